This design comes from an exercise in tuning for small area and a short achievable clock period on the open sky130 flow, not from production work. Only simulation tests tie the RTL to the original design; equivalence was not proved. Runs are listed by start time; runs that overlapped did not see each other's results, and the first one shown may already differ from the original design. Not every run is shown, and edits may drop behaviour that the tests do not exercise.

## flow/design.v

```verilog
module FFTSmall(
  input          clock,
  input          reset,
  input          io_in_valid,
  input  [15:0]  io_in_bits_0_real,
  input  [15:0]  io_in_bits_0_imag,
  input  [15:0]  io_in_bits_1_real,
  input  [15:0]  io_in_bits_1_imag,
  input  [15:0]  io_in_bits_2_real,
  input  [15:0]  io_in_bits_2_imag,
  input  [15:0]  io_in_bits_3_real,
  input  [15:0]  io_in_bits_3_imag,
  input  [15:0]  io_in_bits_4_real,
  input  [15:0]  io_in_bits_4_imag,
  input  [15:0]  io_in_bits_5_real,
  input  [15:0]  io_in_bits_5_imag,
  input  [15:0]  io_in_bits_6_real,
  input  [15:0]  io_in_bits_6_imag,
  input  [15:0]  io_in_bits_7_real,
  input  [15:0]  io_in_bits_7_imag,
  input          io_in_sync,
  output         io_out_valid,
  output [15:0]  io_out_bits_0_real,
  output [15:0]  io_out_bits_0_imag,
  output [15:0]  io_out_bits_1_real,
  output [15:0]  io_out_bits_1_imag,
  output [15:0]  io_out_bits_2_real,
  output [15:0]  io_out_bits_2_imag,
  output [15:0]  io_out_bits_3_real,
  output [15:0]  io_out_bits_3_imag,
  output [15:0]  io_out_bits_4_real,
  output [15:0]  io_out_bits_4_imag,
  output [15:0]  io_out_bits_5_real,
  output [15:0]  io_out_bits_5_imag,
  output [15:0]  io_out_bits_6_real,
  output [15:0]  io_out_bits_6_imag,
  output [15:0]  io_out_bits_7_real,
  output [15:0]  io_out_bits_7_imag,
  output         io_out_sync,
  output         io_data_set_end_status,
  input          io_data_set_end_clear
);
  wire metaReset = 1'b0;
  wire [191:0] auto_cover_out;
  wire  direct_metaReset;  
  wire  direct_clock;  
  wire  direct_reset;  
  wire  direct_io_in_valid;  
  wire [16:0] direct_io_in_bits_0_real;  
  wire [16:0] direct_io_in_bits_0_imag;  
  wire [16:0] direct_io_in_bits_1_real;  
  wire [16:0] direct_io_in_bits_1_imag;  
  wire [16:0] direct_io_in_bits_2_real;  
  wire [16:0] direct_io_in_bits_2_imag;  
  wire [16:0] direct_io_in_bits_3_real;  
  wire [16:0] direct_io_in_bits_3_imag;  
  wire [16:0] direct_io_in_bits_4_real;  
  wire [16:0] direct_io_in_bits_4_imag;  
  wire [16:0] direct_io_in_bits_5_real;  
  wire [16:0] direct_io_in_bits_5_imag;  
  wire [16:0] direct_io_in_bits_6_real;  
  wire [16:0] direct_io_in_bits_6_imag;  
  wire [16:0] direct_io_in_bits_7_real;  
  wire [16:0] direct_io_in_bits_7_imag;  
  wire  direct_io_in_sync;  
  wire  direct_io_out_valid;  
  wire [15:0] direct_io_out_bits_0_real;  
  wire [15:0] direct_io_out_bits_0_imag;  
  wire [15:0] direct_io_out_bits_1_real;  
  wire [15:0] direct_io_out_bits_1_imag;  
  wire [15:0] direct_io_out_bits_2_real;  
  wire [15:0] direct_io_out_bits_2_imag;  
  wire [15:0] direct_io_out_bits_3_real;  
  wire [15:0] direct_io_out_bits_3_imag;  
  wire [15:0] direct_io_out_bits_4_real;  
  wire [15:0] direct_io_out_bits_4_imag;  
  wire [15:0] direct_io_out_bits_5_real;  
  wire [15:0] direct_io_out_bits_5_imag;  
  wire [15:0] direct_io_out_bits_6_real;  
  wire [15:0] direct_io_out_bits_6_imag;  
  wire [15:0] direct_io_out_bits_7_real;  
  wire [15:0] direct_io_out_bits_7_imag;  
  wire  direct_io_out_sync;  
  wire  direct__GEN_161_0;  
  wire  direct__GEN_104_0;  
  wire  direct__GEN_54_0;  
  wire  direct__GEN_176_0;  
  wire  direct__GEN_220_0;  
  wire  direct__GEN_92_0;  
  wire  direct__GEN_214_0;  
  wire  direct__GEN_193_0;  
  wire  direct__GEN_98_0;  
  wire  direct__GEN_142_0;  
  wire  direct__GEN_77_0;  
  wire  direct__GEN_119_0;  
  wire  direct__GEN_179_0;  
  wire  direct__GEN_170_0;  
  wire  direct__GEN_61_0;  
  wire  direct__GEN_107_0;  
  wire  direct__GEN_30_0;  
  wire  direct__GEN_202_0;  
  wire  direct__GEN_101_0;  
  wire  direct__GEN_86_0;  
  wire  direct__GEN_208_0;  
  wire  direct__GEN_164_0;  
  wire  direct__GEN_173_0;  
  wire  direct__GEN_89_0;  
  wire  direct__GEN_49_0;  
  wire  direct__GEN_37_0;  
  wire  direct__GEN_19_0;  
  wire  direct__GEN_167_0;  
  wire  direct__GEN_42_0;  
  wire  direct__GEN_156_0;  
  wire  direct__GEN_135_0;  
  wire  direct__GEN_228_0;  
  wire  direct__GEN_222_0;  
  wire  direct__GEN_106_0;  
  wire  direct__GEN_121_0;  
  wire  direct__GEN_144_0;  
  wire  direct__GEN_159_0;  
  wire  direct__GEN_216_0;  
  wire  direct__GEN_207_0;  
  wire  direct__GEN_150_0;  
  wire  direct__GEN_109_0;  
  wire  direct__GEN_204_0;  
  wire  direct__GEN_210_0;  
  wire  direct__GEN_172_0;  
  wire  direct__GEN_115_0;  
  wire  direct__GEN_147_0;  
  wire  direct__GEN_153_0;  
  wire  direct__GEN_88_0;  
  wire  direct__GEN_94_0;  
  wire  direct__GEN_225_0;  
  wire  direct__GEN_175_0;  
  wire  direct__GEN_41_1;  
  wire  direct__GEN_97_0;  
  wire  direct__GEN_103_0;  
  wire  direct__GEN_91_0;  
  wire  direct__GEN_118_0;  
  wire  direct__GEN_53_0;  
  wire  direct__GEN_192_0;  
  wire  direct__GEN_219_0;  
  wire  direct__GEN_213_0;  
  wire  direct__GEN_160_0;  
  wire  direct__GEN_169_0;  
  wire  direct__GEN_112_0;  
  wire  direct__GEN_29_0;  
  wire  direct__GEN_163_0;  
  wire  direct__GEN_201_0;  
  wire  direct__GEN_58_0;  
  wire  direct__GEN_85_0;  
  wire  direct__GEN_100_0;  
  wire  direct__GEN_178_0;  
  wire  direct__GEN_76_0;  
  wire  direct__GEN_46_0;  
  wire  direct__GEN_34_0;  
  wire  direct__GEN_152_0;  
  wire  direct__GEN_166_0;  
  wire  direct__GEN_5_2;  
  wire  direct__GEN_146_0;  
  wire  direct__GEN_218_0;  
  wire  direct__GEN_111_0;  
  wire  direct__GEN_117_0;  
  wire  direct__GEN_155_0;  
  wire  direct__GEN_149_0;  
  wire  direct__GEN_134_0;  
  wire  direct__GEN_212_0;  
  wire  direct__GEN_200_0;  
  wire  direct__GEN_227_0;  
  wire  direct__GEN_177_0;  
  wire  direct__GEN_120_0;  
  wire  direct__GEN_143_0;  
  wire  direct__GEN_215_0;  
  wire  direct__GEN_158_0;  
  wire  direct__GEN_99_0;  
  wire  direct__GEN_105_0;  
  wire  direct__GEN_221_0;  
  wire  direct__GEN_62_0;  
  wire  direct__GEN_93_0;  
  wire  direct__GEN_108_0;  
  wire  direct__GEN_171_0;  
  wire  direct__GEN_114_0;  
  wire  direct__GEN_87_0;  
  wire  direct__GEN_209_0;  
  wire  direct__GEN_203_0;  
  wire  direct__GEN_102_0;  
  wire  direct__GEN_224_0;  
  wire  direct__GEN_165_0;  
  wire  direct__GEN_38_0;  
  wire  direct__GEN_174_0;  
  wire  direct__GEN_50_0;  
  wire  direct__GEN_206_0;  
  wire  direct__GEN_96_0;  
  wire  direct__GEN_168_0;  
  wire  direct__GEN_90_0;  
  wire  direct__GEN_180_0;  
  wire  direct__GEN_57_0;  
  wire  direct__GEN_84_0;  
  wire  direct__GEN_45_0;  
  wire  direct__GEN_157_0;  
  wire  direct__GEN_26_0;  
  wire  direct__GEN_162_0;  
  wire  direct__GEN_33_1;  
  wire  direct__GEN_4_1;  
  wire  direct__GEN_151_0;  
  wire  direct__GEN_122_0;  
  wire  direct__GEN_113_0;  
  wire  direct__GEN_229_0;  
  wire  direct__GEN_223_0;  
  wire  direct__GEN_145_0;  
  wire  direct__GEN_95_0;  
  wire  direct__GEN_217_0;  
  wire  direct__GEN_211_0;  
  wire  direct__GEN_205_0;  
  wire  direct__GEN_148_0;  
  wire  direct__GEN_116_0;  
  wire  direct__GEN_110_0;  
  wire  direct__GEN_226_0;  
  wire  direct__GEN_154_0;  
  wire  BiplexFFT_metaReset;  
  wire  BiplexFFT_clock;  
  wire  BiplexFFT_reset;  
  wire  BiplexFFT_io_in_valid;  
  wire [15:0] BiplexFFT_io_in_bits_0_real;  
  wire [15:0] BiplexFFT_io_in_bits_0_imag;  
  wire [15:0] BiplexFFT_io_in_bits_1_real;  
  wire [15:0] BiplexFFT_io_in_bits_1_imag;  
  wire [15:0] BiplexFFT_io_in_bits_2_real;  
  wire [15:0] BiplexFFT_io_in_bits_2_imag;  
  wire [15:0] BiplexFFT_io_in_bits_3_real;  
  wire [15:0] BiplexFFT_io_in_bits_3_imag;  
  wire [15:0] BiplexFFT_io_in_bits_4_real;  
  wire [15:0] BiplexFFT_io_in_bits_4_imag;  
  wire [15:0] BiplexFFT_io_in_bits_5_real;  
  wire [15:0] BiplexFFT_io_in_bits_5_imag;  
  wire [15:0] BiplexFFT_io_in_bits_6_real;  
  wire [15:0] BiplexFFT_io_in_bits_6_imag;  
  wire [15:0] BiplexFFT_io_in_bits_7_real;  
  wire [15:0] BiplexFFT_io_in_bits_7_imag;  
  wire  BiplexFFT_io_in_sync;  
  wire  BiplexFFT_io_out_valid;  
  wire [16:0] BiplexFFT_io_out_bits_0_real;  
  wire [16:0] BiplexFFT_io_out_bits_0_imag;  
  wire [16:0] BiplexFFT_io_out_bits_1_real;  
  wire [16:0] BiplexFFT_io_out_bits_1_imag;  
  wire [16:0] BiplexFFT_io_out_bits_2_real;  
  wire [16:0] BiplexFFT_io_out_bits_2_imag;  
  wire [16:0] BiplexFFT_io_out_bits_3_real;  
  wire [16:0] BiplexFFT_io_out_bits_3_imag;  
  wire [16:0] BiplexFFT_io_out_bits_4_real;  
  wire [16:0] BiplexFFT_io_out_bits_4_imag;  
  wire [16:0] BiplexFFT_io_out_bits_5_real;  
  wire [16:0] BiplexFFT_io_out_bits_5_imag;  
  wire [16:0] BiplexFFT_io_out_bits_6_real;  
  wire [16:0] BiplexFFT_io_out_bits_6_imag;  
  wire [16:0] BiplexFFT_io_out_bits_7_real;  
  wire [16:0] BiplexFFT_io_out_bits_7_imag;  
  wire  BiplexFFT_io_out_sync;  
  wire  BiplexFFT__GEN_13_0;  
  wire  BiplexFFT__GEN_52_0;  
  wire  BiplexFFT__GEN_28_0;  
  wire  BiplexFFT__GEN_44_0;  
  wire  BiplexFFT__GEN_36_0;  
  wire  BiplexFFT__GEN_12_0;  
  wire  BiplexFFT__GEN_20_0;  
  wire  BiplexFFT__GEN_55_0;  
  wire  BiplexFFT__GEN_49_1;  
  wire  BiplexFFT__GEN_41_0;  
  wire  BiplexFFT__GEN_25_0;  
  wire  BiplexFFT__GEN_33_0;  
  wire  BiplexFFT__GEN_5_0;  
  wire  BiplexFFT__GEN_17_1;  
  wire  BiplexFFT__GEN_51_0;  
  wire  BiplexFFT__GEN_32_0;  
  wire  BiplexFFT__GEN_43_0;  
  wire  BiplexFFT__GEN_4_0;  
  wire  BiplexFFT__GEN_35_0;  
  wire  BiplexFFT__GEN_27_0;  
  wire  BiplexFFT__GEN_54_1;  
  wire  BiplexFFT__GEN_48_0;  
  wire  BiplexFFT__GEN_9_1;  
  wire  BiplexFFT__GEN_19_1;  
  wire  BiplexFFT__GEN_40_0;  
  wire  BiplexFFT__GEN_24_0;  
  wire  BiplexFFT__GEN_16_1;  
  wire  BiplexFFT__GEN_47_0;  
  wire  BiplexFFT__GEN_50_1;  
  wire  BiplexFFT__GEN_31_0;  
  wire  BiplexFFT__GEN_42_1;  
  wire  BiplexFFT__GEN_23_0;  
  wire  BiplexFFT__GEN_26_1;  
  wire  BiplexFFT__GEN_53_1;  
  wire  BiplexFFT__GEN_34_1;  
  wire  BiplexFFT__GEN_39_0;  
  wire  BiplexFFT__GEN_18_0;  
  wire  BiplexFFT__GEN_8_1;  
  wire  profilePin_0 = ~io_in_valid;  
  wire [9:0] _GEN_221 = {io_data_set_end_clear,profilePin_0,profilePin_0,profilePin_0,profilePin_0,profilePin_0,profilePin_0,profilePin_0,profilePin_0,profilePin_0};
  wire  profilePin_17 = direct__GEN_4_1;
  wire [18:0] _GEN_230 = {_GEN_221,profilePin_0,profilePin_0,profilePin_0,profilePin_0,profilePin_0,profilePin_0,profilePin_0,reset,profilePin_17};
  wire  profilePin_18 = direct__GEN_5_2;
  wire  profilePin_19 = direct__GEN_19_0;
  wire  profilePin_20 = direct__GEN_26_0;
  wire  profilePin_21 = direct__GEN_29_0;
  wire  profilePin_22 = direct__GEN_30_0;
  wire  profilePin_23 = direct__GEN_33_1;
  wire  profilePin_24 = direct__GEN_34_0;
  wire  profilePin_25 = direct__GEN_37_0;
  wire  profilePin_26 = direct__GEN_38_0;
  wire [27:0] _GEN_239 = {_GEN_230,profilePin_18,profilePin_19,profilePin_20,profilePin_21,profilePin_22,profilePin_23,profilePin_24,profilePin_25,profilePin_26};
  wire  profilePin_27 = direct__GEN_41_1;
  wire  profilePin_28 = direct__GEN_42_0;
  wire  profilePin_29 = direct__GEN_45_0;
  wire  profilePin_30 = direct__GEN_46_0;
  wire  profilePin_31 = direct__GEN_49_0;
  wire  profilePin_32 = direct__GEN_50_0;
  wire  profilePin_33 = direct__GEN_53_0;
  wire  profilePin_34 = direct__GEN_54_0;
  wire  profilePin_35 = direct__GEN_57_0;
  wire [36:0] _GEN_248 = {_GEN_239,profilePin_27,profilePin_28,profilePin_29,profilePin_30,profilePin_31,profilePin_32,profilePin_33,profilePin_34,profilePin_35};
  wire  profilePin_36 = direct__GEN_58_0;
  wire  profilePin_37 = direct__GEN_61_0;
  wire  profilePin_38 = direct__GEN_62_0;
  wire  profilePin_39 = direct__GEN_76_0;
  wire  profilePin_40 = direct__GEN_77_0;
  wire  profilePin_41 = direct__GEN_84_0;
  wire  profilePin_42 = direct__GEN_85_0;
  wire  profilePin_43 = direct__GEN_86_0;
  wire  profilePin_44 = direct__GEN_87_0;
  wire [45:0] _GEN_257 = {_GEN_248,profilePin_36,profilePin_37,profilePin_38,profilePin_39,profilePin_40,profilePin_41,profilePin_42,profilePin_43,profilePin_44};
  wire  profilePin_45 = direct__GEN_88_0;
  wire  profilePin_46 = direct__GEN_89_0;
  wire  profilePin_47 = direct__GEN_90_0;
  wire  profilePin_48 = direct__GEN_91_0;
  wire  profilePin_49 = direct__GEN_92_0;
  wire  profilePin_50 = direct__GEN_93_0;
  wire  profilePin_51 = direct__GEN_94_0;
  wire  profilePin_52 = direct__GEN_95_0;
  wire  profilePin_53 = direct__GEN_96_0;
  wire [54:0] _GEN_266 = {_GEN_257,profilePin_45,profilePin_46,profilePin_47,profilePin_48,profilePin_49,profilePin_50,profilePin_51,profilePin_52,profilePin_53};
  wire  profilePin_54 = direct__GEN_97_0;
  wire  profilePin_55 = direct__GEN_98_0;
  wire  profilePin_56 = direct__GEN_99_0;
  wire  profilePin_57 = direct__GEN_100_0;
  wire  profilePin_58 = direct__GEN_101_0;
  wire  profilePin_59 = direct__GEN_102_0;
  wire  profilePin_60 = direct__GEN_103_0;
  wire  profilePin_61 = direct__GEN_104_0;
  wire  profilePin_62 = direct__GEN_105_0;
  wire [63:0] _GEN_275 = {_GEN_266,profilePin_54,profilePin_55,profilePin_56,profilePin_57,profilePin_58,profilePin_59,profilePin_60,profilePin_61,profilePin_62};
  wire  profilePin_63 = direct__GEN_106_0;
  wire  profilePin_64 = direct__GEN_107_0;
  wire  profilePin_65 = direct__GEN_108_0;
  wire  profilePin_66 = direct__GEN_109_0;
  wire  profilePin_67 = direct__GEN_110_0;
  wire  profilePin_68 = direct__GEN_111_0;
  wire  profilePin_69 = direct__GEN_112_0;
  wire  profilePin_70 = direct__GEN_113_0;
  wire  profilePin_71 = direct__GEN_114_0;
  wire [72:0] _GEN_284 = {_GEN_275,profilePin_63,profilePin_64,profilePin_65,profilePin_66,profilePin_67,profilePin_68,profilePin_69,profilePin_70,profilePin_71};
  wire  profilePin_72 = direct__GEN_115_0;
  wire  profilePin_73 = direct__GEN_116_0;
  wire  profilePin_74 = direct__GEN_117_0;
  wire  profilePin_75 = direct__GEN_118_0;
  wire  profilePin_76 = direct__GEN_119_0;
  wire  profilePin_77 = direct__GEN_120_0;
  wire  profilePin_78 = direct__GEN_121_0;
  wire  profilePin_79 = direct__GEN_122_0;
  wire  profilePin_80 = direct__GEN_134_0;
  wire [81:0] _GEN_293 = {_GEN_284,profilePin_72,profilePin_73,profilePin_74,profilePin_75,profilePin_76,profilePin_77,profilePin_78,profilePin_79,profilePin_80};
  wire  profilePin_81 = direct__GEN_135_0;
  wire  profilePin_82 = direct__GEN_142_0;
  wire  profilePin_83 = direct__GEN_143_0;
  wire  profilePin_84 = direct__GEN_144_0;
  wire  profilePin_85 = direct__GEN_145_0;
  wire  profilePin_86 = direct__GEN_146_0;
  wire  profilePin_87 = direct__GEN_147_0;
  wire  profilePin_88 = direct__GEN_148_0;
  wire  profilePin_89 = direct__GEN_149_0;
  wire [90:0] _GEN_302 = {_GEN_293,profilePin_81,profilePin_82,profilePin_83,profilePin_84,profilePin_85,profilePin_86,profilePin_87,profilePin_88,profilePin_89};
  wire  profilePin_90 = direct__GEN_150_0;
  wire  profilePin_91 = direct__GEN_151_0;
  wire  profilePin_92 = direct__GEN_152_0;
  wire  profilePin_93 = direct__GEN_153_0;
  wire  profilePin_94 = direct__GEN_154_0;
  wire  profilePin_95 = direct__GEN_155_0;
  wire  profilePin_96 = direct__GEN_156_0;
  wire  profilePin_97 = direct__GEN_157_0;
  wire  profilePin_98 = direct__GEN_158_0;
  wire [99:0] _GEN_311 = {_GEN_302,profilePin_90,profilePin_91,profilePin_92,profilePin_93,profilePin_94,profilePin_95,profilePin_96,profilePin_97,profilePin_98};
  wire  profilePin_99 = direct__GEN_159_0;
  wire  profilePin_100 = direct__GEN_160_0;
  wire  profilePin_101 = direct__GEN_161_0;
  wire  profilePin_102 = direct__GEN_162_0;
  wire  profilePin_103 = direct__GEN_163_0;
  wire  profilePin_104 = direct__GEN_164_0;
  wire  profilePin_105 = direct__GEN_165_0;
  wire  profilePin_106 = direct__GEN_166_0;
  wire  profilePin_107 = direct__GEN_167_0;
  wire [108:0] _GEN_320 = {_GEN_311,profilePin_99,profilePin_100,profilePin_101,profilePin_102,profilePin_103,profilePin_104,profilePin_105,profilePin_106,profilePin_107};
  wire  profilePin_108 = direct__GEN_168_0;
  wire  profilePin_109 = direct__GEN_169_0;
  wire  profilePin_110 = direct__GEN_170_0;
  wire  profilePin_111 = direct__GEN_171_0;
  wire  profilePin_112 = direct__GEN_172_0;
  wire  profilePin_113 = direct__GEN_173_0;
  wire  profilePin_114 = direct__GEN_174_0;
  wire  profilePin_115 = direct__GEN_175_0;
  wire  profilePin_116 = direct__GEN_176_0;
  wire [117:0] _GEN_329 = {_GEN_320,profilePin_108,profilePin_109,profilePin_110,profilePin_111,profilePin_112,profilePin_113,profilePin_114,profilePin_115,profilePin_116};
  wire  profilePin_117 = direct__GEN_177_0;
  wire  profilePin_118 = direct__GEN_178_0;
  wire  profilePin_119 = direct__GEN_179_0;
  wire  profilePin_120 = direct__GEN_180_0;
  wire  profilePin_121 = direct__GEN_192_0;
  wire  profilePin_122 = direct__GEN_193_0;
  wire  profilePin_123 = direct__GEN_200_0;
  wire  profilePin_124 = direct__GEN_201_0;
  wire  profilePin_125 = direct__GEN_202_0;
  wire [126:0] _GEN_338 = {_GEN_329,profilePin_117,profilePin_118,profilePin_119,profilePin_120,profilePin_121,profilePin_122,profilePin_123,profilePin_124,profilePin_125};
  wire  profilePin_126 = direct__GEN_203_0;
  wire  profilePin_127 = direct__GEN_204_0;
  wire  profilePin_128 = direct__GEN_205_0;
  wire  profilePin_129 = direct__GEN_206_0;
  wire  profilePin_130 = direct__GEN_207_0;
  wire  profilePin_131 = direct__GEN_208_0;
  wire  profilePin_132 = direct__GEN_209_0;
  wire  profilePin_133 = direct__GEN_210_0;
  wire  profilePin_134 = direct__GEN_211_0;
  wire [135:0] _GEN_347 = {_GEN_338,profilePin_126,profilePin_127,profilePin_128,profilePin_129,profilePin_130,profilePin_131,profilePin_132,profilePin_133,profilePin_134};
  wire  profilePin_135 = direct__GEN_212_0;
  wire  profilePin_136 = direct__GEN_213_0;
  wire  profilePin_137 = direct__GEN_214_0;
  wire  profilePin_138 = direct__GEN_215_0;
  wire  profilePin_139 = direct__GEN_216_0;
  wire  profilePin_140 = direct__GEN_217_0;
  wire  profilePin_141 = direct__GEN_218_0;
  wire  profilePin_142 = direct__GEN_219_0;
  wire  profilePin_143 = direct__GEN_220_0;
  wire [144:0] _GEN_356 = {_GEN_347,profilePin_135,profilePin_136,profilePin_137,profilePin_138,profilePin_139,profilePin_140,profilePin_141,profilePin_142,profilePin_143};
  wire  profilePin_144 = direct__GEN_221_0;
  wire  profilePin_145 = direct__GEN_222_0;
  wire  profilePin_146 = direct__GEN_223_0;
  wire  profilePin_147 = direct__GEN_224_0;
  wire  profilePin_148 = direct__GEN_225_0;
  wire  profilePin_149 = direct__GEN_226_0;
  wire  profilePin_150 = direct__GEN_227_0;
  wire  profilePin_151 = direct__GEN_228_0;
  wire  profilePin_152 = direct__GEN_229_0;
  wire [153:0] _GEN_365 = {_GEN_356,profilePin_144,profilePin_145,profilePin_146,profilePin_147,profilePin_148,profilePin_149,profilePin_150,profilePin_151,profilePin_152};
  wire  profilePin_153 = BiplexFFT__GEN_4_0;
  wire  profilePin_154 = BiplexFFT__GEN_5_0;
  wire  profilePin_155 = BiplexFFT__GEN_8_1;
  wire  profilePin_156 = BiplexFFT__GEN_9_1;
  wire  profilePin_157 = BiplexFFT__GEN_12_0;
  wire  profilePin_158 = BiplexFFT__GEN_13_0;
  wire  profilePin_159 = BiplexFFT__GEN_16_1;
  wire  profilePin_160 = BiplexFFT__GEN_17_1;
  wire  profilePin_161 = BiplexFFT__GEN_18_0;
  wire [162:0] _GEN_374 = {_GEN_365,profilePin_153,profilePin_154,profilePin_155,profilePin_156,profilePin_157,profilePin_158,profilePin_159,profilePin_160,profilePin_161};
  wire  profilePin_162 = BiplexFFT__GEN_19_1;
  wire  profilePin_163 = BiplexFFT__GEN_20_0;
  wire  profilePin_164 = BiplexFFT__GEN_23_0;
  wire  profilePin_165 = BiplexFFT__GEN_24_0;
  wire  profilePin_166 = BiplexFFT__GEN_25_0;
  wire  profilePin_167 = BiplexFFT__GEN_26_1;
  wire  profilePin_168 = BiplexFFT__GEN_27_0;
  wire  profilePin_169 = BiplexFFT__GEN_28_0;
  wire  profilePin_170 = BiplexFFT__GEN_31_0;
  wire [171:0] _GEN_383 = {_GEN_374,profilePin_162,profilePin_163,profilePin_164,profilePin_165,profilePin_166,profilePin_167,profilePin_168,profilePin_169,profilePin_170};
  wire  profilePin_171 = BiplexFFT__GEN_32_0;
  wire  profilePin_172 = BiplexFFT__GEN_33_0;
  wire  profilePin_173 = BiplexFFT__GEN_34_1;
  wire  profilePin_174 = BiplexFFT__GEN_35_0;
  wire  profilePin_175 = BiplexFFT__GEN_36_0;
  wire  profilePin_176 = BiplexFFT__GEN_39_0;
  wire  profilePin_177 = BiplexFFT__GEN_40_0;
  wire  profilePin_178 = BiplexFFT__GEN_41_0;
  wire  profilePin_179 = BiplexFFT__GEN_42_1;
  wire [180:0] _GEN_392 = {_GEN_383,profilePin_171,profilePin_172,profilePin_173,profilePin_174,profilePin_175,profilePin_176,profilePin_177,profilePin_178,profilePin_179};
  wire  profilePin_180 = BiplexFFT__GEN_43_0;
  wire  profilePin_181 = BiplexFFT__GEN_44_0;
  wire  profilePin_182 = BiplexFFT__GEN_47_0;
  wire  profilePin_183 = BiplexFFT__GEN_48_0;
  wire  profilePin_184 = BiplexFFT__GEN_49_1;
  wire  profilePin_185 = BiplexFFT__GEN_50_1;
  wire  profilePin_186 = BiplexFFT__GEN_51_0;
  wire  profilePin_187 = BiplexFFT__GEN_52_0;
  wire  profilePin_188 = BiplexFFT__GEN_53_1;
  wire [189:0] _GEN_401 = {_GEN_392,profilePin_180,profilePin_181,profilePin_182,profilePin_183,profilePin_184,profilePin_185,profilePin_186,profilePin_187,profilePin_188};
  wire  profilePin_189 = BiplexFFT__GEN_54_1;
  wire [190:0] _GEN_402 = {_GEN_401,profilePin_189};
  wire  profilePin_190 = BiplexFFT__GEN_55_0;
  reg  valid_delay;  
  reg  dses;  
  wire  _GEN_33 = io_data_set_end_clear ? 1'h0 : dses;  
  wire  _T_1005 = ~io_out_valid;  
  wire  _T_1006 = valid_delay & _T_1005;  
  wire  _T_1008 = ~io_data_set_end_clear;  
  wire  _T_1009 = _T_1008 & _T_1006;  
  wire  _GEN_34 = _T_1009 | _GEN_33;  
  DirectFFT direct (  
    .metaReset(direct_metaReset),
    .clock(direct_clock),
    .reset(direct_reset),
    .io_in_valid(direct_io_in_valid),
    .io_in_bits_0_real(direct_io_in_bits_0_real),
    .io_in_bits_0_imag(direct_io_in_bits_0_imag),
    .io_in_bits_1_real(direct_io_in_bits_1_real),
    .io_in_bits_1_imag(direct_io_in_bits_1_imag),
    .io_in_bits_2_real(direct_io_in_bits_2_real),
    .io_in_bits_2_imag(direct_io_in_bits_2_imag),
    .io_in_bits_3_real(direct_io_in_bits_3_real),
    .io_in_bits_3_imag(direct_io_in_bits_3_imag),
    .io_in_bits_4_real(direct_io_in_bits_4_real),
    .io_in_bits_4_imag(direct_io_in_bits_4_imag),
    .io_in_bits_5_real(direct_io_in_bits_5_real),
    .io_in_bits_5_imag(direct_io_in_bits_5_imag),
    .io_in_bits_6_real(direct_io_in_bits_6_real),
    .io_in_bits_6_imag(direct_io_in_bits_6_imag),
    .io_in_bits_7_real(direct_io_in_bits_7_real),
    .io_in_bits_7_imag(direct_io_in_bits_7_imag),
    .io_in_sync(direct_io_in_sync),
    .io_out_valid(direct_io_out_valid),
    .io_out_bits_0_real(direct_io_out_bits_0_real),
    .io_out_bits_0_imag(direct_io_out_bits_0_imag),
    .io_out_bits_1_real(direct_io_out_bits_1_real),
    .io_out_bits_1_imag(direct_io_out_bits_1_imag),
    .io_out_bits_2_real(direct_io_out_bits_2_real),
    .io_out_bits_2_imag(direct_io_out_bits_2_imag),
    .io_out_bits_3_real(direct_io_out_bits_3_real),
    .io_out_bits_3_imag(direct_io_out_bits_3_imag),
    .io_out_bits_4_real(direct_io_out_bits_4_real),
    .io_out_bits_4_imag(direct_io_out_bits_4_imag),
    .io_out_bits_5_real(direct_io_out_bits_5_real),
    .io_out_bits_5_imag(direct_io_out_bits_5_imag),
    .io_out_bits_6_real(direct_io_out_bits_6_real),
    .io_out_bits_6_imag(direct_io_out_bits_6_imag),
    .io_out_bits_7_real(direct_io_out_bits_7_real),
    .io_out_bits_7_imag(direct_io_out_bits_7_imag),
    .io_out_sync(direct_io_out_sync),
    ._GEN_161_0(direct__GEN_161_0),
    ._GEN_104_0(direct__GEN_104_0),
    ._GEN_54_0(direct__GEN_54_0),
    ._GEN_176_0(direct__GEN_176_0),
    ._GEN_220_0(direct__GEN_220_0),
    ._GEN_92_0(direct__GEN_92_0),
    ._GEN_214_0(direct__GEN_214_0),
    ._GEN_193_0(direct__GEN_193_0),
    ._GEN_98_0(direct__GEN_98_0),
    ._GEN_142_0(direct__GEN_142_0),
    ._GEN_77_0(direct__GEN_77_0),
    ._GEN_119_0(direct__GEN_119_0),
    ._GEN_179_0(direct__GEN_179_0),
    ._GEN_170_0(direct__GEN_170_0),
    ._GEN_61_0(direct__GEN_61_0),
    ._GEN_107_0(direct__GEN_107_0),
    ._GEN_30_0(direct__GEN_30_0),
    ._GEN_202_0(direct__GEN_202_0),
    ._GEN_101_0(direct__GEN_101_0),
    ._GEN_86_0(direct__GEN_86_0),
    ._GEN_208_0(direct__GEN_208_0),
    ._GEN_164_0(direct__GEN_164_0),
    ._GEN_173_0(direct__GEN_173_0),
    ._GEN_89_0(direct__GEN_89_0),
    ._GEN_49_0(direct__GEN_49_0),
    ._GEN_37_0(direct__GEN_37_0),
    ._GEN_19_0(direct__GEN_19_0),
    ._GEN_167_0(direct__GEN_167_0),
    ._GEN_42_0(direct__GEN_42_0),
    ._GEN_156_0(direct__GEN_156_0),
    ._GEN_135_0(direct__GEN_135_0),
    ._GEN_228_0(direct__GEN_228_0),
    ._GEN_222_0(direct__GEN_222_0),
    ._GEN_106_0(direct__GEN_106_0),
    ._GEN_121_0(direct__GEN_121_0),
    ._GEN_144_0(direct__GEN_144_0),
    ._GEN_159_0(direct__GEN_159_0),
    ._GEN_216_0(direct__GEN_216_0),
    ._GEN_207_0(direct__GEN_207_0),
    ._GEN_150_0(direct__GEN_150_0),
    ._GEN_109_0(direct__GEN_109_0),
    ._GEN_204_0(direct__GEN_204_0),
    ._GEN_210_0(direct__GEN_210_0),
    ._GEN_172_0(direct__GEN_172_0),
    ._GEN_115_0(direct__GEN_115_0),
    ._GEN_147_0(direct__GEN_147_0),
    ._GEN_153_0(direct__GEN_153_0),
    ._GEN_88_0(direct__GEN_88_0),
    ._GEN_94_0(direct__GEN_94_0),
    ._GEN_225_0(direct__GEN_225_0),
    ._GEN_175_0(direct__GEN_175_0),
    ._GEN_41_1(direct__GEN_41_1),
    ._GEN_97_0(direct__GEN_97_0),
    ._GEN_103_0(direct__GEN_103_0),
    ._GEN_91_0(direct__GEN_91_0),
    ._GEN_118_0(direct__GEN_118_0),
    ._GEN_53_0(direct__GEN_53_0),
    ._GEN_192_0(direct__GEN_192_0),
    ._GEN_219_0(direct__GEN_219_0),
    ._GEN_213_0(direct__GEN_213_0),
    ._GEN_160_0(direct__GEN_160_0),
    ._GEN_169_0(direct__GEN_169_0),
    ._GEN_112_0(direct__GEN_112_0),
    ._GEN_29_0(direct__GEN_29_0),
    ._GEN_163_0(direct__GEN_163_0),
    ._GEN_201_0(direct__GEN_201_0),
    ._GEN_58_0(direct__GEN_58_0),
    ._GEN_85_0(direct__GEN_85_0),
    ._GEN_100_0(direct__GEN_100_0),
    ._GEN_178_0(direct__GEN_178_0),
    ._GEN_76_0(direct__GEN_76_0),
    ._GEN_46_0(direct__GEN_46_0),
    ._GEN_34_0(direct__GEN_34_0),
    ._GEN_152_0(direct__GEN_152_0),
    ._GEN_166_0(direct__GEN_166_0),
    ._GEN_5_2(direct__GEN_5_2),
    ._GEN_146_0(direct__GEN_146_0),
    ._GEN_218_0(direct__GEN_218_0),
    ._GEN_111_0(direct__GEN_111_0),
    ._GEN_117_0(direct__GEN_117_0),
    ._GEN_155_0(direct__GEN_155_0),
    ._GEN_149_0(direct__GEN_149_0),
    ._GEN_134_0(direct__GEN_134_0),
    ._GEN_212_0(direct__GEN_212_0),
    ._GEN_200_0(direct__GEN_200_0),
    ._GEN_227_0(direct__GEN_227_0),
    ._GEN_177_0(direct__GEN_177_0),
    ._GEN_120_0(direct__GEN_120_0),
    ._GEN_143_0(direct__GEN_143_0),
    ._GEN_215_0(direct__GEN_215_0),
    ._GEN_158_0(direct__GEN_158_0),
    ._GEN_99_0(direct__GEN_99_0),
    ._GEN_105_0(direct__GEN_105_0),
    ._GEN_221_0(direct__GEN_221_0),
    ._GEN_62_0(direct__GEN_62_0),
    ._GEN_93_0(direct__GEN_93_0),
    ._GEN_108_0(direct__GEN_108_0),
    ._GEN_171_0(direct__GEN_171_0),
    ._GEN_114_0(direct__GEN_114_0),
    ._GEN_87_0(direct__GEN_87_0),
    ._GEN_209_0(direct__GEN_209_0),
    ._GEN_203_0(direct__GEN_203_0),
    ._GEN_102_0(direct__GEN_102_0),
    ._GEN_224_0(direct__GEN_224_0),
    ._GEN_165_0(direct__GEN_165_0),
    ._GEN_38_0(direct__GEN_38_0),
    ._GEN_174_0(direct__GEN_174_0),
    ._GEN_50_0(direct__GEN_50_0),
    ._GEN_206_0(direct__GEN_206_0),
    ._GEN_96_0(direct__GEN_96_0),
    ._GEN_168_0(direct__GEN_168_0),
    ._GEN_90_0(direct__GEN_90_0),
    ._GEN_180_0(direct__GEN_180_0),
    ._GEN_57_0(direct__GEN_57_0),
    ._GEN_84_0(direct__GEN_84_0),
    ._GEN_45_0(direct__GEN_45_0),
    ._GEN_157_0(direct__GEN_157_0),
    ._GEN_26_0(direct__GEN_26_0),
    ._GEN_162_0(direct__GEN_162_0),
    ._GEN_33_1(direct__GEN_33_1),
    ._GEN_4_1(direct__GEN_4_1),
    ._GEN_151_0(direct__GEN_151_0),
    ._GEN_122_0(direct__GEN_122_0),
    ._GEN_113_0(direct__GEN_113_0),
    ._GEN_229_0(direct__GEN_229_0),
    ._GEN_223_0(direct__GEN_223_0),
    ._GEN_145_0(direct__GEN_145_0),
    ._GEN_95_0(direct__GEN_95_0),
    ._GEN_217_0(direct__GEN_217_0),
    ._GEN_211_0(direct__GEN_211_0),
    ._GEN_205_0(direct__GEN_205_0),
    ._GEN_148_0(direct__GEN_148_0),
    ._GEN_116_0(direct__GEN_116_0),
    ._GEN_110_0(direct__GEN_110_0),
    ._GEN_226_0(direct__GEN_226_0),
    ._GEN_154_0(direct__GEN_154_0)
  );
  BiplexFFT BiplexFFT (  
    .metaReset(BiplexFFT_metaReset),
    .clock(BiplexFFT_clock),
    .reset(BiplexFFT_reset),
    .io_in_valid(BiplexFFT_io_in_valid),
    .io_in_bits_0_real(BiplexFFT_io_in_bits_0_real),
    .io_in_bits_0_imag(BiplexFFT_io_in_bits_0_imag),
    .io_in_bits_1_real(BiplexFFT_io_in_bits_1_real),
    .io_in_bits_1_imag(BiplexFFT_io_in_bits_1_imag),
    .io_in_bits_2_real(BiplexFFT_io_in_bits_2_real),
    .io_in_bits_2_imag(BiplexFFT_io_in_bits_2_imag),
    .io_in_bits_3_real(BiplexFFT_io_in_bits_3_real),
    .io_in_bits_3_imag(BiplexFFT_io_in_bits_3_imag),
    .io_in_bits_4_real(BiplexFFT_io_in_bits_4_real),
    .io_in_bits_4_imag(BiplexFFT_io_in_bits_4_imag),
    .io_in_bits_5_real(BiplexFFT_io_in_bits_5_real),
    .io_in_bits_5_imag(BiplexFFT_io_in_bits_5_imag),
    .io_in_bits_6_real(BiplexFFT_io_in_bits_6_real),
    .io_in_bits_6_imag(BiplexFFT_io_in_bits_6_imag),
    .io_in_bits_7_real(BiplexFFT_io_in_bits_7_real),
    .io_in_bits_7_imag(BiplexFFT_io_in_bits_7_imag),
    .io_in_sync(BiplexFFT_io_in_sync),
    .io_out_valid(BiplexFFT_io_out_valid),
    .io_out_bits_0_real(BiplexFFT_io_out_bits_0_real),
    .io_out_bits_0_imag(BiplexFFT_io_out_bits_0_imag),
    .io_out_bits_1_real(BiplexFFT_io_out_bits_1_real),
    .io_out_bits_1_imag(BiplexFFT_io_out_bits_1_imag),
    .io_out_bits_2_real(BiplexFFT_io_out_bits_2_real),
    .io_out_bits_2_imag(BiplexFFT_io_out_bits_2_imag),
    .io_out_bits_3_real(BiplexFFT_io_out_bits_3_real),
    .io_out_bits_3_imag(BiplexFFT_io_out_bits_3_imag),
    .io_out_bits_4_real(BiplexFFT_io_out_bits_4_real),
    .io_out_bits_4_imag(BiplexFFT_io_out_bits_4_imag),
    .io_out_bits_5_real(BiplexFFT_io_out_bits_5_real),
    .io_out_bits_5_imag(BiplexFFT_io_out_bits_5_imag),
    .io_out_bits_6_real(BiplexFFT_io_out_bits_6_real),
    .io_out_bits_6_imag(BiplexFFT_io_out_bits_6_imag),
    .io_out_bits_7_real(BiplexFFT_io_out_bits_7_real),
    .io_out_bits_7_imag(BiplexFFT_io_out_bits_7_imag),
    .io_out_sync(BiplexFFT_io_out_sync),
    ._GEN_13_0(BiplexFFT__GEN_13_0),
    ._GEN_52_0(BiplexFFT__GEN_52_0),
    ._GEN_28_0(BiplexFFT__GEN_28_0),
    ._GEN_44_0(BiplexFFT__GEN_44_0),
    ._GEN_36_0(BiplexFFT__GEN_36_0),
    ._GEN_12_0(BiplexFFT__GEN_12_0),
    ._GEN_20_0(BiplexFFT__GEN_20_0),
    ._GEN_55_0(BiplexFFT__GEN_55_0),
    ._GEN_49_1(BiplexFFT__GEN_49_1),
    ._GEN_41_0(BiplexFFT__GEN_41_0),
    ._GEN_25_0(BiplexFFT__GEN_25_0),
    ._GEN_33_0(BiplexFFT__GEN_33_0),
    ._GEN_5_0(BiplexFFT__GEN_5_0),
    ._GEN_17_1(BiplexFFT__GEN_17_1),
    ._GEN_51_0(BiplexFFT__GEN_51_0),
    ._GEN_32_0(BiplexFFT__GEN_32_0),
    ._GEN_43_0(BiplexFFT__GEN_43_0),
    ._GEN_4_0(BiplexFFT__GEN_4_0),
    ._GEN_35_0(BiplexFFT__GEN_35_0),
    ._GEN_27_0(BiplexFFT__GEN_27_0),
    ._GEN_54_1(BiplexFFT__GEN_54_1),
    ._GEN_48_0(BiplexFFT__GEN_48_0),
    ._GEN_9_1(BiplexFFT__GEN_9_1),
    ._GEN_19_1(BiplexFFT__GEN_19_1),
    ._GEN_40_0(BiplexFFT__GEN_40_0),
    ._GEN_24_0(BiplexFFT__GEN_24_0),
    ._GEN_16_1(BiplexFFT__GEN_16_1),
    ._GEN_47_0(BiplexFFT__GEN_47_0),
    ._GEN_50_1(BiplexFFT__GEN_50_1),
    ._GEN_31_0(BiplexFFT__GEN_31_0),
    ._GEN_42_1(BiplexFFT__GEN_42_1),
    ._GEN_23_0(BiplexFFT__GEN_23_0),
    ._GEN_26_1(BiplexFFT__GEN_26_1),
    ._GEN_53_1(BiplexFFT__GEN_53_1),
    ._GEN_34_1(BiplexFFT__GEN_34_1),
    ._GEN_39_0(BiplexFFT__GEN_39_0),
    ._GEN_18_0(BiplexFFT__GEN_18_0),
    ._GEN_8_1(BiplexFFT__GEN_8_1)
  );
  assign direct_metaReset = metaReset;
  assign BiplexFFT_metaReset = metaReset;
  assign io_out_valid = direct_io_out_valid;  
  assign io_out_bits_0_real = direct_io_out_bits_0_real;  
  assign io_out_bits_0_imag = direct_io_out_bits_0_imag;  
  assign io_out_bits_1_real = direct_io_out_bits_1_real;  
  assign io_out_bits_1_imag = direct_io_out_bits_1_imag;  
  assign io_out_bits_2_real = direct_io_out_bits_2_real;  
  assign io_out_bits_2_imag = direct_io_out_bits_2_imag;  
  assign io_out_bits_3_real = direct_io_out_bits_3_real;  
  assign io_out_bits_3_imag = direct_io_out_bits_3_imag;  
  assign io_out_bits_4_real = direct_io_out_bits_4_real;  
  assign io_out_bits_4_imag = direct_io_out_bits_4_imag;  
  assign io_out_bits_5_real = direct_io_out_bits_5_real;  
  assign io_out_bits_5_imag = direct_io_out_bits_5_imag;  
  assign io_out_bits_6_real = direct_io_out_bits_6_real;  
  assign io_out_bits_6_imag = direct_io_out_bits_6_imag;  
  assign io_out_bits_7_real = direct_io_out_bits_7_real;  
  assign io_out_bits_7_imag = direct_io_out_bits_7_imag;  
  assign io_out_sync = direct_io_out_sync;  
  assign io_data_set_end_status = dses;  
  assign auto_cover_out = {_GEN_402,profilePin_190};
  assign direct_clock = clock;
  assign direct_reset = reset;
  assign direct_io_in_valid = BiplexFFT_io_out_valid;  
  assign direct_io_in_bits_0_real = BiplexFFT_io_out_bits_0_real;  
  assign direct_io_in_bits_0_imag = BiplexFFT_io_out_bits_0_imag;  
  assign direct_io_in_bits_1_real = BiplexFFT_io_out_bits_1_real;  
  assign direct_io_in_bits_1_imag = BiplexFFT_io_out_bits_1_imag;  
  assign direct_io_in_bits_2_real = BiplexFFT_io_out_bits_2_real;  
  assign direct_io_in_bits_2_imag = BiplexFFT_io_out_bits_2_imag;  
  assign direct_io_in_bits_3_real = BiplexFFT_io_out_bits_3_real;  
  assign direct_io_in_bits_3_imag = BiplexFFT_io_out_bits_3_imag;  
  assign direct_io_in_bits_4_real = BiplexFFT_io_out_bits_4_real;  
  assign direct_io_in_bits_4_imag = BiplexFFT_io_out_bits_4_imag;  
  assign direct_io_in_bits_5_real = BiplexFFT_io_out_bits_5_real;  
  assign direct_io_in_bits_5_imag = BiplexFFT_io_out_bits_5_imag;  
  assign direct_io_in_bits_6_real = BiplexFFT_io_out_bits_6_real;  
  assign direct_io_in_bits_6_imag = BiplexFFT_io_out_bits_6_imag;  
  assign direct_io_in_bits_7_real = BiplexFFT_io_out_bits_7_real;  
  assign direct_io_in_bits_7_imag = BiplexFFT_io_out_bits_7_imag;  
  assign direct_io_in_sync = BiplexFFT_io_out_sync;  
  assign BiplexFFT_clock = clock;
  assign BiplexFFT_reset = reset;
  assign BiplexFFT_io_in_valid = io_in_valid;  
  assign BiplexFFT_io_in_bits_0_real = profilePin_0 ? $signed(16'sh0) : $signed(io_in_bits_0_real);  
  assign BiplexFFT_io_in_bits_0_imag = profilePin_0 ? $signed(16'sh0) : $signed(io_in_bits_0_imag);  
  assign BiplexFFT_io_in_bits_1_real = profilePin_0 ? $signed(16'sh0) : $signed(io_in_bits_1_real);  
  assign BiplexFFT_io_in_bits_1_imag = profilePin_0 ? $signed(16'sh0) : $signed(io_in_bits_1_imag);  
  assign BiplexFFT_io_in_bits_2_real = profilePin_0 ? $signed(16'sh0) : $signed(io_in_bits_2_real);  
  assign BiplexFFT_io_in_bits_2_imag = profilePin_0 ? $signed(16'sh0) : $signed(io_in_bits_2_imag);  
  assign BiplexFFT_io_in_bits_3_real = profilePin_0 ? $signed(16'sh0) : $signed(io_in_bits_3_real);  
  assign BiplexFFT_io_in_bits_3_imag = profilePin_0 ? $signed(16'sh0) : $signed(io_in_bits_3_imag);  
  assign BiplexFFT_io_in_bits_4_real = profilePin_0 ? $signed(16'sh0) : $signed(io_in_bits_4_real);  
  assign BiplexFFT_io_in_bits_4_imag = profilePin_0 ? $signed(16'sh0) : $signed(io_in_bits_4_imag);  
  assign BiplexFFT_io_in_bits_5_real = profilePin_0 ? $signed(16'sh0) : $signed(io_in_bits_5_real);  
  assign BiplexFFT_io_in_bits_5_imag = profilePin_0 ? $signed(16'sh0) : $signed(io_in_bits_5_imag);  
  assign BiplexFFT_io_in_bits_6_real = profilePin_0 ? $signed(16'sh0) : $signed(io_in_bits_6_real);  
  assign BiplexFFT_io_in_bits_6_imag = profilePin_0 ? $signed(16'sh0) : $signed(io_in_bits_6_imag);  
  assign BiplexFFT_io_in_bits_7_real = profilePin_0 ? $signed(16'sh0) : $signed(io_in_bits_7_real);  
  assign BiplexFFT_io_in_bits_7_imag = profilePin_0 ? $signed(16'sh0) : $signed(io_in_bits_7_imag);  
  assign BiplexFFT_io_in_sync = io_in_sync;  
  always @(posedge clock) begin
    if (metaReset) begin
      valid_delay <= 1'h0;
    end else begin
      valid_delay <= io_out_valid;
    end
    if (metaReset) begin
      dses <= 1'h0;
    end else if (reset) begin
      dses <= 1'h0;
    end else begin
      dses <= _GEN_34;
    end
  end
endmodule
module DirectFFT(
  input         metaReset,
  input         clock,
  input         reset,
  input         io_in_valid,
  input  [16:0] io_in_bits_0_real,
  input  [16:0] io_in_bits_0_imag,
  input  [16:0] io_in_bits_1_real,
  input  [16:0] io_in_bits_1_imag,
  input  [16:0] io_in_bits_2_real,
  input  [16:0] io_in_bits_2_imag,
  input  [16:0] io_in_bits_3_real,
  input  [16:0] io_in_bits_3_imag,
  input  [16:0] io_in_bits_4_real,
  input  [16:0] io_in_bits_4_imag,
  input  [16:0] io_in_bits_5_real,
  input  [16:0] io_in_bits_5_imag,
  input  [16:0] io_in_bits_6_real,
  input  [16:0] io_in_bits_6_imag,
  input  [16:0] io_in_bits_7_real,
  input  [16:0] io_in_bits_7_imag,
  input         io_in_sync,
  output        io_out_valid,
  output [15:0] io_out_bits_0_real,
  output [15:0] io_out_bits_0_imag,
  output [15:0] io_out_bits_1_real,
  output [15:0] io_out_bits_1_imag,
  output [15:0] io_out_bits_2_real,
  output [15:0] io_out_bits_2_imag,
  output [15:0] io_out_bits_3_real,
  output [15:0] io_out_bits_3_imag,
  output [15:0] io_out_bits_4_real,
  output [15:0] io_out_bits_4_imag,
  output [15:0] io_out_bits_5_real,
  output [15:0] io_out_bits_5_imag,
  output [15:0] io_out_bits_6_real,
  output [15:0] io_out_bits_6_imag,
  output [15:0] io_out_bits_7_real,
  output [15:0] io_out_bits_7_imag,
  output        io_out_sync,
  output        _GEN_161_0,
  output        _GEN_104_0,
  output        _GEN_54_0,
  output        _GEN_176_0,
  output        _GEN_220_0,
  output        _GEN_92_0,
  output        _GEN_214_0,
  output        _GEN_193_0,
  output        _GEN_98_0,
  output        _GEN_142_0,
  output        _GEN_77_0,
  output        _GEN_119_0,
  output        _GEN_179_0,
  output        _GEN_170_0,
  output        _GEN_61_0,
  output        _GEN_107_0,
  output        _GEN_30_0,
  output        _GEN_202_0,
  output        _GEN_101_0,
  output        _GEN_86_0,
  output        _GEN_208_0,
  output        _GEN_164_0,
  output        _GEN_173_0,
  output        _GEN_89_0,
  output        _GEN_49_0,
  output        _GEN_37_0,
  output        _GEN_19_0,
  output        _GEN_167_0,
  output        _GEN_42_0,
  output        _GEN_156_0,
  output        _GEN_135_0,
  output        _GEN_228_0,
  output        _GEN_222_0,
  output        _GEN_106_0,
  output        _GEN_121_0,
  output        _GEN_144_0,
  output        _GEN_159_0,
  output        _GEN_216_0,
  output        _GEN_207_0,
  output        _GEN_150_0,
  output        _GEN_109_0,
  output        _GEN_204_0,
  output        _GEN_210_0,
  output        _GEN_172_0,
  output        _GEN_115_0,
  output        _GEN_147_0,
  output        _GEN_153_0,
  output        _GEN_88_0,
  output        _GEN_94_0,
  output        _GEN_225_0,
  output        _GEN_175_0,
  output        _GEN_41_1,
  output        _GEN_97_0,
  output        _GEN_103_0,
  output        _GEN_91_0,
  output        _GEN_118_0,
  output        _GEN_53_0,
  output        _GEN_192_0,
  output        _GEN_219_0,
  output        _GEN_213_0,
  output        _GEN_160_0,
  output        _GEN_169_0,
  output        _GEN_112_0,
  output        _GEN_29_0,
  output        _GEN_163_0,
  output        _GEN_201_0,
  output        _GEN_58_0,
  output        _GEN_85_0,
  output        _GEN_100_0,
  output        _GEN_178_0,
  output        _GEN_76_0,
  output        _GEN_46_0,
  output        _GEN_34_0,
  output        _GEN_152_0,
  output        _GEN_166_0,
  output        _GEN_5_2,
  output        _GEN_146_0,
  output        _GEN_218_0,
  output        _GEN_111_0,
  output        _GEN_117_0,
  output        _GEN_155_0,
  output        _GEN_149_0,
  output        _GEN_134_0,
  output        _GEN_212_0,
  output        _GEN_200_0,
  output        _GEN_227_0,
  output        _GEN_177_0,
  output        _GEN_120_0,
  output        _GEN_143_0,
  output        _GEN_215_0,
  output        _GEN_158_0,
  output        _GEN_99_0,
  output        _GEN_105_0,
  output        _GEN_221_0,
  output        _GEN_62_0,
  output        _GEN_93_0,
  output        _GEN_108_0,
  output        _GEN_171_0,
  output        _GEN_114_0,
  output        _GEN_87_0,
  output        _GEN_209_0,
  output        _GEN_203_0,
  output        _GEN_102_0,
  output        _GEN_224_0,
  output        _GEN_165_0,
  output        _GEN_38_0,
  output        _GEN_174_0,
  output        _GEN_50_0,
  output        _GEN_206_0,
  output        _GEN_96_0,
  output        _GEN_168_0,
  output        _GEN_90_0,
  output        _GEN_180_0,
  output        _GEN_57_0,
  output        _GEN_84_0,
  output        _GEN_45_0,
  output        _GEN_157_0,
  output        _GEN_26_0,
  output        _GEN_162_0,
  output        _GEN_33_1,
  output        _GEN_4_1,
  output        _GEN_151_0,
  output        _GEN_122_0,
  output        _GEN_113_0,
  output        _GEN_229_0,
  output        _GEN_223_0,
  output        _GEN_145_0,
  output        _GEN_95_0,
  output        _GEN_217_0,
  output        _GEN_211_0,
  output        _GEN_205_0,
  output        _GEN_148_0,
  output        _GEN_116_0,
  output        _GEN_110_0,
  output        _GEN_226_0,
  output        _GEN_154_0
);
  reg  valid_delay;  
  wire  _T_553 = ~valid_delay;  
  wire  _T_554 = _T_553 & io_in_valid;  
  reg  value;  
  wire  _T_561 = value + 1'h1;  
  wire  _GEN_1 = io_in_sync ? 1'h0 : _T_561;  
  wire  _GEN_2 = _T_554 | _GEN_1;  
  wire  sync = _T_554 ? 1'h0 : value;  
  wire [2:0] _GEN_768 = {{2'd0}, sync};  
  wire [5:0] start = _GEN_768 * 3'h7;  
  wire  _GEN_413 = 5'h3 == start[4:0];  
  wire [2:0] _GEN_7 = _GEN_413 ? 3'h4 : 3'h0;  
  wire  _GEN_414 = 5'h4 == start[4:0];  
  wire [2:0] _GEN_8 = _GEN_414 ? 3'h4 : _GEN_7;  
  wire  _GEN_415 = 5'h5 == start[4:0];  
  wire [2:0] _GEN_9 = _GEN_415 ? 3'h2 : _GEN_8;  
  wire  _GEN_416 = 5'h6 == start[4:0];  
  wire [2:0] _GEN_10 = _GEN_416 ? 3'h6 : _GEN_9;  
  wire  _GEN_417 = 5'h7 == start[4:0];  
  wire [2:0] _GEN_11 = _GEN_417 ? 3'h4 : _GEN_10;  
  wire  _GEN_418 = 5'h8 == start[4:0];  
  wire [2:0] _GEN_12 = _GEN_418 ? 3'h2 : _GEN_11;  
  wire  _GEN_419 = 5'h9 == start[4:0];  
  wire [2:0] _GEN_13 = _GEN_419 ? 3'h1 : _GEN_12;  
  wire  _GEN_420 = 5'ha == start[4:0];  
  wire [2:0] _GEN_14 = _GEN_420 ? 3'h5 : _GEN_13;  
  wire  _GEN_421 = 5'hb == start[4:0];  
  wire [2:0] _GEN_15 = _GEN_421 ? 3'h6 : _GEN_14;  
  wire  _GEN_422 = 5'hc == start[4:0];  
  wire [2:0] _GEN_16 = _GEN_422 ? 3'h3 : _GEN_15;  
  wire  _GEN_423 = 5'hd == start[4:0];  
  wire [2:0] _GEN_17 = _GEN_423 ? 3'h7 : _GEN_16;  
  wire  _GEN_424 = 2'h1 == _GEN_17[1:0];  
  wire [19:0] _GEN_20 = _GEN_424 ? $signed(20'sh3b20d) : $signed(20'sh40000);  
  wire [19:0] _GEN_21 = _GEN_424 ? $signed(-20'sh187de) : $signed(20'sh0);  
  wire  _GEN_426 = 2'h2 == _GEN_17[1:0];  
  wire [19:0] _GEN_22 = _GEN_426 ? $signed(20'sh2d414) : $signed(_GEN_20);  
  wire [19:0] _GEN_23 = _GEN_426 ? $signed(-20'sh2d414) : $signed(_GEN_21);  
  wire  _GEN_428 = 2'h3 == _GEN_17[1:0];  
  wire [19:0] _GEN_24 = _GEN_428 ? $signed(20'sh187de) : $signed(_GEN_22);  
  wire [19:0] _GEN_25 = _GEN_428 ? $signed(-20'sh3b20d) : $signed(_GEN_23);  
  wire [20:0] _T_790 = 20'sh0 - $signed(_GEN_24);  
  wire [19:0] twiddle_0_real = _GEN_17[2] ? $signed(_GEN_25) : $signed(_GEN_24);  
  wire [19:0] _T_775_imag = _T_790[19:0];  
  wire [19:0] twiddle_0_imag = _GEN_17[2] ? $signed(_T_775_imag) : $signed(_GEN_25);  
  wire [5:0] _T_832 = start + 6'h1;  
  wire  _GEN_464 = 6'h3 == _T_832;  
  wire [2:0] _GEN_65 = _GEN_464 ? 3'h4 : 3'h0;  
  wire  _GEN_465 = 6'h4 == _T_832;  
  wire [2:0] _GEN_66 = _GEN_465 ? 3'h4 : _GEN_65;  
  wire  _GEN_466 = 6'h5 == _T_832;  
  wire [2:0] _GEN_67 = _GEN_466 ? 3'h2 : _GEN_66;  
  wire  _GEN_467 = 6'h6 == _T_832;  
  wire [2:0] _GEN_68 = _GEN_467 ? 3'h6 : _GEN_67;  
  wire  _GEN_468 = 6'h7 == _T_832;  
  wire [2:0] _GEN_69 = _GEN_468 ? 3'h4 : _GEN_68;  
  wire  _GEN_469 = 6'h8 == _T_832;  
  wire [2:0] _GEN_70 = _GEN_469 ? 3'h2 : _GEN_69;  
  wire  _GEN_470 = 6'h9 == _T_832;  
  wire [2:0] _GEN_71 = _GEN_470 ? 3'h1 : _GEN_70;  
  wire  _GEN_471 = 6'ha == _T_832;  
  wire [2:0] _GEN_72 = _GEN_471 ? 3'h5 : _GEN_71;  
  wire  _GEN_472 = 6'hb == _T_832;  
  wire [2:0] _GEN_73 = _GEN_472 ? 3'h6 : _GEN_72;  
  wire  _GEN_473 = 6'hc == _T_832;  
  wire [2:0] _GEN_74 = _GEN_473 ? 3'h3 : _GEN_73;  
  wire  _GEN_474 = 6'hd == _T_832;  
  wire [2:0] _GEN_75 = _GEN_474 ? 3'h7 : _GEN_74;  
  wire  _GEN_475 = 2'h1 == _GEN_75[1:0];  
  wire [19:0] _GEN_78 = _GEN_475 ? $signed(20'sh3b20d) : $signed(20'sh40000);  
  wire [19:0] _GEN_79 = _GEN_475 ? $signed(-20'sh187de) : $signed(20'sh0);  
  wire  _GEN_477 = 2'h2 == _GEN_75[1:0];  
  wire [19:0] _GEN_80 = _GEN_477 ? $signed(20'sh2d414) : $signed(_GEN_78);  
  wire [19:0] _GEN_81 = _GEN_477 ? $signed(-20'sh2d414) : $signed(_GEN_79);  
  wire  _GEN_479 = 2'h3 == _GEN_75[1:0];  
  wire [19:0] _GEN_82 = _GEN_479 ? $signed(20'sh187de) : $signed(_GEN_80);  
  wire [19:0] _GEN_83 = _GEN_479 ? $signed(-20'sh3b20d) : $signed(_GEN_81);  
  wire [20:0] _T_844 = 20'sh0 - $signed(_GEN_82);  
  wire [19:0] twiddle_1_real = _GEN_75[2] ? $signed(_GEN_83) : $signed(_GEN_82);  
  wire [19:0] _T_829_imag = _T_844[19:0];  
  wire [19:0] twiddle_1_imag = _GEN_75[2] ? $signed(_T_829_imag) : $signed(_GEN_83);  
  wire [5:0] _T_886 = start + 6'h2;  
  wire  _GEN_515 = 6'h3 == _T_886;  
  wire [2:0] _GEN_123 = _GEN_515 ? 3'h4 : 3'h0;  
  wire  _GEN_516 = 6'h4 == _T_886;  
  wire [2:0] _GEN_124 = _GEN_516 ? 3'h4 : _GEN_123;  
  wire  _GEN_517 = 6'h5 == _T_886;  
  wire [2:0] _GEN_125 = _GEN_517 ? 3'h2 : _GEN_124;  
  wire  _GEN_518 = 6'h6 == _T_886;  
  wire [2:0] _GEN_126 = _GEN_518 ? 3'h6 : _GEN_125;  
  wire  _GEN_519 = 6'h7 == _T_886;  
  wire [2:0] _GEN_127 = _GEN_519 ? 3'h4 : _GEN_126;  
  wire  _GEN_520 = 6'h8 == _T_886;  
  wire [2:0] _GEN_128 = _GEN_520 ? 3'h2 : _GEN_127;  
  wire  _GEN_521 = 6'h9 == _T_886;  
  wire [2:0] _GEN_129 = _GEN_521 ? 3'h1 : _GEN_128;  
  wire  _GEN_522 = 6'ha == _T_886;  
  wire [2:0] _GEN_130 = _GEN_522 ? 3'h5 : _GEN_129;  
  wire  _GEN_523 = 6'hb == _T_886;  
  wire [2:0] _GEN_131 = _GEN_523 ? 3'h6 : _GEN_130;  
  wire  _GEN_524 = 6'hc == _T_886;  
  wire [2:0] _GEN_132 = _GEN_524 ? 3'h3 : _GEN_131;  
  wire  _GEN_525 = 6'hd == _T_886;  
  wire [2:0] _GEN_133 = _GEN_525 ? 3'h7 : _GEN_132;  
  wire  _GEN_526 = 2'h1 == _GEN_133[1:0];  
  wire [19:0] _GEN_136 = _GEN_526 ? $signed(20'sh3b20d) : $signed(20'sh40000);  
  wire [19:0] _GEN_137 = _GEN_526 ? $signed(-20'sh187de) : $signed(20'sh0);  
  wire  _GEN_528 = 2'h2 == _GEN_133[1:0];  
  wire [19:0] _GEN_138 = _GEN_528 ? $signed(20'sh2d414) : $signed(_GEN_136);  
  wire [19:0] _GEN_139 = _GEN_528 ? $signed(-20'sh2d414) : $signed(_GEN_137);  
  wire  _GEN_530 = 2'h3 == _GEN_133[1:0];  
  wire [19:0] _GEN_140 = _GEN_530 ? $signed(20'sh187de) : $signed(_GEN_138);  
  wire [19:0] _GEN_141 = _GEN_530 ? $signed(-20'sh3b20d) : $signed(_GEN_139);  
  wire [20:0] _T_898 = 20'sh0 - $signed(_GEN_140);  
  wire [19:0] twiddle_2_real = _GEN_133[2] ? $signed(_GEN_141) : $signed(_GEN_140);  
  wire [19:0] _T_883_imag = _T_898[19:0];  
  wire [19:0] twiddle_2_imag = _GEN_133[2] ? $signed(_T_883_imag) : $signed(_GEN_141);  
  wire [5:0] _T_940 = start + 6'h3;  
  wire  _GEN_566 = 6'h3 == _T_940;  
  wire [2:0] _GEN_181 = _GEN_566 ? 3'h4 : 3'h0;  
  wire  _GEN_567 = 6'h4 == _T_940;  
  wire [2:0] _GEN_182 = _GEN_567 ? 3'h4 : _GEN_181;  
  wire  _GEN_568 = 6'h5 == _T_940;  
  wire [2:0] _GEN_183 = _GEN_568 ? 3'h2 : _GEN_182;  
  wire  _GEN_569 = 6'h6 == _T_940;  
  wire [2:0] _GEN_184 = _GEN_569 ? 3'h6 : _GEN_183;  
  wire  _GEN_570 = 6'h7 == _T_940;  
  wire [2:0] _GEN_185 = _GEN_570 ? 3'h4 : _GEN_184;  
  wire  _GEN_571 = 6'h8 == _T_940;  
  wire [2:0] _GEN_186 = _GEN_571 ? 3'h2 : _GEN_185;  
  wire  _GEN_572 = 6'h9 == _T_940;  
  wire [2:0] _GEN_187 = _GEN_572 ? 3'h1 : _GEN_186;  
  wire  _GEN_573 = 6'ha == _T_940;  
  wire [2:0] _GEN_188 = _GEN_573 ? 3'h5 : _GEN_187;  
  wire  _GEN_574 = 6'hb == _T_940;  
  wire [2:0] _GEN_189 = _GEN_574 ? 3'h6 : _GEN_188;  
  wire  _GEN_575 = 6'hc == _T_940;  
  wire [2:0] _GEN_190 = _GEN_575 ? 3'h3 : _GEN_189;  
  wire  _GEN_576 = 6'hd == _T_940;  
  wire [2:0] _GEN_191 = _GEN_576 ? 3'h7 : _GEN_190;  
  wire  _GEN_577 = 2'h1 == _GEN_191[1:0];  
  wire [19:0] _GEN_194 = _GEN_577 ? $signed(20'sh3b20d) : $signed(20'sh40000);  
  wire [19:0] _GEN_195 = _GEN_577 ? $signed(-20'sh187de) : $signed(20'sh0);  
  wire  _GEN_579 = 2'h2 == _GEN_191[1:0];  
  wire [19:0] _GEN_196 = _GEN_579 ? $signed(20'sh2d414) : $signed(_GEN_194);  
  wire [19:0] _GEN_197 = _GEN_579 ? $signed(-20'sh2d414) : $signed(_GEN_195);  
  wire  _GEN_581 = 2'h3 == _GEN_191[1:0];  
  wire [19:0] _GEN_198 = _GEN_581 ? $signed(20'sh187de) : $signed(_GEN_196);  
  wire [19:0] _GEN_199 = _GEN_581 ? $signed(-20'sh3b20d) : $signed(_GEN_197);  
  wire [20:0] _T_952 = 20'sh0 - $signed(_GEN_198);  
  wire [19:0] twiddle_3_real = _GEN_191[2] ? $signed(_GEN_199) : $signed(_GEN_198);  
  wire [19:0] _T_937_imag = _T_952[19:0];  
  wire [19:0] twiddle_3_imag = _GEN_191[2] ? $signed(_T_937_imag) : $signed(_GEN_199);  
  wire [5:0] _T_994 = start + 6'h4;  
  wire  _GEN_617 = 6'h3 == _T_994;  
  wire [2:0] _GEN_239 = _GEN_617 ? 3'h4 : 3'h0;  
  wire  _GEN_618 = 6'h4 == _T_994;  
  wire [2:0] _GEN_240 = _GEN_618 ? 3'h4 : _GEN_239;  
  wire  _GEN_619 = 6'h5 == _T_994;  
  wire [2:0] _GEN_241 = _GEN_619 ? 3'h2 : _GEN_240;  
  wire  _GEN_620 = 6'h6 == _T_994;  
  wire [2:0] _GEN_242 = _GEN_620 ? 3'h6 : _GEN_241;  
  wire  _GEN_621 = 6'h7 == _T_994;  
  wire [2:0] _GEN_243 = _GEN_621 ? 3'h4 : _GEN_242;  
  wire  _GEN_622 = 6'h8 == _T_994;  
  wire [2:0] _GEN_244 = _GEN_622 ? 3'h2 : _GEN_243;  
  wire  _GEN_623 = 6'h9 == _T_994;  
  wire [2:0] _GEN_245 = _GEN_623 ? 3'h1 : _GEN_244;  
  wire  _GEN_624 = 6'ha == _T_994;  
  wire [2:0] _GEN_246 = _GEN_624 ? 3'h5 : _GEN_245;  
  wire  _GEN_625 = 6'hb == _T_994;  
  wire [2:0] _GEN_247 = _GEN_625 ? 3'h6 : _GEN_246;  
  wire  _GEN_626 = 6'hc == _T_994;  
  wire [2:0] _GEN_248 = _GEN_626 ? 3'h3 : _GEN_247;  
  wire  _GEN_627 = 6'hd == _T_994;  
  wire [2:0] _GEN_249 = _GEN_627 ? 3'h7 : _GEN_248;  
  wire  _GEN_628 = 2'h1 == _GEN_249[1:0];  
  wire [19:0] _GEN_252 = _GEN_628 ? $signed(20'sh3b20d) : $signed(20'sh40000);  
  wire [19:0] _GEN_253 = _GEN_628 ? $signed(-20'sh187de) : $signed(20'sh0);  
  wire  _GEN_630 = 2'h2 == _GEN_249[1:0];  
  wire [19:0] _GEN_254 = _GEN_630 ? $signed(20'sh2d414) : $signed(_GEN_252);  
  wire [19:0] _GEN_255 = _GEN_630 ? $signed(-20'sh2d414) : $signed(_GEN_253);  
  wire  _GEN_632 = 2'h3 == _GEN_249[1:0];  
  wire [19:0] _GEN_256 = _GEN_632 ? $signed(20'sh187de) : $signed(_GEN_254);  
  wire [19:0] _GEN_257 = _GEN_632 ? $signed(-20'sh3b20d) : $signed(_GEN_255);  
  wire [20:0] _T_1006 = 20'sh0 - $signed(_GEN_256);  
  wire [19:0] twiddle_4_real = _GEN_249[2] ? $signed(_GEN_257) : $signed(_GEN_256);  
  wire [19:0] _T_991_imag = _T_1006[19:0];  
  wire [19:0] twiddle_4_imag = _GEN_249[2] ? $signed(_T_991_imag) : $signed(_GEN_257);  
  wire [5:0] _T_1048 = start + 6'h5;  
  wire  _GEN_668 = 6'h3 == _T_1048;  
  wire [2:0] _GEN_297 = _GEN_668 ? 3'h4 : 3'h0;  
  wire  _GEN_669 = 6'h4 == _T_1048;  
  wire [2:0] _GEN_298 = _GEN_669 ? 3'h4 : _GEN_297;  
  wire  _GEN_670 = 6'h5 == _T_1048;  
  wire [2:0] _GEN_299 = _GEN_670 ? 3'h2 : _GEN_298;  
  wire  _GEN_671 = 6'h6 == _T_1048;  
  wire [2:0] _GEN_300 = _GEN_671 ? 3'h6 : _GEN_299;  
  wire  _GEN_672 = 6'h7 == _T_1048;  
  wire [2:0] _GEN_301 = _GEN_672 ? 3'h4 : _GEN_300;  
  wire  _GEN_673 = 6'h8 == _T_1048;  
  wire [2:0] _GEN_302 = _GEN_673 ? 3'h2 : _GEN_301;  
  wire  _GEN_674 = 6'h9 == _T_1048;  
  wire [2:0] _GEN_303 = _GEN_674 ? 3'h1 : _GEN_302;  
  wire  _GEN_675 = 6'ha == _T_1048;  
  wire [2:0] _GEN_304 = _GEN_675 ? 3'h5 : _GEN_303;  
  wire  _GEN_676 = 6'hb == _T_1048;  
  wire [2:0] _GEN_305 = _GEN_676 ? 3'h6 : _GEN_304;  
  wire  _GEN_677 = 6'hc == _T_1048;  
  wire [2:0] _GEN_306 = _GEN_677 ? 3'h3 : _GEN_305;  
  wire  _GEN_678 = 6'hd == _T_1048;  
  wire [2:0] _GEN_307 = _GEN_678 ? 3'h7 : _GEN_306;  
  wire  _GEN_679 = 2'h1 == _GEN_307[1:0];  
  wire [19:0] _GEN_310 = _GEN_679 ? $signed(20'sh3b20d) : $signed(20'sh40000);  
  wire [19:0] _GEN_311 = _GEN_679 ? $signed(-20'sh187de) : $signed(20'sh0);  
  wire  _GEN_681 = 2'h2 == _GEN_307[1:0];  
  wire [19:0] _GEN_312 = _GEN_681 ? $signed(20'sh2d414) : $signed(_GEN_310);  
  wire [19:0] _GEN_313 = _GEN_681 ? $signed(-20'sh2d414) : $signed(_GEN_311);  
  wire  _GEN_683 = 2'h3 == _GEN_307[1:0];  
  wire [19:0] _GEN_314 = _GEN_683 ? $signed(20'sh187de) : $signed(_GEN_312);  
  wire [19:0] _GEN_315 = _GEN_683 ? $signed(-20'sh3b20d) : $signed(_GEN_313);  
  wire [20:0] _T_1060 = 20'sh0 - $signed(_GEN_314);  
  wire [19:0] twiddle_5_real = _GEN_307[2] ? $signed(_GEN_315) : $signed(_GEN_314);  
  wire [19:0] _T_1045_imag = _T_1060[19:0];  
  wire [19:0] twiddle_5_imag = _GEN_307[2] ? $signed(_T_1045_imag) : $signed(_GEN_315);  
  wire [5:0] _T_1102 = start + 6'h6;  
  wire  _GEN_719 = 6'h3 == _T_1102;  
  wire [2:0] _GEN_355 = _GEN_719 ? 3'h4 : 3'h0;  
  wire  _GEN_720 = 6'h4 == _T_1102;  
  wire [2:0] _GEN_356 = _GEN_720 ? 3'h4 : _GEN_355;  
  wire  _GEN_721 = 6'h5 == _T_1102;  
  wire [2:0] _GEN_357 = _GEN_721 ? 3'h2 : _GEN_356;  
  wire  _GEN_722 = 6'h6 == _T_1102;  
  wire [2:0] _GEN_358 = _GEN_722 ? 3'h6 : _GEN_357;  
  wire  _GEN_723 = 6'h7 == _T_1102;  
  wire [2:0] _GEN_359 = _GEN_723 ? 3'h4 : _GEN_358;  
  wire  _GEN_724 = 6'h8 == _T_1102;  
  wire [2:0] _GEN_360 = _GEN_724 ? 3'h2 : _GEN_359;  
  wire  _GEN_725 = 6'h9 == _T_1102;  
  wire [2:0] _GEN_361 = _GEN_725 ? 3'h1 : _GEN_360;  
  wire  _GEN_726 = 6'ha == _T_1102;  
  wire [2:0] _GEN_362 = _GEN_726 ? 3'h5 : _GEN_361;  
  wire  _GEN_727 = 6'hb == _T_1102;  
  wire [2:0] _GEN_363 = _GEN_727 ? 3'h6 : _GEN_362;  
  wire  _GEN_728 = 6'hc == _T_1102;  
  wire [2:0] _GEN_364 = _GEN_728 ? 3'h3 : _GEN_363;  
  wire  _GEN_729 = 6'hd == _T_1102;  
  wire [2:0] _GEN_365 = _GEN_729 ? 3'h7 : _GEN_364;  
  wire  _GEN_730 = 2'h1 == _GEN_365[1:0];  
  wire [19:0] _GEN_368 = _GEN_730 ? $signed(20'sh3b20d) : $signed(20'sh40000);  
  wire [19:0] _GEN_369 = _GEN_730 ? $signed(-20'sh187de) : $signed(20'sh0);  
  wire  _GEN_732 = 2'h2 == _GEN_365[1:0];  
  wire [19:0] _GEN_370 = _GEN_732 ? $signed(20'sh2d414) : $signed(_GEN_368);  
  wire [19:0] _GEN_371 = _GEN_732 ? $signed(-20'sh2d414) : $signed(_GEN_369);  
  wire  _GEN_734 = 2'h3 == _GEN_365[1:0];  
  wire [19:0] _GEN_372 = _GEN_734 ? $signed(20'sh187de) : $signed(_GEN_370);  
  wire [19:0] _GEN_373 = _GEN_734 ? $signed(-20'sh3b20d) : $signed(_GEN_371);  
  wire [20:0] _T_1114 = 20'sh0 - $signed(_GEN_372);  
  wire [19:0] twiddle_6_real = _GEN_365[2] ? $signed(_GEN_373) : $signed(_GEN_372);  
  wire [19:0] _T_1099_imag = _T_1114[19:0];  
  wire [19:0] twiddle_6_imag = _GEN_365[2] ? $signed(_T_1099_imag) : $signed(_GEN_373);  
  wire [20:0] _T_1279 = $signed(twiddle_0_real) + $signed(twiddle_0_imag);  
  wire [19:0] stage_outputs_0_4_real = {{3{io_in_bits_4_real[16]}},io_in_bits_4_real};  
  wire [19:0] stage_outputs_0_4_imag = {{3{io_in_bits_4_imag[16]}},io_in_bits_4_imag};  
  wire [20:0] _T_1281 = $signed(stage_outputs_0_4_real) + $signed(stage_outputs_0_4_imag);  
  wire [20:0] _T_1283 = $signed(stage_outputs_0_4_imag) - $signed(stage_outputs_0_4_real);  
  wire [20:0] _GEN_776 = {{1{stage_outputs_0_4_real[19]}},stage_outputs_0_4_real};  
  wire [41:0] _T_1285 = $signed(_GEN_776) * $signed(_T_1279);  
  wire [34:0] _T_1287 = _T_1285[41:7];  
  wire [20:0] _GEN_777 = {{1{twiddle_0_imag[19]}},twiddle_0_imag};  
  wire [41:0] _T_1288 = $signed(_T_1281) * $signed(_GEN_777);  
  wire [34:0] _T_1290 = _T_1288[41:7];  
  wire [20:0] _GEN_778 = {{1{twiddle_0_real[19]}},twiddle_0_real};  
  wire [41:0] _T_1291 = $signed(_T_1283) * $signed(_GEN_778);  
  wire [34:0] _T_1293 = _T_1291[41:7];  
  wire [35:0] _T_1294 = $signed(_T_1287) - $signed(_T_1290);  
  wire [35:0] _T_1296 = $signed(_T_1287) + $signed(_T_1293);  
  wire [19:0] stage_outputs_0_0_real = {{3{io_in_bits_0_real[16]}},io_in_bits_0_real};  
  wire [30:0] _GEN_779 = {$signed(stage_outputs_0_0_real), 11'h0};  
  wire [34:0] _GEN_780 = {{4{_GEN_779[30]}},_GEN_779};  
  wire [35:0] _GEN_0 = {{1{_GEN_780[34]}},_GEN_780};  
  wire [36:0] _T_1306 = $signed(_GEN_0) + $signed(_T_1294);  
  wire [19:0] stage_outputs_0_0_imag = {{3{io_in_bits_0_imag[16]}},io_in_bits_0_imag};  
  wire [30:0] _GEN_781 = {$signed(stage_outputs_0_0_imag), 11'h0};  
  wire [34:0] _GEN_782 = {{4{_GEN_781[30]}},_GEN_781};  
  wire [35:0] _GEN_3 = {{1{_GEN_782[34]}},_GEN_782};  
  wire [36:0] _T_1308 = $signed(_GEN_3) + $signed(_T_1296);  
  wire [36:0] _T_1318 = $signed(_GEN_0) - $signed(_T_1294);  
  wire [36:0] _T_1320 = $signed(_GEN_3) - $signed(_T_1296);  
  wire [19:0] stage_outputs_0_5_real = {{3{io_in_bits_5_real[16]}},io_in_bits_5_real};  
  wire [19:0] stage_outputs_0_5_imag = {{3{io_in_bits_5_imag[16]}},io_in_bits_5_imag};  
  wire [20:0] _T_1338 = $signed(stage_outputs_0_5_real) + $signed(stage_outputs_0_5_imag);  
  wire [20:0] _T_1340 = $signed(stage_outputs_0_5_imag) - $signed(stage_outputs_0_5_real);  
  wire [20:0] _GEN_787 = {{1{stage_outputs_0_5_real[19]}},stage_outputs_0_5_real};  
  wire [41:0] _T_1342 = $signed(_GEN_787) * $signed(_T_1279);  
  wire [34:0] _T_1344 = _T_1342[41:7];  
  wire [41:0] _T_1345 = $signed(_T_1338) * $signed(_GEN_777);  
  wire [34:0] _T_1347 = _T_1345[41:7];  
  wire [41:0] _T_1348 = $signed(_T_1340) * $signed(_GEN_778);  
  wire [34:0] _T_1350 = _T_1348[41:7];  
  wire [35:0] _T_1351 = $signed(_T_1344) - $signed(_T_1347);  
  wire [35:0] _T_1353 = $signed(_T_1344) + $signed(_T_1350);  
  wire [19:0] stage_outputs_0_1_real = {{3{io_in_bits_1_real[16]}},io_in_bits_1_real};  
  wire [30:0] _GEN_790 = {$signed(stage_outputs_0_1_real), 11'h0};  
  wire [34:0] _GEN_791 = {{4{_GEN_790[30]}},_GEN_790};  
  wire [35:0] _GEN_6 = {{1{_GEN_791[34]}},_GEN_791};  
  wire [36:0] _T_1363 = $signed(_GEN_6) + $signed(_T_1351);  
  wire [19:0] stage_outputs_0_1_imag = {{3{io_in_bits_1_imag[16]}},io_in_bits_1_imag};  
  wire [30:0] _GEN_792 = {$signed(stage_outputs_0_1_imag), 11'h0};  
  wire [34:0] _GEN_793 = {{4{_GEN_792[30]}},_GEN_792};  
  wire [35:0] _GEN_18 = {{1{_GEN_793[34]}},_GEN_793};  
  wire [36:0] _T_1365 = $signed(_GEN_18) + $signed(_T_1353);  
  wire [36:0] _T_1375 = $signed(_GEN_6) - $signed(_T_1351);  
  wire [36:0] _T_1377 = $signed(_GEN_18) - $signed(_T_1353);  
  wire [19:0] stage_outputs_0_6_real = {{3{io_in_bits_6_real[16]}},io_in_bits_6_real};  
  wire [19:0] stage_outputs_0_6_imag = {{3{io_in_bits_6_imag[16]}},io_in_bits_6_imag};  
  wire [20:0] _T_1395 = $signed(stage_outputs_0_6_real) + $signed(stage_outputs_0_6_imag);  
  wire [20:0] _T_1397 = $signed(stage_outputs_0_6_imag) - $signed(stage_outputs_0_6_real);  
  wire [20:0] _GEN_798 = {{1{stage_outputs_0_6_real[19]}},stage_outputs_0_6_real};  
  wire [41:0] _T_1399 = $signed(_GEN_798) * $signed(_T_1279);  
  wire [34:0] _T_1401 = _T_1399[41:7];  
  wire [41:0] _T_1402 = $signed(_T_1395) * $signed(_GEN_777);  
  wire [34:0] _T_1404 = _T_1402[41:7];  
  wire [41:0] _T_1405 = $signed(_T_1397) * $signed(_GEN_778);  
  wire [34:0] _T_1407 = _T_1405[41:7];  
  wire [35:0] _T_1408 = $signed(_T_1401) - $signed(_T_1404);  
  wire [35:0] _T_1410 = $signed(_T_1401) + $signed(_T_1407);  
  wire [19:0] stage_outputs_0_2_real = {{3{io_in_bits_2_real[16]}},io_in_bits_2_real};  
  wire [30:0] _GEN_801 = {$signed(stage_outputs_0_2_real), 11'h0};  
  wire [34:0] _GEN_802 = {{4{_GEN_801[30]}},_GEN_801};  
  wire [35:0] _GEN_27 = {{1{_GEN_802[34]}},_GEN_802};  
  wire [36:0] _T_1420 = $signed(_GEN_27) + $signed(_T_1408);  
  wire [19:0] stage_outputs_0_2_imag = {{3{io_in_bits_2_imag[16]}},io_in_bits_2_imag};  
  wire [30:0] _GEN_803 = {$signed(stage_outputs_0_2_imag), 11'h0};  
  wire [34:0] _GEN_804 = {{4{_GEN_803[30]}},_GEN_803};  
  wire [35:0] _GEN_28 = {{1{_GEN_804[34]}},_GEN_804};  
  wire [36:0] _T_1422 = $signed(_GEN_28) + $signed(_T_1410);  
  wire [36:0] _T_1432 = $signed(_GEN_27) - $signed(_T_1408);  
  wire [36:0] _T_1434 = $signed(_GEN_28) - $signed(_T_1410);  
  wire [19:0] stage_outputs_0_7_real = {{3{io_in_bits_7_real[16]}},io_in_bits_7_real};  
  wire [19:0] stage_outputs_0_7_imag = {{3{io_in_bits_7_imag[16]}},io_in_bits_7_imag};  
  wire [20:0] _T_1452 = $signed(stage_outputs_0_7_real) + $signed(stage_outputs_0_7_imag);  
  wire [20:0] _T_1454 = $signed(stage_outputs_0_7_imag) - $signed(stage_outputs_0_7_real);  
  wire [20:0] _GEN_809 = {{1{stage_outputs_0_7_real[19]}},stage_outputs_0_7_real};  
  wire [41:0] _T_1456 = $signed(_GEN_809) * $signed(_T_1279);  
  wire [34:0] _T_1458 = _T_1456[41:7];  
  wire [41:0] _T_1459 = $signed(_T_1452) * $signed(_GEN_777);  
  wire [34:0] _T_1461 = _T_1459[41:7];  
  wire [41:0] _T_1462 = $signed(_T_1454) * $signed(_GEN_778);  
  wire [34:0] _T_1464 = _T_1462[41:7];  
  wire [35:0] _T_1465 = $signed(_T_1458) - $signed(_T_1461);  
  wire [35:0] _T_1467 = $signed(_T_1458) + $signed(_T_1464);  
  wire [19:0] stage_outputs_0_3_real = {{3{io_in_bits_3_real[16]}},io_in_bits_3_real};  
  wire [30:0] _GEN_812 = {$signed(stage_outputs_0_3_real), 11'h0};  
  wire [34:0] _GEN_813 = {{4{_GEN_812[30]}},_GEN_812};  
  wire [35:0] _GEN_31 = {{1{_GEN_813[34]}},_GEN_813};  
  wire [36:0] _T_1477 = $signed(_GEN_31) + $signed(_T_1465);  
  wire [19:0] stage_outputs_0_3_imag = {{3{io_in_bits_3_imag[16]}},io_in_bits_3_imag};  
  wire [30:0] _GEN_814 = {$signed(stage_outputs_0_3_imag), 11'h0};  
  wire [34:0] _GEN_815 = {{4{_GEN_814[30]}},_GEN_814};  
  wire [35:0] _GEN_32 = {{1{_GEN_815[34]}},_GEN_815};  
  wire [36:0] _T_1479 = $signed(_GEN_32) + $signed(_T_1467);  
  wire [36:0] _T_1489 = $signed(_GEN_31) - $signed(_T_1465);  
  wire [36:0] _T_1491 = $signed(_GEN_32) - $signed(_T_1467);  
  wire [20:0] _T_1507 = $signed(twiddle_1_real) + $signed(twiddle_1_imag);  
  wire [25:0] _GEN_820 = _T_1420[36:11];  
  wire [19:0] stage_outputs_1_2_real = _GEN_820[19:0];  
  wire [25:0] _GEN_822 = _T_1422[36:11];  
  wire [19:0] stage_outputs_1_2_imag = _GEN_822[19:0];  
  wire [20:0] _T_1509 = $signed(stage_outputs_1_2_real) + $signed(stage_outputs_1_2_imag);  
  wire [20:0] _T_1511 = $signed(stage_outputs_1_2_imag) - $signed(stage_outputs_1_2_real);  
  wire [20:0] _GEN_824 = {{1{stage_outputs_1_2_real[19]}},stage_outputs_1_2_real};  
  wire [41:0] _T_1513 = $signed(_GEN_824) * $signed(_T_1507);  
  wire [34:0] _T_1515 = _T_1513[41:7];  
  wire [20:0] _GEN_825 = {{1{twiddle_1_imag[19]}},twiddle_1_imag};  
  wire [41:0] _T_1516 = $signed(_T_1509) * $signed(_GEN_825);  
  wire [34:0] _T_1518 = _T_1516[41:7];  
  wire [20:0] _GEN_826 = {{1{twiddle_1_real[19]}},twiddle_1_real};  
  wire [41:0] _T_1519 = $signed(_T_1511) * $signed(_GEN_826);  
  wire [34:0] _T_1521 = _T_1519[41:7];  
  wire [35:0] _T_1522 = $signed(_T_1515) - $signed(_T_1518);  
  wire [35:0] _T_1524 = $signed(_T_1515) + $signed(_T_1521);  
  wire [25:0] _GEN_827 = _T_1306[36:11];  
  wire [19:0] stage_outputs_1_0_real = _GEN_827[19:0];  
  wire [30:0] _GEN_829 = {$signed(stage_outputs_1_0_real), 11'h0};  
  wire [34:0] _GEN_830 = {{4{_GEN_829[30]}},_GEN_829};  
  wire [35:0] _GEN_35 = {{1{_GEN_830[34]}},_GEN_830};  
  wire [36:0] _T_1534 = $signed(_GEN_35) + $signed(_T_1522);  
  wire [25:0] _GEN_831 = _T_1308[36:11];  
  wire [19:0] stage_outputs_1_0_imag = _GEN_831[19:0];  
  wire [30:0] _GEN_833 = {$signed(stage_outputs_1_0_imag), 11'h0};  
  wire [34:0] _GEN_834 = {{4{_GEN_833[30]}},_GEN_833};  
  wire [35:0] _GEN_36 = {{1{_GEN_834[34]}},_GEN_834};  
  wire [36:0] _T_1536 = $signed(_GEN_36) + $signed(_T_1524);  
  wire [36:0] _T_1546 = $signed(_GEN_35) - $signed(_T_1522);  
  wire [36:0] _T_1548 = $signed(_GEN_36) - $signed(_T_1524);  
  wire [25:0] _GEN_839 = _T_1477[36:11];  
  wire [19:0] stage_outputs_1_3_real = _GEN_839[19:0];  
  wire [25:0] _GEN_841 = _T_1479[36:11];  
  wire [19:0] stage_outputs_1_3_imag = _GEN_841[19:0];  
  wire [20:0] _T_1566 = $signed(stage_outputs_1_3_real) + $signed(stage_outputs_1_3_imag);  
  wire [20:0] _T_1568 = $signed(stage_outputs_1_3_imag) - $signed(stage_outputs_1_3_real);  
  wire [20:0] _GEN_843 = {{1{stage_outputs_1_3_real[19]}},stage_outputs_1_3_real};  
  wire [41:0] _T_1570 = $signed(_GEN_843) * $signed(_T_1507);  
  wire [34:0] _T_1572 = _T_1570[41:7];  
  wire [41:0] _T_1573 = $signed(_T_1566) * $signed(_GEN_825);  
  wire [34:0] _T_1575 = _T_1573[41:7];  
  wire [41:0] _T_1576 = $signed(_T_1568) * $signed(_GEN_826);  
  wire [34:0] _T_1578 = _T_1576[41:7];  
  wire [35:0] _T_1579 = $signed(_T_1572) - $signed(_T_1575);  
  wire [35:0] _T_1581 = $signed(_T_1572) + $signed(_T_1578);  
  wire [25:0] _GEN_846 = _T_1363[36:11];  
  wire [19:0] stage_outputs_1_1_real = _GEN_846[19:0];  
  wire [30:0] _GEN_848 = {$signed(stage_outputs_1_1_real), 11'h0};  
  wire [34:0] _GEN_849 = {{4{_GEN_848[30]}},_GEN_848};  
  wire [35:0] _GEN_39 = {{1{_GEN_849[34]}},_GEN_849};  
  wire [36:0] _T_1591 = $signed(_GEN_39) + $signed(_T_1579);  
  wire [25:0] _GEN_850 = _T_1365[36:11];  
  wire [19:0] stage_outputs_1_1_imag = _GEN_850[19:0];  
  wire [30:0] _GEN_852 = {$signed(stage_outputs_1_1_imag), 11'h0};  
  wire [34:0] _GEN_853 = {{4{_GEN_852[30]}},_GEN_852};  
  wire [35:0] _GEN_40 = {{1{_GEN_853[34]}},_GEN_853};  
  wire [36:0] _T_1593 = $signed(_GEN_40) + $signed(_T_1581);  
  wire [36:0] _T_1603 = $signed(_GEN_39) - $signed(_T_1579);  
  wire [36:0] _T_1605 = $signed(_GEN_40) - $signed(_T_1581);  
  wire [20:0] _T_1621 = $signed(twiddle_4_real) + $signed(twiddle_4_imag);  
  wire [25:0] _GEN_858 = _T_1432[36:11];  
  wire [19:0] stage_outputs_1_6_real = _GEN_858[19:0];  
  wire [25:0] _GEN_860 = _T_1434[36:11];  
  wire [19:0] stage_outputs_1_6_imag = _GEN_860[19:0];  
  wire [20:0] _T_1623 = $signed(stage_outputs_1_6_real) + $signed(stage_outputs_1_6_imag);  
  wire [20:0] _T_1625 = $signed(stage_outputs_1_6_imag) - $signed(stage_outputs_1_6_real);  
  wire [20:0] _GEN_862 = {{1{stage_outputs_1_6_real[19]}},stage_outputs_1_6_real};  
  wire [41:0] _T_1627 = $signed(_GEN_862) * $signed(_T_1621);  
  wire [34:0] _T_1629 = _T_1627[41:7];  
  wire [20:0] _GEN_863 = {{1{twiddle_4_imag[19]}},twiddle_4_imag};  
  wire [41:0] _T_1630 = $signed(_T_1623) * $signed(_GEN_863);  
  wire [34:0] _T_1632 = _T_1630[41:7];  
  wire [20:0] _GEN_864 = {{1{twiddle_4_real[19]}},twiddle_4_real};  
  wire [41:0] _T_1633 = $signed(_T_1625) * $signed(_GEN_864);  
  wire [34:0] _T_1635 = _T_1633[41:7];  
  wire [35:0] _T_1636 = $signed(_T_1629) - $signed(_T_1632);  
  wire [35:0] _T_1638 = $signed(_T_1629) + $signed(_T_1635);  
  wire [25:0] _GEN_865 = _T_1318[36:11];  
  wire [19:0] stage_outputs_1_4_real = _GEN_865[19:0];  
  wire [30:0] _GEN_867 = {$signed(stage_outputs_1_4_real), 11'h0};  
  wire [34:0] _GEN_868 = {{4{_GEN_867[30]}},_GEN_867};  
  wire [35:0] _GEN_43 = {{1{_GEN_868[34]}},_GEN_868};  
  wire [36:0] _T_1648 = $signed(_GEN_43) + $signed(_T_1636);  
  wire [25:0] _GEN_869 = _T_1320[36:11];  
  wire [19:0] stage_outputs_1_4_imag = _GEN_869[19:0];  
  wire [30:0] _GEN_871 = {$signed(stage_outputs_1_4_imag), 11'h0};  
  wire [34:0] _GEN_872 = {{4{_GEN_871[30]}},_GEN_871};  
  wire [35:0] _GEN_44 = {{1{_GEN_872[34]}},_GEN_872};  
  wire [36:0] _T_1650 = $signed(_GEN_44) + $signed(_T_1638);  
  wire [36:0] _T_1660 = $signed(_GEN_43) - $signed(_T_1636);  
  wire [36:0] _T_1662 = $signed(_GEN_44) - $signed(_T_1638);  
  wire [25:0] _GEN_877 = _T_1489[36:11];  
  wire [19:0] stage_outputs_1_7_real = _GEN_877[19:0];  
  wire [25:0] _GEN_879 = _T_1491[36:11];  
  wire [19:0] stage_outputs_1_7_imag = _GEN_879[19:0];  
  wire [20:0] _T_1680 = $signed(stage_outputs_1_7_real) + $signed(stage_outputs_1_7_imag);  
  wire [20:0] _T_1682 = $signed(stage_outputs_1_7_imag) - $signed(stage_outputs_1_7_real);  
  wire [20:0] _GEN_881 = {{1{stage_outputs_1_7_real[19]}},stage_outputs_1_7_real};  
  wire [41:0] _T_1684 = $signed(_GEN_881) * $signed(_T_1621);  
  wire [34:0] _T_1686 = _T_1684[41:7];  
  wire [41:0] _T_1687 = $signed(_T_1680) * $signed(_GEN_863);  
  wire [34:0] _T_1689 = _T_1687[41:7];  
  wire [41:0] _T_1690 = $signed(_T_1682) * $signed(_GEN_864);  
  wire [34:0] _T_1692 = _T_1690[41:7];  
  wire [35:0] _T_1693 = $signed(_T_1686) - $signed(_T_1689);  
  wire [35:0] _T_1695 = $signed(_T_1686) + $signed(_T_1692);  
  wire [25:0] _GEN_884 = _T_1375[36:11];  
  wire [19:0] stage_outputs_1_5_real = _GEN_884[19:0];  
  wire [30:0] _GEN_886 = {$signed(stage_outputs_1_5_real), 11'h0};  
  wire [34:0] _GEN_887 = {{4{_GEN_886[30]}},_GEN_886};  
  wire [35:0] _GEN_47 = {{1{_GEN_887[34]}},_GEN_887};  
  wire [36:0] _T_1705 = $signed(_GEN_47) + $signed(_T_1693);  
  wire [25:0] _GEN_888 = _T_1377[36:11];  
  wire [19:0] stage_outputs_1_5_imag = _GEN_888[19:0];  
  wire [30:0] _GEN_890 = {$signed(stage_outputs_1_5_imag), 11'h0};  
  wire [34:0] _GEN_891 = {{4{_GEN_890[30]}},_GEN_890};  
  wire [35:0] _GEN_48 = {{1{_GEN_891[34]}},_GEN_891};  
  wire [36:0] _T_1707 = $signed(_GEN_48) + $signed(_T_1695);  
  wire [36:0] _T_1717 = $signed(_GEN_47) - $signed(_T_1693);  
  wire [36:0] _T_1719 = $signed(_GEN_48) - $signed(_T_1695);  
  wire [20:0] _T_1735 = $signed(twiddle_2_real) + $signed(twiddle_2_imag);  
  wire [25:0] _GEN_896 = _T_1591[36:11];  
  wire [19:0] stage_outputs_2_1_real = _GEN_896[19:0];  
  wire [25:0] _GEN_898 = _T_1593[36:11];  
  wire [19:0] stage_outputs_2_1_imag = _GEN_898[19:0];  
  wire [20:0] _T_1737 = $signed(stage_outputs_2_1_real) + $signed(stage_outputs_2_1_imag);  
  wire [20:0] _T_1739 = $signed(stage_outputs_2_1_imag) - $signed(stage_outputs_2_1_real);  
  wire [20:0] _GEN_900 = {{1{stage_outputs_2_1_real[19]}},stage_outputs_2_1_real};  
  wire [41:0] _T_1741 = $signed(_GEN_900) * $signed(_T_1735);  
  wire [34:0] _T_1743 = _T_1741[41:7];  
  wire [20:0] _GEN_901 = {{1{twiddle_2_imag[19]}},twiddle_2_imag};  
  wire [41:0] _T_1744 = $signed(_T_1737) * $signed(_GEN_901);  
  wire [34:0] _T_1746 = _T_1744[41:7];  
  wire [20:0] _GEN_902 = {{1{twiddle_2_real[19]}},twiddle_2_real};  
  wire [41:0] _T_1747 = $signed(_T_1739) * $signed(_GEN_902);  
  wire [34:0] _T_1749 = _T_1747[41:7];  
  wire [35:0] _T_1750 = $signed(_T_1743) - $signed(_T_1746);  
  wire [35:0] _T_1752 = $signed(_T_1743) + $signed(_T_1749);  
  wire [25:0] _GEN_903 = _T_1534[36:11];  
  wire [19:0] stage_outputs_2_0_real = _GEN_903[19:0];  
  wire [30:0] _GEN_905 = {$signed(stage_outputs_2_0_real), 11'h0};  
  wire [34:0] _GEN_906 = {{4{_GEN_905[30]}},_GEN_905};  
  wire [35:0] _GEN_51 = {{1{_GEN_906[34]}},_GEN_906};  
  wire [36:0] _T_1762 = $signed(_GEN_51) + $signed(_T_1750);  
  wire [25:0] _GEN_907 = _T_1536[36:11];  
  wire [19:0] stage_outputs_2_0_imag = _GEN_907[19:0];  
  wire [30:0] _GEN_909 = {$signed(stage_outputs_2_0_imag), 11'h0};  
  wire [34:0] _GEN_910 = {{4{_GEN_909[30]}},_GEN_909};  
  wire [35:0] _GEN_52 = {{1{_GEN_910[34]}},_GEN_910};  
  wire [36:0] _T_1764 = $signed(_GEN_52) + $signed(_T_1752);  
  wire [36:0] _T_1774 = $signed(_GEN_51) - $signed(_T_1750);  
  wire [36:0] _T_1776 = $signed(_GEN_52) - $signed(_T_1752);  
  wire [20:0] _T_1792 = $signed(twiddle_3_real) + $signed(twiddle_3_imag);  
  wire [25:0] _GEN_915 = _T_1603[36:11];  
  wire [19:0] stage_outputs_2_3_real = _GEN_915[19:0];  
  wire [25:0] _GEN_917 = _T_1605[36:11];  
  wire [19:0] stage_outputs_2_3_imag = _GEN_917[19:0];  
  wire [20:0] _T_1794 = $signed(stage_outputs_2_3_real) + $signed(stage_outputs_2_3_imag);  
  wire [20:0] _T_1796 = $signed(stage_outputs_2_3_imag) - $signed(stage_outputs_2_3_real);  
  wire [20:0] _GEN_919 = {{1{stage_outputs_2_3_real[19]}},stage_outputs_2_3_real};  
  wire [41:0] _T_1798 = $signed(_GEN_919) * $signed(_T_1792);  
  wire [34:0] _T_1800 = _T_1798[41:7];  
  wire [20:0] _GEN_920 = {{1{twiddle_3_imag[19]}},twiddle_3_imag};  
  wire [41:0] _T_1801 = $signed(_T_1794) * $signed(_GEN_920);  
  wire [34:0] _T_1803 = _T_1801[41:7];  
  wire [20:0] _GEN_921 = {{1{twiddle_3_real[19]}},twiddle_3_real};  
  wire [41:0] _T_1804 = $signed(_T_1796) * $signed(_GEN_921);  
  wire [34:0] _T_1806 = _T_1804[41:7];  
  wire [35:0] _T_1807 = $signed(_T_1800) - $signed(_T_1803);  
  wire [35:0] _T_1809 = $signed(_T_1800) + $signed(_T_1806);  
  wire [25:0] _GEN_922 = _T_1546[36:11];  
  wire [19:0] stage_outputs_2_2_real = _GEN_922[19:0];  
  wire [30:0] _GEN_924 = {$signed(stage_outputs_2_2_real), 11'h0};  
  wire [34:0] _GEN_925 = {{4{_GEN_924[30]}},_GEN_924};  
  wire [35:0] _GEN_55 = {{1{_GEN_925[34]}},_GEN_925};  
  wire [36:0] _T_1819 = $signed(_GEN_55) + $signed(_T_1807);  
  wire [25:0] _GEN_926 = _T_1548[36:11];  
  wire [19:0] stage_outputs_2_2_imag = _GEN_926[19:0];  
  wire [30:0] _GEN_928 = {$signed(stage_outputs_2_2_imag), 11'h0};  
  wire [34:0] _GEN_929 = {{4{_GEN_928[30]}},_GEN_928};  
  wire [35:0] _GEN_56 = {{1{_GEN_929[34]}},_GEN_929};  
  wire [36:0] _T_1821 = $signed(_GEN_56) + $signed(_T_1809);  
  wire [36:0] _T_1831 = $signed(_GEN_55) - $signed(_T_1807);  
  wire [36:0] _T_1833 = $signed(_GEN_56) - $signed(_T_1809);  
  wire [20:0] _T_1849 = $signed(twiddle_5_real) + $signed(twiddle_5_imag);  
  wire [25:0] _GEN_934 = _T_1705[36:11];  
  wire [19:0] stage_outputs_2_5_real = _GEN_934[19:0];  
  wire [25:0] _GEN_936 = _T_1707[36:11];  
  wire [19:0] stage_outputs_2_5_imag = _GEN_936[19:0];  
  wire [20:0] _T_1851 = $signed(stage_outputs_2_5_real) + $signed(stage_outputs_2_5_imag);  
  wire [20:0] _T_1853 = $signed(stage_outputs_2_5_imag) - $signed(stage_outputs_2_5_real);  
  wire [20:0] _GEN_938 = {{1{stage_outputs_2_5_real[19]}},stage_outputs_2_5_real};  
  wire [41:0] _T_1855 = $signed(_GEN_938) * $signed(_T_1849);  
  wire [34:0] _T_1857 = _T_1855[41:7];  
  wire [20:0] _GEN_939 = {{1{twiddle_5_imag[19]}},twiddle_5_imag};  
  wire [41:0] _T_1858 = $signed(_T_1851) * $signed(_GEN_939);  
  wire [34:0] _T_1860 = _T_1858[41:7];  
  wire [20:0] _GEN_940 = {{1{twiddle_5_real[19]}},twiddle_5_real};  
  wire [41:0] _T_1861 = $signed(_T_1853) * $signed(_GEN_940);  
  wire [34:0] _T_1863 = _T_1861[41:7];  
  wire [35:0] _T_1864 = $signed(_T_1857) - $signed(_T_1860);  
  wire [35:0] _T_1866 = $signed(_T_1857) + $signed(_T_1863);  
  wire [25:0] _GEN_941 = _T_1648[36:11];  
  wire [19:0] stage_outputs_2_4_real = _GEN_941[19:0];  
  wire [30:0] _GEN_943 = {$signed(stage_outputs_2_4_real), 11'h0};  
  wire [34:0] _GEN_944 = {{4{_GEN_943[30]}},_GEN_943};  
  wire [35:0] _GEN_59 = {{1{_GEN_944[34]}},_GEN_944};  
  wire [36:0] _T_1876 = $signed(_GEN_59) + $signed(_T_1864);  
  wire [25:0] _GEN_945 = _T_1650[36:11];  
  wire [19:0] stage_outputs_2_4_imag = _GEN_945[19:0];  
  wire [30:0] _GEN_947 = {$signed(stage_outputs_2_4_imag), 11'h0};  
  wire [34:0] _GEN_948 = {{4{_GEN_947[30]}},_GEN_947};  
  wire [35:0] _GEN_60 = {{1{_GEN_948[34]}},_GEN_948};  
  wire [36:0] _T_1878 = $signed(_GEN_60) + $signed(_T_1866);  
  wire [36:0] _T_1888 = $signed(_GEN_59) - $signed(_T_1864);  
  wire [36:0] _T_1890 = $signed(_GEN_60) - $signed(_T_1866);  
  wire [20:0] _T_1906 = $signed(twiddle_6_real) + $signed(twiddle_6_imag);  
  wire [25:0] _GEN_953 = _T_1717[36:11];  
  wire [19:0] stage_outputs_2_7_real = _GEN_953[19:0];  
  wire [25:0] _GEN_955 = _T_1719[36:11];  
  wire [19:0] stage_outputs_2_7_imag = _GEN_955[19:0];  
  wire [20:0] _T_1908 = $signed(stage_outputs_2_7_real) + $signed(stage_outputs_2_7_imag);  
  wire [20:0] _T_1910 = $signed(stage_outputs_2_7_imag) - $signed(stage_outputs_2_7_real);  
  wire [20:0] _GEN_957 = {{1{stage_outputs_2_7_real[19]}},stage_outputs_2_7_real};  
  wire [41:0] _T_1912 = $signed(_GEN_957) * $signed(_T_1906);  
  wire [34:0] _T_1914 = _T_1912[41:7];  
  wire [20:0] _GEN_958 = {{1{twiddle_6_imag[19]}},twiddle_6_imag};  
  wire [41:0] _T_1915 = $signed(_T_1908) * $signed(_GEN_958);  
  wire [34:0] _T_1917 = _T_1915[41:7];  
  wire [20:0] _GEN_959 = {{1{twiddle_6_real[19]}},twiddle_6_real};  
  wire [41:0] _T_1918 = $signed(_T_1910) * $signed(_GEN_959);  
  wire [34:0] _T_1920 = _T_1918[41:7];  
  wire [35:0] _T_1921 = $signed(_T_1914) - $signed(_T_1917);  
  wire [35:0] _T_1923 = $signed(_T_1914) + $signed(_T_1920);  
  wire [25:0] _GEN_960 = _T_1660[36:11];  
  wire [19:0] stage_outputs_2_6_real = _GEN_960[19:0];  
  wire [30:0] _GEN_962 = {$signed(stage_outputs_2_6_real), 11'h0};  
  wire [34:0] _GEN_963 = {{4{_GEN_962[30]}},_GEN_962};  
  wire [35:0] _GEN_63 = {{1{_GEN_963[34]}},_GEN_963};  
  wire [36:0] _T_1933 = $signed(_GEN_63) + $signed(_T_1921);  
  wire [25:0] _GEN_964 = _T_1662[36:11];  
  wire [19:0] stage_outputs_2_6_imag = _GEN_964[19:0];  
  wire [30:0] _GEN_966 = {$signed(stage_outputs_2_6_imag), 11'h0};  
  wire [34:0] _GEN_967 = {{4{_GEN_966[30]}},_GEN_966};  
  wire [35:0] _GEN_64 = {{1{_GEN_967[34]}},_GEN_967};  
  wire [36:0] _T_1935 = $signed(_GEN_64) + $signed(_T_1923);  
  wire [36:0] _T_1945 = $signed(_GEN_63) - $signed(_T_1921);  
  wire [36:0] _T_1947 = $signed(_GEN_64) - $signed(_T_1923);  
  wire [25:0] _GEN_972 = _T_1762[36:11];  
  wire [19:0] stage_outputs_3_0_real = _GEN_972[19:0];  
  wire [25:0] _GEN_974 = _T_1764[36:11];  
  wire [19:0] stage_outputs_3_0_imag = _GEN_974[19:0];  
  wire [25:0] _GEN_976 = _T_1774[36:11];  
  wire [19:0] stage_outputs_3_1_real = _GEN_976[19:0];  
  wire [25:0] _GEN_978 = _T_1776[36:11];  
  wire [19:0] stage_outputs_3_1_imag = _GEN_978[19:0];  
  wire [25:0] _GEN_980 = _T_1819[36:11];  
  wire [19:0] stage_outputs_3_2_real = _GEN_980[19:0];  
  wire [25:0] _GEN_982 = _T_1821[36:11];  
  wire [19:0] stage_outputs_3_2_imag = _GEN_982[19:0];  
  wire [25:0] _GEN_984 = _T_1831[36:11];  
  wire [19:0] stage_outputs_3_3_real = _GEN_984[19:0];  
  wire [25:0] _GEN_986 = _T_1833[36:11];  
  wire [19:0] stage_outputs_3_3_imag = _GEN_986[19:0];  
  wire [25:0] _GEN_988 = _T_1876[36:11];  
  wire [19:0] stage_outputs_3_4_real = _GEN_988[19:0];  
  wire [25:0] _GEN_990 = _T_1878[36:11];  
  wire [19:0] stage_outputs_3_4_imag = _GEN_990[19:0];  
  wire [25:0] _GEN_992 = _T_1888[36:11];  
  wire [19:0] stage_outputs_3_5_real = _GEN_992[19:0];  
  wire [25:0] _GEN_994 = _T_1890[36:11];  
  wire [19:0] stage_outputs_3_5_imag = _GEN_994[19:0];  
  wire [25:0] _GEN_996 = _T_1933[36:11];  
  wire [19:0] stage_outputs_3_6_real = _GEN_996[19:0];  
  wire [25:0] _GEN_998 = _T_1935[36:11];  
  wire [19:0] stage_outputs_3_6_imag = _GEN_998[19:0];  
  wire [25:0] _GEN_1000 = _T_1945[36:11];  
  wire [19:0] stage_outputs_3_7_real = _GEN_1000[19:0];  
  wire [25:0] _GEN_1002 = _T_1947[36:11];  
  wire [19:0] stage_outputs_3_7_imag = _GEN_1002[19:0];  
  assign io_out_valid = io_in_valid;  
  assign io_out_bits_0_real = stage_outputs_3_0_real[15:0];  
  assign io_out_bits_0_imag = stage_outputs_3_0_imag[15:0];  
  assign io_out_bits_1_real = stage_outputs_3_1_real[15:0];  
  assign io_out_bits_1_imag = stage_outputs_3_1_imag[15:0];  
  assign io_out_bits_2_real = stage_outputs_3_2_real[15:0];  
  assign io_out_bits_2_imag = stage_outputs_3_2_imag[15:0];  
  assign io_out_bits_3_real = stage_outputs_3_3_real[15:0];  
  assign io_out_bits_3_imag = stage_outputs_3_3_imag[15:0];  
  assign io_out_bits_4_real = stage_outputs_3_4_real[15:0];  
  assign io_out_bits_4_imag = stage_outputs_3_4_imag[15:0];  
  assign io_out_bits_5_real = stage_outputs_3_5_real[15:0];  
  assign io_out_bits_5_imag = stage_outputs_3_5_imag[15:0];  
  assign io_out_bits_6_real = stage_outputs_3_6_real[15:0];  
  assign io_out_bits_6_imag = stage_outputs_3_6_imag[15:0];  
  assign io_out_bits_7_real = stage_outputs_3_7_real[15:0];  
  assign io_out_bits_7_imag = stage_outputs_3_7_imag[15:0];  
  assign io_out_sync = io_in_valid & sync;  
  assign _GEN_161_0 = 6'h9 == _T_994;
  assign _GEN_104_0 = 6'h7 == _T_886;
  assign _GEN_54_0 = 2'h3 == _GEN_17[1:0];
  assign _GEN_176_0 = 6'h5 == _T_1048;
  assign _GEN_220_0 = 6'hd == _T_1102;
  assign _GEN_92_0 = 2'h1 == _GEN_75[1:0];
  assign _GEN_214_0 = 6'h7 == _T_1102;
  assign _GEN_193_0 = 6'hb == _T_1048;
  assign _GEN_98_0 = _GEN_75[2];
  assign _GEN_142_0 = 6'h9 == _T_940;
  assign _GEN_77_0 = 6'h5 == _T_832;
  assign _GEN_119_0 = 6'h3 == _T_940;
  assign _GEN_179_0 = 6'h8 == _T_1048;
  assign _GEN_170_0 = 2'h3 == _GEN_249[1:0];
  assign _GEN_61_0 = _GEN_17[2];
  assign _GEN_107_0 = 6'ha == _T_886;
  assign _GEN_30_0 = 5'h6 == start[4:0];
  assign _GEN_202_0 = 2'h1 == _GEN_307[1:0];
  assign _GEN_101_0 = 6'h4 == _T_886;
  assign _GEN_86_0 = 6'h8 == _T_832;
  assign _GEN_208_0 = _GEN_307[2];
  assign _GEN_164_0 = 6'hc == _T_994;
  assign _GEN_173_0 = _GEN_249[2];
  assign _GEN_89_0 = 6'hb == _T_832;
  assign _GEN_49_0 = 2'h1 == _GEN_17[1:0];
  assign _GEN_37_0 = 5'h9 == start[4:0];
  assign _GEN_19_0 = 5'h3 == start[4:0];
  assign _GEN_167_0 = 2'h1 == _GEN_249[1:0];
  assign _GEN_42_0 = 5'hc == start[4:0];
  assign _GEN_156_0 = 6'h4 == _T_994;
  assign _GEN_135_0 = 6'h8 == _T_940;
  assign _GEN_228_0 = _GEN_365[2];
  assign _GEN_222_0 = 2'h1 == _GEN_365[1:0];
  assign _GEN_106_0 = 6'h9 == _T_886;
  assign _GEN_121_0 = 6'h5 == _T_940;
  assign _GEN_144_0 = 6'hb == _T_940;
  assign _GEN_159_0 = 6'h7 == _T_994;
  assign _GEN_216_0 = 6'h9 == _T_1102;
  assign _GEN_207_0 = 2'h3 == _GEN_307[1:0];
  assign _GEN_150_0 = 2'h2 == _GEN_191[1:0];
  assign _GEN_109_0 = 6'hc == _T_886;
  assign _GEN_204_0 = 2'h2 == _GEN_307[1:0];
  assign _GEN_210_0 = 6'h3 == _T_1102;
  assign _GEN_172_0 = _GEN_249[2];
  assign _GEN_115_0 = 2'h3 == _GEN_133[1:0];
  assign _GEN_147_0 = 2'h1 == _GEN_191[1:0];
  assign _GEN_153_0 = _GEN_191[2];
  assign _GEN_88_0 = 6'ha == _T_832;
  assign _GEN_94_0 = 2'h2 == _GEN_75[1:0];
  assign _GEN_225_0 = 2'h3 == _GEN_365[1:0];
  assign _GEN_175_0 = 6'h4 == _T_1048;
  assign _GEN_41_1 = 5'hb == start[4:0];
  assign _GEN_97_0 = 2'h3 == _GEN_75[1:0];
  assign _GEN_103_0 = 6'h6 == _T_886;
  assign _GEN_91_0 = 6'hd == _T_832;
  assign _GEN_118_0 = _GEN_133[2];
  assign _GEN_53_0 = 2'h2 == _GEN_17[1:0];
  assign _GEN_192_0 = 6'ha == _T_1048;
  assign _GEN_219_0 = 6'hc == _T_1102;
  assign _GEN_213_0 = 6'h6 == _T_1102;
  assign _GEN_160_0 = 6'h8 == _T_994;
  assign _GEN_169_0 = 2'h2 == _GEN_249[1:0];
  assign _GEN_112_0 = 2'h1 == _GEN_133[1:0];
  assign _GEN_29_0 = 5'h5 == start[4:0];
  assign _GEN_163_0 = 6'hb == _T_994;
  assign _GEN_201_0 = 6'hd == _T_1048;
  assign _GEN_58_0 = _GEN_17[2];
  assign _GEN_85_0 = 6'h7 == _T_832;
  assign _GEN_100_0 = 6'h3 == _T_886;
  assign _GEN_178_0 = 6'h7 == _T_1048;
  assign _GEN_76_0 = 6'h4 == _T_832;
  assign _GEN_46_0 = 2'h1 == _GEN_17[1:0];
  assign _GEN_34_0 = 5'h8 == start[4:0];
  assign _GEN_152_0 = 2'h3 == _GEN_191[1:0];
  assign _GEN_166_0 = 2'h1 == _GEN_249[1:0];
  assign _GEN_5_2 = _T_553 & io_in_valid;
  assign _GEN_146_0 = 6'hd == _T_940;
  assign _GEN_218_0 = 6'hb == _T_1102;
  assign _GEN_111_0 = 2'h1 == _GEN_133[1:0];
  assign _GEN_117_0 = _GEN_133[2];
  assign _GEN_155_0 = 6'h3 == _T_994;
  assign _GEN_149_0 = 2'h2 == _GEN_191[1:0];
  assign _GEN_134_0 = 6'h7 == _T_940;
  assign _GEN_212_0 = 6'h5 == _T_1102;
  assign _GEN_200_0 = 6'hc == _T_1048;
  assign _GEN_227_0 = _GEN_365[2];
  assign _GEN_177_0 = 6'h6 == _T_1048;
  assign _GEN_120_0 = 6'h4 == _T_940;
  assign _GEN_143_0 = 6'ha == _T_940;
  assign _GEN_215_0 = 6'h8 == _T_1102;
  assign _GEN_158_0 = 6'h6 == _T_994;
  assign _GEN_99_0 = _GEN_75[2];
  assign _GEN_105_0 = 6'h8 == _T_886;
  assign _GEN_221_0 = 2'h1 == _GEN_365[1:0];
  assign _GEN_62_0 = 6'h3 == _T_832;
  assign _GEN_93_0 = 2'h1 == _GEN_75[1:0];
  assign _GEN_108_0 = 6'hb == _T_886;
  assign _GEN_171_0 = 2'h3 == _GEN_249[1:0];
  assign _GEN_114_0 = 2'h2 == _GEN_133[1:0];
  assign _GEN_87_0 = 6'h9 == _T_832;
  assign _GEN_209_0 = _GEN_307[2];
  assign _GEN_203_0 = 2'h1 == _GEN_307[1:0];
  assign _GEN_102_0 = 6'h5 == _T_886;
  assign _GEN_224_0 = 2'h2 == _GEN_365[1:0];
  assign _GEN_165_0 = 6'hd == _T_994;
  assign _GEN_38_0 = 5'ha == start[4:0];
  assign _GEN_174_0 = 6'h3 == _T_1048;
  assign _GEN_50_0 = 2'h2 == _GEN_17[1:0];
  assign _GEN_206_0 = 2'h3 == _GEN_307[1:0];
  assign _GEN_96_0 = 2'h3 == _GEN_75[1:0];
  assign _GEN_168_0 = 2'h2 == _GEN_249[1:0];
  assign _GEN_90_0 = 6'hc == _T_832;
  assign _GEN_180_0 = 6'h9 == _T_1048;
  assign _GEN_57_0 = 2'h3 == _GEN_17[1:0];
  assign _GEN_84_0 = 6'h6 == _T_832;
  assign _GEN_45_0 = 5'hd == start[4:0];
  assign _GEN_157_0 = 6'h5 == _T_994;
  assign _GEN_26_0 = 5'h4 == start[4:0];
  assign _GEN_162_0 = 6'ha == _T_994;
  assign _GEN_33_1 = 5'h7 == start[4:0];
  assign _GEN_4_1 = io_in_sync;
  assign _GEN_151_0 = 2'h3 == _GEN_191[1:0];
  assign _GEN_122_0 = 6'h6 == _T_940;
  assign _GEN_113_0 = 2'h2 == _GEN_133[1:0];
  assign _GEN_229_0 = reset;
  assign _GEN_223_0 = 2'h2 == _GEN_365[1:0];
  assign _GEN_145_0 = 6'hc == _T_940;
  assign _GEN_95_0 = 2'h2 == _GEN_75[1:0];
  assign _GEN_217_0 = 6'ha == _T_1102;
  assign _GEN_211_0 = 6'h4 == _T_1102;
  assign _GEN_205_0 = 2'h2 == _GEN_307[1:0];
  assign _GEN_148_0 = 2'h1 == _GEN_191[1:0];
  assign _GEN_116_0 = 2'h3 == _GEN_133[1:0];
  assign _GEN_110_0 = 6'hd == _T_886;
  assign _GEN_226_0 = 2'h3 == _GEN_365[1:0];
  assign _GEN_154_0 = _GEN_191[2];
  always @(posedge clock) begin
    if (metaReset) begin
      valid_delay <= 1'h0;
    end else begin
      valid_delay <= io_in_valid;
    end
    if (metaReset) begin
      value <= 1'h0;
    end else if (reset) begin
      value <= 1'h0;
    end else begin
      value <= _GEN_2;
    end
  end
endmodule
module BiplexFFT(
  input         metaReset,
  input         clock,
  input         reset,
  input         io_in_valid,
  input  [15:0] io_in_bits_0_real,
  input  [15:0] io_in_bits_0_imag,
  input  [15:0] io_in_bits_1_real,
  input  [15:0] io_in_bits_1_imag,
  input  [15:0] io_in_bits_2_real,
  input  [15:0] io_in_bits_2_imag,
  input  [15:0] io_in_bits_3_real,
  input  [15:0] io_in_bits_3_imag,
  input  [15:0] io_in_bits_4_real,
  input  [15:0] io_in_bits_4_imag,
  input  [15:0] io_in_bits_5_real,
  input  [15:0] io_in_bits_5_imag,
  input  [15:0] io_in_bits_6_real,
  input  [15:0] io_in_bits_6_imag,
  input  [15:0] io_in_bits_7_real,
  input  [15:0] io_in_bits_7_imag,
  input         io_in_sync,
  output        io_out_valid,
  output [16:0] io_out_bits_0_real,
  output [16:0] io_out_bits_0_imag,
  output [16:0] io_out_bits_1_real,
  output [16:0] io_out_bits_1_imag,
  output [16:0] io_out_bits_2_real,
  output [16:0] io_out_bits_2_imag,
  output [16:0] io_out_bits_3_real,
  output [16:0] io_out_bits_3_imag,
  output [16:0] io_out_bits_4_real,
  output [16:0] io_out_bits_4_imag,
  output [16:0] io_out_bits_5_real,
  output [16:0] io_out_bits_5_imag,
  output [16:0] io_out_bits_6_real,
  output [16:0] io_out_bits_6_imag,
  output [16:0] io_out_bits_7_real,
  output [16:0] io_out_bits_7_imag,
  output        io_out_sync,
  output        _GEN_13_0,
  output        _GEN_52_0,
  output        _GEN_28_0,
  output        _GEN_44_0,
  output        _GEN_36_0,
  output        _GEN_12_0,
  output        _GEN_20_0,
  output        _GEN_55_0,
  output        _GEN_49_1,
  output        _GEN_41_0,
  output        _GEN_25_0,
  output        _GEN_33_0,
  output        _GEN_5_0,
  output        _GEN_17_1,
  output        _GEN_51_0,
  output        _GEN_32_0,
  output        _GEN_43_0,
  output        _GEN_4_0,
  output        _GEN_35_0,
  output        _GEN_27_0,
  output        _GEN_54_1,
  output        _GEN_48_0,
  output        _GEN_9_1,
  output        _GEN_19_1,
  output        _GEN_40_0,
  output        _GEN_24_0,
  output        _GEN_16_1,
  output        _GEN_47_0,
  output        _GEN_50_1,
  output        _GEN_31_0,
  output        _GEN_42_1,
  output        _GEN_23_0,
  output        _GEN_26_1,
  output        _GEN_53_1,
  output        _GEN_34_1,
  output        _GEN_39_0,
  output        _GEN_18_0,
  output        _GEN_8_1
);
  reg  valid_delay;  
  wire  _T_555 = ~valid_delay;  
  wire  _T_556 = _T_555 & io_in_valid;  
  reg  value;  
  wire  _T_563 = value + 1'h1;  
  wire  _GEN_1 = io_in_sync ? 1'h0 : _T_563;  
  wire  _GEN_2 = _T_556 | _GEN_1;  
  wire  sync_0 = _T_556 ? 1'h0 : value;  
  reg  sync_1;  
  reg  _T_579;  
  reg  _T_581;  
  reg [16:0] _T_776_real;  
  reg [16:0] _T_776_imag;  
  wire [1:0] _T_807 = {{1'd0}, sync_0};  
  wire  _T_818 = sync_0 + 1'h1;  
  wire [16:0] stage_outputs_0_0_real = {{1{io_in_bits_0_real[15]}},io_in_bits_0_real};  
  wire [16:0] stage_outputs_0_0_imag = {{1{io_in_bits_0_imag[15]}},io_in_bits_0_imag};  
  wire [16:0] _GEN_21 = _T_818 ? $signed(_T_776_real) : $signed(stage_outputs_0_0_real);  
  wire [16:0] _GEN_22 = _T_818 ? $signed(_T_776_imag) : $signed(stage_outputs_0_0_imag);  
  reg [16:0] _T_855_real;  
  reg [16:0] _T_855_imag;  
  wire [17:0] _T_861 = $signed(_GEN_21) + $signed(_GEN_22);  
  wire [17:0] _T_863 = $signed(_GEN_22) - $signed(_GEN_21);  
  wire [17:0] _GEN_121 = {{1{_GEN_21[16]}},_GEN_21};  
  wire [35:0] _T_865 = $signed(_GEN_121) * 18'sh8000;  
  wire [28:0] _T_867 = _T_865[35:7];  
  wire [35:0] _T_868 = $signed(_T_861) * 18'sh0;  
  wire [28:0] _T_870 = _T_868[35:7];  
  wire [35:0] _T_871 = $signed(_T_863) * 18'sh8000;  
  wire [28:0] _T_873 = _T_871[35:7];  
  wire [29:0] _T_874 = $signed(_T_867) - $signed(_T_870);  
  wire [29:0] _T_876 = $signed(_T_867) + $signed(_T_873);  
  wire [24:0] _GEN_122 = {$signed(_T_855_real), 8'h0};  
  wire [28:0] _GEN_123 = {{4{_GEN_122[24]}},_GEN_122};  
  wire [29:0] _GEN_0 = {{1{_GEN_123[28]}},_GEN_123};  
  wire [30:0] _T_886 = $signed(_GEN_0) + $signed(_T_874);  
  wire [24:0] _GEN_124 = {$signed(_T_855_imag), 8'h0};  
  wire [28:0] _GEN_125 = {{4{_GEN_124[24]}},_GEN_124};  
  wire [29:0] _GEN_3 = {{1{_GEN_125[28]}},_GEN_125};  
  wire [30:0] _T_888 = $signed(_GEN_3) + $signed(_T_876);  
  wire [30:0] _T_898 = $signed(_GEN_0) - $signed(_T_874);  
  wire [30:0] _T_900 = $signed(_GEN_3) - $signed(_T_876);  
  reg [16:0] _T_918_real;  
  reg [16:0] _T_918_imag;  
  wire [16:0] stage_outputs_0_2_real = {{1{io_in_bits_2_real[15]}},io_in_bits_2_real};  
  wire [16:0] stage_outputs_0_2_imag = {{1{io_in_bits_2_imag[15]}},io_in_bits_2_imag};  
  wire [16:0] _GEN_29 = _T_818 ? $signed(_T_918_real) : $signed(stage_outputs_0_2_real);  
  wire [16:0] _GEN_30 = _T_818 ? $signed(_T_918_imag) : $signed(stage_outputs_0_2_imag);  
  reg [16:0] _T_997_real;  
  reg [16:0] _T_997_imag;  
  wire [17:0] _T_1003 = $signed(_GEN_29) + $signed(_GEN_30);  
  wire [17:0] _T_1005 = $signed(_GEN_30) - $signed(_GEN_29);  
  wire [17:0] _GEN_130 = {{1{_GEN_29[16]}},_GEN_29};  
  wire [35:0] _T_1007 = $signed(_GEN_130) * 18'sh8000;  
  wire [28:0] _T_1009 = _T_1007[35:7];  
  wire [35:0] _T_1010 = $signed(_T_1003) * 18'sh0;  
  wire [28:0] _T_1012 = _T_1010[35:7];  
  wire [35:0] _T_1013 = $signed(_T_1005) * 18'sh8000;  
  wire [28:0] _T_1015 = _T_1013[35:7];  
  wire [29:0] _T_1016 = $signed(_T_1009) - $signed(_T_1012);  
  wire [29:0] _T_1018 = $signed(_T_1009) + $signed(_T_1015);  
  wire [24:0] _GEN_131 = {$signed(_T_997_real), 8'h0};  
  wire [28:0] _GEN_132 = {{4{_GEN_131[24]}},_GEN_131};  
  wire [29:0] _GEN_6 = {{1{_GEN_132[28]}},_GEN_132};  
  wire [30:0] _T_1028 = $signed(_GEN_6) + $signed(_T_1016);  
  wire [24:0] _GEN_133 = {$signed(_T_997_imag), 8'h0};  
  wire [28:0] _GEN_134 = {{4{_GEN_133[24]}},_GEN_133};  
  wire [29:0] _GEN_7 = {{1{_GEN_134[28]}},_GEN_134};  
  wire [30:0] _T_1030 = $signed(_GEN_7) + $signed(_T_1018);  
  wire [30:0] _T_1040 = $signed(_GEN_6) - $signed(_T_1016);  
  wire [30:0] _T_1042 = $signed(_GEN_7) - $signed(_T_1018);  
  reg [16:0] _T_1060_real;  
  reg [16:0] _T_1060_imag;  
  wire [16:0] stage_outputs_0_4_real = {{1{io_in_bits_4_real[15]}},io_in_bits_4_real};  
  wire [16:0] stage_outputs_0_4_imag = {{1{io_in_bits_4_imag[15]}},io_in_bits_4_imag};  
  wire [16:0] _GEN_37 = _T_818 ? $signed(_T_1060_real) : $signed(stage_outputs_0_4_real);  
  wire [16:0] _GEN_38 = _T_818 ? $signed(_T_1060_imag) : $signed(stage_outputs_0_4_imag);  
  reg [16:0] _T_1139_real;  
  reg [16:0] _T_1139_imag;  
  wire [17:0] _T_1145 = $signed(_GEN_37) + $signed(_GEN_38);  
  wire [17:0] _T_1147 = $signed(_GEN_38) - $signed(_GEN_37);  
  wire [17:0] _GEN_139 = {{1{_GEN_37[16]}},_GEN_37};  
  wire [35:0] _T_1149 = $signed(_GEN_139) * 18'sh8000;  
  wire [28:0] _T_1151 = _T_1149[35:7];  
  wire [35:0] _T_1152 = $signed(_T_1145) * 18'sh0;  
  wire [28:0] _T_1154 = _T_1152[35:7];  
  wire [35:0] _T_1155 = $signed(_T_1147) * 18'sh8000;  
  wire [28:0] _T_1157 = _T_1155[35:7];  
  wire [29:0] _T_1158 = $signed(_T_1151) - $signed(_T_1154);  
  wire [29:0] _T_1160 = $signed(_T_1151) + $signed(_T_1157);  
  wire [24:0] _GEN_140 = {$signed(_T_1139_real), 8'h0};  
  wire [28:0] _GEN_141 = {{4{_GEN_140[24]}},_GEN_140};  
  wire [29:0] _GEN_10 = {{1{_GEN_141[28]}},_GEN_141};  
  wire [30:0] _T_1170 = $signed(_GEN_10) + $signed(_T_1158);  
  wire [24:0] _GEN_142 = {$signed(_T_1139_imag), 8'h0};  
  wire [28:0] _GEN_143 = {{4{_GEN_142[24]}},_GEN_142};  
  wire [29:0] _GEN_11 = {{1{_GEN_143[28]}},_GEN_143};  
  wire [30:0] _T_1172 = $signed(_GEN_11) + $signed(_T_1160);  
  wire [30:0] _T_1182 = $signed(_GEN_10) - $signed(_T_1158);  
  wire [30:0] _T_1184 = $signed(_GEN_11) - $signed(_T_1160);  
  reg [16:0] _T_1202_real;  
  reg [16:0] _T_1202_imag;  
  wire [16:0] stage_outputs_0_6_real = {{1{io_in_bits_6_real[15]}},io_in_bits_6_real};  
  wire [16:0] stage_outputs_0_6_imag = {{1{io_in_bits_6_imag[15]}},io_in_bits_6_imag};  
  wire [16:0] _GEN_45 = _T_818 ? $signed(_T_1202_real) : $signed(stage_outputs_0_6_real);  
  wire [16:0] _GEN_46 = _T_818 ? $signed(_T_1202_imag) : $signed(stage_outputs_0_6_imag);  
  reg [16:0] _T_1281_real;  
  reg [16:0] _T_1281_imag;  
  wire [17:0] _T_1287 = $signed(_GEN_45) + $signed(_GEN_46);  
  wire [17:0] _T_1289 = $signed(_GEN_46) - $signed(_GEN_45);  
  wire [17:0] _GEN_148 = {{1{_GEN_45[16]}},_GEN_45};  
  wire [35:0] _T_1291 = $signed(_GEN_148) * 18'sh8000;  
  wire [28:0] _T_1293 = _T_1291[35:7];  
  wire [35:0] _T_1294 = $signed(_T_1287) * 18'sh0;  
  wire [28:0] _T_1296 = _T_1294[35:7];  
  wire [35:0] _T_1297 = $signed(_T_1289) * 18'sh8000;  
  wire [28:0] _T_1299 = _T_1297[35:7];  
  wire [29:0] _T_1300 = $signed(_T_1293) - $signed(_T_1296);  
  wire [29:0] _T_1302 = $signed(_T_1293) + $signed(_T_1299);  
  wire [24:0] _GEN_149 = {$signed(_T_1281_real), 8'h0};  
  wire [28:0] _GEN_150 = {{4{_GEN_149[24]}},_GEN_149};  
  wire [29:0] _GEN_14 = {{1{_GEN_150[28]}},_GEN_150};  
  wire [30:0] _T_1312 = $signed(_GEN_14) + $signed(_T_1300);  
  wire [24:0] _GEN_151 = {$signed(_T_1281_imag), 8'h0};  
  wire [28:0] _GEN_152 = {{4{_GEN_151[24]}},_GEN_151};  
  wire [29:0] _GEN_15 = {{1{_GEN_152[28]}},_GEN_152};  
  wire [30:0] _T_1314 = $signed(_GEN_15) + $signed(_T_1302);  
  wire [30:0] _T_1324 = $signed(_GEN_14) - $signed(_T_1300);  
  wire [30:0] _T_1326 = $signed(_GEN_15) - $signed(_T_1302);  
  reg [16:0] _T_1344_real;  
  reg [16:0] _T_1344_imag;  
  wire [1:0] _T_1375 = {{1'd0}, sync_1};  
  wire  _T_1386 = sync_1 + 1'h1;  
  wire [22:0] _GEN_157 = _T_886[30:8];  
  wire [16:0] stage_outputs_1_0_real = _GEN_157[16:0];  
  wire [22:0] _GEN_159 = _T_888[30:8];  
  wire [16:0] stage_outputs_1_0_imag = _GEN_159[16:0];  
  reg [16:0] stage_outputs_2_0_real;  
  reg [16:0] stage_outputs_2_0_imag;  
  reg [16:0] _T_1430_real;  
  reg [16:0] _T_1430_imag;  
  wire [22:0] _GEN_161 = _T_1028[30:8];  
  wire [16:0] stage_outputs_1_2_real = _GEN_161[16:0];  
  wire [22:0] _GEN_163 = _T_1030[30:8];  
  wire [16:0] stage_outputs_1_2_imag = _GEN_163[16:0];  
  reg [16:0] stage_outputs_2_2_real;  
  reg [16:0] stage_outputs_2_2_imag;  
  reg [16:0] _T_1516_real;  
  reg [16:0] _T_1516_imag;  
  wire [22:0] _GEN_165 = _T_1170[30:8];  
  wire [16:0] stage_outputs_1_4_real = _GEN_165[16:0];  
  wire [22:0] _GEN_167 = _T_1172[30:8];  
  wire [16:0] stage_outputs_1_4_imag = _GEN_167[16:0];  
  reg [16:0] stage_outputs_2_4_real;  
  reg [16:0] stage_outputs_2_4_imag;  
  reg [16:0] _T_1602_real;  
  reg [16:0] _T_1602_imag;  
  wire [22:0] _GEN_169 = _T_1312[30:8];  
  wire [16:0] stage_outputs_1_6_real = _GEN_169[16:0];  
  wire [22:0] _GEN_171 = _T_1314[30:8];  
  wire [16:0] stage_outputs_1_6_imag = _GEN_171[16:0];  
  reg [16:0] stage_outputs_2_6_real;  
  reg [16:0] stage_outputs_2_6_imag;  
  wire [22:0] _GEN_173 = _T_898[30:8];  
  wire [22:0] _GEN_175 = _T_900[30:8];  
  wire [22:0] _GEN_177 = _T_1040[30:8];  
  wire [22:0] _GEN_179 = _T_1042[30:8];  
  wire [22:0] _GEN_181 = _T_1182[30:8];  
  wire [22:0] _GEN_183 = _T_1184[30:8];  
  wire [22:0] _GEN_185 = _T_1324[30:8];  
  wire [22:0] _GEN_187 = _T_1326[30:8];  
  assign io_out_valid = _T_581;  
  assign io_out_bits_0_real = stage_outputs_2_0_real;  
  assign io_out_bits_0_imag = stage_outputs_2_0_imag;  
  assign io_out_bits_1_real = _T_1386 ? $signed(_T_1344_real) : $signed(stage_outputs_1_0_real);  
  assign io_out_bits_1_imag = _T_1386 ? $signed(_T_1344_imag) : $signed(stage_outputs_1_0_imag);  
  assign io_out_bits_2_real = stage_outputs_2_2_real;  
  assign io_out_bits_2_imag = stage_outputs_2_2_imag;  
  assign io_out_bits_3_real = _T_1386 ? $signed(_T_1430_real) : $signed(stage_outputs_1_2_real);  
  assign io_out_bits_3_imag = _T_1386 ? $signed(_T_1430_imag) : $signed(stage_outputs_1_2_imag);  
  assign io_out_bits_4_real = stage_outputs_2_4_real;  
  assign io_out_bits_4_imag = stage_outputs_2_4_imag;  
  assign io_out_bits_5_real = _T_1386 ? $signed(_T_1516_real) : $signed(stage_outputs_1_4_real);  
  assign io_out_bits_5_imag = _T_1386 ? $signed(_T_1516_imag) : $signed(stage_outputs_1_4_imag);  
  assign io_out_bits_6_real = stage_outputs_2_6_real;  
  assign io_out_bits_6_imag = stage_outputs_2_6_imag;  
  assign io_out_bits_7_real = _T_1386 ? $signed(_T_1602_real) : $signed(stage_outputs_1_6_real);  
  assign io_out_bits_7_imag = _T_1386 ? $signed(_T_1602_imag) : $signed(stage_outputs_1_6_imag);  
  assign io_out_sync = ~sync_1;  
  assign _GEN_13_0 = sync_0 + 1'h1;
  assign _GEN_52_0 = _T_1375[0];
  assign _GEN_28_0 = sync_1 + 1'h1;
  assign _GEN_44_0 = _T_807[0];
  assign _GEN_36_0 = _T_807[0];
  assign _GEN_12_0 = sync_0 + 1'h1;
  assign _GEN_20_0 = sync_1 + 1'h1;
  assign _GEN_55_0 = _T_1375[0];
  assign _GEN_49_1 = _T_1375[0];
  assign _GEN_41_0 = _T_807[0];
  assign _GEN_25_0 = sync_1 + 1'h1;
  assign _GEN_33_0 = reset;
  assign _GEN_5_0 = _T_555 & io_in_valid;
  assign _GEN_17_1 = sync_0 + 1'h1;
  assign _GEN_51_0 = _T_1375[0];
  assign _GEN_32_0 = reset;
  assign _GEN_43_0 = _T_807[0];
  assign _GEN_4_0 = io_in_sync;
  assign _GEN_35_0 = reset;
  assign _GEN_27_0 = sync_1 + 1'h1;
  assign _GEN_54_1 = _T_1375[0];
  assign _GEN_48_0 = _T_1375[0];
  assign _GEN_9_1 = sync_0 + 1'h1;
  assign _GEN_19_1 = sync_0 + 1'h1;
  assign _GEN_40_0 = _T_807[0];
  assign _GEN_24_0 = sync_1 + 1'h1;
  assign _GEN_16_1 = sync_0 + 1'h1;
  assign _GEN_47_0 = _T_807[0];
  assign _GEN_50_1 = _T_1375[0];
  assign _GEN_31_0 = sync_1 + 1'h1;
  assign _GEN_42_1 = _T_807[0];
  assign _GEN_23_0 = sync_1 + 1'h1;
  assign _GEN_26_1 = sync_1 + 1'h1;
  assign _GEN_53_1 = _T_1375[0];
  assign _GEN_34_1 = reset;
  assign _GEN_39_0 = _T_807[0];
  assign _GEN_18_0 = sync_0 + 1'h1;
  assign _GEN_8_1 = sync_0 + 1'h1;
  always @(posedge clock) begin
    if (metaReset) begin
      valid_delay <= 1'h0;
    end else begin
      valid_delay <= io_in_valid;
    end
    if (metaReset) begin
      value <= 1'h0;
    end else if (reset) begin
      value <= 1'h0;
    end else begin
      value <= _GEN_2;
    end
    if (metaReset) begin
      sync_1 <= 1'h0;
    end else if (reset) begin
      sync_1 <= 1'h0;
    end else if (_T_556) begin
      sync_1 <= 1'h0;
    end else begin
      sync_1 <= value;
    end
    if (metaReset) begin
      _T_579 <= 1'h0;
    end else if (reset) begin
      _T_579 <= 1'h0;
    end else begin
      _T_579 <= io_in_valid;
    end
    if (metaReset) begin
      _T_581 <= 1'h0;
    end else if (reset) begin
      _T_581 <= 1'h0;
    end else begin
      _T_581 <= _T_579;
    end
    if (metaReset) begin
      _T_776_real <= 17'sh0;
    end else begin
      _T_776_real <= {{1{io_in_bits_1_real[15]}},io_in_bits_1_real};
    end
    if (metaReset) begin
      _T_776_imag <= 17'sh0;
    end else begin
      _T_776_imag <= {{1{io_in_bits_1_imag[15]}},io_in_bits_1_imag};
    end
    if (metaReset) begin
      _T_855_real <= 17'sh0;
    end else if (_T_807[0]) begin
      _T_855_real <= _T_776_real;
    end else begin
      _T_855_real <= stage_outputs_0_0_real;
    end
    if (metaReset) begin
      _T_855_imag <= 17'sh0;
    end else if (_T_807[0]) begin
      _T_855_imag <= _T_776_imag;
    end else begin
      _T_855_imag <= stage_outputs_0_0_imag;
    end
    if (metaReset) begin
      _T_918_real <= 17'sh0;
    end else begin
      _T_918_real <= {{1{io_in_bits_3_real[15]}},io_in_bits_3_real};
    end
    if (metaReset) begin
      _T_918_imag <= 17'sh0;
    end else begin
      _T_918_imag <= {{1{io_in_bits_3_imag[15]}},io_in_bits_3_imag};
    end
    if (metaReset) begin
      _T_997_real <= 17'sh0;
    end else if (_T_807[0]) begin
      _T_997_real <= _T_918_real;
    end else begin
      _T_997_real <= stage_outputs_0_2_real;
    end
    if (metaReset) begin
      _T_997_imag <= 17'sh0;
    end else if (_T_807[0]) begin
      _T_997_imag <= _T_918_imag;
    end else begin
      _T_997_imag <= stage_outputs_0_2_imag;
    end
    if (metaReset) begin
      _T_1060_real <= 17'sh0;
    end else begin
      _T_1060_real <= {{1{io_in_bits_5_real[15]}},io_in_bits_5_real};
    end
    if (metaReset) begin
      _T_1060_imag <= 17'sh0;
    end else begin
      _T_1060_imag <= {{1{io_in_bits_5_imag[15]}},io_in_bits_5_imag};
    end
    if (metaReset) begin
      _T_1139_real <= 17'sh0;
    end else if (_T_807[0]) begin
      _T_1139_real <= _T_1060_real;
    end else begin
      _T_1139_real <= stage_outputs_0_4_real;
    end
    if (metaReset) begin
      _T_1139_imag <= 17'sh0;
    end else if (_T_807[0]) begin
      _T_1139_imag <= _T_1060_imag;
    end else begin
      _T_1139_imag <= stage_outputs_0_4_imag;
    end
    if (metaReset) begin
      _T_1202_real <= 17'sh0;
    end else begin
      _T_1202_real <= {{1{io_in_bits_7_real[15]}},io_in_bits_7_real};
    end
    if (metaReset) begin
      _T_1202_imag <= 17'sh0;
    end else begin
      _T_1202_imag <= {{1{io_in_bits_7_imag[15]}},io_in_bits_7_imag};
    end
    if (metaReset) begin
      _T_1281_real <= 17'sh0;
    end else if (_T_807[0]) begin
      _T_1281_real <= _T_1202_real;
    end else begin
      _T_1281_real <= stage_outputs_0_6_real;
    end
    if (metaReset) begin
      _T_1281_imag <= 17'sh0;
    end else if (_T_807[0]) begin
      _T_1281_imag <= _T_1202_imag;
    end else begin
      _T_1281_imag <= stage_outputs_0_6_imag;
    end
    if (metaReset) begin
      _T_1344_real <= 17'sh0;
    end else begin
      _T_1344_real <= _GEN_173[16:0];
    end
    if (metaReset) begin
      _T_1344_imag <= 17'sh0;
    end else begin
      _T_1344_imag <= _GEN_175[16:0];
    end
    if (metaReset) begin
      stage_outputs_2_0_real <= 17'sh0;
    end else if (_T_1375[0]) begin
      stage_outputs_2_0_real <= _T_1344_real;
    end else begin
      stage_outputs_2_0_real <= stage_outputs_1_0_real;
    end
    if (metaReset) begin
      stage_outputs_2_0_imag <= 17'sh0;
    end else if (_T_1375[0]) begin
      stage_outputs_2_0_imag <= _T_1344_imag;
    end else begin
      stage_outputs_2_0_imag <= stage_outputs_1_0_imag;
    end
    if (metaReset) begin
      _T_1430_real <= 17'sh0;
    end else begin
      _T_1430_real <= _GEN_177[16:0];
    end
    if (metaReset) begin
      _T_1430_imag <= 17'sh0;
    end else begin
      _T_1430_imag <= _GEN_179[16:0];
    end
    if (metaReset) begin
      stage_outputs_2_2_real <= 17'sh0;
    end else if (_T_1375[0]) begin
      stage_outputs_2_2_real <= _T_1430_real;
    end else begin
      stage_outputs_2_2_real <= stage_outputs_1_2_real;
    end
    if (metaReset) begin
      stage_outputs_2_2_imag <= 17'sh0;
    end else if (_T_1375[0]) begin
      stage_outputs_2_2_imag <= _T_1430_imag;
    end else begin
      stage_outputs_2_2_imag <= stage_outputs_1_2_imag;
    end
    if (metaReset) begin
      _T_1516_real <= 17'sh0;
    end else begin
      _T_1516_real <= _GEN_181[16:0];
    end
    if (metaReset) begin
      _T_1516_imag <= 17'sh0;
    end else begin
      _T_1516_imag <= _GEN_183[16:0];
    end
    if (metaReset) begin
      stage_outputs_2_4_real <= 17'sh0;
    end else if (_T_1375[0]) begin
      stage_outputs_2_4_real <= _T_1516_real;
    end else begin
      stage_outputs_2_4_real <= stage_outputs_1_4_real;
    end
    if (metaReset) begin
      stage_outputs_2_4_imag <= 17'sh0;
    end else if (_T_1375[0]) begin
      stage_outputs_2_4_imag <= _T_1516_imag;
    end else begin
      stage_outputs_2_4_imag <= stage_outputs_1_4_imag;
    end
    if (metaReset) begin
      _T_1602_real <= 17'sh0;
    end else begin
      _T_1602_real <= _GEN_185[16:0];
    end
    if (metaReset) begin
      _T_1602_imag <= 17'sh0;
    end else begin
      _T_1602_imag <= _GEN_187[16:0];
    end
    if (metaReset) begin
      stage_outputs_2_6_real <= 17'sh0;
    end else if (_T_1375[0]) begin
      stage_outputs_2_6_real <= _T_1602_real;
    end else begin
      stage_outputs_2_6_real <= stage_outputs_1_6_real;
    end
    if (metaReset) begin
      stage_outputs_2_6_imag <= 17'sh0;
    end else if (_T_1375[0]) begin
      stage_outputs_2_6_imag <= _T_1602_imag;
    end else begin
      stage_outputs_2_6_imag <= stage_outputs_1_6_imag;
    end
  end
endmodule
```

## flow/run.sh

```bash
#!/bin/bash
# synth_recipe.tcl (not shown) runs the flow's synth.tcl, then flattens the netlist and writes it again
# the make line also repeats each setting of config.mk as NAME=value (left out here)
make -C /OpenROAD-flow-scripts/flow DESIGN_CONFIG=/design/flow/config.mk WORK_HOME=/design/flow/orfs CLKGATE_MAP_FILE= SYNTH_SCRIPT=/design/flow/synth_recipe.tcl finish
```

## flow/config.mk

```make
export PLATFORM = sky130hd
export DESIGN_NAME = FFTSmall
export DESIGN_NICKNAME = FFTSmall
export VERILOG_FILES = /design/flow/design.v
export SDC_FILE = /design/flow/constraint.sdc
export NUM_CORES = 4
export LEC_CHECK = 0
export ABC_AREA = 1
export CAP_MARGIN = 20
export CORE_MARGIN = 2
export CORE_UTILIZATION = 45
export SLEW_MARGIN = 20
```

## flow/constraint.sdc

```tcl
create_clock -name core_clock -period 80.0 [get_ports {clock}]
set_input_delay 16.0000 -clock core_clock [delete_from_list [all_inputs] [get_ports {clock}]]
set_output_delay 16.0000 -clock core_clock [all_outputs]
set_load 0.01 [all_outputs]
```

==> metrics.yaml, run 1 <==
setup_path:
  timing.critical_path.fanout_max: 73
  worstSetupStartpointType: "input pin"
  slowest_stage_delay_on_critical_path_ns: 1.02
  critical_path.endpoint_type: "output pin"
  timing.critical_path.mode_cell: "sky130_fd_sc_hd__inv_1"
  cp.required_ns: 64.00
  standard_cell_with_the_maximum_stage_delay_on_the_critical_path: "sky130_fd_sc_hd__clkdlybuf4s50_1"
  worst_r2r_path_depth: 31
  critPathArrivalTime_ns: 53.77
  critical_path_class: "in -> out"
placed_design:
  place_hpwl_microns: 1060000
  gpl.final_weighted_congestion: 1.07
  portBuffers: 519
floorplan:
  cell_rows: 312
  die_width_microns: 854
  floorplan.die.height_microns: 854
  core_sq_um: 721000
  io_pins: 520
  floorplan.initialDensity_pct: 45.1
  die_area_sq_um: 730000
finish:
  drive_above_1_share_pct: 2.18
  num-fill-cells: 71400
  final_cell_mix: "sky130_fd_sc_hd__inv_1, sky130_fd_sc_hd__ha_1, sky130_fd_sc_hd__fa_1"
  layout.nets: 52800
  final-seq-area_sq_um: 10700
  layout_commonest_cell: "sky130_fd_sc_hd__inv_1"
  multi_input_area_sq_um: 273000
  area.growth.synth_to_final_pct: 6.57
route:
  route.met3.wl_microns: 61400
  drtAntennaViolNets: 0
  drc: 0
  routed.top_layer: "met5"
  postRouteWirelength_microns: 1150000
  route.vias.total: 261000
  pre_repair_dr_iteration_count: 9
  met1_length_microns: 486000
  via_per_inst: 5.14
  met2WireLength_microns: 523000
  drtIter0Drc: 16200
  avgRoutedWirePerCell_microns: 22.8
clocking:
  cts.repair.resized: 0
  ctsLongestPathBuffers: 3
  cts_hold_buffers: 0
  cts_num_sinks: 534
  number_of_buffers_inserted_during_clock_tree_synthesis: 61
  cts_post_setup_buffers_inserted: 0
  worstSkewPairLatency_ns: 0.73
  library_cell_used_as_clock_root_buffer: "sky130_fd_sc_hd__clkbuf_16"
  clkTransAtPathRegs_ns: 0.07
  cts_tree: "yes"
  cts_max_level: 2
synthesis:
  yosysSeqAreaShare_pct: 3.28
  number_of_distinct_library_cell_variants_in_the_gate_level_netlist_after_synthesis: 88
  yosys-top-cells-area: "sky130_fd_sc_hd__fa_1, sky130_fd_sc_hd__ha_1, sky130_fd_sc_hd__inv_1, sky130_fd_sc_hd__xor2_1, sky130_fd_sc_hd__nand2_1"
  synth_xor_area_share_pct: 7.79
  ys_ff_latch: 534
  synth_compound_gate_area_share_pct: 9.97
  yosys.area.top_type: "sky130_fd_sc_hd__fa_1"
  synth_adder_area_share_pct: 55.0
  syn-cell-area_sq_um: 325000
  mux_share_of_post_synthesis_cell_area_pct: 0.00308
  syn-mean-instance-area_sq_um: 8.04
  synth_enable_flop_cells: 0
  synthSimpleGateAreaFrac_pct: 10.7
  synthesis.instances: 40500
  synthesis.yosys.warnings: 3
  ys_async_rst_share_pct: 0
  netlist.area_leader.share_pct: 28.9
  ys.flop_type: "sky130_fd_sc_hd__dfxtp_1"
  dominant_combinational_cell_family_by_area_after_synthesis: "adder cells"
sta:
  maxClockFrequency_ghz: 0.0143
  timing.hold.ws_ns: 0.409
  finClkSkew_ns: 0.0297
  tightestPinTransition_ns: 1.32
  drv_slew: 0
  setup_repair_after_global_routing_missed_its_margin: "no"
  finalSetupViolCount: 0
  final_min_period_over_clock_period_pct: 87.2
  min_period_ns: 69.77
  final.setup.tns_ns: 0
  worst_slew_margin_rel_pct: 11.4
  final_hold_viol_count: 0
worst_hold_path:
  hp-class: "reg -> reg"
  holdPathStages: 2
grt:
  number_of_global_route_vias_before_repair: 271000
  grt.total_usage_pct: 31.5
  grt_antenna_before_repair: 120
  overflow: 0
  first_pass_grt_wire_length_microns: 1710000
  maximum_number_of_pins_on_one_net_before_global_route_repair: 165
job:
  drv_cap: 0
outcome:
  status: "complete, no violations"
per-layer routing:
| layer | global-route usage [%] | vias to the layer above |
|---|---|---|
| met5 | 0 | - |
| met2 | 52.1 | 5948 |
| met3 | 4.54 | 1506 |
| met4 | 17.9 | 56 |
| li1 | - | 126000 |
| met1 | 39.4 | 127000 |
layout make-up:
cell class                 count  share of cell area, %
clock inverter                32                  0.124
timing repair buffer         906                   2.35
inverter                   10800                   11.7
clock buffer                  79                  0.489
sequential                   534                   3.08
multi-input combinational  28700                   78.7
antenna                       80                 0.0577
tap                         9577                   3.45
cells in the mapped netlist (53+ instances only):
| cell | number |
|---|---|
| sky130_fd_sc_hd__buf_1 | 57 |
| sky130_fd_sc_hd__a21o_1 | 147 |
| sky130_fd_sc_hd__o21ai_1 | 182 |
| sky130_fd_sc_hd__nand4_1 | 195 |
| sky130_fd_sc_hd__nand2_1 | 4513 |
| sky130_fd_sc_hd__buf_2 | 99 |
| sky130_fd_sc_hd__nor4_1 | 71 |
| sky130_fd_sc_hd__nor3_1 | 213 |
| sky130_fd_sc_hd__nor2_1 | 2108 |
| sky130_fd_sc_hd__a21oi_1 | 2770 |
| sky130_fd_sc_hd__o21ai_0 | 1428 |
| sky130_fd_sc_hd__xnor2_1 | 699 |
| sky130_fd_sc_hd__a221oi_1 | 53 |
| sky130_fd_sc_hd__nand3b_1 | 95 |
| sky130_fd_sc_hd__o211ai_1 | 64 |
| sky130_fd_sc_hd__o21bai_1 | 497 |
| sky130_fd_sc_hd__clkbuf_1 | 376 |
| sky130_fd_sc_hd__o31ai_1 | 160 |
| sky130_fd_sc_hd__fa_1 | 4702 |
| sky130_fd_sc_hd__a31oi_1 | 125 |
| sky130_fd_sc_hd__inv_1 | 10800 |
| sky130_fd_sc_hd__dfxtp_1 | 534 |
| sky130_fd_sc_hd__a211oi_1 | 57 |
| sky130_fd_sc_hd__xor2_1 | 2166 |
| sky130_fd_sc_hd__nand3_1 | 968 |
| sky130_fd_sc_hd__or2_2 | 87 |
| sky130_fd_sc_hd__ha_1 | 6795 |
path summary, 6_finish.rpt:
check | endpoint | slack, ns | startpoint
max reg2reg | BiplexFFT.stage_outputs_2_0_imag[15] | 71.47 | BiplexFFT.valid_delay
min | BiplexFFT._T_581 | 0.41 | BiplexFFT._T_579
max | io_out_bits_7_imag[7] | 10.23 | io_in_valid
min reg2reg | BiplexFFT._T_581 | 0.41 | BiplexFFT._T_579
worst max-delay path: cells and delay by family:
kind            cells  cell delay (ns)
fa+ha+maj          35            14.55
buf+inv            32             5.07
xor+xnor           12             4.31
compound gates     37             8.23
simple gates       37             5.30
logic make-up (layout without fill, tap and decap cells):
kind of cell               after synthesis  count (layout)
xor gates and xnor gates              2877            2877
buffers and inverters                11400           11800
other                                    2             197
DFF                                    534             534
muxes                                    1               1
adders and majority gates            11500           11500
AOI/OAI and AO/OA                     5759            5759
and+or+nand+nor                       8425            8425
through the flow:
step | cell area (sq um) | instances | setup slack (ns) | util (%)
3_3_place_gp | 344000 | 50500 | 10.22 | 47.7
6_report | 347000 | 50700 | 10.23 | 48.1
2_1_floorplan | 326000 | 40600 | 17.64 | -
4_1_cts | 347000 | 50600 | 10.27 | 48.0
5_1_grt | 347000 | 50700 | 7.51 | 48.1
3_5_place_dp | 344000 | 50500 | 10.36 | 47.8
sequential cells by signal, indices dropped and copies added (netlist names), 17 cells and up:
signal	count
BiplexFFT._T_1516_imag	17
BiplexFFT._T_1430_imag	17
BiplexFFT.stage_outputs_2_4_imag	17
BiplexFFT.stage_outputs_2_2_imag	17
BiplexFFT._T_1602_imag	17
BiplexFFT.stage_outputs_2_4_real	17
BiplexFFT._T_1430_real	17
BiplexFFT.stage_outputs_2_6_imag	17
BiplexFFT._T_1516_real	17
BiplexFFT.stage_outputs_2_6_real	17
BiplexFFT._T_1344_imag	17
BiplexFFT._T_1602_real	17
BiplexFFT._T_1344_real	17
BiplexFFT.stage_outputs_2_2_real	17
Power of run 1 is not shown: default switching activity piles up to over one toggle a cycle in this logic, so the estimate is an artifact.
--- run 2: outline of the changes from run 1 ---
flow/design.v: 2362 -> 28573 lines; modules unchanged: 0
  FFTSmall: edited, 834 -> 28573 lines, shown in part
  removed: DirectFFT, BiplexFFT
==> module FFTSmall as of run 2, first 55 of 28573 lines <==
module FFTSmall(
  input          clock,
  input          reset,
  input          io_in_valid,
  input  [15:0]  io_in_bits_0_real,
  input  [15:0]  io_in_bits_0_imag,
  input  [15:0]  io_in_bits_1_real,
  input  [15:0]  io_in_bits_1_imag,
  input  [15:0]  io_in_bits_2_real,
  input  [15:0]  io_in_bits_2_imag,
  input  [15:0]  io_in_bits_3_real,
  input  [15:0]  io_in_bits_3_imag,
  input  [15:0]  io_in_bits_4_real,
  input  [15:0]  io_in_bits_4_imag,
  input  [15:0]  io_in_bits_5_real,
  input  [15:0]  io_in_bits_5_imag,
  input  [15:0]  io_in_bits_6_real,
  input  [15:0]  io_in_bits_6_imag,
  input  [15:0]  io_in_bits_7_real,
  input  [15:0]  io_in_bits_7_imag,
  input          io_in_sync,
  output         io_out_valid,
  output [15:0]  io_out_bits_0_real,
  output [15:0]  io_out_bits_0_imag,
  output [15:0]  io_out_bits_1_real,
  output [15:0]  io_out_bits_1_imag,
  output [15:0]  io_out_bits_2_real,
  output [15:0]  io_out_bits_2_imag,
  output [15:0]  io_out_bits_3_real,
  output [15:0]  io_out_bits_3_imag,
  output [15:0]  io_out_bits_4_real,
  output [15:0]  io_out_bits_4_imag,
  output [15:0]  io_out_bits_5_real,
  output [15:0]  io_out_bits_5_imag,
  output [15:0]  io_out_bits_6_real,
  output [15:0]  io_out_bits_6_imag,
  output [15:0]  io_out_bits_7_real,
  output [15:0]  io_out_bits_7_imag,
  output         io_out_sync,
  output         io_data_set_end_status,
  input          io_data_set_end_clear
);
  reg  b_vd;        
  reg  b_cnt;       
  reg  b_sync1;     
  reg  b_v1, b_v2;  
  reg  d_vd;        
  reg  d_cnt;       
  reg  d_sync;      
  reg  t_vd;        
  reg  dses;
  wire b_rise = ~b_vd & io_in_valid;
  wire s0 = ~b_rise & b_cnt;
  wire d_rise = ~d_vd & b_v2;
  wire b_v2_n = ~reset & b_v1;
--- a/flow/config.mk
+++ b/flow/config.mk
@@ -7,6 +7,6 @@
 export LEC_CHECK = 0
 export ABC_AREA = 1
 export CAP_MARGIN = 20
-export CORE_MARGIN = 2
+export CORE_MARGIN = 10
 export CORE_UTILIZATION = 45
 export SLEW_MARGIN = 20
==> metrics.yaml, run 2 <==
floorplan:
  core_sq_um: 482000  # was 721,000 sq um
  die_area_sq_um: 512000  # was 730,000 sq um
  floorplan.die.height_microns: 715  # was 854 microns
  cell_rows: 255  # was 312
  io_pins: 520  # unchanged
  floorplan.initialDensity_pct: 45.1  # about the same
  die_width_microns: 715  # was 854 microns
grt:
  overflow: 0  # unchanged
  maximum_number_of_pins_on_one_net_before_global_route_repair: 219  # was 165
  number_of_global_route_vias_before_repair: 165000  # was 271,000
  grt_antenna_before_repair: 53  # was 120
  grt_use_met2_pct: 45.6  # was 52.1%
  grt.met1_usage_pct: 45.4  # was 39.4%
  first_pass_grt_wire_length_microns: 1170000  # was 1,710,000 microns
  global_route.peak_usage_layer: "met2"  # unchanged
  met3_usage_pct: 8.91  # was 4.54%
  grt.total_usage_pct: 31.9  # was 31.5%
synthesis:
  synth_enable_flop_cells: 0  # unchanged
  netlist.area_leader.share_pct: 40.9  # was 28.9%
  ys_ff_latch: 669  # was 534
  ys.flop_type: "sky130_fd_sc_hd__dfxtp_1"  # unchanged
  syn-mean-instance-area_sq_um: 8.94  # was 8.04 sq um
  ys_async_rst_share_pct: 0  # unchanged
  synthesis.yosys.warnings: 1  # was 3
  yosys-top-cells-area: "sky130_fd_sc_hd__fa_1, sky130_fd_sc_hd__ha_1, sky130_fd_sc_hd__inv_1, sky130_fd_sc_hd__dfxtp_1, sky130_fd_sc_hd__nand2_1"  # was sky130_fd_sc_hd__fa_1, sky130_fd_sc_hd__ha_1, sky130_fd_sc_hd__inv_1, sky130_fd_sc_hd__xor2_1, sky130_fd_sc_hd__nand2_1
  syn-cell-area_sq_um: 218000  # was 325,000 sq um
  most_common_cell_in_the_synthesized_netlist: "sky130_fd_sc_hd__inv_1"  # unchanged
  number_of_distinct_library_cell_variants_in_the_gate_level_netlist_after_synthesis: 70  # was 88
  yosysSeqAreaShare_pct: 6.15  # was 3.28%
  commonest_cells_in_the_synthesized_netlist: "sky130_fd_sc_hd__inv_1, sky130_fd_sc_hd__fa_1, sky130_fd_sc_hd__ha_1"  # was sky130_fd_sc_hd__inv_1, sky130_fd_sc_hd__ha_1, sky130_fd_sc_hd__fa_1
  synthesis.instances: 24400  # was 40,500
  yosys.area.top_type: "sky130_fd_sc_hd__fa_1"  # unchanged
job:
  drv_cap: 0  # unchanged
finish:
  area.growth.synth_to_final_pct: 7.53  # was 6.57%
  drive_above_1_share_pct: 2.66  # was 2.18%
  final_cell_mix: "sky130_fd_sc_hd__inv_1, sky130_fd_sc_hd__fa_1, sky130_fd_sc_hd__ha_1"  # was sky130_fd_sc_hd__inv_1, sky130_fd_sc_hd__ha_1, sky130_fd_sc_hd__fa_1
  layout.nets: 32600  # was 52,800
  layout_commonest_cell: "sky130_fd_sc_hd__inv_1"  # unchanged
  num-fill-cells: 46300  # was 71,400
  multi_input_area_sq_um: 176000  # was 273,000 sq um
  final-seq-area_sq_um: 13400  # was 10,700 sq um
sta:
  setup_repair_after_global_routing_missed_its_margin: "no"  # unchanged
  finClkSkew_ns: 0.160  # was 0.0297 ns
  min_period_ns: 27.89  # was 69.77 ns
  finalSetupViolCount: 0  # unchanged
  drv_slew: 0  # unchanged
  final_hold_viol_count: 0  # unchanged
  tightestPinTransition_ns: 1.37  # was 1.32 ns
  final_min_period_over_clock_period_pct: 34.9  # was 87.2%
  worst_slew_margin_rel_pct: 8.08  # was 11.4%
  final.setup.tns_ns: 0  # unchanged
  maxClockFrequency_ghz: 0.0359  # was 0.0143 GHz
setup_path:
  cp.required_ns: 80.75  # was 64.00 ns
  critical_path.endpoint_type: "flop"  # was output pin
  critical_path_class: "reg -> reg"  # was in -> out
  slowest_stage_delay_on_critical_path_ns: 1.09  # was 1.02 ns
  critPathArrivalTime_ns: 28.64  # was 53.77 ns
  worstSetupStartpointType: "flop"  # was input pin
  timing.critical_path.mode_cell: "sky130_fd_sc_hd__fa_1"  # was sky130_fd_sc_hd__inv_1
  timing.critical_path.fanout_max: 10  # was 73
  standard_cell_with_the_maximum_stage_delay_on_the_critical_path: "sky130_fd_sc_hd__fa_1"  # was sky130_fd_sc_hd__clkdlybuf4s50_1
  worst_r2r_path_depth: 99  # was 31
placed_design:
  gpl.final_weighted_congestion: 1.05  # was 1.07
  portBuffers: 519  # unchanged
  place_hpwl_microns: 756000  # was 1,060,000 microns
clocking:
  cts_num_sinks: 669  # was 534
  number_of_buffers_inserted_during_clock_tree_synthesis: 95  # was 61
  library_cell_used_as_clock_root_buffer: "sky130_fd_sc_hd__clkbuf_16"  # unchanged
  cts_max_level: 3  # was 2
  worstSkewPairLatency_ns: 0.96  # was 0.73 ns
  ctsLongestPathBuffers: 4  # was 3
  cts_tree: "yes"  # unchanged
  cts.repair.resized: 0  # unchanged
  clkTransAtPathRegs_ns: 0.07  # about the same
  cts_post_setup_buffers_inserted: 0  # unchanged
  cts_hold_buffers: 0  # unchanged
worst_hold_path:
  hp-class: "reg -> reg"  # unchanged
  holdPathStages: 0  # was 2
route:
  postRouteWirelength_microns: 827000  # was 1,150,000 microns
  via_per_inst: 5.23  # was 5.14
  drtAntennaViolNets: 0  # unchanged
  route.vias.total: 163000  # was 261,000
  pre_repair_dr_iteration_count: 8  # was 9
  avgRoutedWirePerCell_microns: 26.5  # was 22.8 microns
  drtIter0Drc: 16000  # was 16,200
  drc: 0  # unchanged
outcome:
  status: "complete, no violations"  # unchanged
-- run 2: cell count changes in the layout (fill, tap and decap cells not counted), moves of 416 or more --
cell                      before   now
sky130_fd_sc_hd__nor2_1     2104   584
sky130_fd_sc_hd__nand2_1    4512  2727
sky130_fd_sc_hd__nand3_1     968   465
sky130_fd_sc_hd__ha_1       6794  3239
sky130_fd_sc_hd__o21ai_0    1417  1001
sky130_fd_sc_hd__a21oi_1    2770   719
sky130_fd_sc_hd__xor2_1     2089   644
sky130_fd_sc_hd__inv_1     10764  7180
-- run 2: cells by family after synthesis --
family | count (synthesis) | synth area share, %
AOI/OAI and AO/OA | 2799 | 7.69
xor gates and xnor gates | 1196 | 4.87
DFF | 669 | 6.15
muxes | 39 | 0.179
and+or+nand+nor | 4315 | 8.31
buffers and inverters | 7646 | 13.2
adders and majority gates | 7687 | 59.5
-- run 2: routing by layer --
layer	share of wire, %	vias up
li1	-	73300
met1	44	82300
met2	40	6596
met3	11	922
met4	5.0	22
met5	0.018	-
-- run 2: path summary, 6_finish.rpt --
check	startpoint	endpoint	slack (ns)
min	b_v2	d_vd	0.37
max reg2reg	r1_3_imag[1]	q_7_imag[15]	52.11
max	r1_3_imag[1]	q_7_imag[15]	52.11
min reg2reg	b_v2	d_vd	0.37
-- run 2: area by class of cell --
type / count / area share [%]
multi-input combinational: 16000 / 75.1
inverter: 7191 / 11.5
sequential: 669 / 5.73
tap: 6425 / 3.44
timing repair buffer: 704 / 2.85
clock buffer: 121 / 1.12
clock inverter: 48 / 0.225
antenna: 14 / 0.0150
-- run 2: through the flow --
step | instances | worst slack, ns | utilization [%] | hold WS, ns | instance area [sq um]
finish | 31200 | 52.11 | 48.5 | 0.374 | 234000
global route | 31200 | 50.64 | 48.5 | 0.382 | 234000
CTS | 31200 | 52.01 | 48.5 | 0.376 | 234000
detailed placement | 31000 | 52.13 | 47.9 | 0.363 | 231000
global placement | 31000 | 52.20 | 47.9 | 0.367 | 231000
floorplan | 24400 | 55.57 | - | 0.393 | 218000
-- run 2: critical path, delay by kind of cell, from the launching register on --
kind | cells | cell delay [ns]
buffers and inverters | 22 | 2.35
XOR/XNOR | 3 | 1.58
flip-flops | 1 | 0.41
adder cells (fa/ha/maj) | 42 | 18.31
AO/OA/AOI/OAI | 10 | 1.81
AND/OR/NAND/NOR | 22 | 3.21
Power of run 2 is left out for the same reason.
==> run 3, diff against run 2 <==
==> flow/flow/run.sh (new file) <==
#!/bin/bash
# Layout flow: the standard layout (standard.sh, all ORFS steps) with two knobs changed:
#  - the port buffers are sky130_fd_sc_hd__buf_4 (BUFFER_PORTS_ARGS) rather than the
#    resizer's default pick (a slow clkdlybuf4s50_1);
#  - repair_timing aims for a setup slack margin of 56 ns (SETUP_SLACK_MARGIN), so that it
#    sizes the longest paths instead of stopping at the 80 ns clock's large slack.
# The clock period, the SDC and all other settings are the standard flow's.  make's full output goes to
# standard_flow.log in this folder; ORFS's per-step logs are under orfs/logs.
set -euo pipefail
bash standard.sh SETUP_SLACK_MARGIN=56 "BUFFER_PORTS_ARGS=-buffer_cell sky130_fd_sc_hd__buf_4" finish > standard_flow.log 2>&1
==> flow/standard.sh (new file) <==
#!/bin/bash
# synth_recipe.tcl (not shown) runs the flow's synth.tcl, then flattens the netlist and writes it again
# the make line also repeats each setting of config.mk as NAME=value (left out here)
make -C /OpenROAD-flow-scripts/flow DESIGN_CONFIG=/design/flow/config.mk WORK_HOME=/design/flow/orfs CLKGATE_MAP_FILE= SYNTH_SCRIPT=/design/flow/synth_recipe.tcl "${@:-finish}"
removed: flow/run.sh
==> metrics.yaml, run 3 <==
outcome:
  status: "complete, no violations"  # unchanged
finish:
  final-seq-area_sq_um: 13600  # was 13,400 sq um
  num-fill-cells: 44800  # was 46,300
  final_cell_mix: "sky130_fd_sc_hd__inv_1, sky130_fd_sc_hd__fa_1, sky130_fd_sc_hd__ha_1"  # unchanged
  finish.utilization_pct: 51.6  # was 48.5%
  layout.nets: 33300  # was 32,600
  drive_above_1_share_pct: 14.2  # was 2.66%
  layout_commonest_cell: "sky130_fd_sc_hd__inv_1"  # unchanged
  multi_input_area_sq_um: 185000  # was 176,000 sq um
  area.growth.synth_to_final_pct: 14.3  # was 7.53%
setup_path:
  critPathArrivalTime_ns: 9.66  # was 28.64 ns
  worstSetupStartpointType: "flop"  # unchanged
  cp.required_ns: 64.00  # was 80.75 ns
  timing.critical_path.fanout_max: 3  # was 10
  cp_num_buf_inv: 7  # was 22
  standard_cell_with_the_maximum_stage_delay_on_the_critical_path: "sky130_fd_sc_hd__fa_2"  # was sky130_fd_sc_hd__fa_1
  timing.critical_path.mode_cell: "sky130_fd_sc_hd__nand2_2"  # was sky130_fd_sc_hd__fa_1
  critical_path_class: "reg -> out"  # was reg -> reg
  regToRegStartpoint: "r1_1_real[1]"  # was r1_3_imag[1]
  setup.reg_to_reg.worst_slack_ns: 56.21  # was 52.11 ns
  slowest_stage_delay_on_critical_path_ns: 0.62  # was 1.09 ns
  crit_path_start: "q_7_real[10]"  # was r1_3_imag[1]
  worst_r2r_endpoint: "q_4_imag[10]"  # was q_7_imag[15]
  category_of_cells_accounting_for_the_largest_share_of_critical_path_delay: "adder cells"  # unchanged
  worst_r2r_path_depth: 92  # was 99
  critical_path.endpoint_type: "output pin"  # was flop
floorplan:
  floorplan.die.height_microns: 715  # unchanged
  io_pins: 520  # unchanged
  core_sq_um: 482000  # unchanged
  cell_rows: 255  # unchanged
  floorplan.initialDensity_pct: 45.1  # unchanged
  die_area_sq_um: 512000  # unchanged
  die_width_microns: 715  # unchanged
clocking:
  cts_hold_buffers: 0  # unchanged
  ctsLongestPathBuffers: 4  # unchanged
  cts_max_level: 3  # unchanged
  library_cell_used_as_clock_root_buffer: "sky130_fd_sc_hd__clkbuf_16"  # unchanged
  number_of_buffers_inserted_during_clock_tree_synthesis: 94  # was 95
  cts_num_sinks: 669  # unchanged
  clkTransAtPathRegs_ns: 0.07  # about the same
  cts_tree: "yes"  # unchanged
  worstSkewPairLatency_ns: 0.92  # was 0.96 ns
sta:
  setup_repair_after_global_routing_missed_its_margin: "yes"  # was no
  worst_slew_margin_rel_pct: 9.59  # was 8.08%
  min_period_ns: 25.66  # was 27.89 ns
  drv_slew: 0  # unchanged
  final_hold_viol_count: 0  # unchanged
  final.setup.tns_ns: 0  # unchanged
  finClkSkew_ns: 0.128  # was 0.160 ns
  final_min_period_over_clock_period_pct: 32.1  # was 34.9%
  tightestPinTransition_ns: 1.35  # was 1.37 ns
  finalSetupViolCount: 0  # unchanged
  maxClockFrequency_ghz: 0.0390  # was 0.0359 GHz
synthesis:
  mux_share_of_post_synthesis_cell_area_pct: 0.179  # unchanged
  ys.flop_type: "sky130_fd_sc_hd__dfxtp_1"  # unchanged
  yosys.area.top_type: "sky130_fd_sc_hd__fa_1"  # unchanged
  synth_enable_flop_cells: 0  # unchanged
  synthSimpleGateAreaFrac_pct: 8.31  # unchanged
  yosys-top-cells-area: "sky130_fd_sc_hd__fa_1, sky130_fd_sc_hd__ha_1, sky130_fd_sc_hd__inv_1, sky130_fd_sc_hd__dfxtp_1, sky130_fd_sc_hd__nand2_1"  # unchanged
  dominant_combinational_cell_family_by_area_after_synthesis: "adder cells"  # unchanged
  synth_adder_area_share_pct: 59.5  # unchanged
  yosysSeqAreaShare_pct: 6.15  # unchanged
  syn-cell-area_sq_um: 218000  # unchanged
  most_common_cell_in_the_synthesized_netlist: "sky130_fd_sc_hd__inv_1"  # unchanged
  synthesis.instances: 24400  # unchanged
  synth_compound_gate_area_share_pct: 7.69  # unchanged
  syn-mean-instance-area_sq_um: 8.94  # unchanged
  ys_ff_latch: 669  # unchanged
  netlist.area_leader.share_pct: 40.9  # unchanged
  number_of_distinct_library_cell_variants_in_the_gate_level_netlist_after_synthesis: 70  # unchanged
  synthesis.yosys.warnings: 1  # unchanged
  commonest_cells_in_the_synthesized_netlist: "sky130_fd_sc_hd__inv_1, sky130_fd_sc_hd__fa_1, sky130_fd_sc_hd__ha_1"  # unchanged
  synth_xor_area_share_pct: 4.87  # unchanged
  ys_async_rst_share_pct: 0  # unchanged
placed_design:
  portBuffers: 519  # unchanged
  place_hpwl_microns: 760000  # was 756,000 microns
  gpl.final_weighted_congestion: 1.06  # was 1.05
route:
  route.met3.wl_microns: 95200  # was 90,200 microns
  drtAntennaViolNets: 0  # unchanged
  postRouteWirelength_microns: 853000  # was 827,000 microns
  met2WireLength_microns: 336000  # was 333,000 microns
  via_per_inst: 5.27  # was 5.23
  met1_length_microns: 372000  # was 362,000 microns
  pre_repair_dr_iteration_count: 9  # was 8
  avgRoutedWirePerCell_microns: 26.8  # was 26.5 microns
  routed.top_layer: "met5"  # unchanged
  drc: 0  # unchanged
  drtIter0Drc: 17900  # was 16,000
  route.vias.total: 168000  # was 163,000
job:
  drv_cap: 0  # unchanged
grt:
  first_pass_grt_wire_length_microns: 1190000  # was 1,170,000 microns
  grt.total_usage_pct: 32.5  # was 31.9%
  maximum_number_of_pins_on_one_net_before_global_route_repair: 153  # was 219
  grt_antenna_before_repair: 62  # was 53
  number_of_global_route_vias_before_repair: 168000  # was 165,000
  overflow: 0  # unchanged
worst_hold_path:
  hold-path-endpoint: "d_vd"  # unchanged
  worst_hold_startpoint: "b_v2"  # unchanged
  holdPathStages: 0  # unchanged
  hp-class: "reg -> reg"  # unchanged
## run 3: changes by cell type in the layout (fill, tap and decap cells not counted), moves of 102 or more
cell                              change
sky130_fd_sc_hd__xor2_1             -112
sky130_fd_sc_hd__ha_1               -229
sky130_fd_sc_hd__a21oi_1            -102
sky130_fd_sc_hd__buf_6              +123
sky130_fd_sc_hd__buf_4             +1045
sky130_fd_sc_hd__inv_1              -277
sky130_fd_sc_hd__inv_2              +198
sky130_fd_sc_hd__fa_1               -415
sky130_fd_sc_hd__o21ai_0            -165
sky130_fd_sc_hd__ha_4               +192
sky130_fd_sc_hd__nand2_1            -119
sky130_fd_sc_hd__clkdlybuf4s50_1    -518
sky130_fd_sc_hd__fa_2               +415
## run 3: cells by family after synthesis
family,after synthesis
muxes,39
DFF,669
AOI/OAI and AO/OA,2799
and+or+nand+nor,4315
adders and majority gates,7687
buffers and inverters,7646
xor gates and xnor gates,1196
## run 3: area by class of cell
| cell class | count | area share, % |
|---|---|---|
| timing repair buffer | 1375 | 4.50 |
| inverter | 7191 | 11.0 |
| sequential | 669 | 5.45 |
| clock inverter | 47 | 0.188 |
| clock buffer | 116 | 1.04 |
| antenna | 16 | 0.0161 |
| tap | 6425 | 3.23 |
| multi-input combinational | 16000 | 74.6 |
## run 3: metrics by stage
step | area [sq um] | setup WS, ns | instances | hold slack [ns]
after global placement | 230000 | 52.67 | 31000 | 0.360
after CTS | 241000 | 54.35 | 31500 | 0.376
final | 249000 | 54.34 | 31900 | 0.374
after global routing | 249000 | 54.10 | 31900 | 0.384
after floorplan | 218000 | 55.70 | 24400 | 0.393
after detailed placement | 230000 | 52.56 | 31000 | 0.364
## run 3: worst max path at each step
| stage | cells past startpoint | slack, ns | end |
|---|---|---|---|
| global route | 41 | 54.10 | io_out_bits_7_imag[14] |
| finish | 41 | 54.34 | io_out_bits_7_imag[14] |
| CTS | 45 | 54.35 | io_out_bits_7_imag[14] |
| detailed placement | 98 | 52.56 | q_7_imag[17] |
| floorplan | 33 | 55.70 | io_out_bits_6_imag[14] |
| global placement | 93 | 52.67 | q_5_real[15] |
## run 3: timing repair
item | 4_1_cts | 5_1_grt
pin swaps | 366 | 606
hold endpoints to repair | 0 | 0
buffers inserted | 330 | 340
gates resized for setup | 1378 | 1058
setup endpoints to repair | 394 | 332
gates cloned | 3 | 4
## run 3: layer usage
layer / vias up / GRT usage [%]
met3: 1116 / 8.42
li1: 74600 / -
met5: - / 0.159
met4: 32 / 14.3
met2: 7413 / 44.9
met1: 85000 / 47.4
Power of run 3 is left out for the same reason.
==> run 4, diff against run 3 <==
--- a/flow/design.v
+++ b/flow/design.v
@@ -68,7 +68,7 @@
     dses <= ~reset & ~io_data_set_end_clear & ((t_vd & ~b_v2) | dses);
   end
   assign io_out_valid = b_v2;
-  assign io_out_sync = d_sync;
+  assign io_out_sync = b_v2 & d_sync;
   assign io_data_set_end_status = dses;
   wire signed [15:0] xv_0_real = io_in_valid ? io_in_bits_0_real : 16'sd0;
   wire signed [15:0] xv_0_imag = io_in_valid ? io_in_bits_0_imag : 16'sd0;
--- a/flow/config.mk
+++ b/flow/config.mk
@@ -8,5 +8,5 @@
 export ABC_AREA = 1
 export CAP_MARGIN = 20
 export CORE_MARGIN = 10
-export CORE_UTILIZATION = 45
+export CORE_UTILIZATION = 55
 export SLEW_MARGIN = 20
==> metrics.yaml, run 4 <==
outcome:
  status: "complete, no violations"  # unchanged
sta:
  drv_slew: 0  # unchanged
  final_min_period_over_clock_period_pct: 32.0  # was 32.1%
  finalSetupViolCount: 0  # unchanged
  worst_slew_margin_rel_pct: 11.9  # was 9.59%
  setup_repair_after_global_routing_missed_its_margin: "yes"  # unchanged
  maxClockFrequency_ghz: 0.0390  # about the same
  final_hold_viol_count: 0  # unchanged
  min_period_ns: 25.62  # was 25.66 ns
  final.setup.tns_ns: 0  # unchanged
  finClkSkew_ns: 0.0829  # was 0.128 ns
  tightestPinTransition_ns: 1.32  # was 1.35 ns
synthesis:
  number_of_distinct_library_cell_variants_in_the_gate_level_netlist_after_synthesis: 69  # was 70
  synth_enable_flop_cells: 0  # unchanged
  ys.flop_type: "sky130_fd_sc_hd__dfxtp_1"  # unchanged
  most_common_cell_in_the_synthesized_netlist: "sky130_fd_sc_hd__inv_1"  # unchanged
  yosysSeqAreaShare_pct: 6.15  # about the same
  syn-mean-instance-area_sq_um: 8.93  # was 8.94 sq um
  ys_async_rst_share_pct: 0  # unchanged
  commonest_cells_in_the_synthesized_netlist: "sky130_fd_sc_hd__inv_1, sky130_fd_sc_hd__fa_1, sky130_fd_sc_hd__ha_1"  # unchanged
  synthesis.yosys.warnings: 1  # unchanged
  yosys-top-cells-area: "sky130_fd_sc_hd__fa_1, sky130_fd_sc_hd__ha_1, sky130_fd_sc_hd__inv_1, sky130_fd_sc_hd__dfxtp_1, sky130_fd_sc_hd__nand2_1"  # unchanged
  synthesis.instances: 24400  # about the same
  netlist.area_leader.share_pct: 40.9  # about the same
  ys_ff_latch: 669  # unchanged
  yosys.area.top_type: "sky130_fd_sc_hd__fa_1"  # unchanged
  syn-cell-area_sq_um: 218000  # about the same
floorplan:
  core_sq_um: 393000  # was 482,000 sq um
  floorplan.die.height_microns: 649  # was 715 microns
  die_area_sq_um: 421000  # was 512,000 sq um
  floorplan.initialDensity_pct: 55.3  # was 45.1%
  cell_rows: 230  # was 255
  die_width_microns: 649  # was 715 microns
  io_pins: 520  # unchanged
worst_hold_path:
  hold-path-endpoint: "r2_2_real[13]"  # was d_vd
  hp-class: "reg -> reg"  # unchanged
  worst_hold_startpoint: "r1_2_real[13]"  # was b_v2
  holdPathStages: 2  # was 0
finish:
  finish.utilization_pct: 63.1  # was 51.6%
  final_cell_mix: "sky130_fd_sc_hd__inv_1, sky130_fd_sc_hd__fa_1, sky130_fd_sc_hd__ha_1"  # unchanged
  multi_input_area_sq_um: 185000  # about the same
  area.growth.synth_to_final_pct: 14.1  # was 14.3%
  drive_above_1_share_pct: 14.7  # was 14.2%
  layout.nets: 33400  # was 33,300
  num-fill-cells: 33800  # was 44,800
  layout_commonest_cell: "sky130_fd_sc_hd__inv_1"  # unchanged
  post-route-cell-area_sq_um: 248000  # was 249,000 sq um
  final-seq-area_sq_um: 13600  # unchanged
route:
  drc: 0  # unchanged
  via_per_inst: 5.50  # was 5.27
  pre_repair_dr_iteration_count: 6  # was 9
  drtIter0Drc: 17700  # was 17,900
  avgRoutedWirePerCell_microns: 27.6  # was 26.8 microns
  route.vias.total: 170000  # was 168,000
  drtAntennaViolNets: 0  # unchanged
  postRouteWirelength_microns: 850000  # was 853,000 microns
setup_path:
  standard_cell_with_the_maximum_stage_delay_on_the_critical_path: "sky130_fd_sc_hd__dfxtp_1"  # was sky130_fd_sc_hd__fa_2
  cp.required_ns: 64.00  # about the same
  worstSetupStartpointType: "flop"  # unchanged
  setup.reg_to_reg.worst_slack_ns: 56.09  # was 56.21 ns
  critical_path_class: "reg -> out"  # unchanged
  worst_r2r_path_depth: 101  # was 92
  regToRegStartpoint: "r1_1_real[1]"  # unchanged
  timing.critical_path.fanout_max: 4  # was 3
  critical_path.endpoint_type: "output pin"  # unchanged
  critPathArrivalTime_ns: 9.62  # was 9.66 ns
  crit_path_start: "q_7_imag[10]"  # was q_7_real[10]
  slowest_stage_delay_on_critical_path_ns: 0.74  # was 0.62 ns
  timing.critical_path.mode_cell: "sky130_fd_sc_hd__fa_1"  # was sky130_fd_sc_hd__nand2_2
  worst_r2r_endpoint: "q_7_imag[18]"  # was q_4_imag[10]
placed_design:
  postPlaceCellArea_sq_um: 228000  # was 230,000 sq um
  portBuffers: 519  # unchanged
  place_hpwl_microns: 754000  # was 760,000 microns
  gpl.final_weighted_congestion: 1.07  # was 1.06
grt:
  number_of_global_route_vias_before_repair: 168000  # about the same
  maximum_number_of_pins_on_one_net_before_global_route_repair: 216  # was 153
  overflow: 0  # unchanged
  grt.total_usage_pct: 39.2  # was 32.5%
  grt_antenna_before_repair: 50  # was 62
  first_pass_grt_wire_length_microns: 1190000  # about the same
clocking:
  ctsLongestPathBuffers: 3  # was 4
  library_cell_used_as_clock_root_buffer: "sky130_fd_sc_hd__clkbuf_16"  # unchanged
  worstSkewPairLatency_ns: 0.81  # was 0.92 ns
  number_of_buffers_inserted_during_clock_tree_synthesis: 92  # was 94
  cts_tree: "yes"  # unchanged
  cts_hold_buffers: 0  # unchanged
  cts_max_level: 3  # unchanged
  clkTransAtPathRegs_ns: 0.06  # was 0.07 ns
  cts_num_sinks: 669  # unchanged
job:
  drv_cap: 0  # unchanged
## run 4: worst max-delay path by stage
stage                                   endpoint  slack (ns)  depth (start not counted)
final                     io_out_bits_7_real[12]       54.38                         37
after detailed placement            q_7_imag[17]       52.57                        100
after global placement              q_7_imag[17]       52.81                        100
after CTS                 io_out_bits_7_imag[14]       54.48                         37
after global routing      io_out_bits_7_imag[14]       54.18                         44
after floorplan           io_out_bits_6_imag[14]       55.70                         33
## run 4: area by class of cell
type	count	share of cell area, %
diodes	24	0.0242
multi-input cells	16100	74.7
repair buffers	1471	4.86
well taps	5220	2.63
flip-flops and latches	669	5.46
clock buffers	136	1.08
inverters	7199	11.0
clock inverters	33	0.238
## run 4: kinds of logic (layout without fill, tap and decap cells)
| kind of cell | Yosys count | count (layout) | share of synthesized area [%] |
|---|---|---|---|
| other | 0 | 24 | 0 |
| xor gates and xnor gates | 1193 | 1193 | 4.86 |
| AOI/OAI and AO/OA | 2794 | 2794 | 7.69 |
| muxes | 40 | 40 | 0.184 |
| adders and majority gates | 7681 | 7681 | 59.5 |
| DFF | 669 | 669 | 6.15 |
| buffers and inverters | 7654 | 8839 | 13.2 |
| and+or+nand+nor | 4347 | 4349 | 8.39 |
## run 4: per-layer routing
metal | wire, microns | part of all wire [%] | vias to the layer above | track usage (%)
li1 | - | - | 75000 | -
met1 | 359000 | 42 | 85500 | 55.9
met2 | 342000 | 40 | 7878 | 55.4
met3 | 97100 | 11 | 1188 | 11.0
met4 | 50800 | 6.0 | 34 | 17.7
met5 | 240 | 0.028 | - | 0
## run 4: worst max-delay path: cells and delay by family (launching register included)
| kind | cells | cell delay [ns] |
|---|---|---|
| DFF | 1 | 0.74 |
| AOI/OAI and AO/OA | 11 | 1.45 |
| and+or+nand+nor | 8 | 1.11 |
| buffers and inverters | 7 | 0.73 |
| adders and majority gates | 11 | 4.82 |
## run 4: per-stage QoR
stage / setup WS, ns / cells / hold WS [ns]
6_report: 54.38 / 30800 / 0.483
5_1_grt: 54.18 / 30800 / 0.501
4_1_cts: 54.48 / 30400 / 0.478
3_5_place_dp: 52.57 / 29900 / 0.503
3_3_place_gp: 52.81 / 29900 / 0.498
2_1_floorplan: 55.70 / 24400 / 0.403
## run 4: timing repair
action / 4_1_cts / 5_1_grt
endpoints found under the setup margin: 396 / 340
resized for setup: 1327 / 1199
setup buffers: 383 / 372
cloned: 3 / 1
pin swaps: 414 / 614
Power of run 4 is left out for the same reason.
==> run 5: too many edits to list; what changed since run 4 <==
flow/design.v: 28573 -> 29011 lines; modules unchanged: 0
  FFTSmall: edited, 28573 -> 29011 lines, shown in part
==> module FFTSmall, changes in run 5, first 24 of 9118 lines <==
@@ -24148,4426 +24148,4864 @@
   reg signed [15:0] q_4_imag;
   wire signed [15:0] v23914 = {o17745, o17744, o17743, o17742, o17741, o17740, o17739, o17738, o17737, o17736, o17735, o17734, o17733, o17732, o17731, p17648};
   always @(posedge clock) q_4_imag <= d_sync_n ? v23914 : v23913;
-  wire signed [19:0] v23915 = {o23479, o23478, o23477, o23476, o23475, o23474, o23473, o23472, o23471, o23470, o23469, o23468, o23467, o23466, o23465, o23464, o23463, o23462, o23461, p23356};
-  reg signed [19:0] q_5_real;
-  wire signed [19:0] v23916 = {o17234, o17234, o17234, o17234, o17234, o17233, o17232, o17231, o17230, o17229, o17228, o17227, o17226, o17225, o17224, o17223, o17222, o17221, o17220, o17219};
-  always @(posedge clock) q_5_real <= d_sync_n ? v23916 : v23915;
-  wire signed [19:0] v23917 = {o23624, o23623, o23622, o23621, o23620, o23619, o23618, o23617, o23616, o23615, o23614, o23613, o23612, o23611, o23610, o23609, o23608, o23607, o23606, o23605};
-  reg signed [19:0] q_5_imag;
-  wire signed [19:0] v23918 = {o17862, o17862, o17862, o17862, o17862, o17861, o17860, o17859, o17858, o17857, o17856, o17855, o17854, o17853, o17852, o17851, o17850, o17849, o17848, o17847};
-  always @(posedge clock) q_5_imag <= d_sync_n ? v23918 : v23917;
-  wire signed [15:0] v23919 = {o23225, o23224, o23223, o23222, o23221, o23220, o23219, o23218, o23217, o23216, o23215, o23214, o23213, o23212, o23211, o23210};
+  wire i23915 = ~o20640;
+  wire i23916 = ~o20770;
+  wire s23917, c23918;
+  assign {c23918, s23917} = 1'b1 + o20623;
+  wire s23919, c23920;
+  assign {c23920, s23919} = o20624 + o21718;
+  wire s23921, c23922;
+  assign {c23922, s23921} = o20625 + o21719;
+  wire s23923, c23924;
+  assign {c23924, s23923} = o20626 + o21720;
+  wire s23925, c23926;
--- a/flow/config.mk
+++ b/flow/config.mk
@@ -8,5 +8,5 @@
 export ABC_AREA = 1
 export CAP_MARGIN = 20
 export CORE_MARGIN = 10
-export CORE_UTILIZATION = 55
+export CORE_UTILIZATION = 45
 export SLEW_MARGIN = 20
==> metrics.yaml, run 5 <==
outcome:
  status: "complete, no violations"  # unchanged
sta:
  drv_slew: 0  # unchanged
  worst_slew_margin_rel_pct: 14.0  # was 11.9%
  final.setup.tns_ns: 0  # unchanged
  tightestPinTransition_ns: 1.29  # was 1.32 ns
  finalSetupViolCount: 0  # unchanged
  min_period_ns: 25.19  # was 25.62 ns
  final_min_period_over_clock_period_pct: 31.5  # was 32.0%
  setup_repair_after_global_routing_missed_its_margin: "yes"  # unchanged
  finClkSkew_ns: 0.0504  # was 0.0829 ns
  maxClockFrequency_ghz: 0.0397  # was 0.0390 GHz
  final_hold_viol_count: 0  # unchanged
  finalWorstSetupSlack_ns: 54.81  # was 54.38 ns
floorplan:
  die_width_microns: 720  # was 649 microns
  cell_rows: 257  # was 230
  floorplan.die.height_microns: 720  # was 649 microns
  core_sq_um: 489000  # was 393,000 sq um
  io_pins: 520  # unchanged
  floorplan.initialDensity_pct: 45.1  # was 55.3%
  die_area_sq_um: 519000  # was 421,000 sq um
synthesis:
  ys.flop_type: "sky130_fd_sc_hd__dfxtp_1"  # unchanged
  yosys-top-cells-area: "sky130_fd_sc_hd__fa_1, sky130_fd_sc_hd__ha_1, sky130_fd_sc_hd__inv_1, sky130_fd_sc_hd__dfxtp_1, sky130_fd_sc_hd__nand2_1"  # unchanged
  synthesis.instances: 24600  # was 24,400
  synth_enable_flop_cells: 0  # unchanged
  ys_async_rst_share_pct: 0  # unchanged
  number_of_distinct_library_cell_variants_in_the_gate_level_netlist_after_synthesis: 68  # was 69
  syn-cell-area_sq_um: 221000  # was 218,000 sq um
  synthesis.yosys.warnings: 1  # unchanged
  commonest_cells_in_the_synthesized_netlist: "sky130_fd_sc_hd__inv_1, sky130_fd_sc_hd__fa_1, sky130_fd_sc_hd__ha_1"  # unchanged
  yosysSeqAreaShare_pct: 6.29  # was 6.15%
  syn-mean-instance-area_sq_um: 8.96  # was 8.93 sq um
  ys_ff_latch: 693  # was 669
  yosys.area.top_type: "sky130_fd_sc_hd__fa_1"  # unchanged
  netlist.area_leader.share_pct: 41.4  # was 40.9%
  most_common_cell_in_the_synthesized_netlist: "sky130_fd_sc_hd__inv_1"  # unchanged
placed_design:
  place_hpwl_microns: 794000  # was 754,000 microns
  portBuffers: 519  # unchanged
  gpl.final_weighted_congestion: 1.08  # was 1.07
  postPlaceCellArea_sq_um: 233000  # was 228,000 sq um
  placement_stage_worst_setup_slack_ns: 52.55  # was 52.57 ns
setup_path:
  timing.critical_path.fanout_max: 4  # unchanged
  critPathArrivalTime_ns: 9.19  # was 9.62 ns
  crit_path_start: "q_7_c[10]"  # was q_7_imag[10]
  regToRegStartpoint: "r1_1_real[1]"  # unchanged
  worstSetupStartpointType: "flop"  # unchanged
  critical_path_class: "reg -> out"  # unchanged
  cp.required_ns: 64.00  # about the same
  standard_cell_with_the_maximum_stage_delay_on_the_critical_path: "sky130_fd_sc_hd__fa_2"  # was sky130_fd_sc_hd__dfxtp_1
  critical_path.endpoint_type: "output pin"  # unchanged
  slowest_stage_delay_on_critical_path_ns: 0.63  # was 0.74 ns
finish:
  area.growth.synth_to_final_pct: 13.9  # was 14.1%
  drive_above_1_share_pct: 13.6  # was 14.7%
  finish.utilization_pct: 51.4  # was 63.1%
  num-fill-cells: 45600  # was 33,800
  layout_commonest_cell: "sky130_fd_sc_hd__inv_1"  # unchanged
  multi_input_area_sq_um: 187000  # was 185,000 sq um
  final_cell_mix: "sky130_fd_sc_hd__inv_1, sky130_fd_sc_hd__fa_1, sky130_fd_sc_hd__ha_1"  # unchanged
  final-seq-area_sq_um: 14000  # was 13,600 sq um
  layout.nets: 33700  # was 33,400
  post-route-cell-area_sq_um: 251000  # was 248,000 sq um
grt:
  grt_antenna_before_repair: 64  # was 50
  number_of_global_route_vias_before_repair: 172000  # was 168,000
  first_pass_grt_wire_length_microns: 1240000  # was 1,190,000 microns
  overflow: 0  # unchanged
  maximum_number_of_pins_on_one_net_before_global_route_repair: 188  # was 216
  grt.total_usage_pct: 33.5  # was 39.2%
clocking:
  cts_hold_buffers: 0  # unchanged
  number_of_buffers_inserted_during_clock_tree_synthesis: 94  # was 92
  cts_tree: "yes"  # unchanged
  worstSkewPairLatency_ns: 0.79  # was 0.81 ns
  library_cell_used_as_clock_root_buffer: "sky130_fd_sc_hd__clkbuf_16"  # unchanged
  cts_max_level: 3  # unchanged
  clkTransAtPathRegs_ns: 0.07  # was 0.06 ns
  cts_num_sinks: 693  # was 669
  ctsLongestPathBuffers: 3  # unchanged
route:
  avgRoutedWirePerCell_microns: 27.7  # was 27.6 microns
  postRouteWirelength_microns: 892000  # was 850,000 microns
  route.vias.total: 170000  # about the same
  drtIter0Drc: 16200  # was 17,700
  via_per_inst: 5.27  # was 5.50
  drtAntennaViolNets: 0  # unchanged
  drc: 0  # unchanged
  pre_repair_dr_iteration_count: 8  # was 6
worst_hold_path:
  hp-class: "reg -> reg"  # unchanged
  worst_hold_startpoint: "b_v1"  # was r1_2_real[13]
job:
  drv_cap: 0  # unchanged
## run 5: repair_timing
action	in CTS	in global routing
pin swaps	336	581
resized for setup	1069	1255
setup buffers	254	337
hold endpoints to repair	0	0
cloned	14	6
endpoints found under the setup margin	354	293
## run 5: cell families (layout without fill, tap and decap cells)
| family | count (synthesis) | after routing | share of synthesized area [%] |
|---|---|---|---|
| and+or+nand+nor | 4335 | 4339 | 8.20 |
| buffers and inverters | 7803 | 8860 | 13.3 |
| muxes | 30 | 30 | 0.136 |
| other | 0 | 28 | 0 |
| DFF | 693 | 693 | 6.29 |
| xor gates and xnor gates | 1146 | 1146 | 4.58 |
| AOI/OAI and AO/OA | 2817 | 2817 | 7.66 |
| adders and majority gates | 7811 | 7811 | 59.8 |
## run 5: worst paths after layout
| path | endpoint | slack, ns | cells after the start |
|---|---|---|---|
| max | io_out_bits_6_imag[10] | 54.81 | 32 |
| min | b_v2 | 0.47 | 2 |
| max reg2reg | q_7_b[20] | 55.54 | 100 |
| min reg2reg | b_v2 | 0.47 | 2 |
## run 5: critical path, delay by kind of cell, from the launching register on
kind | cells | cell delay, ns
simple gates | 5 | 0.39
compound gates | 5 | 1.26
buf+inv | 9 | 0.65
fa+ha+maj | 13 | 5.68
flops | 1 | 0.41
## run 5: per-stage QoR
stage,instances,hold slack [ns]
global placement,31400,0.451
finish,32200,0.473
global route,32200,0.492
detailed placement,31400,0.456
CTS,31800,0.476
floorplan,24600,0.405
## run 5: cell type report
class / instances / share of cell area [%]
Antenna cell: 28 / 0.0279
Clock buffer: 125 / 1.06
Inverter: 7373 / 11.1
Tap cell: 6475 / 3.22
Multi-Input combinational cell: 16100 / 74.4
Sequential cell: 693 / 5.58
Clock inverter: 47 / 0.210
Timing Repair Buffer: 1315 / 4.36
## run 5: layer usage
metal  global-route usage, %  vias up  routed length (microns)
met2                    48.4     7142                   364000
met1                    45.5    85900                   368000
met4                    17.4       34                    61800
li1                        -    75400                        -
met5                       0        -                      230
met3                    9.60     1336                    97900
Power of run 5 is left out for the same reason.

what the ideal ports hide:
Ports are ideal in the flow. The routed layouts listed here were re-timed in OpenROAD.
Step 1, drivers: a clkbuf_16 drives clock and a buf_2 each remaining input, both assumed.
Step 2, shift: input delay + t, output delay - t, t = (earliest + latest rising clock arrival at the registers) / 2. This alone moves slack from input paths to output paths.
Three values: no drivers, after step 1, after step 2; two values: the first two.
run | shift t [ns] | slack for setup (ns) | worst hold slack (ns)
run 1 | 0.784 | 10.235 / 10.180 / 10.180 | 0.409 / 0.409 / 0.409
run 2 | 0.990 | 52.113 / 52.082 / 52.113 | 0.374 / 0.374 / 0.374
run 3 | 0.957 | 54.343 / 54.244 / 54.935 | 0.374 / 0.374 / 0.374
run 4 | 0.885 | 54.382 / 54.267 / 55.152 | 0.483 / 0.483 / 0.483
run 5 | 0.869 | 54.808 / 54.704 / 54.808 | 0.473 / 0.473 / 0.473
After both steps setup and hold are still met in every run listed. The setup slack of run 1, which loses most, moves by -0.055 ns with the drivers and by -0.055 ns with both steps.
